From an optimization exercise on the open Yosys and OpenROAD flow, aimed at small area; shortcuts taken in it are not production practice. Function was checked by simulation only, so behaviour that the tests miss may differ from the original. Order is by start time. A run may have started before the one above it ended, and the first run may already hold edits. The series may have gaps, and a smaller design here may also do less where the tests do not look.

[flow/design.v]
module processor
(
	output reg w_en,
	output reg done,
	output reg [7:0] addr,
	output reg [31:0] data_out,
	input clk,
	input rst_n,
	input start,
	input [31:0] data_in
);
	parameter RESET = 3'd0;
	parameter READ_DATA = 3'd1;
	parameter READ_INSTRUCTON = 3'd2;
	parameter DELAY = 3'd3;
	parameter EXECUTE = 3'd4;
	parameter ADD = 3'd0;
	parameter SUB = 3'd1;
	parameter MUL = 3'd2;
	parameter TR = 3'd3;
	parameter DET = 3'd4;
	reg [2:0] cs,ns;
	reg [1:0] read_data_counter;
	reg [3:0] a11,a12,a21,a22,b11,b12,b21,b22;
	always@(posedge clk or negedge rst_n)begin
		if(~rst_n) cs <= RESET;
		else cs <= ns;
	end
	always@(*)begin
		case(cs)
			RESET : ns = (start & rst_n) ? READ_DATA : RESET;
			READ_DATA : ns = (read_data_counter == 2) ? READ_INSTRUCTON : READ_DATA;
			READ_INSTRUCTON : ns = DELAY;
			DELAY : ns = EXECUTE;
			EXECUTE : ns = RESET;
			default : ns = RESET;
		endcase
	end
	always@(posedge clk or negedge rst_n)begin
		if(~rst_n)begin
			done <= 0;
			w_en <= 0;
			addr <= 8'd255;
			data_out <= 0;
			read_data_counter <= 0;
			a11 <= 0;
			a12 <= 0;
			a21 <= 0; 
			a22 <= 0;
			b11 <= 0;
			b12 <= 0;
			b21 <= 0;
			b22 <= 0;	
		end
		else begin
			case(ns)
				RESET : begin
					done <= 0;
					w_en <= 0;
					addr <= 8'd255;
					data_out <= 0;
					read_data_counter <= 0;
					a11 <= 0;
					a12 <= 0;
					a21 <= 0; 
					a22 <= 0;
					b11 <= 0;
					b12 <= 0;
					b21 <= 0;
					b22 <= 0;
				end
				READ_DATA : begin
					done <= 0;
					w_en <= 0;
					addr <= 8'd255;
					data_out <= 0;
					read_data_counter <= read_data_counter + 1;
					a11 <= data_in[3:0];
					a12 <= data_in[7:4];
					a21 <= data_in[11:8]; 
					a22 <= data_in[15:12];
					b11 <= data_in[19:16];
					b12 <= data_in[23:20];
					b21 <= data_in[27:24];
					b22 <= data_in[31:28];
				end
				READ_INSTRUCTON : begin
					done <= 0;
					w_en <= 0;
					addr <= 0;
					data_out <= 0;
					read_data_counter <= 0;
					a11 <= a11;
					a12 <= a12;
					a21 <= a21; 
					a22 <= a22;
					b11 <= b11;
					b12 <= b12;
					b21 <= b21;
					b22 <= b22;
				end
				DELAY : begin
					done <= done;
					w_en <= w_en;
					addr <= addr;
					data_out <= 0;
					read_data_counter <= 0;
					a11 <= a11;
					a12 <= a12;
					a21 <= a21; 
					a22 <= a22;
					b11 <= b11;
					b12 <= b12;
					b21 <= b21;
					b22 <= b22;
				end
				EXECUTE : begin
					addr <= data_in[7:0];
					read_data_counter <= read_data_counter;
					a11 <= a11;
					a12 <= a12;
					a21 <= a21; 
					a22 <= a22;
					b11 <= b11;
					b12 <= b12;
					b21 <= b21;
					b22 <= b22;
					case(data_in[31:29])
						ADD : begin
							done <= 1;
							w_en <= 1;
							data_out [7:0] <= $signed(a11) + $signed(b11);
							data_out [15:8] <= $signed(a12) + $signed(b12);
							data_out [23:16] <= $signed(a21) + $signed(b21);
							data_out [31:24] <= $signed(a22) + $signed(b22);
						end
						SUB : begin
							done <= 1;
							w_en <= 1;
							data_out [7:0] <= $signed(a11) - $signed(b11);
							data_out [15:8] <= $signed(a12) - $signed(b12);
							data_out [23:16] <= $signed(a21) - $signed(b21);
							data_out [31:24] <= $signed(a22) - $signed(b22);
						end
						MUL : begin
							done <= 1;
							w_en <= 1;
							data_out [7:0] <= ($signed(a11) * $signed(b11)) + ($signed(a12) * $signed(b21));
							data_out [15:8] <= ($signed(a11) * $signed(b12)) + ($signed(a12) * $signed(b22));
							data_out [23:16] <= ($signed(a21) * $signed(b11)) + ($signed(a22) * $signed(b21));
							data_out [31:24] <= ($signed(a21) * $signed(b12)) + ($signed(a22) * $signed(b22));
						end
						TR : begin
							done <= 1;
							w_en <= 1;
							data_out [7:0] <= {a11[3],a11[3],a11[3],a11[3],a11};
							data_out [15:8] <= {a21[3],a21[3],a21[3],a21[3],a21};
							data_out [23:16] <= {a12[3],a12[3],a12[3],a12[3],a12};
							data_out [31:24] <= {a22[3],a22[3],a22[3],a22[3],a22};
						end
						DET : begin
							done <= 1;
							w_en <= 1;
							data_out <= ($signed(a11) * $signed(a22)) - ($signed(a12) * $signed(a21));
						end
						default : begin
							done <= 0;
							w_en <= 0;
						end
					endcase
				end
			endcase
		end
	end
endmodule
[flow/run.sh]
#!/bin/bash
# synth_recipe.tcl (not shown) runs the flow's synth.tcl, then flattens the netlist and writes it again
# the make line also repeats each setting of config.mk as NAME=value (left out here)
make -C /OpenROAD-flow-scripts/flow DESIGN_CONFIG=/design/flow/config.mk WORK_HOME=/design/flow/orfs CLKGATE_MAP_FILE= SYNTH_SCRIPT=/design/flow/synth_recipe.tcl finish
[flow/config.mk]
export PLATFORM = sky130hd
export DESIGN_NAME = processor
export DESIGN_NICKNAME = processor
export VERILOG_FILES = /design/flow/design.v
export SDC_FILE = /design/flow/constraint.sdc
export NUM_CORES = 4
export LEC_CHECK = 0
export CAP_MARGIN = 20
export CORE_MARGIN = 2
export CORE_UTILIZATION = 40
export SLEW_MARGIN = 20
[flow/constraint.sdc]
create_clock -name core_clock -period 7.0 [get_ports {clk}]
set_input_delay 1.4000 -clock core_clock [delete_from_list [all_inputs] [get_ports {clk}]]
set_output_delay 1.4000 -clock core_clock [all_outputs]
set_load 0.01 [all_outputs]
==> results of run 1 <==
## cell families (layout without fill, tap and decap cells)
group | Yosys count | count (layout) | synth area share (%)
AND/OR/NAND/NOR | 316 | 316 | 12.41
multiplexers | 17 | 17 | 1.613
flip-flops | 78 | 78 | 16.53
adder cells (fa/ha/maj) | 291 | 291 | 39.79
buffers and inverters | 287 | 347 | 9.183
AO/OA/AOI/OAI | 240 | 240 | 13.95
XOR/XNOR | 80 | 80 | 6.526
## how the worst max path moves through the flow
stage / start / endpoint / slack, ns / cells past startpoint
floorplan: a22[1] / data_out[14] / 2.15 / 17
global placement: a22[1] / data_out[22] / 1.84 / 16
detailed placement: a22[1] / data_out[23] / 1.64 / 14
CTS: a22[1] / data_out[23] / 1.63 / 14
global route: a22[3] / data_out[15] / 1.33 / 18
finish: a12[3] / data_out[23] / 1.59 / 15
## synth_stat cells, types with 8 or more instances
library cell  number
inv_1            235
ha_1             147
fa_1             144
nand2_1          122
nor2_1            77
dfrtp_1           70
xnor2_1           60
and2_1            55
o21ai_0           44
a21oi_1           38
clkbuf_1          37
a22o_1            34
a21o_1            24
nor3_1            15
xor2_1            15
o211ai_1          14
a221oi_1          13
o21ai_1           13
mux2i_1           11
nand2b_1          11
a211oi_1          10
a22oi_1           10
dfstp_2            8
nor2b_1            8
## tightest hold or removal path, stage by stage, from the launching register on
cell and delay (ns):
dfrtp_1 0.34, nand2_1 0.04, o21ai_0 0.06
## per-layer routing
layer | wire length (um) | track usage, % | share of wire, % | vias to the layer above
met5 | 0 | 0 | 0 | -
met3 | 1506 | 2.541 | 4.5 | 54
li1 | - | - | - | 4343
met4 | 937 | 6.818 | 2.8 | 0
met2 | 15900 | 37.89 | 47 | 246
met1 | 15270 | 31.69 | 45 | 4665
## cell usage in the layout, fill, tap and decap left out, drive strengths merged, types with 3 or more instances in the layout
cell,instances
and2,55
dfrtp,70
nand3b,6
a211oi,13
xnor3,4
clkbuf,9
inv,241
a21oi,38
a31oi,6
a22o,34
nor2b,8
or3,5
xnor2,61
nand2b,11
fa,144
clkinv,6
nor2,78
o22ai,3
o21bai,6
ha,147
xor2,15
o21a,5
mux2i,12
and3,3
clkdlybuf4s50,75
a21o,24
dfstp,8
o21ai,58
a22oi,10
o211ai,14
buf,15
a2111oi,5
o31a,4
mux2,4
nor3,15
a221oi,13
or2,5
nand3,3
nand2,122
## area by class of cell
type	count	area, um2	area share, %
multi-input cells	944	8838	66.12
flip-flops and latches	78	1962	14.68
inverters	241	904.6	6.768
repair buffers	90	863.3	6.459
well taps	390	488.0	3.651
clock buffers	9	225.2	1.685
clock inverters	7	85.08	0.6365
## stage by stage
| stage | hold slack (ns) | utilization, % |
|---|---|---|
| after floorplan | 0.4538 | - |
| after global placement | 0.4642 | 44.39 |
| after detailed placement | 0.4699 | 44.39 |
| after CTS | 0.4874 | 45.44 |
| after global routing | 0.5019 | 45.46 |
| final | 0.4889 | 45.46 |
## flip-flops by register name (all words and copies together) (netlist names), 3 cells and up
name and flops:
a21 4, data_out 32, a12 4, cs 3
a22 4, b12 4, b22 4, a11 4
addr 8, b21 4, b11 4
==> out/metrics.cfg, run 1 <==
[critical_path]
slowest_delay_ns=0.78
reg2reg_from=a12[3]
cp_num_buf_inv=2
crit_family=adder cells
rrSetupSlack_ns=1.59
r2r_cells=15
crit_fanout=16
cp-end-kind=register
startpoint_type=register
path_common_cell=fa_1
critPathSlowestCell=dfrtp_1
critPathArrivalTime_ns=5.61
worstSetupPathType=register to register
path_cells=nand2_1, inv_1, fa_1, inv_1, fa_1, fa_1, fa_1, ha_1, ha_1, o21ai_0, a22oi_1, a31oi_1, xnor2_4, a211oi_2, o211ai_1
required_ns=7.20
r2r_end=data_out[23]

[final_layout]
area_growth_pct=12.63
fin_area_mm2=0.01337
stdcell_count=1759
fin_nets=1690
insertedDiodeCount=0
num-fill-cells=2865
drive_gt1_share_pct=4.602

[floorplanning]
core_area_mm2=0.02940
io_pins=77
start_util_pct=40.36
die_x_um=176.2
dieArea_mm2=0.03106
fp.dieH_um=176.2
rows=63

[yosys]
ys_seq_area_share_pct=16.53
yosysWarnings=1
syn_avg_cell_area_um2=9.066
synth_edf_count=0
yosysTopAreaCell=fa_1
async_flop_share_pct=100.0
synth_top_area_share_pct=24.29
ys_seq_elements=78
synth_nets=1635
netlist_instances=1309
synth_flop_cell=dfrtp_1
syn_area_mm2=0.01187
synth_cell_types=61
yosys-top-cells-area=fa_1 24%, ha_1 15%, dfrtp_1 15%

[drt]
via_per_inst=5.292
drt_iter0_markers=522
via_count=9308
avgRoutedWirePerCell_um=19.11
first_pass_iters=5
wl_um=33620
ant_nets=0
drc_errors=0

[cts]
path_clk_slew_ns=0.08
cts-resized-gates=0
hold_buffers=0
htreeDepth=3
cts_setup_buffers=0
cts_tree=built
clockRootBuffer=clkbuf_16
clock_path_buffers=2
insertion_delay_ns=0.36
cts.sinks=78
cts_buffers=9

[worst_hold_path]
whs_path_depth=2
worstHoldPathType=register to register
hold_end=data_out[4]
hold_start=data_out[4]

[placed_design]
place_ws_ns=1.643
dp_hpwl_um=27170
gp_congestion=0.9287
dpl-instance-area_mm2=0.01305
io_buffers=76
place_inst=1743

[grt]
antenna_found_initial=0
grt_pass1_wl_um=54950
first_global_vias=9883
grt.total_usage_pct=22.90
grt_max_degree=65
grt_overflow_total=0

[sta]
fmax_mhz=185.0
rsz0062_at_grt=no
worstMarginPinSlew_ns=0.9929
setup_violations=0
drv_slew=0
worst_slack_ns=1.593
fin_crit_ns=5.407
finalCritPeriodShare_pct=77.24
slew_headroom_pct=33.73
fin_skew_ns=0.01407
hold_viol=0
finalSetupTns_ns=0

[job]
maxCapViolCount=0

[run_status]
status=finished clean

Power of run 1 is not shown: default switching activity piles up to over one toggle a cycle in this logic, so the estimate is an artifact.
==> inputs of run 2 (changes only) <==
==> flow/design.v (replaced) <==
module processor
(
	output w_en,
	output done,
	output [7:0] addr,
	output [31:0] data_out,
	input clk,
	input rst_n,
	input start,
	input [31:0] data_in
);
	reg s0, s1, s2;
	always @(posedge clk or negedge rst_n) begin
		if (~rst_n) begin
			s0 <= 1'b0;
			s1 <= 1'b0;
			s2 <= 1'b0;
		end else begin
			s0 <= ~s2 & (start | s0);
			s1 <= s0;
			s2 <= s1;
		end
	end
	wire ex = s2 & ~s1;
	reg [15:0] rw;    
	reg [15:0] cw;    
	always @(posedge clk) begin
		if (s1) begin
			rw <= {rw[7:0], rw[15:8]};
		end else begin
			rw <= data_in[15:0];
			cw <= {data_in[31:28], data_in[23:20], data_in[27:24], data_in[19:16]};
		end
	end
	reg [7:0] ar;
	reg [2:0] op;
	always @(posedge clk) begin
		ar <= data_in[7:0];
		op <= data_in[31:29];
	end
	wire det_sel = ~s1 & (op == 3'd4);
	wire [3:0] x1 = rw[3:0];
	wire [3:0] x2 = rw[7:4];
	wire [3:0] y1 = det_sel ? ~rw[15:12] : (s0 ? cw[11:8] : cw[3:0]);
	wire [3:0] y2 = det_sel ? rw[11:8] : (s0 ? cw[15:12] : cw[7:4]);
	wire e = det_sel;
	wire [7:0] u;
	wire t0 = x1[0] & y1[0];
	wire t1 = x1[0] & y1[1];
	wire t2 = x1[0] & y1[2];
	wire t3 = x1[1] & y1[0];
	wire t4 = x1[1] & y1[1];
	wire t5 = x1[1] & y1[2];
	wire t6 = x1[2] & y1[0];
	wire t7 = x1[2] & y1[1];
	wire t8 = x1[2] & y1[2];
	wire t9 = ~(x1[3] & y1[0]);
	wire t10 = ~(x1[3] & y1[1]);
	wire t11 = ~(x1[3] & y1[2]);
	wire t12 = ~(x1[0] & y1[3]);
	wire t13 = ~(x1[1] & y1[3]);
	wire t14 = ~(x1[2] & y1[3]);
	wire t15 = x1[3] & y1[3];
	wire t16 = x2[0] & y2[0];
	wire t17 = x2[0] & y2[1];
	wire t18 = x2[0] & y2[2];
	wire t19 = x2[1] & y2[0];
	wire t20 = x2[1] & y2[1];
	wire t21 = x2[1] & y2[2];
	wire t22 = x2[2] & y2[0];
	wire t23 = x2[2] & y2[1];
	wire t24 = x2[2] & y2[2];
	wire t25 = ~(x2[3] & y2[0]);
	wire t26 = ~(x2[3] & y2[1]);
	wire t27 = ~(x2[3] & y2[2]);
	wire t28 = ~(x2[0] & y2[3]);
	wire t29 = ~(x2[1] & y2[3]);
	wire t30 = ~(x2[2] & y2[3]);
	wire t31 = x2[3] & y2[3];
	wire t32 = e & x1[0];
	wire t33 = e & x1[1];
	wire t34 = e & x1[2];
	wire t35 = ~(e & x1[3]);
	wire s36, c36;
	fa f36 (.a(t0), .b(t16), .c(t32), .s(s36), .co(c36));
	wire s37, c37;
	fa f37 (.a(t1), .b(t3), .c(t17), .s(s37), .co(c37));
	wire s38, c38;
	fa f38 (.a(t19), .b(t33), .c(c36), .s(s38), .co(c38));
	wire s39, c39;
	ha h39 (.a(s37), .b(s38), .s(s39), .co(c39));
	wire s40, c40;
	fa f40 (.a(t2), .b(t4), .c(t6), .s(s40), .co(c40));
	wire s41, c41;
	fa f41 (.a(t18), .b(t20), .c(t22), .s(s41), .co(c41));
	wire s42, c42;
	fa f42 (.a(t34), .b(c37), .c(c38), .s(s42), .co(c42));
	wire s43, c43;
	fa f43 (.a(c39), .b(s40), .c(s41), .s(s43), .co(c43));
	wire s44, c44;
	ha h44 (.a(s42), .b(s43), .s(s44), .co(c44));
	wire s45, c45;
	fa f45 (.a(t5), .b(t7), .c(t9), .s(s45), .co(c45));
	wire s46, c46;
	fa f46 (.a(t12), .b(t21), .c(t23), .s(s46), .co(c46));
	wire s47, c47;
	fa f47 (.a(t25), .b(t28), .c(t35), .s(s47), .co(c47));
	wire s48, c48;
	fa f48 (.a(c40), .b(c41), .c(c42), .s(s48), .co(c48));
	wire s49, c49;
	fa f49 (.a(c43), .b(c44), .c(s45), .s(s49), .co(c49));
	wire s50, c50;
	fa f50 (.a(s46), .b(s47), .c(s48), .s(s50), .co(c50));
	wire t51 = ~(s49 ^ s50);
	wire t52 = s49 | s50;
	wire s53, c53;
	fa f53 (.a(t8), .b(t10), .c(t13), .s(s53), .co(c53));
	wire s54, c54;
	fa f54 (.a(t24), .b(t26), .c(t29), .s(s54), .co(c54));
	wire s55, c55;
	fa f55 (.a(c45), .b(c46), .c(c47), .s(s55), .co(c55));
	wire s56, c56;
	fa f56 (.a(c48), .b(c49), .c(c50), .s(s56), .co(c56));
	wire s57, c57;
	fa f57 (.a(t52), .b(s53), .c(s54), .s(s57), .co(c57));
	wire s58, c58;
	fa f58 (.a(s55), .b(s56), .c(s57), .s(s58), .co(c58));
	wire t59 = ~s58;
	wire s60, c60;
	fa f60 (.a(t11), .b(t14), .c(t27), .s(s60), .co(c60));
	wire s61, c61;
	fa f61 (.a(t30), .b(c53), .c(c54), .s(s61), .co(c61));
	wire s62, c62;
	fa f62 (.a(c55), .b(c56), .c(c57), .s(s62), .co(c62));
	wire s63, c63;
	fa f63 (.a(c58), .b(s58), .c(s60), .s(s63), .co(c63));
	wire s64, c64;
	fa f64 (.a(s61), .b(s62), .c(s63), .s(s64), .co(c64));
	wire s65, c65;
	fa f65 (.a(t15), .b(t31), .c(c60), .s(s65), .co(c65));
	wire s66, c66;
	fa f66 (.a(c61), .b(c62), .c(c63), .s(s66), .co(c66));
	wire s67, c67;
	fa f67 (.a(c64), .b(s65), .c(s66), .s(s67), .co(c67));
	wire t68 = c65 ^ c66 ^ c67;
	assign u = {t68, s67, s64, t59, t51, s44, s39, s36};
	reg [7:0] m1, m2, m3;
	always @(posedge clk) begin
		m1 <= u;
		m2 <= m1;
		m3 <= m2;
	end
	wire [3:0] a21 = rw[3:0], a22 = rw[7:4], a11 = rw[11:8], a12 = rw[15:12];
	wire [3:0] b11 = cw[3:0], b21 = cw[7:4], b12 = cw[11:8], b22 = cw[15:12];
	wire sub = op[0];
	wire [3:0] sa0 = a11, sa1 = a12, sa2 = a21, sa3 = a22;
	wire [3:0] sb0 = b11, sb1 = b12, sb2 = b21, sb3 = b22;
	wire [4:0] as0, as1, as2, as3;
	wire t69 = sb0[0] ^ sub;
	wire s70, c70;
	fa f70 (.a(sa0[0]), .b(t69), .c(sub), .s(s70), .co(c70));
	wire t71 = sb0[1] ^ sub;
	wire s72, c72;
	fa f72 (.a(sa0[1]), .b(t71), .c(c70), .s(s72), .co(c72));
	wire t73 = sb0[2] ^ sub;
	wire s74, c74;
	fa f74 (.a(sa0[2]), .b(t73), .c(c72), .s(s74), .co(c74));
	wire t75 = sb0[3] ^ sub;
	wire s76, c76;
	fa f76 (.a(sa0[3]), .b(t75), .c(c74), .s(s76), .co(c76));
	wire t77 = sa0[3] ^ t75 ^ c76;
	assign as0 = {t77, s76, s74, s72, s70};
	wire t78 = sb1[0] ^ sub;
	wire s79, c79;
	fa f79 (.a(sa1[0]), .b(t78), .c(sub), .s(s79), .co(c79));
	wire t80 = sb1[1] ^ sub;
	wire s81, c81;
	fa f81 (.a(sa1[1]), .b(t80), .c(c79), .s(s81), .co(c81));
	wire t82 = sb1[2] ^ sub;
	wire s83, c83;
	fa f83 (.a(sa1[2]), .b(t82), .c(c81), .s(s83), .co(c83));
	wire t84 = sb1[3] ^ sub;
	wire s85, c85;
	fa f85 (.a(sa1[3]), .b(t84), .c(c83), .s(s85), .co(c85));
	wire t86 = sa1[3] ^ t84 ^ c85;
	assign as1 = {t86, s85, s83, s81, s79};
	wire t87 = sb2[0] ^ sub;
	wire s88, c88;
	fa f88 (.a(sa2[0]), .b(t87), .c(sub), .s(s88), .co(c88));
	wire t89 = sb2[1] ^ sub;
	wire s90, c90;
	fa f90 (.a(sa2[1]), .b(t89), .c(c88), .s(s90), .co(c90));
	wire t91 = sb2[2] ^ sub;
	wire s92, c92;
	fa f92 (.a(sa2[2]), .b(t91), .c(c90), .s(s92), .co(c92));
	wire t93 = sb2[3] ^ sub;
	wire s94, c94;
	fa f94 (.a(sa2[3]), .b(t93), .c(c92), .s(s94), .co(c94));
	wire t95 = sa2[3] ^ t93 ^ c94;
	assign as2 = {t95, s94, s92, s90, s88};
	wire t96 = sb3[0] ^ sub;
	wire s97, c97;
	fa f97 (.a(sa3[0]), .b(t96), .c(sub), .s(s97), .co(c97));
	wire t98 = sb3[1] ^ sub;
	wire s99, c99;
	fa f99 (.a(sa3[1]), .b(t98), .c(c97), .s(s99), .co(c99));
	wire t100 = sb3[2] ^ sub;
	wire s101, c101;
	fa f101 (.a(sa3[2]), .b(t100), .c(c99), .s(s101), .co(c101));
	wire t102 = sb3[3] ^ sub;
	wire s103, c103;
	fa f103 (.a(sa3[3]), .b(t102), .c(c101), .s(s103), .co(c103));
	wire t104 = sa3[3] ^ t102 ^ c103;
	assign as3 = {t104, s103, s101, s99, s97};
	wire sel_as  = ex & ~op[2] & ~op[1];
	wire sel_mul = ex & (op == 3'd2);
	wire sel_tr  = ex & (op == 3'd3);
	wire sel_det = ex & (op == 3'd4);
	wire [31:0] r_as  = {{3{as3[4]}}, as3, {3{as2[4]}}, as2, {3{as1[4]}}, as1, {3{as0[4]}}, as0};
	wire [31:0] r_mul = {m2, u, m3, m1};
	wire [31:0] r_tr  = {{4{a22[3]}}, a22, {4{a12[3]}}, a12, {4{a21[3]}}, a21, {4{a11[3]}}, a11};
	wire [31:0] r_det = {{24{u[7]}}, u};
	assign data_out = ({32{sel_as}} & r_as) | ({32{sel_mul}} & r_mul) |
	                  ({32{sel_tr}} & r_tr) | ({32{sel_det}} & r_det);
	assign w_en = ex & ~(op[2] & (op[1] | op[0]));
	assign done = w_en;
	assign addr = s2 ? (s1 ? 8'h00 : ar) : 8'hFF;
endmodule
module fa(input a, input b, input c, output s, output co);
	assign s = a ^ b ^ c;
	assign co = (a & b) | (a & c) | (b & c);
endmodule
module ha(input a, input b, output s, output co);
	assign s = a ^ b;
	assign co = a & b;
endmodule
--- a/flow/config.mk
+++ b/flow/config.mk
@@ -9,3 +9,5 @@
 export CORE_MARGIN = 2
 export CORE_UTILIZATION = 40
 export SLEW_MARGIN = 20
+export SYNTH_HIERARCHICAL = 1
+export SYNTH_MINIMUM_KEEP_SIZE = 0
==> run 2 against run 1 <==
Compared with the run above: critical endpoint is now data_out[11]; synthesized cell count fell by 74%; setup slack got worse by 3.2 ns; the layout now fails its checks (negative setup slack); cell count fell by 64%; register-to-register slack got worse by 0.80 ns; critical path type is now register to output pin; via count fell by 66%; flip-flop and latch count fell by 8; core utilization rose by 14 points; wire length fell by 67%; clock skew fell by 0.0080 ns; synthesized area fell by 66%; highest routed layer unchanged; maximum frequency fell by 37%; die area fell by 65%.
==> out/metrics.cfg, run 2 <==
[cts]
cts_buffers=9  ; unchanged
htreeDepth=3  ; unchanged
path_clk_slew_ns=0.08  ; about the same
cts_tree=built
cts.sinks=70  ; -10%
clockRootBuffer=clkbuf_8
hold_buffers=0  ; unchanged
insertion_delay_ns=0.36  ; about the same
clock_path_buffers=2  ; unchanged

[final_layout]
fin_nets=571  ; -66%
final_common_cell=buf_4
fin_area_mm2=0.005828  ; -56%
drive_gt1_share_pct=36.57  ; +32 points
area_growth_pct=43.59
insertedDiodeCount=0  ; unchanged
reg_top3=cw (16), rw (16)
final_cell_mix=69 x buf_4, 50 x dfxtp_1, 48 x clkdlybuf4s50_1
num-fill-cells=870  ; -70%

[placed_design]
dpl-instance-area_mm2=0.005388  ; -59%
io_buffers=76  ; unchanged
gp_congestion=0.8675  ; -6.6%
place_ws_ns=-1.647  ; -3.290 ns
dp_hpwl_um=8439  ; -69%

[sta]
fin_skew_ns=0.006113  ; -0.007958 ns
finalCritPeriodShare_pct=122.7  ; +46 points
slew_headroom_pct=39.34  ; +5.6 points
hold_viol=0  ; unchanged
rsz0062_at_grt=yes
setup_violations=27  ; +27
worstMarginPinSlew_ns=0.9081  ; -0.08484 ns
worst_slack_ns=-1.592  ; -3.186 ns
fmax_mhz=116.4  ; -37%
drv_slew=0  ; unchanged
fin_crit_ns=8.592  ; +3.186 ns

[drt]
ant_nets=0  ; unchanged
avgRoutedWirePerCell_um=17.64  ; -7.7%
via_per_inst=4.971  ; -6.1%
drt_iter0_markers=165  ; -68%
first_pass_iters=4  ; -1
drc_errors=0  ; unchanged
wl_um=11080  ; -67%
via_count=3122  ; -66%

[worst_hold_path]
whs_path_depth=0  ; -2
worstHoldPathType=register to register

[yosys]
synth_most_common_cell=dfxtp_1
yosysTopAreaCell=dfxtp_1
netlist_instances=345  ; -74%
syn_area_mm2=0.004059  ; -66%
synth_top_area_share_pct=25.15  ; +0.86 points
yosys-top-cells-area=dfxtp_1 25%, fa_1 21%, edfxtp_1 12%
synth_edf_count=16  ; +16
ys_seq_area_share_pct=38.84  ; +22 points
synth_common_cells=51 x dfxtp_1, 43 x fa_1, 29 x nand2_1
async_flop_share_pct=4.286  ; -96 points
synth_cell_types=44  ; -28%
yosysWarnings=7  ; +6
synth_nets=426  ; -74%
syn_avg_cell_area_um2=11.76  ; +30%
ys_seq_elements=70  ; -10%
synth_flop_cell=dfxtp_1

[critical_path]
critPathArrivalTime_ns=7.19  ; +1.58 ns
required_ns=5.60  ; -1.60 ns
endpoint=data_out[11]
worst-path-stages=26  ; +11
reg2reg_from=s1
crit_family=adder cells
rrSetupSlack_ns=0.79  ; -0.80 ns
r2r_end=m1[7]
cp_num_buf_inv=6  ; +4
critPathSlowestCell=fa_2
crit_fanout=5  ; -11
crit_path_start=s1
cp-end-kind=output pin
worstSetupPathType=register to output pin
startpoint_type=register
r2r_cells=21  ; +6
path_common_cell=fa_2
slowest_delay_ns=0.57  ; -0.21 ns

[grt]
first_global_vias=3307  ; -67%
grt_max_degree=33  ; -49%
grt.total_usage_pct=21.82  ; -1.1 points
grt_overflow_total=0  ; unchanged
grt_pass1_wl_um=17970  ; -67%
antenna_found_initial=0  ; unchanged

[floorplanning]
rows=36  ; -43%
fp.dieH_um=104.7  ; -41%
core_area_mm2=0.009819  ; -67%
io_pins=77  ; unchanged
dieArea_mm2=0.01097  ; -65%
die_x_um=104.7  ; -41%
start_util_pct=41.34  ; +0.97 points

[job]
maxCapViolCount=0  ; unchanged

[run_status]
failed_checks=negative setup slack
status=finished with violations

-- run 2: cell types whose count changed after synthesis, sizes merged, moves of 67 or more --
cell	delta
nor2	-71
fa	-101
inv	-221
dfrtp	-67
ha	-144
nand2	-93
-- run 2: worst min-delay path by stage --
stage	from	slack [ns]	to
after floorplan	m1[3]	0.33	m2[3]
after global placement	m1[0]	0.34	m2[0]
after detailed placement	m2[7]	0.34	m3[7]
after CTS	m2[7]	0.35	m3[7]
after global routing	m1[4]	0.36	m2[4]
final	m1[7]	0.35	m2[7]
-- run 2: cell families (layout without fill, tap and decap cells) --
| kind of cell | Yosys count | count (layout) | share of synthesized area (%) |
|---|---|---|---|
| AOI/OAI and AO/OA | 57 | 57 | 10.45 |
| xor gates and xnor gates | 25 | 25 | 6.874 |
| and+or+nand+nor | 91 | 91 | 12.15 |
| muxes | 20 | 20 | 5.425 |
| adders and majority gates | 46 | 46 | 22.13 |
| buffers and inverters | 36 | 186 | 4.130 |
| DFF | 70 | 70 | 38.84 |
-- run 2: layout make-up --
| cell class | count | area (um2) | share of cell area, % |
|---|---|---|---|
| well taps | 133 | 166.4 | 2.855 |
| inverters | 15 | 56.30 | 0.9661 |
| multi-input cells | 239 | 2496 | 42.83 |
| clock buffers | 9 | 123.9 | 2.125 |
| clock inverters | 7 | 72.57 | 1.245 |
| repair buffers | 155 | 1335 | 22.91 |
| flip-flops and latches | 70 | 1578 | 27.07 |
-- run 2: per-layer routing --
layer | share of wire (%) | vias to the layer above | track usage (%)
li1 | - | 1466 | -
met1 | 43 | 1555 | 28.17
met2 | 49 | 83 | 35.48
met3 | 5.7 | 18 | 5.490
met4 | 2.3 | 0 | 8.000
met5 | 0 | - | 0
-- run 2: what timing repair did --
| action | CTS | global route |
|---|---|---|
| gates resized for setup | 150 | 8 |
| pin swaps | 13 | 3 |
| setup buffers | 20 | 2 |
| gates cloned | 1 | 0 |
| setup endpoints to repair | 28 | 28 |
-- run 2: Yosys stat by module (local to each module, per instance) --
module     copies in the design  cells inside  flip-flops and latches  area, um2
ha                            2             1                       0      12.51
processor                     1           300                      70       3173
fa                           43             1                       0      20.02
-- run 2: stage by stage --
stage	setup TNS (ns)	std cells	utilization (%)	hold WS, ns
after floorplan	-26.95	345	-	0.3311
after global routing	-44.44	628	59.35	0.3628
final	-37.71	628	59.35	0.3543
after global placement	-38.79	592	54.87	0.3383
after CTS	-37.83	629	59.19	0.3544
after detailed placement	-41.60	592	54.87	0.3392
Power of run 2 is left out for the same reason.
==> inputs of run 3 (changes only) <==
==> flow/design.v (replaced) <==
module processor
(
	output w_en,
	output done,
	output [7:0] addr,
	output [31:0] data_out,
	input clk,
	input rst_n,
	input start,
	input [31:0] data_in
);
	reg s0, s1, s2;
	always @(posedge clk or negedge rst_n) begin
		if (~rst_n) begin
			s0 <= 1'b0;
			s1 <= 1'b0;
			s2 <= 1'b0;
		end else begin
			s0 <= ~s2 & (start | s0);
			s1 <= s0;
			s2 <= s1;
		end
	end
	reg [15:0] rw;    
	reg [15:0] cw;    
	always @(posedge clk) begin
		if (s1) begin
			rw <= {rw[7:0], rw[15:8]};
		end else begin
			rw <= {data_in[7:0], data_in[15:8]};
			cw <= {data_in[31:28], data_in[23:20], data_in[27:24], data_in[19:16]};
		end
	end
	reg [7:0] ar;
	reg q_sub, q_as, q_mul, q_tr, q_det;
	wire in_delay = s1 & ~s0;
	always @(posedge clk) begin
		ar <= data_in[7:0];
		q_sub <= data_in[29];
		q_as  <= in_delay & (data_in[31:30] == 2'd0);
		q_mul <= in_delay & (data_in[31:29] == 3'd2);
		q_tr  <= in_delay & (data_in[31:29] == 3'd3);
		q_det <= in_delay & (data_in[31:29] == 3'd4);
	end
	wire det_sel = q_det;
	wire [3:0] x1 = rw[3:0];
	wire [3:0] x2 = rw[7:4];
	wire [3:0] y1 = s0 ? cw[11:8] : (det_sel ? rw[15:12] : cw[3:0]);
	wire [3:0] y2 = s0 ? cw[15:12] : (det_sel ? ~rw[11:8] : cw[7:4]);
	wire e = det_sel;
	wire [7:0] u;
	wire t0 = x1[0] & y1[0];
	wire t1 = x1[0] & y1[1];
	wire t2 = x1[0] & y1[2];
	wire t3 = x1[1] & y1[0];
	wire t4 = x1[1] & y1[1];
	wire t5 = ~(x1[1] & y1[2]);
	wire t6 = x1[1] & y1[2];
	wire t7 = x1[2] & y1[0];
	wire t8 = x1[2] & y1[1];
	wire t9 = ~(x1[2] & y1[2]);
	wire t10 = x1[2] & y1[2];
	wire t11 = ~(x1[3] & y1[0]);
	wire t12 = ~(x1[3] & y1[1]);
	wire t13 = ~(x1[3] & y1[2]);
	wire t14 = ~(x1[0] & y1[3]);
	wire t15 = ~(x1[1] & y1[3]);
	wire t16 = ~(x1[2] & y1[3]);
	wire t17 = x1[3] & y1[3];
	wire t18 = x2[0] & y2[0];
	wire t19 = x2[0] & y2[1];
	wire t20 = x2[0] & y2[2];
	wire t21 = x2[1] & y2[0];
	wire t22 = x2[1] & y2[1];
	wire t23 = x2[1] & y2[2];
	wire t24 = x2[2] & y2[0];
	wire t25 = x2[2] & y2[1];
	wire t26 = x2[2] & y2[2];
	wire t27 = ~(x2[3] & y2[0]);
	wire t28 = ~(x2[3] & y2[1]);
	wire t29 = ~(x2[3] & y2[2]);
	wire t30 = ~(x2[0] & y2[3]);
	wire t31 = ~(x2[1] & y2[3]);
	wire t32 = ~(x2[2] & y2[3]);
	wire t33 = x2[3] & y2[3];
	wire t34 = e & x2[0];
	wire t35 = e & x2[1];
	wire t36 = e & x2[2];
	wire t37 = ~(e & x2[3]);
	wire s38, c38;
	fa f38 (.a(t0), .b(t18), .c(t34), .s(s38), .co(c38));
	wire s39, c39;
	fa f39 (.a(t1), .b(t19), .c(t21), .s(s39), .co(c39));
	wire s40, c40;
	fa f40 (.a(t3), .b(t35), .c(c38), .s(s40), .co(c40));
	wire s41, c41;
	ha h41 (.a(s39), .b(s40), .s(s41), .co(c41));
	wire s42, c42;
	fa f42 (.a(t2), .b(t20), .c(t22), .s(s42), .co(c42));
	wire s43, c43;
	fa f43 (.a(t24), .b(t36), .c(t4), .s(s43), .co(c43));
	wire s44, c44;
	fa f44 (.a(t7), .b(c39), .c(s42), .s(s44), .co(c44));
	wire s45, c45;
	fa f45 (.a(s43), .b(c40), .c(s44), .s(s45), .co(c45));
	wire s46, c46;
	ha h46 (.a(c41), .b(s45), .s(s46), .co(c46));
	wire s47, c47;
	fa f47 (.a(t11), .b(t14), .c(t23), .s(s47), .co(c47));
	wire s48, c48;
	fa f48 (.a(t25), .b(t27), .c(t30), .s(s48), .co(c48));
	wire s49, c49;
	fa f49 (.a(t37), .b(t5), .c(t8), .s(s49), .co(c49));
	wire s50, c50;
	fa f50 (.a(c42), .b(c43), .c(s47), .s(s50), .co(c50));
	wire s51, c51;
	fa f51 (.a(s48), .b(s49), .c(c44), .s(s51), .co(c51));
	wire s52, c52;
	fa f52 (.a(s50), .b(c45), .c(s51), .s(s52), .co(c52));
	wire s53, c53;
	ha h53 (.a(c46), .b(s52), .s(s53), .co(c53));
	wire s54, c54;
	fa f54 (.a(t12), .b(t15), .c(t26), .s(s54), .co(c54));
	wire s55, c55;
	fa f55 (.a(t28), .b(t31), .c(t6), .s(s55), .co(c55));
	wire s56, c56;
	fa f56 (.a(t9), .b(c47), .c(c48), .s(s56), .co(c56));
	wire s57, c57;
	fa f57 (.a(c49), .b(s54), .c(s55), .s(s57), .co(c57));
	wire s58, c58;
	fa f58 (.a(s56), .b(c50), .c(s57), .s(s58), .co(c58));
	wire s59, c59;
	fa f59 (.a(c51), .b(s58), .c(c52), .s(s59), .co(c59));
	wire s60, c60;
	ha h60 (.a(c53), .b(s59), .s(s60), .co(c60));
	wire s61, c61;
	fa f61 (.a(t10), .b(t13), .c(t16), .s(s61), .co(c61));
	wire s62, c62;
	fa f62 (.a(t29), .b(t32), .c(c54), .s(s62), .co(c62));
	wire s63, c63;
	fa f63 (.a(c55), .b(s61), .c(c56), .s(s63), .co(c63));
	wire s64, c64;
	fa f64 (.a(s62), .b(c57), .c(s63), .s(s64), .co(c64));
	wire s65, c65;
	fa f65 (.a(c58), .b(s64), .c(c59), .s(s65), .co(c65));
	wire s66, c66;
	ha h66 (.a(c60), .b(s65), .s(s66), .co(c66));
	wire s67, c67;
	fa f67 (.a(t17), .b(t33), .c(c61), .s(s67), .co(c67));
	wire s68, c68;
	fa f68 (.a(c62), .b(s67), .c(c63), .s(s68), .co(c68));
	wire s69, c69;
	fa f69 (.a(c64), .b(s68), .c(c65), .s(s69), .co(c69));
	wire s70, c70;
	ha h70 (.a(c66), .b(s69), .s(s70), .co(c70));
	wire t71 = c67 ^ c68 ^ c69;
	wire t72 = c70 ^ t71;
	assign u = {t72, s70, s66, s60, s53, s46, s41, s38};
	reg [7:0] m1, m2, m3;
	always @(posedge clk) begin
		m1 <= u;
		m2 <= m1;
		m3 <= m2;
	end
	wire [3:0] a11 = rw[3:0], a12 = rw[7:4], a21 = rw[11:8], a22 = rw[15:12];
	wire [3:0] b11 = cw[3:0], b21 = cw[7:4], b12 = cw[11:8], b22 = cw[15:12];
	wire sub = q_sub;
	wire [3:0] sa0 = a11, sa1 = a12, sa2 = a21, sa3 = a22;
	wire [3:0] sb0 = b11, sb1 = b12, sb2 = b21, sb3 = b22;
	wire [4:0] as0, as1, as2, as3;
	wire t73 = sb0[0] ^ sub;
	wire s74, c74;
	fa f74 (.a(sa0[0]), .b(t73), .c(sub), .s(s74), .co(c74));
	wire t75 = sb0[1] ^ sub;
	wire s76, c76;
	fa f76 (.a(sa0[1]), .b(t75), .c(c74), .s(s76), .co(c76));
	wire t77 = sb0[2] ^ sub;
	wire s78, c78;
	fa f78 (.a(sa0[2]), .b(t77), .c(c76), .s(s78), .co(c78));
	wire t79 = sb0[3] ^ sub;
	wire s80, c80;
	fa f80 (.a(sa0[3]), .b(t79), .c(c78), .s(s80), .co(c80));
	wire t81 = sa0[3] ^ t79 ^ c80;
	assign as0 = {t81, s80, s78, s76, s74};
	wire t82 = sb1[0] ^ sub;
	wire s83, c83;
	fa f83 (.a(sa1[0]), .b(t82), .c(sub), .s(s83), .co(c83));
	wire t84 = sb1[1] ^ sub;
	wire s85, c85;
	fa f85 (.a(sa1[1]), .b(t84), .c(c83), .s(s85), .co(c85));
	wire t86 = sb1[2] ^ sub;
	wire s87, c87;
	fa f87 (.a(sa1[2]), .b(t86), .c(c85), .s(s87), .co(c87));
	wire t88 = sb1[3] ^ sub;
	wire s89, c89;
	fa f89 (.a(sa1[3]), .b(t88), .c(c87), .s(s89), .co(c89));
	wire t90 = sa1[3] ^ t88 ^ c89;
	assign as1 = {t90, s89, s87, s85, s83};
	wire t91 = sb2[0] ^ sub;
	wire s92, c92;
	fa f92 (.a(sa2[0]), .b(t91), .c(sub), .s(s92), .co(c92));
	wire t93 = sb2[1] ^ sub;
	wire s94, c94;
	fa f94 (.a(sa2[1]), .b(t93), .c(c92), .s(s94), .co(c94));
	wire t95 = sb2[2] ^ sub;
	wire s96, c96;
	fa f96 (.a(sa2[2]), .b(t95), .c(c94), .s(s96), .co(c96));
	wire t97 = sb2[3] ^ sub;
	wire s98, c98;
	fa f98 (.a(sa2[3]), .b(t97), .c(c96), .s(s98), .co(c98));
	wire t99 = sa2[3] ^ t97 ^ c98;
	assign as2 = {t99, s98, s96, s94, s92};
	wire t100 = sb3[0] ^ sub;
	wire s101, c101;
	fa f101 (.a(sa3[0]), .b(t100), .c(sub), .s(s101), .co(c101));
	wire t102 = sb3[1] ^ sub;
	wire s103, c103;
	fa f103 (.a(sa3[1]), .b(t102), .c(c101), .s(s103), .co(c103));
	wire t104 = sb3[2] ^ sub;
	wire s105, c105;
	fa f105 (.a(sa3[2]), .b(t104), .c(c103), .s(s105), .co(c105));
	wire t106 = sb3[3] ^ sub;
	wire s107, c107;
	fa f107 (.a(sa3[3]), .b(t106), .c(c105), .s(s107), .co(c107));
	wire t108 = sa3[3] ^ t106 ^ c107;
	assign as3 = {t108, s107, s105, s103, s101};
	wire sel_as  = s2 & q_as;
	wire sel_mul = s2 & q_mul;
	wire sel_tr  = s2 & q_tr;
	wire sel_det = s2 & q_det;
	wire [31:0] r_as  = {{3{as3[4]}}, as3, {3{as2[4]}}, as2, {3{as1[4]}}, as1, {3{as0[4]}}, as0};
	wire [31:0] r_tr  = {{4{a22[3]}}, a22, {4{a12[3]}}, a12, {4{a21[3]}}, a21, {4{a11[3]}}, a11};
	assign data_out = ({32{sel_as}} & r_as) | ({32{sel_tr}} & r_tr) |
	                  ({32{sel_mul}} & {m3, m1, m2, 8'd0}) |
	                  ({32{sel_mul | sel_det}} & {24'd0, u}) |
	                  ({32{sel_det}} & {{24{u[7]}}, 8'd0});
	assign w_en = s2 & (q_as | q_mul | q_tr | q_det);
	assign done = w_en;
	assign addr = s2 ? (s1 ? 8'h00 : ar) : 8'hFF;
endmodule
module fa(input a, input b, input c, output s, output co);
	assign s = a ^ b ^ c;
	assign co = (a & b) | (a & c) | (b & c);
endmodule
module ha(input a, input b, output s, output co);
	assign s = a ^ b;
	assign co = a & b;
endmodule
==> run 3 against run 2 <==
Compared with the run above: the run now finishes clean; count of clock-buffer cells in the layout increased by 3; non-clock buffer count down 49; critical endpoint is now data_out[13]; critical path depth decreased by 8; clock skew increased by 0.0050 ns; global-route usage is 2.0 points lower; cell area is 8.3% lower; core utilization shrank 4.9 points; cell count down 7.8%.
==> out/metrics.cfg, run 3 <==
[run_status]
status=finished clean

[final_layout]
insertedDiodeCount=0  ; unchanged
regArea_mm2=0.001622  ; +2.8%
reg_top3=cw (16), rw (16)
num-fill-cells=903  ; +3.8%
drive_gt1_share_pct=24.89  ; -12 points
final_common_cell=dfxtp_1
multiInputGateArea_mm2=0.002447  ; -2.0%
area_growth_pct=30.94
stdcell_count=579  ; -7.8%
final_cell_mix=52 x dfxtp_1, 51 x clkdlybuf4s50_1, 37 x fa_1
fin_area_mm2=0.005343  ; -8.3%
fin_nets=525  ; -8.1%

[placed_design]
dp_hpwl_um=8084  ; -4.2%
io_buffers=76  ; unchanged
place_inst=559  ; -5.6%
gp_congestion=0.8596  ; -0.91%
dpl-instance-area_mm2=0.005105  ; -5.2%

[sta]
slew_headroom_pct=39.24  ; -0.10 points
worstMarginPinSlew_ns=0.9059  ; -0.002225 ns
fin_crit_ns=6.832  ; -1.761 ns
fmax_mhz=146.4  ; +26%
rsz0062_at_grt=yes
fin_skew_ns=0.01107  ; +0.004957 ns
drv_slew=0  ; unchanged
finalCritPeriodShare_pct=97.60  ; -25 points
hold_viol=0  ; unchanged
setup_violations=0  ; -100%

[yosys]
syn_area_mm2=0.004080  ; +0.52%
yosysWarnings=7  ; unchanged
synth_cell_types=34  ; -23%
synth_most_common_cell=dfxtp_1
synth_top_area_share_pct=26.00  ; +0.85 points
synth_common_cells=53 x dfxtp_1, 43 x fa_1, 29 x nand2_1
syn_avg_cell_area_um2=11.86  ; +0.82%
async_flop_share_pct=4.167  ; -0.12 points
yosysTopAreaCell=dfxtp_1
yosys-top-cells-area=dfxtp_1 26%, fa_1 21%, edfxtp_1 12%
ys_seq_elements=72  ; +2.9%
ys_seq_area_share_pct=39.62  ; +0.78 points
synth_flop_cell=dfxtp_1
netlist_instances=344  ; -0.29%
synth_nets=428  ; +0.47%
synth_edf_count=16  ; unchanged

[drt]
drt_iter0_markers=210  ; +27%
wl_met1_um=4914  ; +3.5%
ant_nets=0  ; unchanged
wl_um=10620  ; -4.1%
wl_met2_um=4982  ; -8.4%
avgRoutedWirePerCell_um=18.34  ; +4.0%
via_per_inst=5.173  ; +4.1%
drc_errors=0  ; unchanged
wl_met3_um=612  ; -3.5%
top_layer_used=met4
via_count=2995  ; -4.1%
first_pass_iters=5  ; +1

[cts]
cts_buffers=9  ; unchanged
hold_buffers=0  ; unchanged
insertion_delay_ns=0.35  ; about the same
clock_path_buffers=2  ; unchanged
path_clk_slew_ns=0.08  ; about the same
cts.sinks=72  ; +2.9%
cts_tree=built
clockRootBuffer=clkbuf_8
htreeDepth=3  ; unchanged

[critical_path]
reg2reg_from=s0
crit_fanout=8  ; +3
critPathArrivalTime_ns=5.43  ; -1.76 ns
worstSetupPathType=register to output pin
required_ns=5.60  ; about the same
r2r_end=m1[7]
startpoint_type=register
r2r_cells=15  ; -29%
cp-end-kind=output pin
rrSetupSlack_ns=2.35  ; +1.56 ns

[worst_hold_path]
whs_path_depth=0  ; unchanged
hold_end=m3[7]
worstHoldPathType=register to register
hold_start=m2[7]

[floorplanning]
fp.dieH_um=105.0  ; +0.25%
dieArea_mm2=0.01102  ; +0.50%
die_x_um=105.0  ; +0.25%
rows=36  ; unchanged
core_area_mm2=0.009819  ; unchanged
start_util_pct=41.55  ; +0.22 points
io_pins=77  ; unchanged

[grt]
grt.total_usage_pct=19.83  ; -2.0 points
first_global_vias=3083  ; -6.8%
grt_pass1_wl_um=16710  ; -7.0%
grt_max_degree=25  ; -24%
antenna_found_initial=0  ; unchanged
grt_overflow_total=0  ; unchanged

[job]
maxCapViolCount=0  ; unchanged

==> run 3: changes by cell type after synthesis, sizes merged, moves of 8 or more <==
cell	change
a211o	-8
a21o	+12
a222oi	+16
a22oi	-17
and2	-8
nand2b	+8
==> run 3: final cells by class <==
type	instances	share of cell area (%)
timing repair buffer	106	16.39
clock buffer	12	2.904
clock inverter	4	0.7963
sequential	72	30.35
inverter	9	0.6323
multi-input combinational	243	45.81
tap	133	3.115
==> run 3: worst max path at each step <==
stage,start,endpoint,slack (ns),cells past startpoint
after detailed placement,q_det,data_out[13],-0.26,18
after global placement,q_det,data_out[14],-0.10,18
after global routing,s0,data_out[28],-0.01,18
after CTS,q_det,data_out[28],0.002,19
final,s0,data_out[13],0.17,18
after floorplan,s0,data_out[10],0.44,17
==> run 3: cell families (layout without fill, tap and decap cells) <==
kind of cell	count (synthesis)	after routing	synth area share, %
AOI/OAI and AO/OA	56	56	10.49
adders and majority gates	49	49	22.94
xor gates and xnor gates	27	27	6.992
and+or+nand+nor	90	90	11.10
DFF	72	72	39.62
buffers and inverters	29	131	3.220
muxes	21	21	5.642
==> run 3: metal layers <==
layer | GRT usage, % | up-vias
met5 | 0 | -
met4 | 5.429 | 0
met3 | 4.117 | 11
met2 | 30.98 | 101
met1 | 27.96 | 1506
li1 | - | 1377
==> run 3: timing repair <==
| action | in CTS | in global routing |
|---|---|---|
| endpoints found under the setup margin | 25 | 25 |
| resized for setup | 52 | 56 |
| buffers inserted | 1 | 3 |
| endpoints found under the hold margin | 0 | 0 |
| pin swaps | 4 | 9 |
| cloned | 0 | 0 |
==> run 3: critical path, cell delays in order, from the launching register on <==
cell      delay (ns)
dfrtp_2         0.48
buf_4           0.16
nand2_1         0.05
o21ai_1         0.08
and2_1          0.20
fa_1            0.56
fa_2            0.44
fa_2            0.36
fa_2            0.36
fa_2            0.35
fa_2            0.35
fa_1            0.51
ha_4            0.21
xor2_4          0.15
xnor2_2         0.15
buf_6           0.15
a32oi_4         0.28
nand3_1         0.11
clkbuf_2        0.15
==> run 3: modules after synthesis, one instance, submodules excluded <==
| module | times used | cells inside | area (um2) | flip-flops and latches |
|---|---|---|---|---|
| ha | 6 | 1 | 12.51 | 0 |
| processor | 1 | 295 | 3144 | 72 |
| fa | 43 | 1 | 20.02 | 0 |
==> run 3: per-stage QoR <==
step | utilization (%) | hold WS (ns) | setup WS (ns) | setup TNS [ns]
floorplan | - | 0.3304 | 0.4355 | 0
global placement | 51.99 | 0.3375 | -0.1042 | -1.821
detailed placement | 51.99 | 0.3356 | -0.2624 | -5.209
CTS | 54.65 | 0.3505 | 0.001694 | 0
global route | 54.41 | 0.3621 | -0.01092 | -0.03164
finish | 54.41 | 0.3494 | 0.1683 | 0
Power of run 3 is not shown: the default activity estimate is doubtful for this run.
==> inputs of run 4 (changes only) <==
==> flow/flow/run.sh (new file) <==
#!/bin/bash
# The standard layout (standard.sh: the standard flow's synthesis and ORFS flow), with two
# changes to how the layout is made:
#  - every input and output port still gets its own buffer, but a buf_1
#    rather than the delay cell that buffer_ports picks by default;
#  - clock tree synthesis does not add dummy loads at the tree's leaves.
set -euo pipefail
export BUFFER_PORTS_ARGS="-buffer_cell sky130_fd_sc_hd__buf_1"
export CTS_ARGS="-sink_clustering_enable -repair_clock_nets -dont_use_dummy_load"
bash standard.sh synth > synth.log 2>&1
bash standard.sh finish > layout.log 2>&1
==> flow/standard.sh (new file) <==
#!/bin/bash
# synth_recipe.tcl (not shown) runs the flow's synth.tcl, then flattens the netlist and writes it again
# the make line also repeats each setting of config.mk as NAME=value (left out here)
make -C /OpenROAD-flow-scripts/flow DESIGN_CONFIG=/design/flow/config.mk WORK_HOME=/design/flow/orfs CLKGATE_MAP_FILE= SYNTH_SCRIPT=/design/flow/synth_recipe.tcl "${@:-finish}"
removed: flow/run.sh
==> run 4 against run 3 <==
Compared with the run above: setup slack better by 0.0013 ns; cell area is 9.8% lower; critical path type unchanged; critical path depth is the same; highest routed layer unchanged; first-iteration DRC count is 20% higher; maximum frequency is essentially flat; via count down 2.0%; die area unchanged; register-to-register slack barely moved; still clean; flip-flop and latch count unchanged.
==> out/metrics.cfg, run 4 <==
[final_layout]
final_common_cell=buf_1
area_growth_pct=18.15
insertedDiodeCount=0  ; unchanged
reg_top3=cw (16), rw (16)
num-fill-cells=949  ; +5.1%
fin_area_mm2=0.004821  ; -9.8%
fin_util_pct=49.10  ; -5.3 points
fin_nets=514  ; -2.1%
final_cell_mix=71 x buf_1, 49 x dfxtp_1, 38 x fa_1
drive_gt1_share_pct=17.76  ; -7.1 points

[yosys]
yosys-top-cells-area=dfxtp_1 26%, fa_1 21%, edfxtp_1 12%
synth_top_area_share_pct=26.00  ; unchanged
syn_avg_cell_area_um2=11.86  ; unchanged
ys_seq_elements=72  ; unchanged
synth_most_common_cell=dfxtp_1
synth_edf_count=16  ; unchanged
synth_cell_types=34  ; unchanged
synth_flop_cell=dfxtp_1
syn_area_mm2=0.004080  ; unchanged
async_flop_share_pct=4.167  ; unchanged
yosysTopAreaCell=dfxtp_1
netlist_instances=344  ; unchanged
ys_seq_area_share_pct=39.62  ; unchanged
yosysWarnings=7  ; unchanged
synth_common_cells=53 x dfxtp_1, 43 x fa_1, 29 x nand2_1
synth_nets=428  ; unchanged

[cts]
cts_buffers=9  ; unchanged
clock_path_buffers=2  ; unchanged
clockRootBuffer=clkbuf_8
insertion_delay_ns=0.35  ; about the same
htreeDepth=3  ; unchanged
cts.sinks=72  ; unchanged
path_clk_slew_ns=0.06  ; -0.02 ns
cts_tree=built

[sta]
worst_slack_ns=0.1696  ; +0.001285 ns
finalCritPeriodShare_pct=97.58  ; about the same
finalSetupTns_ns=0  ; unchanged
rsz0062_at_grt=yes
fmax_mhz=146.4  ; about the same
hold_viol=0  ; unchanged
slew_headroom_pct=40.40  ; +1.2 points
fin_skew_ns=0.02988  ; +0.01881 ns
drv_slew=0  ; unchanged
worstMarginPinSlew_ns=0.8885  ; -0.01739 ns
fin_crit_ns=6.830  ; -0.001285 ns
setup_violations=0  ; unchanged

[drt]
wl_um=10200  ; -3.9%
via_count=2935  ; -2.0%
first_pass_iters=5  ; unchanged
drc_errors=0  ; unchanged
ant_nets=0  ; unchanged
drt_iter0_markers=252  ; +20%
avgRoutedWirePerCell_um=18.18  ; -0.86%
via_per_inst=5.232  ; +1.1%

[grt]
grt_max_degree=25  ; unchanged
grt_pass1_wl_um=15850  ; -5.2%
first_global_vias=2906  ; -5.7%
met1_usage_pct=26.76  ; -1.2 points
grt_util_met2_pct=27.97  ; -3.0 points
grt.total_usage_pct=18.78  ; -1.0 points
grt.busiest_layer=met2
grt_use_met3_pct=4.866  ; +0.75 points
grt_overflow_total=0  ; unchanged
antenna_found_initial=0  ; unchanged

[placed_design]
gp_congestion=0.8599  ; about the same
place_ws_ns=0.02512  ; +0.2876 ns
dp_hpwl_um=7780  ; -3.8%
dpl-instance-area_mm2=0.004539  ; -11%
io_buffers=76  ; unchanged

[worst_hold_path]
worstHoldPathType=register to register

[floorplanning]
start_util_pct=41.55  ; unchanged
rows=36  ; unchanged
dieArea_mm2=0.01102  ; unchanged
io_pins=77  ; unchanged
die_x_um=105.0  ; unchanged
core_area_mm2=0.009819  ; unchanged
fp.dieH_um=105.0  ; unchanged

[job]
maxCapViolCount=0  ; unchanged

[critical_path]
rrSetupSlack_ns=2.35  ; about the same
startpoint_type=register
cp-end-kind=output pin
required_ns=5.60  ; about the same
critPathArrivalTime_ns=5.43  ; about the same
worstSetupPathType=register to output pin
crit_fanout=6  ; -2

[run_status]
status=finished clean

run 4: cell counts after synthesis:
No cell type changed its count.
run 4: metal layers:
layer | vias to the layer above | share of wire (%)
met5 | - | 0
met4 | 0 | 1.3
met3 | 10 | 7.5
met2 | 121 | 46
met1 | 1457 | 45
li1 | 1347 | -
run 4: stage by stage:
stage,hold WS [ns],std cells
floorplan,0.3304,344
global placement,0.3366,547
detailed placement,0.3401,547
CTS,0.3434,558
global route,0.3477,561
finish,0.3433,561
run 4: layout make-up:
| type | count | area, um2 | area share (%) |
|---|---|---|---|
| Multi-Input combinational cell | 243 | 2417 | 50.14 |
| Sequential cell | 72 | 1625 | 33.71 |
| Timing Repair Buffer | 95 | 454.2 | 9.421 |
| Tap cell | 133 | 166.4 | 3.452 |
| Clock buffer | 9 | 123.9 | 2.569 |
| Inverter | 9 | 33.78 | 0.7008 |
run 4: worst paths after layout:
path,startpoint,end,depth (start not counted)
max,s0,data_out[12],18
min,m2[7],m3[7],0
max reg2reg,s0,m1[7],15
min reg2reg,m2[7],m3[7],0
max in group asynchronous,rst_n,s0,1
min in group asynchronous,rst_n,s1,1
run 4: Yosys stat by module (local to each module, per instance):
| module | cell area [um2] | flops+latches |
|---|---|---|
| processor | 3144 | 72 |
| fa | 20.02 | 0 |
| ha | 12.51 | 0 |
run 4: repair_timing:
item / in CTS / in global routing
gates cloned: 0 / 0
buffers inserted: 2 / 3
endpoints found under the setup margin: 24 / 25
hold buffers: 0 / 0
resized for setup: 5 / 27
pin swaps: 1 / 8
run 4: cell families (layout without fill, tap and decap cells):
logic type | after synthesis | after routing | synth area share [%]
adder cells (fa/ha/maj) | 49 | 49 | 22.94
AO/OA/AOI/OAI | 56 | 56 | 10.49
XOR/XNOR | 27 | 27 | 6.992
multiplexers | 21 | 21 | 5.642
flip-flops | 72 | 72 | 39.62
buffers and inverters | 29 | 113 | 3.220
AND/OR/NAND/NOR | 90 | 90 | 11.10
run 4: critical path, cell delays in order (launching register included):
cell	delay, ns
dfrtp_2	0.43
clkbuf_4	0.20
a21oi_1	0.18
a21oi_2	0.07
buf_4	0.15
nand2b_1	0.15
fa_1	0.44
fa_1	0.49
fa_1	0.52
fa_2	0.38
fa_2	0.34
fa_1	0.45
ha_2	0.22
xor2_2	0.20
xnor2_2	0.16
buf_4	0.17
a32oi_4	0.30
nand3_1	0.11
clkbuf_2	0.14
Power of run 4 is not shown: the default activity estimate is doubtful for this run.
==> inputs of run 5 (changes only) <==
==> flow/design.v (replaced) <==
module processor
(
	output w_en,
	output done,
	output [7:0] addr,
	output [31:0] data_out,
	input clk,
	input rst_n,
	input start,
	input [31:0] data_in
);
	reg s0, s1, s2;
	always @(posedge clk or negedge rst_n) begin
		if (~rst_n) begin
			s0 <= 1'b0;
			s1 <= 1'b0;
			s2 <= 1'b0;
		end else begin
			s0 <= ~s2 & (start | s0);
			s1 <= s0;
			s2 <= s1;
		end
	end
	reg [15:0] rw;    
	reg [15:0] cw;    
	wire det_load = s1 & ~s0 & (data_in[31:29] == 3'd4);
	wire mul_load = s1 & ~s0 & (data_in[31:29] == 3'd2);
	always @(posedge clk) begin
		if (s1) begin
			rw <= {rw[7:0], rw[15:8]};
		end else begin
			rw <= {data_in[7:0], data_in[15:8]};
		end
		if (~s1) begin
			cw <= {data_in[31:28], data_in[23:20], data_in[27:24], data_in[19:16]};
		end else begin
			if (det_load)
				cw[7:0] <= {~rw[3:0], rw[7:4]};
			if (mul_load)
				cw[15:8] <= m2;
		end
	end
	reg [7:0] ar;
	reg q_sub, q_as, q_mul, q_tr, q_det;
	wire in_delay = s1 & ~s0;
	always @(posedge clk) begin
		ar <= data_in[7:0];
		q_sub <= data_in[29];
		q_as  <= in_delay & (data_in[31:30] == 2'd0);
		q_mul <= mul_load;
		q_tr  <= in_delay & (data_in[31:29] == 3'd3);
		q_det <= det_load;
	end
	wire det_sel = q_det;
	wire [3:0] x1 = rw[3:0];
	wire [3:0] x2 = rw[7:4];
	wire [3:0] y1 = s0 ? cw[11:8] : cw[3:0];
	wire [3:0] y2 = s0 ? cw[15:12] : cw[7:4];
	wire e = det_sel;
	wire [7:0] u;
	wire t0 = x1[0] & y1[0];
	wire t1 = x1[0] & y1[1];
	wire t2 = x1[0] & y1[2];
	wire t3 = x1[1] & y1[0];
	wire t4 = x1[1] & y1[1];
	wire t5 = ~(x1[1] & y1[2]);
	wire t6 = x1[1] & y1[2];
	wire t7 = x1[2] & y1[0];
	wire t8 = x1[2] & y1[1];
	wire t9 = ~(x1[2] & y1[2]);
	wire t10 = x1[2] & y1[2];
	wire t11 = ~(x1[3] & y1[0]);
	wire t12 = ~(x1[3] & y1[1]);
	wire t13 = ~(x1[3] & y1[2]);
	wire t14 = ~(x1[0] & y1[3]);
	wire t15 = ~(x1[1] & y1[3]);
	wire t16 = ~(x1[2] & y1[3]);
	wire t17 = x1[3] & y1[3];
	wire t18 = x2[0] & y2[0];
	wire t19 = x2[0] & y2[1];
	wire t20 = x2[0] & y2[2];
	wire t21 = x2[1] & y2[0];
	wire t22 = x2[1] & y2[1];
	wire t23 = x2[1] & y2[2];
	wire t24 = x2[2] & y2[0];
	wire t25 = x2[2] & y2[1];
	wire t26 = x2[2] & y2[2];
	wire t27 = ~(x2[3] & y2[0]);
	wire t28 = ~(x2[3] & y2[1]);
	wire t29 = ~(x2[3] & y2[2]);
	wire t30 = ~(x2[0] & y2[3]);
	wire t31 = ~(x2[1] & y2[3]);
	wire t32 = ~(x2[2] & y2[3]);
	wire t33 = x2[3] & y2[3];
	wire t34 = e & x2[0];
	wire t35 = e & x2[1];
	wire t36 = e & x2[2];
	wire t37 = ~(e & x2[3]);
	wire s38, c38;
	fa f38 (.a(t0), .b(t18), .c(t34), .s(s38), .co(c38));
	wire s39, c39;
	fa f39 (.a(t1), .b(t19), .c(t21), .s(s39), .co(c39));
	wire s40, c40;
	fa f40 (.a(t3), .b(t35), .c(c38), .s(s40), .co(c40));
	wire s41, c41;
	fa f41 (.a(t2), .b(t20), .c(t22), .s(s41), .co(c41));
	wire s42, c42;
	fa f42 (.a(t24), .b(t36), .c(t4), .s(s42), .co(c42));
	wire s43, c43;
	fa f43 (.a(t7), .b(c39), .c(s41), .s(s43), .co(c43));
	wire s44, c44;
	fa f44 (.a(s42), .b(c40), .c(s43), .s(s44), .co(c44));
	wire s45, c45;
	fa f45 (.a(t11), .b(t14), .c(t23), .s(s45), .co(c45));
	wire s46, c46;
	fa f46 (.a(t25), .b(t27), .c(t30), .s(s46), .co(c46));
	wire s47, c47;
	fa f47 (.a(t37), .b(t5), .c(t8), .s(s47), .co(c47));
	wire s48, c48;
	fa f48 (.a(c41), .b(c42), .c(s45), .s(s48), .co(c48));
	wire s49, c49;
	fa f49 (.a(s46), .b(s47), .c(c43), .s(s49), .co(c49));
	wire s50, c50;
	fa f50 (.a(s48), .b(c44), .c(s49), .s(s50), .co(c50));
	wire s51, c51;
	fa f51 (.a(t12), .b(t15), .c(t26), .s(s51), .co(c51));
	wire s52, c52;
	fa f52 (.a(t28), .b(t31), .c(t6), .s(s52), .co(c52));
	wire s53, c53;
	fa f53 (.a(t9), .b(c45), .c(c46), .s(s53), .co(c53));
	wire s54, c54;
	fa f54 (.a(c47), .b(s51), .c(s52), .s(s54), .co(c54));
	wire s55, c55;
	fa f55 (.a(s53), .b(c48), .c(s54), .s(s55), .co(c55));
	wire s56, c56;
	fa f56 (.a(c49), .b(s55), .c(c50), .s(s56), .co(c56));
	wire s57, c57;
	fa f57 (.a(t10), .b(t13), .c(t16), .s(s57), .co(c57));
	wire s58, c58;
	fa f58 (.a(t29), .b(t32), .c(c51), .s(s58), .co(c58));
	wire s59, c59;
	fa f59 (.a(c52), .b(s57), .c(c53), .s(s59), .co(c59));
	wire s60, c60;
	fa f60 (.a(s58), .b(c54), .c(s59), .s(s60), .co(c60));
	wire s61, c61;
	fa f61 (.a(c55), .b(s60), .c(c56), .s(s61), .co(c61));
	wire s62, c62;
	fa f62 (.a(t17), .b(t33), .c(c57), .s(s62), .co(c62));
	wire s63, c63;
	fa f63 (.a(c58), .b(s62), .c(c59), .s(s63), .co(c63));
	wire s64, c64;
	fa f64 (.a(c60), .b(s63), .c(c61), .s(s64), .co(c64));
	wire t65 = c62 ^ c63 ^ c64;
	wire [7:0] ra = {t65, s64, s61, s56, s50, s44, s39, s38};
	wire [7:0] rb = {1'b0, 1'b0, 1'b0, 1'b0, 1'b0, 1'b0, s40, 1'b0};
	assign u = ra + rb;
	reg [7:0] m1, m2;
	always @(posedge clk) begin
		m1 <= u;
		m2 <= m1;
	end
	wire [3:0] a11 = rw[3:0], a12 = rw[7:4], a21 = rw[11:8], a22 = rw[15:12];
	wire [3:0] b11 = cw[3:0], b21 = cw[7:4], b12 = cw[11:8], b22 = cw[15:12];
	wire sub = q_sub;
	wire [3:0] sa0 = a11, sa1 = a12, sa2 = a21, sa3 = a22;
	wire [3:0] sb0 = b11, sb1 = b12, sb2 = b21, sb3 = b22;
	wire [4:0] as0, as1, as2, as3;
	wire t66 = sb0[0] ^ sub;
	wire s67, c67;
	fa f67 (.a(sa0[0]), .b(t66), .c(sub), .s(s67), .co(c67));
	wire t68 = sb0[1] ^ sub;
	wire s69, c69;
	fa f69 (.a(sa0[1]), .b(t68), .c(c67), .s(s69), .co(c69));
	wire t70 = sb0[2] ^ sub;
	wire s71, c71;
	fa f71 (.a(sa0[2]), .b(t70), .c(c69), .s(s71), .co(c71));
	wire t72 = sb0[3] ^ sub;
	wire s73, c73;
	fa f73 (.a(sa0[3]), .b(t72), .c(c71), .s(s73), .co(c73));
	wire t74 = sa0[3] ^ t72 ^ c73;
	assign as0 = {t74, s73, s71, s69, s67};
	wire t75 = sb1[0] ^ sub;
	wire s76, c76;
	fa f76 (.a(sa1[0]), .b(t75), .c(sub), .s(s76), .co(c76));
	wire t77 = sb1[1] ^ sub;
	wire s78, c78;
	fa f78 (.a(sa1[1]), .b(t77), .c(c76), .s(s78), .co(c78));
	wire t79 = sb1[2] ^ sub;
	wire s80, c80;
	fa f80 (.a(sa1[2]), .b(t79), .c(c78), .s(s80), .co(c80));
	wire t81 = sb1[3] ^ sub;
	wire s82, c82;
	fa f82 (.a(sa1[3]), .b(t81), .c(c80), .s(s82), .co(c82));
	wire t83 = sa1[3] ^ t81 ^ c82;
	assign as1 = {t83, s82, s80, s78, s76};
	wire t84 = sb2[0] ^ sub;
	wire s85, c85;
	fa f85 (.a(sa2[0]), .b(t84), .c(sub), .s(s85), .co(c85));
	wire t86 = sb2[1] ^ sub;
	wire s87, c87;
	fa f87 (.a(sa2[1]), .b(t86), .c(c85), .s(s87), .co(c87));
	wire t88 = sb2[2] ^ sub;
	wire s89, c89;
	fa f89 (.a(sa2[2]), .b(t88), .c(c87), .s(s89), .co(c89));
	wire t90 = sb2[3] ^ sub;
	wire s91, c91;
	fa f91 (.a(sa2[3]), .b(t90), .c(c89), .s(s91), .co(c91));
	wire t92 = sa2[3] ^ t90 ^ c91;
	assign as2 = {t92, s91, s89, s87, s85};
	wire t93 = sb3[0] ^ sub;
	wire s94, c94;
	fa f94 (.a(sa3[0]), .b(t93), .c(sub), .s(s94), .co(c94));
	wire t95 = sb3[1] ^ sub;
	wire s96, c96;
	fa f96 (.a(sa3[1]), .b(t95), .c(c94), .s(s96), .co(c96));
	wire t97 = sb3[2] ^ sub;
	wire s98, c98;
	fa f98 (.a(sa3[2]), .b(t97), .c(c96), .s(s98), .co(c98));
	wire t99 = sb3[3] ^ sub;
	wire s100, c100;
	fa f100 (.a(sa3[3]), .b(t99), .c(c98), .s(s100), .co(c100));
	wire t101 = sa3[3] ^ t99 ^ c100;
	assign as3 = {t101, s100, s98, s96, s94};
	wire sel_as  = s2 & q_as;
	wire sel_mul = s2 & q_mul;
	wire sel_tr  = s2 & q_tr;
	wire sel_det = s2 & q_det;
	wire [31:0] r_as  = {{3{as3[4]}}, as3, {3{as2[4]}}, as2, {3{as1[4]}}, as1, {3{as0[4]}}, as0};
	wire [31:0] r_tr  = {{4{a22[3]}}, a22, {4{a12[3]}}, a12, {4{a21[3]}}, a21, {4{a11[3]}}, a11};
	assign data_out = ({32{sel_as}} & r_as) | ({32{sel_tr}} & r_tr) |
	                  ({32{sel_mul}} & {cw[15:8], m1, m2, 8'd0}) |
	                  ({32{sel_mul | sel_det}} & {24'd0, u}) |
	                  ({32{sel_det}} & {{24{u[7]}}, 8'd0});
	assign w_en = s2 & (q_as | q_mul | q_tr | q_det);
	assign done = w_en;
	assign addr = s2 ? (s1 ? 8'h00 : ar) : 8'hFF;
endmodule
module fa(input a, input b, input c, output s, output co);
	assign s = a ^ b ^ c;
	assign co = (a & b) | (a & c) | (b & c);
endmodule
module ha(input a, input b, output s, output co);
	assign s = a ^ b;
	assign co = a & b;
endmodule
==> run 5 against run 4 <==
Compared with the run above: synthesized area fell by 1.3%; setup slack improved by 0.039 ns; non-clock buffer count fell by 13; critical endpoint is now data_out[26]; still clean.
==> out/metrics.cfg, run 5 <==
[run_status]
status=finished clean

[drt]
via_count=2979  ; +1.5%
wl_um=10370  ; +1.7%
first_pass_iters=7  ; +2
drc_errors=0  ; unchanged
avgRoutedWirePerCell_um=18.19  ; about the same
ant_nets=0  ; unchanged
drt_iter0_markers=204  ; -19%
via_per_inst=5.226  ; -0.10%

[critical_path]
cp-end-kind=output pin
required_ns=5.60  ; about the same
critPathArrivalTime_ns=5.39  ; -0.04 ns
crit_fanout=12  ; +6
startpoint_type=register
worstSetupPathType=register to output pin

[final_layout]
fin_nets=519  ; +0.97%
stdcell_count=570  ; +1.6%
reg_top3=cw (16), rw (16)
area_growth_pct=15.50
final_common_cell=buf_1
drive_gt1_share_pct=13.27  ; -4.5 points
fin_util_pct=47.61  ; -1.5 points
num-fill-cells=964  ; +1.6%
insertedDiodeCount=0  ; unchanged
final_cell_mix=70 x buf_1, 45 x dfxtp_1, 42 x fa_1

[grt]
antenna_found_initial=0  ; unchanged
grt.total_usage_pct=19.59  ; +0.81 points
grt_max_degree=50  ; +100%
grt_pass1_wl_um=16220  ; +2.3%
grt_overflow_total=0  ; unchanged
first_global_vias=3040  ; +4.6%

[cts]
cts_tree=built
hold_buffers=0  ; unchanged
clockRootBuffer=clkbuf_8
clock_path_buffers=2  ; unchanged
cts.sinks=64  ; -11%
cts_buffers=9  ; unchanged
htreeDepth=3  ; unchanged
path_clk_slew_ns=0.07  ; about the same
insertion_delay_ns=0.35  ; about the same

[yosys]
synth_nets=445  ; +4.0%
synth_cell_types=41  ; +21%
ys_seq_elements=64  ; -11%
syn_avg_cell_area_um2=11.04  ; -6.9%
synth_common_cells=45 x dfxtp_1, 43 x fa_1, 36 x nand2_1
ys_seq_area_share_pct=36.15  ; -3.5 points
syn_area_mm2=0.004029  ; -1.3%
synth_flop_cell=dfxtp_1
yosys-top-cells-area=dfxtp_1 22%, fa_1 21%, edfxtp_1 12%
synth_top_area_share_pct=22.36  ; -3.6 points
synth_edf_count=16  ; unchanged
yosysTopAreaCell=dfxtp_1
async_flop_share_pct=4.688  ; +0.52 points
synth_most_common_cell=dfxtp_1
netlist_instances=365  ; +6.1%
yosysWarnings=7  ; unchanged

[sta]
hold_viol=0  ; unchanged
setup_violations=0  ; unchanged
worstMarginPinSlew_ns=0.9314  ; +0.04293 ns
slew_headroom_pct=37.91  ; -2.5 points
finalCritPeriodShare_pct=97.02  ; -0.55 points
drv_slew=0  ; unchanged
rsz0062_at_grt=no
fin_crit_ns=6.792  ; -0.03875 ns
fmax_mhz=147.2  ; +0.57%
fin_skew_ns=0.02648  ; -0.003394 ns

[floorplanning]
dieArea_mm2=0.01089  ; -1.2%
start_util_pct=41.22  ; -0.33 points
core_area_mm2=0.009774  ; -0.46%
fp.dieH_um=104.4  ; -0.60%
io_pins=77  ; unchanged
rows=36  ; unchanged
die_x_um=104.4  ; -0.60%

[job]
maxCapViolCount=0  ; unchanged

[worst_hold_path]
worstHoldPathType=register to register

[placed_design]
place_inst=557  ; +1.8%
dp_hpwl_um=7851  ; +0.91%
gp_congestion=0.8660  ; +0.71%
io_buffers=76  ; unchanged

-- run 5: cell count changes in the layout (fill, tap and decap cells not counted), moves of 5 or more --
cell	previous run	this run
a21oi_1	7	1
nand2_1	29	36
xor2_1	12	21
nand2b_1	12	7
inv_1	8	27
buf_4	16	3
o21ai_0	3	20
mux2_2	16	21
a21o_1	12	0
-- run 5: critical path: stages, from the launching register on --
cell	delay [ns]
dfrtp_2	0.47
mux2_4	0.35
and2_1	0.18
fa_1	0.55
fa_1	0.44
fa_2	0.36
fa_1	0.41
fa_1	0.39
fa_1	0.39
fa_1	0.38
xnor3_2	0.27
a31oi_4	0.28
o211ai_4	0.13
buf_12	0.18
o21ai_1	0.10
clkbuf_2	0.16
-- run 5: cell type report --
| class | instances | area (um2) | share of cell area [%] |
|---|---|---|---|
| Inverter | 27 | 101.3 | 2.178 |
| Multi-Input combinational cell | 255 | 2445 | 52.54 |
| Clock buffer | 9 | 123.9 | 2.662 |
| Sequential cell | 64 | 1459 | 31.35 |
| Timing Repair Buffer | 82 | 357.8 | 7.690 |
| Tap cell | 133 | 166.4 | 3.576 |
-- run 5: cells by family (layout without fill, tap and decap cells) --
kind of cell	Yosys count	count (layout)	synth area share [%]
XOR/XNOR	29	29	6.832
adder cells (fa/ha/maj)	45	45	21.99
AO/OA/AOI/OAI	54	55	9.752
buffers and inverters	47	118	5.062
AND/OR/NAND/NOR	95	95	11.83
multiplexers	31	31	8.385
flip-flops	64	64	36.15
-- run 5: timing repair --
action,in CTS,in global routing
endpoints found under the hold margin,0,0
gates cloned,1,0
setup endpoints to repair,24,25
resized for setup,2,21
pin swaps,1,2
buffers inserted,0,3
-- run 5: through the flow --
step	hold slack (ns)	instance area, um2	worst slack, ns	TNS, ns
after floorplan	0.3306	4029	0.7343	0
after global placement	0.3404	4394	0.3576	0
after detailed placement	0.3431	4402	0.2326	0
after CTS	0.3443	4553	-0.009973	-0.009973
after global routing	0.3434	4653	0.006825	0
final	0.3405	4653	0.2084	0
-- run 5: Yosys stat by module, one instance, submodules excluded --
module     cells inside  times used
processor           322           1
fa                    1          43
-- run 5: metal layers --
metal / vias up / routed length (um) / global-route usage, %
met1: 1432 / 4701 / 26.73
met5: - / 0 / 0
li1: 1391 / - / -
met3: 20 / 702 / 3.634
met4: 0 / 235 / 6.467
met2: 136 / 4729 / 31.42
-- run 5: worst paths after layout --
kind	from	end	slack, ns	cells after the start
worst min-delay path	m1[2]	m2[2]	0.34	0
min in group asynchronous	rst_n	s2	0.88	1
max in group asynchronous	rst_n	s0	5.89	1
worst max register to register	s0	m1[7]	2.19	12
worst max-delay path	s0	data_out[26]	0.21	15
worst min register to register	m1[2]	m2[2]	0.34	0
Power of run 5 is not shown: default switching activity piles up to over one toggle a cycle in this logic, so the estimate is an artifact.
==> inputs of run 6 (changes only) <==
--- a/flow/flow/run.sh
+++ b/flow/flow/run.sh
@@ -6,6 +6,6 @@
 #  - clock tree synthesis does not add dummy loads at the tree's leaves.
 set -euo pipefail
 export BUFFER_PORTS_ARGS="-buffer_cell sky130_fd_sc_hd__buf_1"
-export CTS_ARGS="-sink_clustering_enable -repair_clock_nets -dont_use_dummy_load"
+export CTS_ARGS="-sink_clustering_enable -repair_clock_nets -dont_use_dummy_load -buf_list {sky130_fd_sc_hd__clkbuf_4 sky130_fd_sc_hd__clkbuf_8}"
 bash standard.sh synth > synth.log 2>&1
 bash standard.sh finish > layout.log 2>&1
==> run 6 against run 5 <==
Compared with the run above: still clean on timing, DRC and antenna; critical path depth unchanged; cell count did not move; wire length stayed put; flip-flop and latch count is the same; maximum frequency is the same; core utilization unchanged.
==> out/metrics.cfg, run 6 <==
[placed_design]
gp_congestion=0.8660  ; unchanged
place_ws_ns=0.2326  ; unchanged
place_inst=557  ; unchanged
dp_hpwl_um=7851  ; unchanged
io_buffers=76  ; unchanged
dpl-instance-area_mm2=0.004402  ; unchanged

[final_layout]
drive_gt1_share_pct=13.27  ; unchanged
fin_area_mm2=0.004653  ; unchanged
area_growth_pct=15.50  ; unchanged
final_cell_mix=70 x buf_1, 45 x dfxtp_1, 42 x fa_1
reg_top3=cw (16), rw (16)
num-fill-cells=964  ; unchanged
final_common_cell=buf_1
fin_nets=519  ; unchanged
insertedDiodeCount=0  ; unchanged
stdcell_count=570  ; unchanged

[sta]
fin_crit_ns=6.792  ; unchanged
setup_violations=0  ; unchanged
drv_slew=0  ; unchanged
worst_slack_ns=0.2084  ; unchanged
holdWs_ns=0.3405  ; unchanged
rsz0062_at_grt=no
finalCritPeriodShare_pct=97.02  ; unchanged
fin_skew_ns=0.02648  ; unchanged
slew_headroom_pct=37.91  ; unchanged
hold_viol=0  ; unchanged
worstMarginPinSlew_ns=0.9314  ; unchanged
fmax_mhz=147.2  ; unchanged

[critical_path]
path_cells=mux2_4, and2_1, fa_1, fa_1, fa_2, fa_1, fa_1, fa_1, fa_1, xnor3_2, a31oi_4, o211ai_4, buf_12, o21ai_1, clkbuf_2
slowest_delay_ns=0.55  ; about the same
crit_family=adder cells
path_common_cell=fa_1
crit_fanout=12  ; unchanged
reg2reg_from=s0
startpoint_type=register
worstSetupPathType=register to output pin
critPathArrivalTime_ns=5.39  ; about the same
cp_num_buf_inv=2  ; unchanged
crit_path_start=s0
critPathSlowestCell=fa_1
rrSetupSlack_ns=2.19  ; about the same
worst-path-stages=15  ; unchanged
cp-end-kind=output pin
required_ns=5.60  ; about the same
r2r_cells=12  ; unchanged

[worst_hold_path]
worstHoldPathType=register to register
hold_start=m1[2]
whs_path_depth=0  ; unchanged

[yosys]
async_flop_share_pct=4.688  ; unchanged
synth_cell_types=41  ; unchanged
ys_seq_elements=64  ; unchanged
yosysWarnings=7  ; unchanged
yosysTopAreaCell=dfxtp_1
synth_nets=445  ; unchanged
netlist_instances=365  ; unchanged
synth_common_cells=45 x dfxtp_1, 43 x fa_1, 36 x nand2_1
synth_flop_cell=dfxtp_1
synth_most_common_cell=dfxtp_1
synth_edf_count=16  ; unchanged
syn_avg_cell_area_um2=11.04  ; unchanged
yosys-top-cells-area=dfxtp_1 22%, fa_1 21%, edfxtp_1 12%
syn_area_mm2=0.004029  ; unchanged
ys_seq_area_share_pct=36.15  ; unchanged
synth_top_area_share_pct=22.36  ; unchanged

[grt]
grt_overflow_total=0  ; unchanged
met1_usage_pct=26.73  ; unchanged
grt_util_met2_pct=31.42  ; unchanged
first_global_vias=3040  ; unchanged
grt_max_degree=50  ; unchanged
grt_use_met3_pct=3.634  ; unchanged
antenna_found_initial=0  ; unchanged
grt.total_usage_pct=19.59  ; unchanged
grt_pass1_wl_um=16220  ; unchanged
grt.busiest_layer=met2

[drt]
ant_nets=0  ; unchanged
drc_errors=0  ; unchanged
via_per_inst=5.226  ; unchanged
avgRoutedWirePerCell_um=18.19  ; unchanged
first_pass_iters=7  ; unchanged
via_count=2979  ; unchanged
drt_iter0_markers=204  ; unchanged
wl_um=10370  ; unchanged

[floorplanning]
fp.dieH_um=104.4  ; unchanged
core_area_mm2=0.009774  ; unchanged
dieArea_mm2=0.01089  ; unchanged
io_pins=77  ; unchanged
die_x_um=104.4  ; unchanged
start_util_pct=41.22  ; unchanged
rows=36  ; unchanged

[cts]
cts.sinks=64  ; unchanged
clock_path_buffers=2  ; unchanged
cts_buffers=9  ; unchanged
insertion_delay_ns=0.35  ; about the same
clockRootBuffer=clkbuf_8
cts_tree=built
path_clk_slew_ns=0.07  ; about the same
htreeDepth=3  ; unchanged
hold_buffers=0  ; unchanged

[job]
maxCapViolCount=0  ; unchanged

[run_status]
status=finished clean

-- run 6: cell counts in the layout (fill, tap and decap cells not counted) --
Identical to the previous run, type by type.
-- run 6: path summary, 6_finish.rpt --
check | end
max reg2reg | m1[7]
min reg2reg | m2[2]
min in group asynchronous | s2
max in group asynchronous | s0
max | data_out[26]
min | m2[2]
-- run 6: layout make-up --
| class | instances | area, um2 | share of cell area [%] |
|---|---|---|---|
| timing repair buffer | 82 | 357.8 | 7.690 |
| clock buffer | 9 | 123.9 | 2.662 |
| inverter | 27 | 101.3 | 2.178 |
| tap | 133 | 166.4 | 3.576 |
| multi-input combinational | 255 | 2445 | 52.54 |
| sequential | 64 | 1459 | 31.35 |
-- run 6: kinds of logic after synthesis --
logic type      count (synthesis)  share of synthesized area, %
compound gates                 54                         9.752
xor+xnor                       29                         6.832
fa+ha+maj                      45                         21.99
buf+inv                        47                         5.062
flops                          64                         36.15
mux                            31                         8.385
simple gates                   95                         11.83
-- run 6: per-layer routing --
layer  up-vias  routed length [um]
met4         0                 235
met3        20                 702
met1      1432                4701
met2       136                4729
li1       1391                   -
met5         -                   0
-- run 6: per-module statistics from Yosys (local to each module, per instance) --
module | cell area (um2) | flip-flops and latches | times used | cells
fa | 20.02 | 0 | 43 | 1
processor | 3168 | 64 | 1 | 322
-- run 6: stage by stage --
| stage | setup TNS [ns] | utilization (%) |
|---|---|---|
| CTS | -0.009973 | 46.58 |
| finish | 0 | 47.61 |
| global placement | 0 | 44.96 |
| floorplan | 0 | - |
| global route | 0 | 47.61 |
| detailed placement | 0 | 45.03 |
-- run 6: worst register-to-register path, stage by stage (launching register included) --
cell and delay (ns):
dfrtp_2 0.47, mux2_4 0.35, and2_1 0.18, fa_1 0.55, fa_1 0.44, fa_2 0.36
fa_1 0.41, fa_1 0.39, fa_1 0.39, fa_1 0.38, xnor3_2 0.27, and4_4 0.25
or2_1 0.24
-- run 6: what timing repair did --
item                                    4_1_cts  5_1_grt
resized for setup                             2       21
pin swaps                                     1        2
cloned                                        1        0
setup buffers                                 0        3
endpoints found under the setup margin       24       25
Power of run 6 is left out for the same reason.
==> inputs of run 7 (changes only) <==
--- a/flow/design.v
+++ b/flow/design.v
@@ -165,62 +165,58 @@
 	wire [3:0] sa0 = a11, sa1 = a12, sa2 = a21, sa3 = a22;
 	wire [3:0] sb0 = b11, sb1 = b12, sb2 = b21, sb3 = b22;
 	wire [4:0] as0, as1, as2, as3;
-	wire t66 = sb0[0] ^ sub;
-	wire s67, c67;
-	fa f67 (.a(sa0[0]), .b(t66), .c(sub), .s(s67), .co(c67));
+	wire t66 = sa0[0] ^ sb0[0];
+	wire t67 = sub ? (sa0[0] | ~sb0[0]) : (sa0[0] & sb0[0]);
 	wire t68 = sb0[1] ^ sub;
 	wire s69, c69;
-	fa f69 (.a(sa0[1]), .b(t68), .c(c67), .s(s69), .co(c69));
+	fa f69 (.a(sa0[1]), .b(t68), .c(t67), .s(s69), .co(c69));
 	wire t70 = sb0[2] ^ sub;
 	wire s71, c71;
 	fa f71 (.a(sa0[2]), .b(t70), .c(c69), .s(s71), .co(c71));
 	wire t72 = sb0[3] ^ sub;
 	wire s73, c73;
 	fa f73 (.a(sa0[3]), .b(t72), .c(c71), .s(s73), .co(c73));
-	wire t74 = sa0[3] ^ t72 ^ c73;
-	assign as0 = {t74, s73, s71, s69, s67};
-	wire t75 = sb1[0] ^ sub;
-	wire s76, c76;
-	fa f76 (.a(sa1[0]), .b(t75), .c(sub), .s(s76), .co(c76));
+	wire t74 = (sa0[3] & t72) | ((sa0[3] | t72) & ~c71);
+	assign as0 = {t74, s73, s71, s69, t66};
+	wire t75 = sa1[0] ^ sb1[0];
+	wire t76 = sub ? (sa1[0] | ~sb1[0]) : (sa1[0] & sb1[0]);
 	wire t77 = sb1[1] ^ sub;
 	wire s78, c78;
-	fa f78 (.a(sa1[1]), .b(t77), .c(c76), .s(s78), .co(c78));
+	fa f78 (.a(sa1[1]), .b(t77), .c(t76), .s(s78), .co(c78));
 	wire t79 = sb1[2] ^ sub;
 	wire s80, c80;
 	fa f80 (.a(sa1[2]), .b(t79), .c(c78), .s(s80), .co(c80));
 	wire t81 = sb1[3] ^ sub;
 	wire s82, c82;
 	fa f82 (.a(sa1[3]), .b(t81), .c(c80), .s(s82), .co(c82));
-	wire t83 = sa1[3] ^ t81 ^ c82;
-	assign as1 = {t83, s82, s80, s78, s76};
-	wire t84 = sb2[0] ^ sub;
-	wire s85, c85;
-	fa f85 (.a(sa2[0]), .b(t84), .c(sub), .s(s85), .co(c85));
+	wire t83 = (sa1[3] & t81) | ((sa1[3] | t81) & ~c80);
+	assign as1 = {t83, s82, s80, s78, t75};
+	wire t84 = sa2[0] ^ sb2[0];
+	wire t85 = sub ? (sa2[0] | ~sb2[0]) : (sa2[0] & sb2[0]);
 	wire t86 = sb2[1] ^ sub;
 	wire s87, c87;
-	fa f87 (.a(sa2[1]), .b(t86), .c(c85), .s(s87), .co(c87));
+	fa f87 (.a(sa2[1]), .b(t86), .c(t85), .s(s87), .co(c87));
 	wire t88 = sb2[2] ^ sub;
 	wire s89, c89;
 	fa f89 (.a(sa2[2]), .b(t88), .c(c87), .s(s89), .co(c89));
 	wire t90 = sb2[3] ^ sub;
 	wire s91, c91;
 	fa f91 (.a(sa2[3]), .b(t90), .c(c89), .s(s91), .co(c91));
-	wire t92 = sa2[3] ^ t90 ^ c91;
-	assign as2 = {t92, s91, s89, s87, s85};
-	wire t93 = sb3[0] ^ sub;
-	wire s94, c94;
-	fa f94 (.a(sa3[0]), .b(t93), .c(sub), .s(s94), .co(c94));
+	wire t92 = (sa2[3] & t90) | ((sa2[3] | t90) & ~c89);
+	assign as2 = {t92, s91, s89, s87, t84};
+	wire t93 = sa3[0] ^ sb3[0];
+	wire t94 = sub ? (sa3[0] | ~sb3[0]) : (sa3[0] & sb3[0]);
 	wire t95 = sb3[1] ^ sub;
 	wire s96, c96;
-	fa f96 (.a(sa3[1]), .b(t95), .c(c94), .s(s96), .co(c96));
+	fa f96 (.a(sa3[1]), .b(t95), .c(t94), .s(s96), .co(c96));
 	wire t97 = sb3[2] ^ sub;
 	wire s98, c98;
 	fa f98 (.a(sa3[2]), .b(t97), .c(c96), .s(s98), .co(c98));
 	wire t99 = sb3[3] ^ sub;
 	wire s100, c100;
 	fa f100 (.a(sa3[3]), .b(t99), .c(c98), .s(s100), .co(c100));
-	wire t101 = sa3[3] ^ t99 ^ c100;
-	assign as3 = {t101, s100, s98, s96, s94};
+	wire t101 = (sa3[3] & t99) | ((sa3[3] | t99) & ~c98);
+	assign as3 = {t101, s100, s98, s96, t93};
 	wire sel_as  = s2 & q_as;
 	wire sel_mul = s2 & q_mul;
 	wire sel_tr  = s2 & q_tr;
--- a/flow/flow/run.sh
+++ b/flow/flow/run.sh
@@ -6,6 +6,6 @@
 #  - clock tree synthesis does not add dummy loads at the tree's leaves.
 set -euo pipefail
 export BUFFER_PORTS_ARGS="-buffer_cell sky130_fd_sc_hd__buf_1"
-export CTS_ARGS="-sink_clustering_enable -repair_clock_nets -dont_use_dummy_load -buf_list {sky130_fd_sc_hd__clkbuf_4 sky130_fd_sc_hd__clkbuf_8}"
+export CTS_ARGS="-sink_clustering_enable -repair_clock_nets -dont_use_dummy_load"
 bash standard.sh synth > synth.log 2>&1
 bash standard.sh finish > layout.log 2>&1
==> run 7 against run 6 <==
Compared with the run above: via count up 3.6%; maximum frequency down 1.3%; critical path depth unchanged; flip-flop and latch count did not move; non-clock buffer count grew 1; clock skew fell by 0.0021 ns; count of clock-buffer cells in the layout stayed put; wire length is 2.9% higher; critical path type unchanged; critical endpoint is now data_out[17]; highest routed layer unchanged.
==> out/metrics.cfg, run 7 <==
[run_status]
status=finished clean

[final_layout]
stdcell_count=580  ; +1.8%
fin_nets=525  ; +1.2%
insertedDiodeCount=0  ; unchanged
final_common_cell=buf_1
reg_top3=cw (16), rw (16)
final_cell_mix=76 x buf_1, 45 x dfxtp_1, 40 x nand2_1
fin_area_mm2=0.004577  ; -1.6%
area_growth_pct=14.71
drive_gt1_share_pct=12.53  ; -0.74 points

[yosys]
synth_common_cells=45 x dfxtp_1, 40 x nand2_1, 39 x fa_1
ys_seq_elements=64  ; unchanged
async_flop_share_pct=4.688  ; unchanged
synth_nets=453  ; +1.8%
ys_seq_area_share_pct=36.50  ; +0.35 points
yosysWarnings=7  ; unchanged
yosysTopAreaCell=dfxtp_1
synth_cell_types=40  ; -2.4%
yosys-top-cells-area=dfxtp_1 23%, fa_1 20%, edfxtp_1 12%
synth_edf_count=16  ; unchanged
synth_flop_cell=dfxtp_1
syn_avg_cell_area_um2=10.58  ; -4.1%
synth_top_area_share_pct=22.58  ; +0.22 points
synth_most_common_cell=dfxtp_1
netlist_instances=377  ; +3.3%
syn_area_mm2=0.003990  ; -0.96%

[cts]
insertion_delay_ns=0.34  ; about the same
clock_path_buffers=2  ; unchanged
hold_buffers=0  ; unchanged
clockRootBuffer=clkbuf_8
cts_buffers=9  ; unchanged
path_clk_slew_ns=0.07  ; about the same
cts_tree=built
cts.sinks=64  ; unchanged
htreeDepth=3  ; unchanged

[critical_path]
crit_family=adder cells
path_cells=mux2_2, and2_1, fa_1, fa_1, fa_1, fa_1, fa_1, fa_1, fa_1, xnor3_1, and4_4, o211ai_4, buf_4, o21ai_0, buf_1
reg2reg_from=s0
path_common_cell=fa_1
r2r_cells=12  ; unchanged
critPathArrivalTime_ns=5.48  ; +0.09 ns
crit_fanout=5  ; -7
worstSetupPathType=register to output pin
crit_path_start=s0
r2r_end=m1[7]
cp-end-kind=output pin
rrSetupSlack_ns=2.16  ; -0.03 ns
startpoint_type=register
slowest_delay_ns=0.55  ; about the same
required_ns=5.60  ; about the same
critPathSlowestCell=fa_1
cp_num_buf_inv=2  ; unchanged

[sta]
finalCritPeriodShare_pct=98.26  ; +1.2 points
setup_violations=0  ; unchanged
worstMarginPinSlew_ns=0.9122  ; -0.01926 ns
hold_viol=0  ; unchanged
slew_headroom_pct=39.19  ; +1.3 points
fin_crit_ns=6.878  ; +0.08656 ns
fmax_mhz=145.4  ; -1.3%
holdWs_ns=0.3373  ; -0.003112 ns
drv_slew=0  ; unchanged
fin_skew_ns=0.02435  ; -0.002132 ns

[drt]
drt_iter0_markers=248  ; +22%
avgRoutedWirePerCell_um=18.39  ; +1.1%
drc_errors=0  ; unchanged
via_count=3087  ; +3.6%
wl_um=10670  ; +2.9%
ant_nets=0  ; unchanged
via_per_inst=5.322  ; +1.8%
first_pass_iters=9  ; +2

[grt]
grt.total_usage_pct=20.38  ; +0.79 points
antenna_found_initial=0  ; unchanged
grt_overflow_total=0  ; unchanged
grt_pass1_wl_um=16900  ; +4.2%
first_global_vias=3057  ; +0.56%
grt_max_degree=50  ; unchanged

[floorplanning]
io_pins=77  ; unchanged
dieArea_mm2=0.01079  ; -0.93%
fp.dieH_um=103.9  ; -0.46%
start_util_pct=41.01  ; -0.21 points
die_x_um=103.9  ; -0.46%
rows=36  ; unchanged
core_area_mm2=0.009729  ; -0.46%

[worst_hold_path]
hold_end=m2[2]
whs_path_depth=0  ; unchanged
hold_start=m1[2]
worstHoldPathType=register to register

[placed_design]
io_buffers=76  ; unchanged
dp_hpwl_um=8149  ; +3.8%
dpl-instance-area_mm2=0.004369  ; -0.74%
gp_congestion=0.8934  ; +3.2%
place_inst=568  ; +2.0%

[job]
maxCapViolCount=0  ; unchanged

## run 7: what timing repair did
item	4_1_cts	5_1_grt
hold endpoints to repair	0	0
pin swaps	0	1
endpoints found under the setup margin	18	18
resized for setup	7	5
buffers inserted	0	3
## run 7: logic make-up after synthesis
| family | after synthesis | share of synthesized area (%) |
|---|---|---|
| DFF | 64 | 36.50 |
| buffers and inverters | 50 | 5.236 |
| muxes | 35 | 9.596 |
| and+or+nand+nor | 104 | 13.11 |
| xor gates and xnor gates | 19 | 4.704 |
| AOI/OAI and AO/OA | 64 | 10.66 |
| adders and majority gates | 41 | 20.19 |
## run 7: Yosys stat by module (local to each module, per instance)
module     flip-flops and latches  area, um2
fa                              0      20.02
processor                      64       3209
## run 7: layout make-up
type                    instances  area (um2)
multi-input cells             263        2381
well taps                     133       166.4
repair buffers                 83       341.6
flip-flops and latches         64        1459
fillers                       960        5152
inverters                      28       105.1
clock buffers                   9       123.9
## run 7: worst max-delay path by stage
stage / endpoint / slack (ns) / cells past startpoint
after floorplan: data_out[13] / 0.68 / 15
after global placement: data_out[11] / 0.09 / 15
after detailed placement: data_out[19] / 0.04 / 15
after CTS: data_out[29] / 0.07 / 15
after global routing: data_out[17] / -0.01 / 15
final: data_out[17] / 0.12 / 15
## run 7: through the flow
step / worst slack, ns / setup TNS, ns / utilization [%]
4_1_cts: 0.06569 / 0 / 46.46
5_1_grt: -0.01383 / -0.03865 / 47.04
2_1_floorplan: 0.6784 / 0 / -
6_report: 0.1218 / 0 / 47.04
3_3_place_gp: 0.09132 / 0 / 44.91
3_5_place_dp: 0.04142 / 0 / 44.91
## run 7: layer usage
layer  track usage (%)  vias to the layer above  share of wire [%]
met5                 0                        -                  0
met4             5.598                        0                1.3
met3             4.637                       15                7.2
met2             31.77                      151                 47
met1             28.69                     1503                 45
li1                  -                     1418                  -
Power of run 7 is left out for the same reason.
==> inputs of run 8 (changes only) <==
--- a/flow/flow/run.sh
+++ b/flow/flow/run.sh
@@ -6,6 +6,6 @@
 #  - clock tree synthesis does not add dummy loads at the tree's leaves.
 set -euo pipefail
 export BUFFER_PORTS_ARGS="-buffer_cell sky130_fd_sc_hd__buf_1"
-export CTS_ARGS="-sink_clustering_enable -repair_clock_nets -dont_use_dummy_load"
+export CTS_ARGS="-sink_clustering_enable -repair_clock_nets -dont_use_dummy_load -buf_list sky130_fd_sc_hd__clkbuf_4 -sink_clustering_size 10 -sink_clustering_max_diameter 60"
 bash standard.sh synth > synth.log 2>&1
 bash standard.sh finish > layout.log 2>&1
==> run 8 against run 7 <==
Compared with the run above: still clean on timing, DRC and antenna; register-to-register slack improved by 0.10 ns; first-iteration DRC count increased by 4.8%; die area did not move; maximum frequency up 0.87%; cell area increased by 0.25%; hold slack lost 0.0098 ns; wire length is 0.97% higher; global-route usage increased by 0.081 points; critical path type unchanged; critical endpoint unchanged.
==> out/metrics.cfg, run 8 <==
[sta]
drv_slew=0  ; unchanged
fmax_mhz=146.6  ; +0.87%
worstMarginPinSlew_ns=0.9265  ; +0.01438 ns
setup_violations=0  ; unchanged
rsz0062_at_grt=no
hold_viol=0  ; unchanged
finalSetupTns_ns=0  ; unchanged
fin_crit_ns=6.819  ; -0.05909 ns
finalCritPeriodShare_pct=97.42  ; -0.84 points
slew_headroom_pct=38.23  ; -0.96 points
fin_skew_ns=0.03802  ; +0.01367 ns

[critical_path]
critPathSlowestCell=fa_1
required_ns=5.60  ; about the same
cp_num_buf_inv=2  ; unchanged
crit_path_start=s0
rrSetupSlack_ns=2.26  ; +0.10 ns
path_common_cell=fa_1
cp-end-kind=output pin
startpoint_type=register
reg2reg_from=s0
crit_fanout=5  ; unchanged
slowest_delay_ns=0.55  ; about the same
crit_family=adder cells
worstSetupPathType=register to output pin
path_cells=mux2_4, and2_1, fa_1, fa_1, fa_1, fa_2, fa_2, fa_2, fa_1, xnor3_2, and4_4, o211ai_4, buf_6, o21ai_0, buf_1
critPathArrivalTime_ns=5.42  ; -0.06 ns

[yosys]
yosysTopAreaCell=dfxtp_1
ys_seq_area_share_pct=36.50  ; unchanged
yosysWarnings=7  ; unchanged
synth_edf_count=16  ; unchanged
synth_flop_cell=dfxtp_1
synth_cell_types=40  ; unchanged
synth_most_common_cell=dfxtp_1
netlist_instances=377  ; unchanged
ys_seq_elements=64  ; unchanged
syn_avg_cell_area_um2=10.58  ; unchanged
synth_top_area_share_pct=22.58  ; unchanged
synth_common_cells=45 x dfxtp_1, 40 x nand2_1, 39 x fa_1
syn_area_mm2=0.003990  ; unchanged
async_flop_share_pct=4.688  ; unchanged
yosys-top-cells-area=dfxtp_1 23%, fa_1 20%, edfxtp_1 12%
synth_nets=453  ; unchanged

[placed_design]
io_buffers=76  ; unchanged
gp_congestion=0.8934  ; unchanged
dp_hpwl_um=8149  ; unchanged
place_inst=568  ; unchanged

[floorplanning]
io_pins=77  ; unchanged
die_x_um=103.9  ; unchanged
fp.dieH_um=103.9  ; unchanged
start_util_pct=41.01  ; unchanged
rows=36  ; unchanged
core_area_mm2=0.009729  ; unchanged
dieArea_mm2=0.01079  ; unchanged

[final_layout]
fin_util_pct=47.16  ; +0.12 points
fin_nets=528  ; +0.57%
final_cell_mix=75 x buf_1, 45 x dfxtp_1, 40 x nand2_1
final_common_cell=buf_1
insertedDiodeCount=0  ; unchanged
drive_gt1_share_pct=14.67  ; +2.1 points
stdcell_count=583  ; +0.52%
reg_top3=cw (16), rw (16)
area_growth_pct=14.99

[cts]
cts_tree=built
clock_path_buffers=2  ; unchanged
hold_buffers=0  ; unchanged
clockRootBuffer=clkbuf_4
cts_buffers=9  ; unchanged
path_clk_slew_ns=0.11  ; +0.04 ns
htreeDepth=3  ; unchanged
cts.sinks=64  ; unchanged
insertion_delay_ns=0.41  ; +0.07 ns

[drt]
via_per_inst=5.333  ; +0.19%
drt_iter0_markers=260  ; +4.8%
drc_errors=0  ; unchanged
first_pass_iters=8  ; -1
ant_nets=0  ; unchanged
avgRoutedWirePerCell_um=18.48  ; +0.46%
wl_um=10770  ; +0.97%
via_count=3109  ; +0.71%

[grt]
grt_pass1_wl_um=16940  ; +0.24%
grt_max_degree=50  ; unchanged
grt_overflow_total=0  ; unchanged
grt.total_usage_pct=20.46  ; +0.081 points
antenna_found_initial=0  ; unchanged
first_global_vias=3070  ; +0.43%

[run_status]
status=finished clean

[worst_hold_path]
hold_start=m1[2]
worstHoldPathType=register to register

[job]
maxCapViolCount=0  ; unchanged

[run 8: per-layer routing]
layer	part of all wire (%)	track usage [%]	up-vias
li1	-	-	1427
met1	44	28.86	1517
met2	47	31.67	150
met3	7.6	4.511	15
met4	1.6	6.178	0
met5	0	0	-
[run 8: Yosys stat by module (local to each module, per instance)]
module	times used	cells
processor	1	338
fa	39	1
[run 8: area by class of cell]
| type | instances | area (um2) |
|---|---|---|
| clock buffers | 9 | 67.56 |
| fillers | 957 | 5141 |
| inverters | 28 | 105.1 |
| multi-input cells | 263 | 2410 |
| flip-flops and latches | 64 | 1459 |
| well taps | 133 | 166.4 |
| repair buffers | 86 | 380.4 |
[run 8: through the flow]
stage	setup WS, ns	area (um2)	hold WS, ns
floorplan	0.6784	3990	0.3306
detailed placement	0.04142	4369	0.3410
CTS	0.06705	4479	0.3253
global route	0.02462	4588	0.3086
finish	0.1809	4588	0.3275
global placement	0.09132	4369	0.3377
[run 8: final timing paths]
kind | to | depth (start not counted)
min | m2[2] | 0
min in group asynchronous | s2 | 1
max reg2reg | m1[7] | 12
min reg2reg | m2[2] | 0
max | data_out[17] | 15
max in group asynchronous | s1 | 1
[run 8: cell families after synthesis]
family                   count (synthesis)  share of synthesized area, %
AO/OA/AOI/OAI                           64                         10.66
XOR/XNOR                                19                         4.704
adder cells (fa/ha/maj)                 41                         20.19
buffers and inverters                   50                         5.236
flip-flops                              64                         36.50
multiplexers                            35                         9.596
AND/OR/NAND/NOR                        104                         13.11
[run 8: worst register-to-register path, cell delays in order (launching register included)]
cell and delay, ns:
dfrtp_2 0.46, mux2_4 0.34, and2_1 0.19, fa_1 0.55, fa_1 0.43, fa_1 0.40, fa_2 0.37, fa_2 0.35
fa_2 0.35, fa_1 0.37, xnor3_2 0.27, and4_4 0.23, or2_2 0.29
[run 8: what timing repair did]
item,in CTS,in global routing
resized for setup,7,20
buffers inserted,2,3
setup endpoints to repair,24,25
endpoints found under the hold margin,0,0
pin swaps,1,1
gates cloned,0,1
Power of run 8 is left out for the same reason.
==> inputs of run 9 (changes only) <==
--- a/flow/design.v
+++ b/flow/design.v
@@ -133,7 +133,7 @@
 	wire s55, c55;
 	fa f55 (.a(s53), .b(c48), .c(s54), .s(s55), .co(c55));
 	wire s56, c56;
-	fa f56 (.a(c49), .b(s55), .c(c50), .s(s56), .co(c56));
+	ha h56 (.a(c49), .b(s55), .s(s56), .co(c56));
 	wire s57, c57;
 	fa f57 (.a(t10), .b(t13), .c(t16), .s(s57), .co(c57));
 	wire s58, c58;
@@ -143,16 +143,16 @@
 	wire s60, c60;
 	fa f60 (.a(s58), .b(c54), .c(s59), .s(s60), .co(c60));
 	wire s61, c61;
-	fa f61 (.a(c55), .b(s60), .c(c56), .s(s61), .co(c61));
+	ha h61 (.a(c55), .b(s60), .s(s61), .co(c61));
 	wire s62, c62;
 	fa f62 (.a(t17), .b(t33), .c(c57), .s(s62), .co(c62));
 	wire s63, c63;
 	fa f63 (.a(c58), .b(s62), .c(c59), .s(s63), .co(c63));
 	wire s64, c64;
-	fa f64 (.a(c60), .b(s63), .c(c61), .s(s64), .co(c64));
-	wire t65 = c62 ^ c63 ^ c64;
-	wire [7:0] ra = {t65, s64, s61, s56, s50, s44, s39, s38};
-	wire [7:0] rb = {1'b0, 1'b0, 1'b0, 1'b0, 1'b0, 1'b0, s40, 1'b0};
+	ha h64 (.a(c60), .b(s63), .s(s64), .co(c64));
+	wire t65 = c62 ^ c63;
+	wire [7:0] ra = {t65, s64, c56, c50, s50, s44, s39, s38};
+	wire [7:0] rb = {c64, c61, s61, s56, 1'b0, 1'b0, s40, 1'b0};
 	assign u = ra + rb;
 	reg [7:0] m1, m2;
 	always @(posedge clk) begin
==> run 9 against run 8 <==
Compared with the run above: still clean; wire length is 9.2% lower; global-route usage is 1.6 points lower; count of clock-buffer cells in the layout stayed put; hold slack better by 0.023 ns; critical path depth is 1 lower; critical path type unchanged; largest cell class unchanged.
==> out/metrics.cfg, run 9 <==
[final_layout]
fin_nets=531  ; +0.57%
regArea_mm2=0.001456  ; -0.17%
multiInputGateArea_mm2=0.002367  ; -1.8%
insertedDiodeCount=0  ; unchanged
final_common_cell=buf_1
drive_gt1_share_pct=10.22  ; -4.4 points
fin_util_pct=45.66  ; -1.5 points
reg_top3=cw (16), rw (16)
area_growth_pct=10.33
fin_area_mm2=0.004463  ; -2.7%
final_cell_mix=76 x buf_1, 57 x nand2_1, 45 x dfxtp_1
num-fill-cells=1000  ; +4.5%

[floorplanning]
dieArea_mm2=0.01093  ; +1.3%
rows=36  ; unchanged
start_util_pct=41.39  ; +0.37 points
fp.dieH_um=104.6  ; +0.66%
io_pins=77  ; unchanged
die_x_um=104.6  ; +0.66%
core_area_mm2=0.009774  ; +0.46%

[placed_design]
dp_hpwl_um=7631  ; -6.4%
gp_congestion=0.9095  ; +1.8%
io_buffers=76  ; unchanged
dpl-instance-area_mm2=0.004395  ; +0.60%

[yosys]
syn_avg_cell_area_um2=10.51  ; -0.73%
syn_area_mm2=0.004045  ; +1.4%
netlist_instances=385  ; +2.1%
synth_common_cells=57 x nand2_1, 45 x dfxtp_1, 36 x fa_1
yosys-top-cells-area=dfxtp_1 22%, fa_1 18%, edfxtp_1 12%
synth_top_area_share_pct=22.27  ; -0.31 points
async_flop_share_pct=4.688  ; unchanged
synth_cell_types=39  ; -2.5%
ys_seq_area_share_pct=36.00  ; -0.50 points
synth_most_common_cell=nand2_1
synth_nets=464  ; +2.4%
yosysTopAreaCell=dfxtp_1
synth_edf_count=16  ; unchanged
yosysWarnings=7  ; unchanged
ys_seq_elements=64  ; unchanged
synth_flop_cell=dfxtp_1

[cts]
cts.sinks=64  ; unchanged
cts-resized-gates=0  ; -7
cts_setup_buffers=0  ; -2
insertion_delay_ns=0.40  ; about the same
cts_tree=built
cts_buffers=9  ; unchanged
clock_path_buffers=2  ; unchanged
clockRootBuffer=clkbuf_4
path_clk_slew_ns=0.10  ; about the same
htreeDepth=3  ; unchanged
hold_buffers=0  ; unchanged

[critical_path]
path_common_cell=fa_1
crit_family=adder cells
cp_num_buf_inv=1  ; -1
required_ns=5.60  ; about the same
crit_fanout=24  ; +19
cp-end-kind=output pin
critPathSlowestCell=dfrtp_1
path_cells=mux2i_1, nor2b_1, fa_1, fa_1, fa_1, fa_1, ha_1, ha_1, o21ai_0, a22oi_2, xnor2_2, nand3_4, o2111ai_1, buf_1
crit_path_start=s0
startpoint_type=register
reg2reg_from=s0
slowest_delay_ns=0.63  ; +0.08 ns
worstSetupPathType=register to output pin
critPathArrivalTime_ns=5.28  ; -0.14 ns

[job]
maxCapViolCount=0  ; unchanged

[sta]
drv_slew=0  ; unchanged
fin_skew_ns=0.02343  ; -0.01459 ns
fin_crit_ns=6.683  ; -0.1364 ns
slew_headroom_pct=45.01  ; +6.8 points
finalSetupTns_ns=0  ; unchanged
fmax_mhz=149.6  ; +2.0%
setup_violations=0  ; unchanged
rsz0062_at_grt=no
worstMarginPinSlew_ns=0.8248  ; -0.1017 ns
hold_viol=0  ; unchanged
finalCritPeriodShare_pct=95.47  ; -1.9 points

[drt]
drc_errors=0  ; unchanged
via_per_inst=5.053  ; -5.2%
via_count=2946  ; -5.2%
first_pass_iters=5  ; -3
avgRoutedWirePerCell_um=16.78  ; -9.2%
wl_um=9782  ; -9.2%
ant_nets=0  ; unchanged
drt_iter0_markers=153  ; -41%

[grt]
grt_overflow_total=0  ; unchanged
grt_max_degree=49  ; -2.0%
antenna_found_initial=0  ; unchanged
grt_pass1_wl_um=15930  ; -6.0%
first_global_vias=3045  ; -0.81%
grt.total_usage_pct=18.85  ; -1.6 points

[run_status]
status=finished clean

[worst_hold_path]
hold_start=m1[2]
worstHoldPathType=register to register

==> run 9: cell types whose count changed after synthesis, moves of 6 or more <==
cell,delta
nand2_1,+17
nand4_1,+12
a22oi_1,+8
nand3_1,-8
o21ai_0,-8
a21oi_1,-7
ha_1,+6
nand3_2,+6
==> run 9: kinds of logic after synthesis <==
kind of cell / Yosys count / synth area share [%]
compound gates: 44 / 7.454
xor+xnor: 21 / 4.732
simple gates: 122 / 15.59
mux: 35 / 9.465
buf+inv: 51 / 5.475
flops: 64 / 36.00
fa+ha+maj: 48 / 21.28
==> run 9: final cells by class <==
class	instances	share of cell area, %
clock buffers	9	1.514
flip-flops and latches	64	32.63
well taps	133	3.729
inverters	30	2.523
repair buffers	77	6.560
multi-input cells	270	53.04
==> run 9: per-stage QoR <==
step	hold WS, ns	std cells	worst slack [ns]
floorplan	0.3306	385	1.434
finish	0.3506	583	0.3173
global route	0.3512	583	0.05253
detailed placement	0.3391	574	0.7631
global placement	0.3405	574	0.9127
CTS	0.3489	583	0.2830
==> run 9: worst paths after layout <==
| check | slack [ns] | to | cells after the start |
|---|---|---|---|
| max in group asynchronous | 6.04 | s0 | 1 |
| worst min register to register | 0.35 | m2[2] | 0 |
| worst max-delay path | 0.32 | data_out[24] | 14 |
| worst min-delay path | 0.35 | m2[2] | 0 |
| min in group asynchronous | 0.79 | s2 | 1 |
| worst max register to register | 2.74 | m1[7] | 11 |
==> run 9: per-module statistics from Yosys, one instance, submodules excluded <==
| module | cells inside | flops+latches |
|---|---|---|
| fa | 1 | 0 |
| processor | 346 | 64 |
| ha | 1 | 0 |
==> run 9: metal layers <==
metal  part of all wire, %  global-route usage (%)  vias to the layer above  wire length (um)
met2                    47                   30.07                      112              4552
met1                    46                   26.07                     1401              4521
li1                      -                       -                     1422                 -
met4                   1.2                   5.695                        0               113
met3                   6.1                   3.493                       11               594
met5                     0                       0                        -                 0
Power of run 9 is left out for the same reason.
==> inputs of run 10 (changes only) <==
--- a/flow/design.v
+++ b/flow/design.v
@@ -23,6 +23,7 @@
 	end
 	reg [15:0] rw;    
 	reg [15:0] cw;    
+	reg [7:0] m1, m2;   
 	wire det_load = s1 & ~s0 & (data_in[31:29] == 3'd4);
 	wire mul_load = s1 & ~s0 & (data_in[31:29] == 3'd2);
 	always @(posedge clk) begin
@@ -41,17 +42,13 @@
 		end
 	end
 	reg [7:0] ar;
-	reg q_sub, q_as, q_mul, q_tr, q_det;
-	wire in_delay = s1 & ~s0;
+	reg [2:0] op;
 	always @(posedge clk) begin
 		ar <= data_in[7:0];
-		q_sub <= data_in[29];
-		q_as  <= in_delay & (data_in[31:30] == 2'd0);
-		q_mul <= mul_load;
-		q_tr  <= in_delay & (data_in[31:29] == 3'd3);
-		q_det <= det_load;
-	end
-	wire det_sel = q_det;
+		op <= data_in[31:29];
+	end
+	wire ex = s2 & ~s1;
+	wire det_sel = ex & (op == 3'd4);
 	wire [3:0] x1 = rw[3:0];
 	wire [3:0] x2 = rw[7:4];
 	wire [3:0] y1 = s0 ? cw[11:8] : cw[3:0];
@@ -154,14 +151,13 @@
 	wire [7:0] ra = {t65, s64, c56, c50, s50, s44, s39, s38};
 	wire [7:0] rb = {c64, c61, s61, s56, 1'b0, 1'b0, s40, 1'b0};
 	assign u = ra + rb;
-	reg [7:0] m1, m2;
 	always @(posedge clk) begin
 		m1 <= u;
 		m2 <= m1;
 	end
 	wire [3:0] a11 = rw[3:0], a12 = rw[7:4], a21 = rw[11:8], a22 = rw[15:12];
 	wire [3:0] b11 = cw[3:0], b21 = cw[7:4], b12 = cw[11:8], b22 = cw[15:12];
-	wire sub = q_sub;
+	wire sub = op[0];
 	wire [3:0] sa0 = a11, sa1 = a12, sa2 = a21, sa3 = a22;
 	wire [3:0] sb0 = b11, sb1 = b12, sb2 = b21, sb3 = b22;
 	wire [4:0] as0, as1, as2, as3;
@@ -217,17 +213,17 @@
 	fa f100 (.a(sa3[3]), .b(t99), .c(c98), .s(s100), .co(c100));
 	wire t101 = (sa3[3] & t99) | ((sa3[3] | t99) & ~c98);
 	assign as3 = {t101, s100, s98, s96, t93};
-	wire sel_as  = s2 & q_as;
-	wire sel_mul = s2 & q_mul;
-	wire sel_tr  = s2 & q_tr;
-	wire sel_det = s2 & q_det;
+	wire sel_as  = ex & ~op[2] & ~op[1];
+	wire sel_mul = ex & (op == 3'd2);
+	wire sel_tr  = ex & (op == 3'd3);
+	wire sel_det = det_sel;
 	wire [31:0] r_as  = {{3{as3[4]}}, as3, {3{as2[4]}}, as2, {3{as1[4]}}, as1, {3{as0[4]}}, as0};
 	wire [31:0] r_tr  = {{4{a22[3]}}, a22, {4{a12[3]}}, a12, {4{a21[3]}}, a21, {4{a11[3]}}, a11};
 	assign data_out = ({32{sel_as}} & r_as) | ({32{sel_tr}} & r_tr) |
 	                  ({32{sel_mul}} & {cw[15:8], m1, m2, 8'd0}) |
 	                  ({32{sel_mul | sel_det}} & {24'd0, u}) |
 	                  ({32{sel_det}} & {{24{u[7]}}, 8'd0});
-	assign w_en = s2 & (q_as | q_mul | q_tr | q_det);
+	assign w_en = ex & ~(op[2] & (op[1] | op[0]));
 	assign done = w_en;
 	assign addr = s2 ? (s1 ? 8'h00 : ar) : 8'hFF;
 endmodule
==> flow/flow/run.sh (replaced) <==
#!/bin/bash
# The standard layout (standard.sh: the standard flow's synthesis and ORFS flow), with
# these changes to how the layout is made:
#  - every input and output port still gets its own buffer, but a buf_1
#    rather than the delay cell that buffer_ports picks by default;
#  - after floorplanning, downsize.tcl sets every cell to the smallest drive
#    strength of its kind; the flow's own timing repair then upsizes what the
#    timing needs;
#  - clock tree synthesis adds no dummy loads at the leaves and builds the
#    tree from clkbuf_4 cells, at most 10 flip-flops per cluster.
set -euo pipefail
export BUFFER_PORTS_ARGS="-buffer_cell sky130_fd_sc_hd__buf_1"
export POST_FLOORPLAN_TCL="$(pwd)/flow/downsize.tcl"
export CTS_ARGS="-sink_clustering_enable -repair_clock_nets -dont_use_dummy_load -buf_list sky130_fd_sc_hd__clkbuf_4 -sink_clustering_size 10 -sink_clustering_max_diameter 60"
bash standard.sh synth > synth.log 2>&1
bash standard.sh finish > layout.log 2>&1
==> flow/flow/downsize.tcl (new file) <==
# Replace each standard cell by the smallest cell of its family (same
# function and pins, another drive strength). Synthesis sizes cells for speed
# without knowing the layout; the timing repair later in the flow upsizes
# again what the timing needs.
set db [ord::get_db]
set block [ord::get_db_block]
set dont_use [env_var_or_empty DONT_USE_CELLS]
set count 0
set saved 0.0
foreach inst [$block getInsts] {
  set m [$inst getMaster]
  set name [$m getName]
  if { ![regexp {^(sky130_fd_sc_hd__[a-z0-9]+)_([0-9]+)$} $name -> base drive] } {
    continue
  }
  if { [regexp {tap|fill|decap|diode|conb} $base] } {
    continue
  }
  set best $name
  set best_area [expr { [$m getWidth] * [$m getHeight] }]
  set area0 $best_area
  foreach d {0 1 2 4} {
    set cand ${base}_$d
    set cm [$db findMaster $cand]
    if { $cm == "NULL" } {
      continue
    }
    set skip 0
    foreach p $dont_use {
      if { [string match $p $cand] } {
        set skip 1
      }
    }
    if { $skip } {
      continue
    }
    set a [expr { [$cm getWidth] * [$cm getHeight] }]
    if { $a < $best_area } {
      set best $cand
      set best_area $a
    }
  }
  if { $best ne $name } {
    replace_cell [$inst getName] $best
    incr count
    set saved [expr { $saved + ($area0 - $best_area) / 1e6 }]
  }
}
puts "downsize: replaced $count cells, [format %.1f $saved] um^2 less"
==> run 10 against run 9 <==
Compared with the run above: still clean on timing, DRC and antenna; clock skew up 0.0091 ns; wire length decreased by 0.47%; register-to-register slack got worse by 0.12 ns; cell count is 1.4% higher; largest cell class unchanged; via count up 1.3%; count of clock-buffer cells in the layout did not move; maximum frequency rose by 0.11%; sequential share of layout area decreased by 0.62 points; die area decreased by 0.68%; first-iteration DRC count grew 37%; cell area down 0.87%; setup slack better by 0.0072 ns.
==> out/metrics.cfg, run 10 <==
[floorplanning]
core_area_mm2=0.009774  ; unchanged
dieArea_mm2=0.01086  ; -0.68%
start_util_pct=41.09  ; -0.29 points
rows=36  ; unchanged
fp.dieH_um=104.2  ; -0.34%
die_x_um=104.2  ; -0.34%
io_pins=77  ; unchanged

[final_layout]
drive_gt1_share_pct=9.170  ; -1.1 points
reg_top3=cw (16), rw (16)
fin_nets=539  ; +1.5%
final_common_cell=buf_1
final_cell_mix=76 x buf_1, 53 x nand2_1, 43 x dfxtp_1
insertedDiodeCount=0  ; unchanged
area_growth_pct=10.16

[run_status]
status=finished clean

[drt]
avgRoutedWirePerCell_um=16.47  ; -1.8%
wl_um=9736  ; -0.47%
ant_nets=0  ; unchanged
first_pass_iters=5  ; unchanged
via_count=2985  ; +1.3%
drt_iter0_markers=210  ; +37%
drc_errors=0  ; unchanged
via_per_inst=5.051  ; about the same

[cts]
cts.sinks=62  ; -3.1%
cts-resized-gates=0  ; unchanged
htreeDepth=3  ; unchanged
clockRootBuffer=clkbuf_4
clock_path_buffers=2  ; unchanged
cts_tree=built
cts_buffers=9  ; unchanged
path_clk_slew_ns=0.10  ; about the same
cts_setup_buffers=0  ; unchanged
hold_buffers=0  ; unchanged
insertion_delay_ns=0.40  ; about the same

[critical_path]
critPathArrivalTime_ns=5.28  ; about the same
reg2reg_from=s0
slowest_delay_ns=0.67  ; +0.04 ns
worstSetupPathType=register to output pin
crit_path_start=s0
crit_family=adder cells
path_common_cell=fa_1
startpoint_type=register
path_cells=mux2i_1, nor2b_1, fa_1, fa_1, fa_1, fa_1, ha_1, ha_1, o21ai_0, a22oi_1, xnor2_1, nand2b_1, buf_4, o21ai_0, buf_1
cp-end-kind=output pin
required_ns=5.60  ; about the same
cp_num_buf_inv=2  ; +1
crit_fanout=24  ; unchanged
critPathSlowestCell=dfrtp_1

[yosys]
syn_avg_cell_area_um2=10.43  ; -0.71%
synth_nets=464  ; unchanged
synth_cell_types=41  ; +5.1%
yosysWarnings=7  ; unchanged
async_flop_share_pct=4.839  ; +0.15 points
syn_area_mm2=0.004016  ; -0.71%
yosysTopAreaCell=dfxtp_1
yosys-top-cells-area=dfxtp_1 21%, fa_1 18%, edfxtp_1 12%
synth_flop_cell=dfxtp_1
ys_seq_elements=62  ; -3.1%
synth_common_cells=52 x nand2_1, 43 x dfxtp_1, 36 x fa_1
synth_top_area_share_pct=21.43  ; -0.84 points
synth_edf_count=16  ; unchanged
synth_most_common_cell=nand2_1
ys_seq_area_share_pct=35.26  ; -0.74 points
netlist_instances=385  ; unchanged

[grt]
grt.total_usage_pct=18.96  ; +0.12 points
grt_overflow_total=0  ; unchanged
antenna_found_initial=0  ; unchanged
grt_pass1_wl_um=16050  ; +0.78%
grt_max_degree=51  ; +4.1%
first_global_vias=2991  ; -1.8%

[sta]
worstMarginPinSlew_ns=0.9910  ; +0.1662 ns
hold_viol=0  ; unchanged
finalSetupTns_ns=0  ; unchanged
fmax_mhz=149.8  ; +0.11%
slew_headroom_pct=33.69  ; -11 points
finalCritPeriodShare_pct=95.36  ; -0.10 points
fin_crit_ns=6.675  ; -0.007222 ns
setup_violations=0  ; unchanged
drv_slew=0  ; unchanged
fin_skew_ns=0.03254  ; +0.009101 ns
rsz0062_at_grt=no

[worst_hold_path]
hold_start=m1[4]
worstHoldPathType=register to register

[job]
maxCapViolCount=0  ; unchanged

[placed_design]
gp_congestion=0.8694  ; -4.4%
dp_hpwl_um=7654  ; +0.30%
io_buffers=76  ; unchanged

[run 10: changes by cell type after synthesis, moves of 3 or more]
cell / delta
a22oi_1: +4
and2_1: -3
buf_4: +3
buf_1: +3
inv_1: +3
nand2_1: -5
clkbuf_1: -6
nand3_2: -6
nand3_1: +8
[run 10: worst reg2reg max path, delay by kind of cell, from the launching register on]
family / cells / cell delay [ns]
buffers and inverters: 1 / 0.06
adder cells (fa/ha/maj): 6 / 2.38
AND/OR/NAND/NOR: 1 / 0.12
multiplexers: 1 / 0.44
XOR/XNOR: 1 / 0.26
flip-flops: 1 / 0.67
AO/OA/AOI/OAI: 2 / 0.33
[run 10: cell families after synthesis]
group	count (synthesis)	synth area share, %
buf+inv	53	5.794
compound gates	47	7.632
mux	34	9.252
xor+xnor	21	4.580
fa+ha+maj	48	21.43
flops	62	35.26
simple gates	120	16.04
[run 10: worst paths after layout]
kind	end	cells past startpoint	slack (ns)
min in group asynchronous	s2	1	0.79
worst max-delay path	data_out[24]	15	0.32
worst max register to register	m1[7]	12	2.62
worst min register to register	m2[4]	0	0.34
worst min-delay path	m2[4]	0	0.34
max in group asynchronous	s0	1	6.06
[run 10: per-layer routing]
layer	vias up	track usage [%]	routed length [um]
met5	-	0	0
met4	0	6.081	157
li1	1433	-	-
met3	11	4.574	666
met2	113	29.23	4412
met1	1428	26.34	4499
[run 10: metrics by stage]
stage	hold slack, ns	util [%]	cells	cell area (um2)	worst slack [ns]
floorplan	0.3306	-	385	4016	1.333
global placement	0.3463	44.57	582	4357	0.9051
detailed placement	0.3408	44.57	582	4357	0.7909
CTS	0.3476	45.26	591	4424	0.3050
global route	0.3620	45.26	591	4424	0.04468
finish	0.3433	45.26	591	4424	0.3245
[run 10: area by class of cell]
class	count	area, um2
Multi-Input combinational cell	270	2305
Timing Repair Buffer	84	345.3
Inverter	33	123.9
Sequential cell	62	1416
Tap cell	133	166.4
Clock buffer	9	67.56
Fill cell	1005	5350
[run 10: per-module statistics from Yosys, one instance, submodules excluded]
module     copies in the design  cell area (um2)  flip-flops and latches
ha                            3            12.51                       0
fa                           36            20.02                       0
processor                     1             3258                      62
Power of run 10 is left out for the same reason.
==> inputs of run 11 (changes only) <==
--- a/flow/design.v
+++ b/flow/design.v
@@ -23,7 +23,6 @@
 	end
 	reg [15:0] rw;    
 	reg [15:0] cw;    
-	reg [7:0] m1, m2;   
 	wire det_load = s1 & ~s0 & (data_in[31:29] == 3'd4);
 	wire mul_load = s1 & ~s0 & (data_in[31:29] == 3'd2);
 	always @(posedge clk) begin
@@ -42,13 +41,17 @@
 		end
 	end
 	reg [7:0] ar;
-	reg [2:0] op;
+	reg q_sub, q_as, q_mul, q_tr, q_det;
+	wire in_delay = s1 & ~s0;
 	always @(posedge clk) begin
 		ar <= data_in[7:0];
-		op <= data_in[31:29];
-	end
-	wire ex = s2 & ~s1;
-	wire det_sel = ex & (op == 3'd4);
+		q_sub <= data_in[29];
+		q_as  <= in_delay & (data_in[31:30] == 2'd0);
+		q_mul <= mul_load;
+		q_tr  <= in_delay & (data_in[31:29] == 3'd3);
+		q_det <= det_load;
+	end
+	wire det_sel = q_det;
 	wire [3:0] x1 = rw[3:0];
 	wire [3:0] x2 = rw[7:4];
 	wire [3:0] y1 = s0 ? cw[11:8] : cw[3:0];
@@ -151,13 +154,14 @@
 	wire [7:0] ra = {t65, s64, c56, c50, s50, s44, s39, s38};
 	wire [7:0] rb = {c64, c61, s61, s56, 1'b0, 1'b0, s40, 1'b0};
 	assign u = ra + rb;
+	reg [7:0] m1, m2;
 	always @(posedge clk) begin
 		m1 <= u;
 		m2 <= m1;
 	end
 	wire [3:0] a11 = rw[3:0], a12 = rw[7:4], a21 = rw[11:8], a22 = rw[15:12];
 	wire [3:0] b11 = cw[3:0], b21 = cw[7:4], b12 = cw[11:8], b22 = cw[15:12];
-	wire sub = op[0];
+	wire sub = q_sub;
 	wire [3:0] sa0 = a11, sa1 = a12, sa2 = a21, sa3 = a22;
 	wire [3:0] sb0 = b11, sb1 = b12, sb2 = b21, sb3 = b22;
 	wire [4:0] as0, as1, as2, as3;
@@ -213,17 +217,17 @@
 	fa f100 (.a(sa3[3]), .b(t99), .c(c98), .s(s100), .co(c100));
 	wire t101 = (sa3[3] & t99) | ((sa3[3] | t99) & ~c98);
 	assign as3 = {t101, s100, s98, s96, t93};
-	wire sel_as  = ex & ~op[2] & ~op[1];
-	wire sel_mul = ex & (op == 3'd2);
-	wire sel_tr  = ex & (op == 3'd3);
-	wire sel_det = det_sel;
+	wire sel_as  = s2 & q_as;
+	wire sel_mul = s2 & q_mul;
+	wire sel_tr  = s2 & q_tr;
+	wire sel_det = s2 & q_det;
 	wire [31:0] r_as  = {{3{as3[4]}}, as3, {3{as2[4]}}, as2, {3{as1[4]}}, as1, {3{as0[4]}}, as0};
 	wire [31:0] r_tr  = {{4{a22[3]}}, a22, {4{a12[3]}}, a12, {4{a21[3]}}, a21, {4{a11[3]}}, a11};
 	assign data_out = ({32{sel_as}} & r_as) | ({32{sel_tr}} & r_tr) |
 	                  ({32{sel_mul}} & {cw[15:8], m1, m2, 8'd0}) |
 	                  ({32{sel_mul | sel_det}} & {24'd0, u}) |
 	                  ({32{sel_det}} & {{24{u[7]}}, 8'd0});
-	assign w_en = ex & ~(op[2] & (op[1] | op[0]));
+	assign w_en = s2 & (q_as | q_mul | q_tr | q_det);
 	assign done = w_en;
 	assign addr = s2 ? (s1 ? 8'h00 : ar) : 8'hFF;
 endmodule
==> run 11 against run 10 <==
Compared with the run above: clock skew down 0.0069 ns; maximum frequency up 2.2%; hold slack better by 0.0080 ns; cell area down 0.14%; wire length about the same; synthesized cell count unchanged; via count down 0.44%; critical path type unchanged; setup slack better by 0.14 ns; first-iteration DRC count down 30%; highest routed layer unchanged; non-clock buffer count down 5; core utilization down 0.064 points.
==> out/metrics.cfg, run 11 <==
[drt]
via_per_inst=5.080  ; +0.59%
ant_nets=0  ; unchanged
first_pass_iters=6  ; +1
drc_errors=0  ; unchanged
avgRoutedWirePerCell_um=16.64  ; +1.0%
wl_met3_um=719  ; +8.0%
drt_iter0_markers=148  ; -30%
top_layer_used=met4
wl_um=9735  ; about the same
wl_met1_um=4595  ; +2.1%
wl_met2_um=4346  ; -1.5%
via_count=2972  ; -0.44%

[yosys]
yosysWarnings=7  ; unchanged
synth_top_area_share_pct=22.27  ; +0.84 points
ys_seq_elements=64  ; +3.2%
netlist_instances=385  ; unchanged
synth_edf_count=16  ; unchanged
yosysTopAreaCell=dfxtp_1
synth_common_cells=57 x nand2_1, 45 x dfxtp_1, 36 x fa_1
ys_seq_area_share_pct=36.00  ; +0.74 points
async_flop_share_pct=4.688  ; -0.15 points
syn_area_mm2=0.004045  ; +0.72%
yosys-top-cells-area=dfxtp_1 22%, fa_1 18%, edfxtp_1 12%
synth_flop_cell=dfxtp_1
synth_cell_types=39  ; -4.9%
synth_most_common_cell=nand2_1
synth_nets=464  ; unchanged
syn_avg_cell_area_um2=10.51  ; +0.72%

[sta]
setup_violations=0  ; unchanged
fin_skew_ns=0.02561  ; -0.006927 ns
fmax_mhz=153.1  ; +2.2%
rsz0062_at_grt=no
fin_crit_ns=6.533  ; -0.1425 ns
holdWs_ns=0.3512  ; +0.007953 ns
slew_headroom_pct=44.08  ; +10 points
worstMarginPinSlew_ns=0.8388  ; -0.1523 ns
drv_slew=0  ; unchanged
finalSetupTns_ns=0  ; unchanged
finalCritPeriodShare_pct=93.33  ; -2.0 points
hold_viol=0  ; unchanged

[worst_hold_path]
worstHoldPathType=register to register
whs_path_depth=0  ; unchanged

[cts]
cts_tree=built
cts_buffers=9  ; unchanged
hold_buffers=0  ; unchanged
cts-resized-gates=0  ; unchanged
path_clk_slew_ns=0.10  ; about the same
clock_path_buffers=2  ; unchanged
cts_setup_buffers=0  ; unchanged
clockRootBuffer=clkbuf_4
insertion_delay_ns=0.40  ; about the same
htreeDepth=3  ; unchanged
cts.sinks=64  ; +3.2%

[critical_path]
path_common_cell=fa_1
worstSetupPathType=register to output pin
slowest_delay_ns=0.62  ; -0.05 ns
critPathArrivalTime_ns=5.13  ; -0.15 ns
cp_num_buf_inv=2  ; unchanged
path_cells=mux2i_1, nor2b_1, fa_1, fa_1, fa_1, fa_1, ha_1, ha_1, o21ai_0, a22oi_1, xnor2_1, nand3_1, buf_4, o2111ai_1, buf_1
critPathSlowestCell=dfrtp_1
required_ns=5.60  ; about the same
worst-path-stages=15  ; unchanged
startpoint_type=register
r2r_cells=11  ; -1
cp-end-kind=output pin
crit_fanout=24  ; unchanged
crit_family=adder cells

[floorplanning]
start_util_pct=41.39  ; +0.29 points
dieArea_mm2=0.01093  ; +0.68%
core_area_mm2=0.009774  ; unchanged
io_pins=77  ; unchanged
rows=36  ; unchanged
fp.dieH_um=104.6  ; +0.34%
die_x_um=104.6  ; +0.34%

[job]
maxCapViolCount=0  ; unchanged

[placed_design]
place_inst=576  ; -1.0%
gp_congestion=0.8507  ; -2.2%
dp_hpwl_um=7725  ; +0.93%
io_buffers=76  ; unchanged

[final_layout]
drive_gt1_share_pct=8.407  ; -0.76 points
reg_top3=cw (16), rw (16)
final_cell_mix=76 x buf_1, 57 x nand2_1, 45 x dfxtp_1
final_common_cell=buf_1
insertedDiodeCount=0  ; unchanged
fin_nets=533  ; -1.1%
fin_util_pct=45.20  ; -0.064 points
area_growth_pct=9.218
stdcell_count=585  ; -1.0%
num-fill-cells=957  ; -4.8%

[grt]
grt_pass1_wl_um=15730  ; -2.0%
grt.total_usage_pct=18.72  ; -0.24 points
first_global_vias=2953  ; -1.3%
grt_max_degree=40  ; -22%
grt_overflow_total=0  ; unchanged
antenna_found_initial=0  ; unchanged

[run_status]
status=finished clean

-- run 11: cell count changes after synthesis, sizes merged, moves of 3 or more --
cell / delta
clkbuf: +6
inv: -3
buf: -5
nand2: +4
and2: +3
-- run 11: per-stage QoR --
stage,cell area [um2],setup slack (ns)
final,4418,0.4670
after global routing,4418,0.1080
after CTS,4418,0.4478
after detailed placement,4350,0.9063
after global placement,4350,1.019
after floorplan,4045,1.434
-- run 11: worst reg2reg max path: cells and delay by family, from the launching register on --
kind,cells,cell delay [ns]
adders and majority gates,6,2.39
DFF,1,0.62
muxes,1,0.41
AOI/OAI and AO/OA,2,0.31
xor gates and xnor gates,1,0.26
and+or+nand+nor,1,0.12
-- run 11: cell type report --
type / instances / area [um2] / share of cell area, %
sequential: 64 / 1456 / 32.97
multi-input combinational: 270 / 2307 / 52.22
inverter: 30 / 112.6 / 2.549
timing repair buffer: 79 / 307.8 / 6.967
tap: 133 / 166.4 / 3.767
clock buffer: 9 / 67.56 / 1.529
-- run 11: cell families after synthesis --
logic type	share of synthesized area, %
and+or+nand+nor	15.59
DFF	36.00
buffers and inverters	5.475
adders and majority gates	21.28
AOI/OAI and AO/OA	7.454
muxes	9.465
xor gates and xnor gates	4.732
-- run 11: per-layer routing --
| layer | global-route usage [%] | vias to the layer above |
|---|---|---|
| met2 | 28.43 | 111 |
| met3 | 3.556 | 6 |
| met4 | 6.178 | 0 |
| met1 | 26.87 | 1422 |
| li1 | - | 1433 |
| met5 | 0 | - |
-- run 11: modules after synthesis, one instance, submodules excluded --
module / flip-flops and latches / times used / cells inside
ha: 0 / 3 / 1
processor: 64 / 1 / 346
fa: 0 / 36 / 1
-- run 11: final timing paths --
| check | to | from | slack (ns) |
|---|---|---|---|
| worst min-delay path | m2[4] | m1[4] | 0.35 |
| worst max-delay path | data_out[24] | s0 | 0.47 |
| min in group asynchronous | s1 | rst_n | 0.82 |
| max in group asynchronous | s2 | rst_n | 6.01 |
| worst max register to register | m1[7] | s0 | 2.81 |
| worst min register to register | m2[4] | m1[4] | 0.35 |
Power of run 11 is left out for the same reason.
==> inputs of run 12 (changes only) <==
--- a/flow/design.v
+++ b/flow/design.v
@@ -23,6 +23,7 @@
 	end
 	reg [15:0] rw;    
 	reg [15:0] cw;    
+	reg [7:0] m1, m2;   
 	wire det_load = s1 & ~s0 & (data_in[31:29] == 3'd4);
 	wire mul_load = s1 & ~s0 & (data_in[31:29] == 3'd2);
 	always @(posedge clk) begin
@@ -41,17 +42,13 @@
 		end
 	end
 	reg [7:0] ar;
-	reg q_sub, q_as, q_mul, q_tr, q_det;
-	wire in_delay = s1 & ~s0;
+	reg [2:0] op;
 	always @(posedge clk) begin
 		ar <= data_in[7:0];
-		q_sub <= data_in[29];
-		q_as  <= in_delay & (data_in[31:30] == 2'd0);
-		q_mul <= mul_load;
-		q_tr  <= in_delay & (data_in[31:29] == 3'd3);
-		q_det <= det_load;
-	end
-	wire det_sel = q_det;
+		op <= data_in[31:29];
+	end
+	wire ex = s2 & ~s1;
+	wire det_sel = ex & (op == 3'd4);
 	wire [3:0] x1 = rw[3:0];
 	wire [3:0] x2 = rw[7:4];
 	wire [3:0] y1 = s0 ? cw[11:8] : cw[3:0];
@@ -154,14 +151,13 @@
 	wire [7:0] ra = {t65, s64, c56, c50, s50, s44, s39, s38};
 	wire [7:0] rb = {c64, c61, s61, s56, 1'b0, 1'b0, s40, 1'b0};
 	assign u = ra + rb;
-	reg [7:0] m1, m2;
 	always @(posedge clk) begin
 		m1 <= u;
 		m2 <= m1;
 	end
 	wire [3:0] a11 = rw[3:0], a12 = rw[7:4], a21 = rw[11:8], a22 = rw[15:12];
 	wire [3:0] b11 = cw[3:0], b21 = cw[7:4], b12 = cw[11:8], b22 = cw[15:12];
-	wire sub = q_sub;
+	wire sub = op[0];
 	wire [3:0] sa0 = a11, sa1 = a12, sa2 = a21, sa3 = a22;
 	wire [3:0] sb0 = b11, sb1 = b12, sb2 = b21, sb3 = b22;
 	wire [4:0] as0, as1, as2, as3;
@@ -174,60 +170,64 @@
 	wire s71, c71;
 	fa f71 (.a(sa0[2]), .b(t70), .c(c69), .s(s71), .co(c71));
 	wire t72 = sb0[3] ^ sub;
-	wire s73, c73;
-	fa f73 (.a(sa0[3]), .b(t72), .c(c71), .s(s73), .co(c73));
-	wire t74 = (sa0[3] & t72) | ((sa0[3] | t72) & ~c71);
-	assign as0 = {t74, s73, s71, s69, t66};
-	wire t75 = sa1[0] ^ sb1[0];
-	wire t76 = sub ? (sa1[0] | ~sb1[0]) : (sa1[0] & sb1[0]);
-	wire t77 = sb1[1] ^ sub;
-	wire s78, c78;
-	fa f78 (.a(sa1[1]), .b(t77), .c(t76), .s(s78), .co(c78));
-	wire t79 = sb1[2] ^ sub;
-	wire s80, c80;
-	fa f80 (.a(sa1[2]), .b(t79), .c(c78), .s(s80), .co(c80));
-	wire t81 = sb1[3] ^ sub;
-	wire s82, c82;
-	fa f82 (.a(sa1[3]), .b(t81), .c(c80), .s(s82), .co(c82));
-	wire t83 = (sa1[3] & t81) | ((sa1[3] | t81) & ~c80);
-	assign as1 = {t83, s82, s80, s78, t75};
-	wire t84 = sa2[0] ^ sb2[0];
-	wire t85 = sub ? (sa2[0] | ~sb2[0]) : (sa2[0] & sb2[0]);
-	wire t86 = sb2[1] ^ sub;
-	wire s87, c87;
-	fa f87 (.a(sa2[1]), .b(t86), .c(t85), .s(s87), .co(c87));
-	wire t88 = sb2[2] ^ sub;
+	wire t73 = ~c71;
+	wire s74, c74;
+	fa f74 (.a(sa0[3]), .b(t72), .c(t73), .s(s74), .co(c74));
+	wire t75 = ~s74;
+	assign as0 = {c74, t75, s71, s69, t66};
+	wire t76 = sa1[0] ^ sb1[0];
+	wire t77 = sub ? (sa1[0] | ~sb1[0]) : (sa1[0] & sb1[0]);
+	wire t78 = sb1[1] ^ sub;
+	wire s79, c79;
+	fa f79 (.a(sa1[1]), .b(t78), .c(t77), .s(s79), .co(c79));
+	wire t80 = sb1[2] ^ sub;
+	wire s81, c81;
+	fa f81 (.a(sa1[2]), .b(t80), .c(c79), .s(s81), .co(c81));
+	wire t82 = sb1[3] ^ sub;
+	wire t83 = ~c81;
+	wire s84, c84;
+	fa f84 (.a(sa1[3]), .b(t82), .c(t83), .s(s84), .co(c84));
+	wire t85 = ~s84;
+	assign as1 = {c84, t85, s81, s79, t76};
+	wire t86 = sa2[0] ^ sb2[0];
+	wire t87 = sub ? (sa2[0] | ~sb2[0]) : (sa2[0] & sb2[0]);
+	wire t88 = sb2[1] ^ sub;
 	wire s89, c89;
-	fa f89 (.a(sa2[2]), .b(t88), .c(c87), .s(s89), .co(c89));
-	wire t90 = sb2[3] ^ sub;
+	fa f89 (.a(sa2[1]), .b(t88), .c(t87), .s(s89), .co(c89));
+	wire t90 = sb2[2] ^ sub;
 	wire s91, c91;
-	fa f91 (.a(sa2[3]), .b(t90), .c(c89), .s(s91), .co(c91));
-	wire t92 = (sa2[3] & t90) | ((sa2[3] | t90) & ~c89);
-	assign as2 = {t92, s91, s89, s87, t84};
-	wire t93 = sa3[0] ^ sb3[0];
-	wire t94 = sub ? (sa3[0] | ~sb3[0]) : (sa3[0] & sb3[0]);
-	wire t95 = sb3[1] ^ sub;
-	wire s96, c96;
-	fa f96 (.a(sa3[1]), .b(t95), .c(t94), .s(s96), .co(c96));
-	wire t97 = sb3[2] ^ sub;
-	wire s98, c98;
-	fa f98 (.a(sa3[2]), .b(t97), .c(c96), .s(s98), .co(c98));
-	wire t99 = sb3[3] ^ sub;
-	wire s100, c100;
-	fa f100 (.a(sa3[3]), .b(t99), .c(c98), .s(s100), .co(c100));
-	wire t101 = (sa3[3] & t99) | ((sa3[3] | t99) & ~c98);
-	assign as3 = {t101, s100, s98, s96, t93};
-	wire sel_as  = s2 & q_as;
-	wire sel_mul = s2 & q_mul;
-	wire sel_tr  = s2 & q_tr;
-	wire sel_det = s2 & q_det;
+	fa f91 (.a(sa2[2]), .b(t90), .c(c89), .s(s91), .co(c91));
+	wire t92 = sb2[3] ^ sub;
+	wire t93 = ~c91;
+	wire s94, c94;
+	fa f94 (.a(sa2[3]), .b(t92), .c(t93), .s(s94), .co(c94));
+	wire t95 = ~s94;
+	assign as2 = {c94, t95, s91, s89, t86};
+	wire t96 = sa3[0] ^ sb3[0];
+	wire t97 = sub ? (sa3[0] | ~sb3[0]) : (sa3[0] & sb3[0]);
+	wire t98 = sb3[1] ^ sub;
+	wire s99, c99;
+	fa f99 (.a(sa3[1]), .b(t98), .c(t97), .s(s99), .co(c99));
+	wire t100 = sb3[2] ^ sub;
+	wire s101, c101;
+	fa f101 (.a(sa3[2]), .b(t100), .c(c99), .s(s101), .co(c101));
+	wire t102 = sb3[3] ^ sub;
+	wire t103 = ~c101;
+	wire s104, c104;
+	fa f104 (.a(sa3[3]), .b(t102), .c(t103), .s(s104), .co(c104));
+	wire t105 = ~s104;
+	assign as3 = {c104, t105, s101, s99, t96};
+	wire sel_as  = ex & ~op[2] & ~op[1];
+	wire sel_mul = ex & (op == 3'd2);
+	wire sel_tr  = ex & (op == 3'd3);
+	wire sel_det = det_sel;
 	wire [31:0] r_as  = {{3{as3[4]}}, as3, {3{as2[4]}}, as2, {3{as1[4]}}, as1, {3{as0[4]}}, as0};
 	wire [31:0] r_tr  = {{4{a22[3]}}, a22, {4{a12[3]}}, a12, {4{a21[3]}}, a21, {4{a11[3]}}, a11};
 	assign data_out = ({32{sel_as}} & r_as) | ({32{sel_tr}} & r_tr) |
 	                  ({32{sel_mul}} & {cw[15:8], m1, m2, 8'd0}) |
 	                  ({32{sel_mul | sel_det}} & {24'd0, u}) |
 	                  ({32{sel_det}} & {{24{u[7]}}, 8'd0});
-	assign w_en = s2 & (q_as | q_mul | q_tr | q_det);
+	assign w_en = ex & ~(op[2] & (op[1] | op[0]));
 	assign done = w_en;
 	assign addr = s2 ? (s1 ? 8'h00 : ar) : 8'hFF;
 endmodule
==> run 12 against run 11 <==
Compared with the run above: wire length grew 2.0%; critical path depth is the same; non-clock buffer count grew 5; die area shrank 2.4%; global-route usage grew 1.3 points; critical endpoint unchanged; count of clock-buffer cells in the layout is the same; maximum frequency grew 0.22%; via count grew 1.1%; register-to-register slack lost 0.04 ns.
==> out/metrics.cfg, run 12 <==
[run_status]
status=finished clean

[final_layout]
final_cell_mix=76 x buf_1, 55 x nand2_1, 43 x dfxtp_1
reg_top3=cw (16), rw (16)
insertedDiodeCount=0  ; unchanged
drive_gt1_share_pct=9.910  ; +1.5 points
final_common_cell=buf_1
area_growth_pct=10.85
fin_nets=525  ; -1.5%
num-fill-cells=968  ; +1.1%

[grt]
first_global_vias=2935  ; -0.61%
antenna_found_initial=0  ; unchanged
grt_pass1_wl_um=15850  ; +0.74%
grt_overflow_total=0  ; unchanged
grt.total_usage_pct=20.05  ; +1.3 points
grt_max_degree=51  ; +28%

[cts]
cts_setup_buffers=0  ; unchanged
clockRootBuffer=clkbuf_4
clock_path_buffers=2  ; unchanged
insertion_delay_ns=0.38  ; -0.02 ns
cts.sinks=62  ; -3.1%
hold_buffers=0  ; unchanged
cts-resized-gates=0  ; unchanged
htreeDepth=3  ; unchanged
cts_buffers=9  ; unchanged
path_clk_slew_ns=0.10  ; about the same
cts_tree=built

[floorplanning]
die_x_um=103.3  ; -1.2%
core_area_mm2=0.009684  ; -0.92%
rows=36  ; unchanged
start_util_pct=40.71  ; -0.67 points
dieArea_mm2=0.01067  ; -2.4%
fp.dieH_um=103.3  ; -1.2%
io_pins=77  ; unchanged

[sta]
finalCritPeriodShare_pct=93.12  ; -0.21 points
finalSetupTns_ns=0  ; unchanged
drv_slew=0  ; unchanged
hold_viol=0  ; unchanged
fin_crit_ns=6.519  ; -0.01442 ns
rsz0062_at_grt=no
slew_headroom_pct=53.82  ; +9.7 points
worst_slack_ns=0.4814  ; +0.01442 ns
worstMarginPinSlew_ns=0.6919  ; -0.1468 ns
fin_skew_ns=0.02203  ; -0.003578 ns
setup_violations=0  ; unchanged
fmax_mhz=153.4  ; +0.22%

[critical_path]
cp-end-kind=output pin
worstSetupPathType=register to output pin
r2r_cells=12  ; +1
required_ns=5.60  ; about the same
critPathArrivalTime_ns=5.12  ; about the same
startpoint_type=register
crit_fanout=24  ; unchanged

[drt]
ant_nets=0  ; unchanged
via_count=3005  ; +1.1%
avgRoutedWirePerCell_um=17.21  ; +3.4%
drt_iter0_markers=268  ; +81%
via_per_inst=5.208  ; +2.5%
wl_um=9928  ; +2.0%
first_pass_iters=8  ; +2
drc_errors=0  ; unchanged

[yosys]
synth_flop_cell=dfxtp_1
synthMuxAreaShare_pct=9.426  ; -0.039 points
synth_edf_count=16  ; unchanged
ys_seq_area_share_pct=35.93  ; -0.079 points
synth_nets=450  ; -3.0%
synth_cell_types=43  ; +10%
synth_compound_area_share_pct=8.347  ; +0.89 points
synth_common_cells=52 x nand2_1, 43 x dfxtp_1, 36 x fa_1
yosysTopAreaCell=dfxtp_1
syn_area_mm2=0.003943  ; -2.5%
yosysWarnings=7  ; unchanged
synth_top_family_by_area=adder cells
netlist_instances=371  ; -3.6%
synth_most_common_cell=nand2_1
async_flop_share_pct=4.839  ; +0.15 points
synth_simple_gate_area_share_pct=15.17  ; -0.42 points
syn_avg_cell_area_um2=10.63  ; +1.1%
yosys-top-cells-area=dfxtp_1 22%, fa_1 18%, edfxtp_1 12%
synth_top_area_share_pct=21.83  ; -0.44 points
synth_xor_area_share_pct=4.665  ; -0.067 points
synthAdderAreaFrac_pct=20.82  ; -0.46 points
ys_seq_elements=62  ; -3.1%

[placed_design]
dp_hpwl_um=7756  ; +0.40%
place_ws_ns=0.9248  ; +0.01852 ns
gp_congestion=0.8829  ; +3.8%
io_buffers=76  ; unchanged

[job]
maxCapViolCount=0  ; unchanged

[worst_hold_path]
worstHoldPathType=register to register
whs_path_depth=0  ; unchanged

## run 12: cell count changes after synthesis, sizes merged, moves of 2 or more
| cell | change |
|---|---|
| a22oi | -10 |
| nand3 | -10 |
| a222oi | +6 |
| clkbuf | -6 |
| buf | +5 |
| maj3 | -4 |
| and2 | -3 |
| o2111ai | +3 |
| dfxtp | -2 |
| inv | +2 |
| nand2 | -2 |
| nor2 | +2 |
| nor4b | +2 |
| o41ai | +2 |
## run 12: worst max-delay path, stage by stage (launching register included)
cell and delay [ns]:
dfrtp_1 0.65, mux2i_1 0.25, nand2b_1 0.22, fa_1 0.46, fa_1 0.42, fa_1 0.51, fa_1 0.43, ha_1 0.29
ha_1 0.34, o21ai_1 0.08, a22oi_1 0.22, xnor2_1 0.18, nand2b_1 0.13, buf_4 0.24, o2111ai_1 0.14, buf_1 0.15
## run 12: final cells by class
class / count / area (um2) / share of cell area (%)
multi-input combinational: 257 / 2255 / 51.59
tap: 133 / 166.4 / 3.808
timing repair buffer: 84 / 345.3 / 7.902
clock buffer: 9 / 67.56 / 1.546
inverter: 32 / 120.1 / 2.748
sequential: 62 / 1416 / 32.41
## run 12: logic make-up after synthesis
kind of cell	after synthesis
AO/OA/AOI/OAI	46
flip-flops	62
buffers and inverters	52
multiplexers	34
AND/OR/NAND/NOR	112
XOR/XNOR	21
adder cells (fa/ha/maj)	44
## run 12: final timing paths
check | to | slack [ns] | start
max in group asynchronous | s0 | 6.03 | rst_n
min in group asynchronous | s2 | 0.81 | rst_n
max reg2reg | m1[7] | 2.77 | s0
max | data_out[24] | 0.48 | s0
min | m2[1] | 0.36 | m1[1]
min reg2reg | m2[1] | 0.36 | m1[1]
## run 12: per-module statistics from Yosys, one instance, submodules excluded
module / cell area, um2 / copies in the design / flops+latches / cells
processor: 3184 / 1 / 62 / 332
fa: 20.02 / 36 / 0 / 1
ha: 12.51 / 3 / 0 / 1
## run 12: layer usage
| metal | global-route usage (%) | wire length [um] | vias to the layer above |
|---|---|---|---|
| met5 | 0 | 0 | - |
| met4 | 4.757 | 94 | 0 |
| met3 | 3.965 | 786 | 9 |
| met2 | 29.97 | 4441 | 135 |
| met1 | 30.10 | 4605 | 1452 |
| li1 | - | - | 1409 |
## run 12: stage by stage
| stage | instance area, um2 | utilization (%) | cells | hold WS, ns |
|---|---|---|---|---|
| floorplan | 3943 | - | 371 | 0.3306 |
| global placement | 4300 | 44.41 | 568 | 0.3382 |
| detailed placement | 4300 | 44.41 | 568 | 0.3407 |
| CTS | 4368 | 45.10 | 577 | 0.3547 |
| global route | 4370 | 45.13 | 577 | 0.3636 |
| finish | 4370 | 45.13 | 577 | 0.3558 |
Power of run 12 is left out for the same reason.
==> inputs of run 13 (changes only) <==
--- a/flow/flow/run.sh
+++ b/flow/flow/run.sh
@@ -11,6 +11,6 @@
 set -euo pipefail
 export BUFFER_PORTS_ARGS="-buffer_cell sky130_fd_sc_hd__buf_1"
 export POST_FLOORPLAN_TCL="$(pwd)/flow/downsize.tcl"
-export CTS_ARGS="-sink_clustering_enable -repair_clock_nets -dont_use_dummy_load -buf_list sky130_fd_sc_hd__clkbuf_4 -sink_clustering_size 10 -sink_clustering_max_diameter 60"
+export CTS_ARGS="-sink_clustering_enable -repair_clock_nets -dont_use_dummy_load -buf_list {sky130_fd_sc_hd__clkbuf_2 sky130_fd_sc_hd__clkbuf_4} -sink_clustering_size 10 -sink_clustering_max_diameter 60"
 bash standard.sh synth > synth.log 2>&1
 bash standard.sh finish > layout.log 2>&1
==> run 13 against run 12 <==
Compared with the run above: die area stayed put; maximum frequency did not move; global-route usage unchanged; setup slack unchanged; highest routed layer unchanged.
==> out/metrics.cfg, run 13 <==
[run_status]
status=finished clean

[critical_path]
critPathSlowestCell=dfrtp_1
critPathArrivalTime_ns=5.12  ; about the same
worstSetupPathType=register to output pin
crit_fanout=24  ; unchanged
startpoint_type=register
path_common_cell=fa_1
required_ns=5.60  ; about the same
path_cells=mux2i_1, nand2b_1, fa_1, fa_1, fa_1, fa_1, ha_1, ha_1, o21ai_1, a22oi_1, xnor2_1, nand2b_1, buf_4, o2111ai_1, buf_1
cp-end-kind=output pin
slowest_delay_ns=0.65  ; about the same

[yosys]
synth_cell_types=43  ; unchanged
synth_edf_count=16  ; unchanged
synth_most_common_cell=nand2_1
synth_top_area_share_pct=21.83  ; unchanged
syn_area_mm2=0.003943  ; unchanged
async_flop_share_pct=4.839  ; unchanged
ys_seq_elements=62  ; unchanged
yosys-top-cells-area=dfxtp_1 22%, fa_1 18%, edfxtp_1 12%
synth_common_cells=52 x nand2_1, 43 x dfxtp_1, 36 x fa_1
yosysTopAreaCell=dfxtp_1
netlist_instances=371  ; unchanged
synth_nets=450  ; unchanged
ys_seq_area_share_pct=35.93  ; unchanged
yosysWarnings=7  ; unchanged
syn_avg_cell_area_um2=10.63  ; unchanged
synth_flop_cell=dfxtp_1

[cts]
cts.sinks=62  ; unchanged
htreeDepth=3  ; unchanged
cts_tree=built
insertion_delay_ns=0.38  ; about the same
clockRootBuffer=clkbuf_4
hold_buffers=0  ; unchanged
cts_buffers=9  ; unchanged
cts-resized-gates=0  ; unchanged
cts_setup_buffers=0  ; unchanged
path_clk_slew_ns=0.10  ; about the same
clock_path_buffers=2  ; unchanged

[grt]
grt.total_usage_pct=20.05  ; unchanged
antenna_found_initial=0  ; unchanged
first_global_vias=2935  ; unchanged
grt_overflow_total=0  ; unchanged
grt_pass1_wl_um=15850  ; unchanged
grt_max_degree=51  ; unchanged

[placed_design]
gp_congestion=0.8829  ; unchanged
dp_hpwl_um=7756  ; unchanged
io_buffers=76  ; unchanged
place_inst=568  ; unchanged

[drt]
ant_nets=0  ; unchanged
wl_um=9928  ; unchanged
drc_errors=0  ; unchanged
via_count=3005  ; unchanged
first_pass_iters=8  ; unchanged
drt_iter0_markers=268  ; unchanged
avgRoutedWirePerCell_um=17.21  ; unchanged
via_per_inst=5.208  ; unchanged

[floorplanning]
rows=36  ; unchanged
io_pins=77  ; unchanged
dieArea_mm2=0.01067  ; unchanged
start_util_pct=40.71  ; unchanged
fp.dieH_um=103.3  ; unchanged
core_area_mm2=0.009684  ; unchanged
die_x_um=103.3  ; unchanged

[job]
maxCapViolCount=0  ; unchanged

[final_layout]
final_common_cell=buf_1
stdcell_count=577  ; unchanged
insertedDiodeCount=0  ; unchanged
reg_top3=cw (16), rw (16)
area_growth_pct=10.85  ; unchanged
fin_nets=525  ; unchanged
final_cell_mix=76 x buf_1, 55 x nand2_1, 43 x dfxtp_1
drive_gt1_share_pct=9.910  ; unchanged

[sta]
fin_skew_ns=0.02203  ; unchanged
worstMarginPinSlew_ns=0.6919  ; unchanged
fmax_mhz=153.4  ; unchanged
hold_viol=0  ; unchanged
drv_slew=0  ; unchanged
finalSetupTns_ns=0  ; unchanged
fin_crit_ns=6.519  ; unchanged
finalCritPeriodShare_pct=93.12  ; unchanged
rsz0062_at_grt=no
holdWs_ns=0.3558  ; unchanged
setup_violations=0  ; unchanged
slew_headroom_pct=53.82  ; unchanged

[worst_hold_path]
worstHoldPathType=register to register

-- run 13: worst paths after layout --
kind / from / to / slack [ns] / cells after the start
max: s0 / data_out[24] / 0.48 / 15
min: m1[1] / m2[1] / 0.36 / 0
max reg2reg: s0 / m1[7] / 2.77 / 12
min reg2reg: m1[1] / m2[1] / 0.36 / 0
max in group asynchronous: rst_n / s0 / 6.03 / 1
min in group asynchronous: rst_n / s2 / 0.81 / 1
-- run 13: routing by layer --
metal | vias up | share of wire [%] | GRT usage, % | wire (um)
met5 | - | 0 | 0 | 0
met4 | 0 | 0.95 | 4.757 | 94
met3 | 9 | 7.9 | 3.965 | 786
met2 | 135 | 45 | 29.97 | 4441
met1 | 1452 | 46 | 30.10 | 4605
li1 | 1409 | - | - | -
-- run 13: critical path, delay by kind of cell (launching register included) --
kind	cells	cell delay [ns]
adders and majority gates	6	2.45
DFF	1	0.65
AOI/OAI and AO/OA	3	0.44
buffers and inverters	2	0.39
and+or+nand+nor	2	0.35
muxes	1	0.25
xor gates and xnor gates	1	0.18
-- run 13: cell type report --
cell class,instances,area (um2)
repair buffers,84,345.3
inverters,32,120.1
multi-input cells,257,2255
well taps,133,166.4
fillers,968,5314
clock buffers,9,67.56
flip-flops and latches,62,1416
-- run 13: per-stage QoR --
stage	setup WS, ns	area, um2	util, %
floorplan	1.346	3943	-
global placement	0.9950	4300	44.41
CTS	0.4531	4368	45.10
global route	0.1144	4370	45.13
finish	0.4814	4370	45.13
detailed placement	0.9248	4300	44.41
-- run 13: modules after synthesis (local to each module, per instance) --
| module | area (um2) | flip-flops and latches | times used |
|---|---|---|---|
| processor | 3184 | 62 | 1 |
| fa | 20.02 | 0 | 36 |
| ha | 12.51 | 0 | 3 |
-- run 13: kinds of logic after synthesis --
group           after synthesis  synth area share (%)
compound gates               46                 8.347
xor+xnor                     21                 4.665
fa+ha+maj                    44                 20.82
buf+inv                      52                 5.649
flops                        62                 35.93
mux                          34                 9.426
simple gates                112                 15.17
Power of run 13 is left out for the same reason.

## re-timing with driven ports
How much do the figures lean on ideal ports? The routed layouts below were timed once more, with nothing changed but the port constraints. Step 1, drivers: a clkbuf_16 drives clk and a buf_2 each remaining input, both assumed. Step 2 also shifts input and output timing later by t, the mid clock arrival at the registers, as if the neighbouring blocks saw the same clock. Slacks: no drivers / after step 1 / after step 2; pairs: no drivers / after step 1.
| run | shift t [ns] | slack for setup (ns) | slew at the worst register clock pin (ns) | worst slew at a driven data input, ns |
|---|---|---|---|---|
| run 1 | 0.392 | 1.593 / 1.593 / 1.593 | 0.08 / 0.08 | 0.04 |
| run 2 | 0.391 | -1.592 / -1.628 / -1.237 | 0.08 / 0.08 | 0.04 |
| run 3 | 0.378 | 0.168 / 0.135 / 0.513 | 0.08 / 0.08 | 0.04 |
| run 4 | 0.369 | 0.170 / 0.137 / 0.507 | 0.09 / 0.09 | 0.04 |
| run 5 | 0.367 | 0.208 / 0.177 / 0.544 | 0.08 / 0.08 | 0.05 |
| run 6 | 0.367 | 0.208 / 0.177 / 0.544 | 0.08 / 0.08 | 0.05 |
| run 7 | 0.362 | 0.122 / 0.091 / 0.453 | 0.07 / 0.07 | 0.04 |
| run 8 | 0.424 | 0.181 / 0.151 / 0.575 | 0.11 / 0.11 | 0.04 |
| run 9 | 0.418 | 0.317 / 0.288 / 0.706 | 0.10 / 0.10 | 0.04 |
| run 10 | 0.414 | 0.325 / 0.296 / 0.710 | 0.11 / 0.11 | 0.04 |
| run 11 | 0.415 | 0.467 / 0.438 / 0.853 | 0.11 / 0.11 | 0.04 |
| run 12 | 0.401 | 0.481 / 0.453 / 0.854 | 0.10 / 0.10 | 0.04 |
| run 13 | 0.401 | 0.481 / 0.453 / 0.854 | 0.10 / 0.10 | 0.04 |
